Source: an optimization exercise on an open RTL-to-GDS flow (aim: a short achievable clock period and few clock cycles). Production flows keep margins and buffers that such runs may drop. Where RTL was checked, it was by simulation tests only, not by an equivalence proof against the original. The runs stand in the order in which they began. Some may have run side by side, so a run need not build on the results above it, and the first need not be the original design. The series may have gaps, and a smaller design here may also do less where the tests do not look. The RTL of runs 3 to 6, 10, 12 to 14, 17, 18, 20 and 21 was laid out without a check of its function. No activity file was given, so power comes from the tool's default toggle rates.

File: run.sh
#!/bin/bash
# synth_recipe.tcl (not shown) runs the flow's synth.tcl, then flattens the netlist and writes it again
# the make line also repeats each setting of config.mk as NAME=value (left out here)
make -C /OpenROAD-flow-scripts/flow DESIGN_CONFIG=/design/flow/config.mk WORK_HOME=/design/flow/orfs CLKGATE_MAP_FILE= SYNTH_SCRIPT=/design/flow/synth_recipe.tcl finish
File: config.mk
export PLATFORM = sky130hd
export DESIGN_NAME = CPU
export DESIGN_NICKNAME = CPU
export VERILOG_FILES = /design/flow/design.v
export SDC_FILE = /design/flow/constraint.sdc
export NUM_CORES = 4
export LEC_CHECK = 0
export CAP_MARGIN = 20
export CORE_MARGIN = 2
export CORE_UTILIZATION = 40
export SLEW_MARGIN = 20
File: constraint.sdc
create_clock -name core_clock -period 13.0 [get_ports {clk}]
set_input_delay 2.6000 -clock core_clock [delete_from_list [all_inputs] [get_ports {clk}]]
set_output_delay 2.6000 -clock core_clock [all_outputs]
set_load 0.01 [all_outputs]
File: design.v
`timescale 1ns / 1ps
module alu1b(
  input [8:0] ctrl,  
  input a, b, ci, ri,
  output q, co, ro
  );
  and (and_b, b, ctrl[8]);
  xor (nb, and_b, ctrl[7]);
  xor (xor_ab, nb, a);
  xor (sum_ab, xor_ab, ci);
  and (and_ab, nb, a);
  and (and_xabc, xor_ab, ci);
  or (co_ab, and_xabc, and_ab);
  and (qsum, sum_ab, ctrl[1]);
  and (csum, co_ab, ctrl[1]);
  and (qxor, xor_ab, ctrl[0]);
  or (or_ab, nb, a);
  and (qor, or_ab, ctrl[3]);
  nor (nor_ab, nb, a);
  and (qnor, nor_ab, ctrl[4]);
  and (qand, and_ab, ctrl[2]);
  and (cshl, a, ctrl[5]);
  and (qshl, ci, ctrl[5]);
  and (qshr, ri, ctrl[6]);  
  or (q, qxor, qsum, qand, qor, qnor, qshl, qshr);
  or (co, csum, cshl);
  buf (ro, a);
endmodule
`timescale 1ns / 1ps
module ALU(
  input [15:0] Ai, Bi,
  input [5:0] oper,  
  input wb, CFi,
  output [15:0] Qo,
  output CF, ZF, SF, VF, HCF, ALU_en
  );
  wire [8:0] ctrl;  
  not (nalu2, oper[5]);
  not (nalu1, oper[4]);
  not (nalu0, oper[3]);
  not (narg1, oper[2]);
  not (narg0, oper[1]);
  not (nfunc, oper[0]);
  and (xor_and_ctrl, oper[5], nalu1, nalu0);
  and (shift_ctrl, nalu2, nalu1, oper[3]);
  and (or_nor_ctrl, oper[5], nalu1, oper[3]);
  and (add_ctrl, oper[4], nalu0);
  and (notb_ctrl, oper[4], oper[3]);
  buf (ctrl[8], oper[5]);
  buf (ctrl[7], notb_ctrl);
  and (ctrl[6], oper[0], shift_ctrl);
  and (ctrl[5], nfunc,   shift_ctrl);
  and (ctrl[4], oper[0], or_nor_ctrl);
  and (ctrl[3], nfunc,   or_nor_ctrl);
  and (ctrl[2], oper[0], xor_and_ctrl);
  or  (ctrl[1], add_ctrl, notb_ctrl);
  and (ctrl[0], nfunc, xor_and_ctrl);
  or (ALU_en, oper[5], oper[4], oper[3]);
  alu1b u0(ctrl, Ai[0], Bi[0], carryi0, righti1,
           Qo0, carryo1, righto0);
  or (Qo[0], Qo0, ci0);
  buf (carryi1, carryo1); buf (righti1, righto1);
  alu1b u1(ctrl, Ai[1], Bi[1], carryi1, righti2,
           Qo[1], carryo2, righto1);
  buf (carryi2, carryo2); buf (righti2, righto2);  
  alu1b u2(ctrl, Ai[2], Bi[2], carryi2, righti3,
           Qo[2], carryo3, righto2);
  buf (carryi3, carryo3); buf (righti3, righto3);  
  alu1b u3(ctrl, Ai[3], Bi[3], carryi3, righti4,
           Qo[3], carryo4, righto3);
  buf (carryi4, carryo4); buf (righti4, righto4);  
  alu1b u4(ctrl, Ai[4], Bi[4], carryi4, righti5,
           Qo[4], carryo5, righto4);
  buf (carryi5, carryo5); buf (righti5, righto5);  
  alu1b u5(ctrl, Ai[5], Bi[5], carryi5, righti6,
           Qo[5], carryo6, righto5);
  buf (carryi6, carryo6); buf (righti6, righto6);  
  alu1b u6(ctrl, Ai[6], Bi[6], carryi6, righti7,
           Qo[6], carryo7, righto6);
  buf (carryi7, carryo7); buf (righti7, righto7);  
  alu1b u7(ctrl, Ai[7], Bi[7], carryi7, righti8,
           Qo[7], carryo8, righto7);
  buf (carryi8, carryo8); or (righti8, righto8, ri8);  
  alu1b u8(ctrl, Ai[8], Bi[8], carryi8, righti9,
           Qo[8], carryo9, righto8);
  buf (carryi9, carryo9); buf (righti9, righto9);  
  alu1b u9(ctrl, Ai[9], Bi[9], carryi9, righti10,
           Qo[9], carryo10, righto9);
  buf (carryi10, carryo10); buf (righti10, righto10);  
  alu1b u10(ctrl, Ai[10], Bi[10], carryi10, righti11,
           Qo[10], carryo11, righto10);
  buf (carryi11, carryo11); buf (righti11, righto11);  
  alu1b u11(ctrl, Ai[11], Bi[11], carryi11, righti12,
           Qo[11], carryo12, righto11);
  buf (carryi12, carryo12); buf (righti12, righto12);  
  alu1b u12(ctrl, Ai[12], Bi[12], carryi12, righti13,
           Qo[12], carryo13, righto12);
  buf (carryi13, carryo13); buf (righti13, righto13);  
  alu1b u13(ctrl, Ai[13], Bi[13], carryi13, righti14,
           Qo[13], carryo14, righto13);
  buf (carryi14, carryo14); buf (righti14, righto14);  
  alu1b u14(ctrl, Ai[14], Bi[14], carryi14, righti15,
           Qo[14], carryo15, righto14);
  buf (carryi15, carryo15); buf (righti15, righto15);  
  alu1b u15(ctrl, Ai[15], Bi[15], carryi15, righti16,
           Qo[15], carryo16, righto15);
  assign CF = (notb_ctrl ^ (wb ? carryo8 : carryo16)) | 
              (righto0 & ctrl[6]);   
  nor (lo_zero, Qo[0], Qo[1], Qo[2], Qo[3], Qo[4], Qo[5], Qo[6], Qo[7]);
  nor (hi_zero, Qo[8], Qo[9], Qo[10], Qo[11], Qo[12], Qo[13], Qo[14], Qo[15]);
  assign ZF = wb ? lo_zero : (lo_zero & hi_zero);
  assign SF = wb ? Qo[7] : Qo[15];
  assign VF = wb ? (carryo8 ^ carryo7) : (carryo16 ^ carryo15);
  buf (HCF, carryo4);
  and (arth_shift, shift_ctrl, narg1, oper[1]);  
  and (rotate, shift_ctrl, oper[2], narg0);  
  and (cy_rotate, shift_ctrl, oper[2], oper[1]);  
  assign adc_sbb_rotc = notb_ctrl ^ (CFi & ((oper[0] & add_ctrl) | cy_rotate));
  assign sar = arth_shift & (wb ? Ai[7] : Ai[15]);
  assign rot = rotate & ((wb ? carryo8 : carryo16) | (righto0 & ctrl[6]));
  buf (carryi0, adc_sbb_rotc);
  not (nwb, wb);
  or (sar_rot, sar, rot);
  and (righti16, sar_rot, nwb, ctrl[6]);
  and (ri8, sar_rot, wb, ctrl[6]);
  and (ci0, rot, ctrl[5]);
endmodule
`timescale 1ns / 1ps
module REGU(
  input clk, rst, execution_signal,
  input [15:0] alu_Q, imm_value, mem_data,
  input [4:0] pcpos,
  input [2:0] isrc, idst,
  input twb, 
  tgpr_dst, titr_dst, tss_dst, tds_dst, tcs_dst, 
  tgpr_src, titr_src, imm_src, tss_src, tds_src, tcs_src, mem_src,
  input [2:0] iscra,
  input [1:0] iscrb,
  input ALU_en, awb, 
  output [15:0] out_A, out_B,  
                PC, V2, ACC,    
  output reg [7:0] CS, DS, SS
  );
  wire [15:0] main_bus;
  reg [7:0] lo_ITR [7:0];
  reg [7:0] hi_ITR [7:0];
  reg [7:0] lo_GPR [7:0];
  reg [7:0] hi_GPR [7:0];
  always @(posedge clk or posedge rst) begin
    if (rst) begin
      lo_ITR[0] <= 8'h00; hi_ITR[0] <= 8'h00;  
      lo_ITR[1] <= 8'h00; hi_ITR[1] <= 8'h00;  
      lo_ITR[2] <= 8'h00; hi_ITR[2] <= 8'h00;  
      lo_ITR[3] <= 8'h00; hi_ITR[3] <= 8'h00;  
      lo_ITR[4] <= 8'h00; hi_ITR[4] <= 8'h00;  
      lo_ITR[5] <= 8'h00; hi_ITR[5] <= 8'h00;  
      lo_ITR[6] <= 8'h00; hi_ITR[6] <= 8'h00;  
      lo_ITR[7] <= 8'h00; hi_ITR[7] <= 8'h00;  
      lo_GPR[0] <= 8'h00; hi_GPR[0] <= 8'h00;  
      lo_GPR[1] <= 8'h00; hi_GPR[1] <= 8'h00;  
      lo_GPR[2] <= 8'h00; hi_GPR[2] <= 8'h00;  
      lo_GPR[3] <= 8'h00; hi_GPR[3] <= 8'h00;  
      lo_GPR[4] <= 8'h00; hi_GPR[4] <= 8'h00;  
      lo_GPR[5] <= 8'h00; hi_GPR[5] <= 8'h00;  
      lo_GPR[6] <= 8'h00; hi_GPR[6] <= 8'h00;  
      lo_GPR[7] <= 8'h00; hi_GPR[7] <= 8'h00;  
      CS <= 8'hff;
      DS <= 8'hff;
      SS <= 8'hff;
    end
    else if (execution_signal) begin
      if (!(titr_dst && idst == 3'h7)) begin
        {hi_ITR[7], lo_ITR[7]} <= {hi_ITR[7], lo_ITR[7]} + 
          {pcpos[4] ? 10'h3ff : 10'h0, pcpos[3:0], 2'b00} + 3'h4;
      end
      if (titr_dst) begin  
        lo_ITR[idst] <= main_bus[7:0];
        if (!twb) begin
          hi_ITR[idst] <= main_bus[15:8];
        end
      end
      else if (tgpr_dst) begin  
        lo_GPR[idst] <= main_bus[7:0];
        if (!twb) begin
          hi_GPR[idst] <= main_bus[15:8];
        end
      end
      else begin  
        if (tss_dst) SS <= main_bus[7:0];
        if (tds_dst) DS <= main_bus[7:0];
        if (tcs_dst) CS <= main_bus[7:0];
      end
      if (ALU_en) begin  
        lo_ITR[3] <= alu_Q[7:0];
        if (!awb) begin
          hi_ITR[3] <= alu_Q[15:8];
        end
      end
      if (mem_src) begin
        lo_ITR[2] <= mem_data[7:0];
        if (!awb) begin
          hi_ITR[2] <= mem_data[15:8];
        end
      end
    end
  end
  assign main_bus = ({16{titr_src}} & { hi_ITR[isrc], lo_ITR[isrc] }) |
                    ({16{tgpr_src}} & { hi_GPR[isrc], lo_GPR[isrc] }) |
                    ({16{imm_src}}  & imm_value) |
                    ({16{tss_src}}  & { 8'h00, SS }) |
                    ({16{tds_src}}  & { 8'h00, DS }) |
                    ({16{tcs_src}}  & { 8'h00, CS });
  assign out_A = { hi_ITR[iscra], lo_ITR[iscra] };
  assign out_B = { hi_ITR[iscrb], lo_ITR[iscrb] };
  assign PC = {hi_ITR[7], lo_ITR[7]}; 
  assign V2 = {hi_ITR[2], lo_ITR[2]};
  assign ACC = {hi_ITR[3], lo_ITR[3]};
endmodule
`timescale 1ns / 1ps
module CPU(
  input clk, rst, ready,
  input [15:0] data_in,
  output reg load, store, 
  output code_seg, data_seg, stack_seg, alu_wb,
  output [23:0] addr_out,
  output [15:0] data_out
  );
  reg [15:0] IR [1:0];  
  reg [4:0] flags;  
  reg [3:0] main_state;  
  wire [15:0] alu_Ai, alu_Bi, alu_Qo, imm_value, mem_data, PC, V2, ACC;
  wire [7:0] CS, DS, SS;
  wire [5:0] alu_opc;
  wire [4:0] pcpos;
  wire [2:0] isrc, idst, iscra;
  wire [1:0] iscrb;
  wire new_carry_flag;
  wire [15:0] fetch_pc;
  ALU alu(
    alu_Ai, alu_Bi,
    alu_opc,  
    alu_wb, alu_CFi,
    alu_Qo,
    CF, ZF, SF, VF, HCF, ALU_en
  );
  REGU regu(
    clk, rst, execution_signal,
    alu_Qo, imm_value, mem_data,
    pcpos,
    isrc, idst,
    twb,   
    tgpr_dst, titr_dst, tss_dst, tds_dst, tcs_dst, 
    tgpr_src, titr_src, imm_src, tss_src, tds_src, tcs_src, mem_src,
    iscra,
    iscrb,
    ALU_en, alu_wb, 
    alu_Ai, alu_Bi, PC, V2, ACC,
    CS, DS, SS
  );
  always @(posedge clk or posedge rst) begin
    if (rst) begin
      IR[1] <= 16'h0; IR[0] <= 16'h0;
      main_state <= 4'b0100;  
      load <= 1'b0;
      store <= 1'b0;
    end
    else begin
      if (main_state == 4'b0001) begin  
        main_state <= 4'b0100;  
      end
      else if (main_state == 4'b0010) begin  
        if (ready) begin
          main_state <= 4'b0100;  
          load <= 1'b0;
          store <= 1'b0;
        end
        else begin
          if (IR[0][7]) store <= 1'b1;
          else load <= 1'b1;
        end
      end
      else if (main_state == 4'b0100) begin  
        if (ready && load) begin
          IR[1] <= data_in;
          main_state <= 4'b1000;  
        end 
        else begin
          load <= 1'b1;
        end
      end
      else if (main_state == 4'b1000) begin  
        if (ready && load) begin
          IR[0] <= data_in;                
          load <= 1'b0;
          if (IR[1][15:14] == 2'b01 && data_in[8]) begin
            main_state <= 4'b0010;  
          end
          else begin
            main_state <= 4'b0001;  
          end
        end
      end
    end
  end
  buf (bIR0,  IR[0][0]);
  buf (bIR30, IR[1][14]);
  buf (bIR31, IR[1][15]);
  not (nIR0,  IR[0][0]);
  not (nIR30, IR[1][14]);
  not (nIR31, IR[1][15]);  
  and (poso1, nIR31, nIR30);
  and (ctrlo, nIR31, bIR30);
  and (poso2, ctrlo, nIR0);
  and (immo1, ctrlo, bIR0);
  or (poso, poso1, poso2);
  or (immo, bIR31, immo1);
  or (aluo, bIR31, poso1);
  assign ctrl_oper = 
  (main_state[1:0] == 2'h1) | (ready && (main_state[1:0] == 2'h2)) ? ctrlo : 1'b0;
  assign alu_oper = 
  (main_state[1:0] == 2'h1) | (ready && (main_state[1:0] == 2'h2)) ? aluo : 1'b0;
  assign pstr_oper = 
  (main_state[1:0] == 2'h1) | (ready && (main_state[1:0] == 2'h2)) ? poso : 1'b0;
  assign imm_oper = 
  (main_state[1:0] == 2'h1) | (ready && (main_state[1:0] == 2'h2)) ? immo : 1'b0;
  always @(posedge clk or posedge rst) begin
    if (rst) begin
      flags <= 5'b00000;
    end
    else if (execution_signal) begin
      if (ALU_en) begin
        flags <= {CF, ZF, SF, VF, HCF};
      end
      else if (ctrl_oper) begin
        flags[4] <= new_carry_flag;
      end
    end
  end
  wire [3:0] ir_flags;
  assign ir_flags = IR[1][7:4];
  assign hc_temp  = flags[0] & (~ir_flags[3]) & (~ir_flags[2]) & (~ir_flags[1]); 
  assign c_temp   = flags[4] & (~ir_flags[3]) & ir_flags[1];
  assign z_temp1  = flags[3] & (~ir_flags[3]) & ir_flags[2];
  assign s_temp   = flags[2] & ir_flags[3]    & (~ir_flags[2]) & (~ir_flags[1]);
  assign v_temp   = flags[1] & ir_flags[3]    & (~ir_flags[2]) & ir_flags[1];
  assign ls_temp  = (flags[1] ^ flags[2])     & ir_flags[3]    & ir_flags[2];
  assign z_temp2  = flags[3] & ir_flags[3]    & ir_flags[2]    & ir_flags[1];
  assign branch_signal = ir_flags[0] ^ (hc_temp | c_temp | z_temp1 | v_temp |
                                        s_temp | c_temp | ls_temp | z_temp2);
  assign pcpos = ((branch_signal | (~IR[1][13])) & pstr_oper) ? IR[1][12:8] : 5'h0;
  assign bit_D = IR[1][3];
  assign bit_18 = IR[1][2];
  assign bit_14 = IR[0][14];
  assign twb = IR[0][10];
  assign isrc = bit_D ? {IR[1][1:0], IR[0][15]} : IR[0][13:11];
  assign idst = bit_D ? IR[0][13:11] : {IR[1][1:0], IR[0][15]} ;
  assign tgpr_src = ({pstr_oper, bit_D, bit_14} == 3'b100) ? 1'b1 : 1'b0;
  assign titr_src = ({pstr_oper, bit_D, bit_18} == 3'b111 ||
                     {pstr_oper, bit_D, bit_14} == 3'b101) ? 1'b1 : 1'b0;
  assign tcs_src  = ({pstr_oper, bit_D, bit_18, IR[1][1:0], IR[0][15]} == 6'b110100) ? 1'b1 : 1'b0;
  assign tds_src  = ({pstr_oper, bit_D, bit_18, IR[1][1:0], IR[0][15]} == 6'b110010) ? 1'b1 : 1'b0;
  assign tss_src  = ({pstr_oper, bit_D, bit_18, IR[1][1:0], IR[0][15]} == 6'b110001) ? 1'b1 : 1'b0;
  assign tgpr_dst = ({pstr_oper, imm_oper, bit_14} == 3'b010 ||
                     {pstr_oper, bit_D, bit_14}    == 3'b110) ? 1'b1 : 1'b0;
  assign titr_dst = ({pstr_oper, imm_oper, bit_14} == 3'b011 ||
                     {pstr_oper, bit_D, bit_14}    == 3'b111 ||
                     {pstr_oper, bit_D, bit_18}    == 3'b101) ? 1'b1 : 1'b0;
  assign tcs_dst  = ({pstr_oper, imm_oper, IR[1][1], twb} == 4'b0111 ||
                     {pstr_oper, bit_D, bit_18, IR[1][1]} == 4'b1001) ? 1'b1 : 1'b0;
  assign tds_dst  = ({pstr_oper, imm_oper, IR[1][1], twb} == 4'b0111 ||
                     {pstr_oper, bit_D, bit_18, IR[1][0]} == 4'b1001) ? 1'b1 : 1'b0;
  assign tss_dst  = ({pstr_oper, imm_oper, IR[1][1], twb} == 4'b0111 ||
                    {pstr_oper, bit_D, bit_18, IR[0][15]} == 4'b1001) ? 1'b1 : 1'b0;
  assign imm_src = imm_oper;
  assign imm_value = {twb ? 8'h00 : {IR[1][6:0], IR[0][15]}, 
                      alu_oper ? IR[1][14] : IR[0][5], IR[1][13:7]};
  assign alu_opc = alu_oper ? {IR[0][8:6], IR[0][2:0]} : 6'h0;
  assign iscra = IR[0][5:3];
  assign iscrb = IR[0][2:1];
  assign alu_wb = IR[0][9];
  assign alu_CFi = flags[4];
  assign code_seg = main_state[3:2] != 2'b00;
  assign data_seg = main_state[1] & (~IR[0][6]);
  assign stack_seg = main_state[1] & IR[0][6];
  assign fetch_pc = main_state[3] ? PC + 16'h2 : PC;
  assign addr_out = {stack_seg ? SS : code_seg ? CS : DS, code_seg ? fetch_pc : ACC};
  assign data_out = V2;
  assign mem_data = data_in;
  assign mem_done = main_state[1] & ready;
  assign mem_src = mem_done & ~IR[0][7];
  assign execution_signal = main_state[0] | mem_done;
  assign new_carry_flag = IR[0][4] ? IR[0][3] : flags[4] ^ IR[0][3];
endmodule
==> impl_metrics.csv, run 1 <==
group,metric,value,unit
timing,fin_crit,12.38,ns
timing,max_freq,0.0807,GHz
outcome,status,"complete, no violations",
synthesis,synthCells,2260,
cts,clock-root-buffer,"clkbuf_16",
layout,area_growth_syn_to_layout,13.6,%
route,firstDrtPassIters,5,
hold_path,min_from,"regu.lo_GPR[0][1]",
timing,max_slew_margin,26.0,%
synthesis,yosysWarnings,163,
synthesis,synth_fa_ha_area_share,5.32,%
layout,layout_common_cells,"nand2_1, dfrtp_1, nor2_1, a21oi_1, o21ai_0",
route,num_vias,18000,
critical_path,setup.worst_path.start,"ready",
synthesis,synthMuxAreaShare,8.62,%
die,initial_core_util,40.2,%
cts,cts_tree,"built",
die,dieArea,51900,um2
timing,fin_ws,0.616,ns
cts,cts_buffer_depth,3,
placed_design,port_buffers,64,
placed_design,place_ws,-0.405,ns
synthesis,netlist_area,20100,um2
timing,hold_violations,0,
synthesis,synthXorXnorAreaFrac,2.62,%
timing,rsz0062_at_grt,"false",
synthesis,synth_compound_area_share,21.8,%
critical_path,required,13.43,ns
die,io_pins,65,
placed_design,place_congestion,0.965,
layout,fin_cells,2965,
timing,setup_violations,0,
route,ant_nets,0,
die,num_rows,82,
route,drt_wl_total,75.0,mm
timing,worstMarginPinSlew,1.11,ns
critical_path,cp_slowest_stage_delay,0.48,ns
synthesis,syn_area_per_cell,8.87,um2
cts,h-tree-depth,2,
cts,path_clk_slew,0.06,ns
critical_path,crit_fanout,5,
global_routing,grt_max_degree,104,
global_routing,grt_pass1_vias,17100,
die,core-area,49900,um2
critical_path,r2r_start,"IR[0][5]",
synthesis,synth.distinct_cells,84,
global_routing,grt_overflow,0,
critical_path,end_kind,"register",
route,vias_per_cell,6.08,
synthesis,synth_top_family_by_area,"compound AO/OA/AOI/OAI gates",
synthesis,synth.net_count,2354,
synthesis,synthArstFlopShare,100,%
synthesis,yosysTopAreaCellShare,37.2,%
critical_path,crit_type,"in -> reg",
timing,maxSlewViolCount,0,
synthesis,synth_top_area_cell,"dfrtp_1",
critical_path,crit_path_start_kind,"input pin",
die,chipWidth,228,um
synthesis,synth_edf_count,0,
synthesis,synth_simple_gate_area_share,16.4,%
critical_path,reg2reg_slack,1.70,ns
synthesis,synth_flop_cell,"dfrtp_1",
route,drt_iter0_drc,1790,
placed_design,placed_cells,2895,
layout,fin_nets,2361,
synthesis,synth-seq-cells,323,
cts,postCtsHoldBufs,0,
global_routing,grt_pass1_wl,112,mm
route,wire_per_inst,25.3,um
timing,fin_skew,0.0287,ns
layout,diodes,0,
job,max_cap_violations,0,
placed_design,dp_hpwl,54.0,mm
die,die_h,228,um
layout,drive_gt1_share,13.4,%
cts,clk_latency,0.57,ns
timing,post-route-period-util,95.3,%
cts,cts.sinks,323,
hold_path,holdCritPathClass,"reg -> reg",
synthesis,ys_seq_area_share,40.5,%
route,route.detailed.drc,0,
global_routing,antenna_found_initial,2,
cts,cts-buffers-inserted,38,
critical_path,crit_path_top_delay_cell,"fa_1",
layout,final_common_cell,"nand2_1",
global_routing,grt_util_all_layers,28.3,%
timing,timing.hold.ws,0.474,ns
layout,final_util,45.7,%
synthesis,yosys-top-cells-area,"dfrtp_1, nand2_1, nor2_1, a21oi_1, o21ai_0",
critical_path,worstPathArrival,12.81,ns
## stage by stage
| stage | TNS [ns] | area (um2) |
|---|---|---|
| finish | 0 | 22800 |
| global route | 0 | 22800 |
| CTS | 0 | 22600 |
| detailed placement | -0.889 | 21400 |
| global placement | -0.534 | 21400 |
| floorplan | 0 | 20100 |
## critical path, delay by kind of cell
| kind | cells | cell delay (ns) |
|---|---|---|
| adders and majority gates | 16 | 5.78 |
| AOI/OAI and AO/OA | 15 | 1.95 |
| xor gates and xnor gates | 1 | 0.21 |
| buffers and inverters | 2 | 0.28 |
| and+or+nand+nor | 19 | 2.00 |
## state kept, by name, summed over array words and instances, names as in the netlist
register,count
IR,32
flags,5
load,1
main_state,4
regu.CS,8
regu.DS,8
regu.SS,8
regu.hi_GPR,64
regu.hi_ITR,64
regu.lo_GPR,64
regu.lo_ITR,64
store,1
## path summary, 6_finish.rpt
path / endpoint / depth (start not counted)
max: flags[3] / 53
min: regu.lo_GPR[0][1] / 2
max reg2reg: flags[3] / 51
min reg2reg: regu.lo_GPR[0][1] / 2
max in group asynchronous: IR[0][3] / 3
min in group asynchronous: regu.hi_GPR[2][2] / 2
## metal layers
layer / wire length, um / share of wire, % / vias to the layer above / track usage, %
met2: 34200 / 46 / 812 / 44.6
met5: 20 / 0.027 / - / 0
met3: 5880 / 7.8 / 172 / 4.58
met1: 31700 / 42 / 8927 / 38.8
met4: 3190 / 4.3 / 4 / 11.6
li1: - / - / 8103 / -
## cell families after synthesis
kind of cell	count (synthesis)
AO/OA/AOI/OAI	678
adder cells (fa/ha/maj)	75
buffers and inverters	229
AND/OR/NAND/NOR	756
flip-flops	323
XOR/XNOR	60
multiplexers	139
## cells in the mapped netlist, types with 21 or more instances
library cell / number
a21oi_1: 192
buf_2: 54
a21o_1: 21
mux2_2: 59
ha_1: 58
inv_1: 56
dfstp_2: 25
nand2_1: 311
a211oi_1: 28
xor2_1: 33
o211ai_1: 26
dfrtp_1: 298
a221oi_1: 27
nor2b_1: 29
clkbuf_1: 99
nor2_1: 264
mux2i_1: 57
nand3_1: 56
xnor2_1: 27
o21ai_0: 172
## final cells by class
| type | count | area (um2) |
|---|---|---|
| fill | 4885 | 27100 |
| clock inverter | 18 | 180 |
| timing repair buffer | 138 | 1200 |
| tap | 672 | 841 |
| inverter | 58 | 225 |
| clock buffer | 48 | 1070 |
| multi-input combinational | 1708 | 11100 |
| sequential | 323 | 8120 |
## what timing repair did
item / in CTS / in global routing
gates resized for setup: 0 / 26
endpoints found under the setup margin: 0 / 6
setup buffers: 0 / 3
Testbench counts, summed over its fixed seeds: cycles 48,316.
Power of run 1 is not shown: the default activity estimate is doubtful for this run.
==> inputs of run 2 (changes only) <==
==> design.v (replaced) <==
`timescale 1ns / 1ps
module alu1b(
  input [8:0] ctrl,  
  input a, b, ci, ri,
  output q, co, ro
  );
  and (and_b, b, ctrl[8]);
  xor (nb, and_b, ctrl[7]);
  xor (xor_ab, nb, a);
  xor (sum_ab, xor_ab, ci);
  and (and_ab, nb, a);
  and (and_xabc, xor_ab, ci);
  or (co_ab, and_xabc, and_ab);
  and (qsum, sum_ab, ctrl[1]);
  and (csum, co_ab, ctrl[1]);
  and (qxor, xor_ab, ctrl[0]);
  or (or_ab, nb, a);
  and (qor, or_ab, ctrl[3]);
  nor (nor_ab, nb, a);
  and (qnor, nor_ab, ctrl[4]);
  and (qand, and_ab, ctrl[2]);
  and (cshl, a, ctrl[5]);
  and (qshl, ci, ctrl[5]);
  and (qshr, ri, ctrl[6]);  
  or (q, qxor, qsum, qand, qor, qnor, qshl, qshr);
  or (co, csum, cshl);
  buf (ro, a);
endmodule
`timescale 1ns / 1ps
module ALU(
  input [15:0] Ai, Bi,
  input [5:0] oper,  
  input wb, CFi,
  output [15:0] Qo,
  output CF, ZF, SF, VF, HCF, ALU_en
  );
  wire [8:0] ctrl;  
  not (nalu2, oper[5]);
  not (nalu1, oper[4]);
  not (nalu0, oper[3]);
  not (narg1, oper[2]);
  not (narg0, oper[1]);
  not (nfunc, oper[0]);
  and (xor_and_ctrl, oper[5], nalu1, nalu0);
  and (shift_ctrl, nalu2, nalu1, oper[3]);
  and (or_nor_ctrl, oper[5], nalu1, oper[3]);
  and (add_ctrl, oper[4], nalu0);
  and (notb_ctrl, oper[4], oper[3]);
  buf (ctrl[8], oper[5]);
  buf (ctrl[7], notb_ctrl);
  and (ctrl[6], oper[0], shift_ctrl);
  and (ctrl[5], nfunc,   shift_ctrl);
  and (ctrl[4], oper[0], or_nor_ctrl);
  and (ctrl[3], nfunc,   or_nor_ctrl);
  and (ctrl[2], oper[0], xor_and_ctrl);
  or  (ctrl[1], add_ctrl, notb_ctrl);
  and (ctrl[0], nfunc, xor_and_ctrl);
  or (ALU_en, oper[5], oper[4], oper[3]);
  alu1b u0(ctrl, Ai[0], Bi[0], carryi0, righti1,
           Qo0, carryo1, righto0);
  or (Qo[0], Qo0, ci0);
  buf (carryi1, carryo1); buf (righti1, righto1);
  alu1b u1(ctrl, Ai[1], Bi[1], carryi1, righti2,
           Qo[1], carryo2, righto1);
  buf (carryi2, carryo2); buf (righti2, righto2);  
  alu1b u2(ctrl, Ai[2], Bi[2], carryi2, righti3,
           Qo[2], carryo3, righto2);
  buf (carryi3, carryo3); buf (righti3, righto3);  
  alu1b u3(ctrl, Ai[3], Bi[3], carryi3, righti4,
           Qo[3], carryo4, righto3);
  buf (carryi4, carryo4); buf (righti4, righto4);  
  alu1b u4(ctrl, Ai[4], Bi[4], carryi4, righti5,
           Qo[4], carryo5, righto4);
  buf (carryi5, carryo5); buf (righti5, righto5);  
  alu1b u5(ctrl, Ai[5], Bi[5], carryi5, righti6,
           Qo[5], carryo6, righto5);
  buf (carryi6, carryo6); buf (righti6, righto6);  
  alu1b u6(ctrl, Ai[6], Bi[6], carryi6, righti7,
           Qo[6], carryo7, righto6);
  buf (carryi7, carryo7); buf (righti7, righto7);  
  alu1b u7(ctrl, Ai[7], Bi[7], carryi7, righti8,
           Qo[7], carryo8, righto7);
  buf (carryi8, carryo8); or (righti8, righto8, ri8);  
  alu1b u8(ctrl, Ai[8], Bi[8], carryi8, righti9,
           Qo[8], carryo9, righto8);
  buf (carryi9, carryo9); buf (righti9, righto9);  
  alu1b u9(ctrl, Ai[9], Bi[9], carryi9, righti10,
           Qo[9], carryo10, righto9);
  buf (carryi10, carryo10); buf (righti10, righto10);  
  alu1b u10(ctrl, Ai[10], Bi[10], carryi10, righti11,
           Qo[10], carryo11, righto10);
  buf (carryi11, carryo11); buf (righti11, righto11);  
  alu1b u11(ctrl, Ai[11], Bi[11], carryi11, righti12,
           Qo[11], carryo12, righto11);
  buf (carryi12, carryo12); buf (righti12, righto12);  
  alu1b u12(ctrl, Ai[12], Bi[12], carryi12, righti13,
           Qo[12], carryo13, righto12);
  buf (carryi13, carryo13); buf (righti13, righto13);  
  alu1b u13(ctrl, Ai[13], Bi[13], carryi13, righti14,
           Qo[13], carryo14, righto13);
  buf (carryi14, carryo14); buf (righti14, righto14);  
  alu1b u14(ctrl, Ai[14], Bi[14], carryi14, righti15,
           Qo[14], carryo15, righto14);
  buf (carryi15, carryo15); buf (righti15, righto15);  
  alu1b u15(ctrl, Ai[15], Bi[15], carryi15, righti16,
           Qo[15], carryo16, righto15);
  assign CF = (notb_ctrl ^ (wb ? carryo8 : carryo16)) | 
              (righto0 & ctrl[6]);   
  nor (lo_zero, Qo[0], Qo[1], Qo[2], Qo[3], Qo[4], Qo[5], Qo[6], Qo[7]);
  nor (hi_zero, Qo[8], Qo[9], Qo[10], Qo[11], Qo[12], Qo[13], Qo[14], Qo[15]);
  assign ZF = wb ? lo_zero : (lo_zero & hi_zero);
  assign SF = wb ? Qo[7] : Qo[15];
  assign VF = wb ? (carryo8 ^ carryo7) : (carryo16 ^ carryo15);
  buf (HCF, carryo4);
  and (arth_shift, shift_ctrl, narg1, oper[1]);  
  and (rotate, shift_ctrl, oper[2], narg0);  
  and (cy_rotate, shift_ctrl, oper[2], oper[1]);  
  assign adc_sbb_rotc = notb_ctrl ^ (CFi & ((oper[0] & add_ctrl) | cy_rotate));
  assign sar = arth_shift & (wb ? Ai[7] : Ai[15]);
  assign rot = rotate & ((wb ? carryo8 : carryo16) | (righto0 & ctrl[6]));
  buf (carryi0, adc_sbb_rotc);
  not (nwb, wb);
  or (sar_rot, sar, rot);
  and (righti16, sar_rot, nwb, ctrl[6]);
  and (ri8, sar_rot, wb, ctrl[6]);
  and (ci0, rot, ctrl[5]);
endmodule
`timescale 1ns / 1ps
module REGU(
  input clk, rst, execution_signal,
  input [15:0] alu_Q, imm_value, mem_data,
  input [4:0] pcpos,
  input [2:0] isrc, idst,
  input twb,
  tgpr_dst, titr_dst, tss_dst, tds_dst, tcs_dst,
  tgpr_src, titr_src, imm_src, tss_src, tds_src, tcs_src, mem_src,
  input [2:0] iscra,
  input [1:0] iscrb,
  input ALU_en, awb,
  input pc_write, cs_write,
  output [15:0] out_A, out_B,  
                PC, V2, ACC,
  output reg [7:0] CS, DS, SS,
  output [15:0] pc_next,
  output [7:0] cs_next
  );
  wire [15:0] main_bus;
  reg [7:0] lo_ITR [7:0];
  reg [7:0] hi_ITR [7:0];
  reg [7:0] lo_GPR [7:0];
  reg [7:0] hi_GPR [7:0];
  wire [15:0] pc_inc = {hi_ITR[7], lo_ITR[7]} +
          {pcpos[4] ? 10'h3ff : 10'h0, pcpos[3:0], 2'b00} + 3'h4;
  integer i;
  always @(posedge clk or posedge rst) begin
    if (rst) begin
      for (i = 0; i < 8; i = i + 1) begin
        lo_ITR[i] <= 8'h00; hi_ITR[i] <= 8'h00;
        lo_GPR[i] <= 8'h00; hi_GPR[i] <= 8'h00;
      end
      CS <= 8'hff;
      DS <= 8'hff;
      SS <= 8'hff;
    end
    else if (execution_signal) begin
      if (!pc_write) begin
        {hi_ITR[7], lo_ITR[7]} <= pc_inc;
      end
      if (titr_dst) begin
        lo_ITR[idst] <= main_bus[7:0];
        if (!twb) begin
          hi_ITR[idst] <= main_bus[15:8];
        end
      end
      else if (tgpr_dst) begin
        lo_GPR[idst] <= main_bus[7:0];
        if (!twb) begin
          hi_GPR[idst] <= main_bus[15:8];
        end
      end
      else begin
        if (tss_dst) SS <= main_bus[7:0];
        if (tds_dst) DS <= main_bus[7:0];
        if (tcs_dst) CS <= main_bus[7:0];
      end
      if (ALU_en) begin
        lo_ITR[3] <= alu_Q[7:0];
        if (!awb) begin
          hi_ITR[3] <= alu_Q[15:8];
        end
      end
      if (mem_src) begin
        lo_ITR[2] <= mem_data[7:0];
        if (!awb) begin
          hi_ITR[2] <= mem_data[15:8];
        end
      end
    end
  end
  assign main_bus = ({16{titr_src}} & { hi_ITR[isrc], lo_ITR[isrc] }) |
                    ({16{tgpr_src}} & { hi_GPR[isrc], lo_GPR[isrc] }) |
                    ({16{imm_src}}  & imm_value) |
                    ({16{tss_src}}  & { 8'h00, SS }) |
                    ({16{tds_src}}  & { 8'h00, DS }) |
                    ({16{tcs_src}}  & { 8'h00, CS });
  assign out_A = { hi_ITR[iscra], lo_ITR[iscra] };
  assign out_B = { hi_ITR[iscrb], lo_ITR[iscrb] };
  assign PC = {hi_ITR[7], lo_ITR[7]};
  assign V2 = {hi_ITR[2], lo_ITR[2]};
  assign ACC = {hi_ITR[3], lo_ITR[3]};
  assign pc_next = pc_write ? {twb ? hi_ITR[7] : main_bus[15:8], main_bus[7:0]} : pc_inc;
  assign cs_next = cs_write ? main_bus[7:0] : CS;
endmodule
`timescale 1ns / 1ps
module DEC(
  input [15:0] IRH, IRL,
  input [4:0] flags,
  output ctrlo, aluo, poso, immo,
  output [4:0] pcpos,
  output [2:0] isrc, idst,
  output twb,
  output tgpr_dst, titr_dst, tss_dst, tds_dst, tcs_dst,
  output tgpr_src, titr_src, tss_src, tds_src, tcs_src,
  output [15:0] imm_value,
  output [5:0] alu_opc,
  output [2:0] iscra,
  output [1:0] iscrb,
  output awb,
  output new_carry_flag,
  output pc_write, cs_write
  );
  wire poso1 = ~IRH[15] & ~IRH[14];
  assign ctrlo = ~IRH[15] & IRH[14];
  assign poso = poso1 | (ctrlo & ~IRL[0]);
  assign immo = IRH[15] | (ctrlo & IRL[0]);
  assign aluo = IRH[15] | poso1;
  wire [3:0] ir_flags = IRH[7:4];
  wire hc_temp  = flags[0] & (~ir_flags[3]) & (~ir_flags[2]) & (~ir_flags[1]);
  wire c_temp   = flags[4] & (~ir_flags[3]) & ir_flags[1];
  wire z_temp1  = flags[3] & (~ir_flags[3]) & ir_flags[2];
  wire s_temp   = flags[2] & ir_flags[3]    & (~ir_flags[2]) & (~ir_flags[1]);
  wire v_temp   = flags[1] & ir_flags[3]    & (~ir_flags[2]) & ir_flags[1];
  wire ls_temp  = (flags[1] ^ flags[2])     & ir_flags[3]    & ir_flags[2];
  wire z_temp2  = flags[3] & ir_flags[3]    & ir_flags[2]    & ir_flags[1];
  wire branch_signal = ir_flags[0] ^ (hc_temp | c_temp | z_temp1 | v_temp |
                                      s_temp | ls_temp | z_temp2);
  assign pcpos = ((branch_signal | (~IRH[13])) & poso) ? IRH[12:8] : 5'h0;
  wire bit_D = IRH[3];
  wire bit_18 = IRH[2];
  wire bit_14 = IRL[14];
  assign twb = IRL[10];
  wire pstr_oper = poso, imm_oper = immo;
  assign isrc = bit_D ? {IRH[1:0], IRL[15]} : IRL[13:11];
  assign idst = bit_D ? IRL[13:11] : {IRH[1:0], IRL[15]};
  assign tgpr_src = ({pstr_oper, bit_D, bit_14} == 3'b100);
  assign titr_src = ({pstr_oper, bit_D, bit_18} == 3'b111 ||
                     {pstr_oper, bit_D, bit_14} == 3'b101);
  assign tcs_src  = ({pstr_oper, bit_D, bit_18, IRH[1:0], IRL[15]} == 6'b110100);
  assign tds_src  = ({pstr_oper, bit_D, bit_18, IRH[1:0], IRL[15]} == 6'b110010);
  assign tss_src  = ({pstr_oper, bit_D, bit_18, IRH[1:0], IRL[15]} == 6'b110001);
  assign tgpr_dst = ({pstr_oper, imm_oper, bit_14} == 3'b010 ||
                     {pstr_oper, bit_D, bit_14}    == 3'b110);
  assign titr_dst = ({pstr_oper, imm_oper, bit_14} == 3'b011 ||
                     {pstr_oper, bit_D, bit_14}    == 3'b111 ||
                     {pstr_oper, bit_D, bit_18}    == 3'b101);
  assign tcs_dst  = ({pstr_oper, imm_oper, IRH[1], twb} == 4'b0111 ||
                     {pstr_oper, bit_D, bit_18, IRH[1]} == 4'b1001);
  assign tds_dst  = ({pstr_oper, imm_oper, IRH[1], twb} == 4'b0111 ||
                     {pstr_oper, bit_D, bit_18, IRH[0]} == 4'b1001);
  assign tss_dst  = ({pstr_oper, imm_oper, IRH[1], twb} == 4'b0111 ||
                     {pstr_oper, bit_D, bit_18, IRL[15]} == 4'b1001);
  assign imm_value = {twb ? 8'h00 : {IRH[6:0], IRL[15]},
                      aluo ? IRH[14] : IRL[5], IRH[13:7]};
  assign alu_opc = aluo ? {IRL[8:6], IRL[2:0]} : 6'h0;
  assign iscra = IRL[5:3];
  assign iscrb = IRL[2:1];
  assign awb = IRL[9];
  assign new_carry_flag = IRL[4] ? IRL[3] : flags[4] ^ IRL[3];
  assign pc_write = titr_dst && idst == 3'h7;
  assign cs_write = !titr_dst && !tgpr_dst && tcs_dst;
endmodule
module CPU(
  input clk, rst, ready,
  input [15:0] data_in,
  output reg load, store,
  output reg code_seg, data_seg, stack_seg,
  output alu_wb,
  output [23:0] addr_out,
  output [15:0] data_out
  );
  reg [15:0] IR [1:0];  
  reg [4:0] flags;  
  reg st_H, st_L, st_M, st_B;  
  reg xp;  
  reg [23:0] addr_r;
  wire [15:0] alu_Ai, alu_Bi, alu_Qo, PC, V2, ACC, pc_next;
  wire [7:0] CS, DS, SS, cs_next;
  wire ctrlo, aluo, poso, immo, twb, awb, new_carry_flag;
  wire tgpr_dst, titr_dst, tss_dst, tds_dst, tcs_dst;
  wire tgpr_src, titr_src, tss_src, tds_src, tcs_src;
  wire [4:0] pcpos;
  wire [2:0] isrc, idst, iscra;
  wire [1:0] iscrb;
  wire [15:0] imm_value;
  wire [5:0] alu_opc;
  wire pc_write_x, cs_write_x;
  DEC dec_x(IR[1], IR[0], flags,
    ctrlo, aluo, poso, immo, pcpos, isrc, idst, twb,
    tgpr_dst, titr_dst, tss_dst, tds_dst, tcs_dst,
    tgpr_src, titr_src, tss_src, tds_src, tcs_src,
    imm_value, alu_opc, iscra, iscrb, awb, new_carry_flag,
    pc_write_x, cs_write_x);
  wire n_ctrlo, n_aluo, n_poso, n_immo, n_twb, n_awb, n_ncf;
  wire n_tgpr_dst, n_titr_dst, n_tss_dst, n_tds_dst, n_tcs_dst;
  wire n_tgpr_src, n_titr_src, n_tss_src, n_tds_src, n_tcs_src;
  wire [4:0] n_pcpos;
  wire [2:0] n_isrc, n_idst, n_iscra;
  wire [1:0] n_iscrb;
  wire [15:0] n_imm_value;
  wire [5:0] n_alu_opc;
  wire n_pc_write, n_cs_write;
  DEC dec_n(IR[1], data_in, flags,
    n_ctrlo, n_aluo, n_poso, n_immo, n_pcpos, n_isrc, n_idst, n_twb,
    n_tgpr_dst, n_titr_dst, n_tss_dst, n_tds_dst, n_tcs_dst,
    n_tgpr_src, n_titr_src, n_tss_src, n_tds_src, n_tcs_src,
    n_imm_value, n_alu_opc, n_iscra, n_iscrb, n_awb, n_ncf,
    n_pc_write, n_cs_write);
  wire mem_done = st_M & ready;
  wire execution_signal = xp | st_B | mem_done;
  wire mem_src = mem_done & ~IR[0][7];
  ALU alu(
    alu_Ai, alu_Bi,
    alu_opc,
    awb, flags[4],
    alu_Qo,
    CF, ZF, SF, VF, HCF, ALU_en
  );
  REGU regu(
    clk, rst, execution_signal,
    alu_Qo, imm_value, data_in,
    pcpos,
    isrc, idst,
    twb,
    tgpr_dst, titr_dst, tss_dst, tds_dst, tcs_dst,
    tgpr_src, titr_src, immo, tss_src, tds_src, tcs_src, mem_src,
    iscra,
    iscrb,
    ALU_en, awb,
    pc_write_x, cs_write_x,
    alu_Ai, alu_Bi, PC, V2, ACC,
    CS, DS, SS,
    pc_next, cs_next
  );
  wire [15:0] pc_seq = PC + 16'h4;
  wire [15:0] pc_br = PC + {{10{IR[1][12]}}, IR[1][11:8], 2'b00} + 16'h4;
  wire [15:0] pc_pred = n_pcpos[4] | n_pcpos[3] | n_pcpos[2] | n_pcpos[1] | n_pcpos[0]
                        ? pc_br : pc_seq;
  wire n_mem = IR[1][15:14] == 2'b01 && data_in[8];
  wire n_bub = n_pc_write | n_cs_write;
  always @(posedge clk or posedge rst) begin
    if (rst) begin
      IR[1] <= 16'h0; IR[0] <= 16'h0;
      st_H <= 1'b1; st_L <= 1'b0; st_M <= 1'b0; st_B <= 1'b0;
      xp <= 1'b0;
      load <= 1'b0;
      store <= 1'b0;
      code_seg <= 1'b1; data_seg <= 1'b0; stack_seg <= 1'b0;
      addr_r <= 24'hff0000;
    end
    else begin
      xp <= 1'b0;
      if (st_H) begin
        if (ready && load) begin
          IR[1] <= data_in;
          st_H <= 1'b0; st_L <= 1'b1;
          addr_r[15:0] <= addr_r[15:0] + 16'h2;
        end
        else load <= 1'b1;
      end
      if (st_L && ready) begin
        IR[0] <= data_in;
        st_L <= 1'b0;
        if (n_mem) begin
          st_M <= 1'b1;
          load <= ~data_in[7];
          store <= data_in[7];
          code_seg <= 1'b0;
          data_seg <= ~data_in[6];
          stack_seg <= data_in[6];
          addr_r <= {data_in[6] ? SS : DS, ACC};
        end
        else if (n_bub) begin
          st_B <= 1'b1;
          load <= 1'b0;
        end
        else begin
          st_H <= 1'b1;
          xp <= 1'b1;
          addr_r <= {CS, pc_pred};
        end
      end
      if (mem_done | st_B) begin
        st_M <= 1'b0; st_B <= 1'b0; st_H <= 1'b1;
        load <= 1'b1; store <= 1'b0;
        code_seg <= 1'b1; data_seg <= 1'b0; stack_seg <= 1'b0;
        addr_r <= {cs_next, pc_next};
      end
    end
  end
  always @(posedge clk or posedge rst) begin
    if (rst) begin
      flags <= 5'b00000;
    end
    else if (execution_signal) begin
      if (ALU_en) begin
        flags <= {CF, ZF, SF, VF, HCF};
      end
      else if (ctrlo) begin
        flags[4] <= new_carry_flag;
      end
    end
  end
  assign alu_wb = awb;
  assign addr_out = addr_r;
  assign data_out = V2;
endmodule
==> impl_metrics.csv, run 2 <==
group,metric,value,unit
outcome,status,"complete, no violations",
critical_path,crit_path_start_kind,"register",
die,num_rows,87,
synthesis,synth_top_family_by_area,"compound AO/OA/AOI/OAI gates",
timing,rsz0062_at_grt,"false",
synthesis,ys_seq_area_share,39.0,%
route,ant_nets,0,
critical_path,crit_top_cell,"fa_1",
timing,tns,0,ns
synthesis,synth_compound_area_share,21.5,%
layout,final_util,45.5,%
placed_design,port_buffers,64,
die,core-area,56200,um2
synthesis,synthXorXnorAreaFrac,3.33,%
route,num_vias,20300,
critical_path,reg2reg_slack,1.02,ns
timing,fin_ws,1.02,ns
layout,area_growth_syn_to_layout,12.8,%
die,io_pins,65,
cts,cts.sinks,351,
route,wire_per_inst,27.0,um
critical_path,crit_path_top_delay_cell,"fa_1",
global_routing,grt_overflow,0,
cts,postCtsHoldBufs,0,
cts,cts_tree,"built",
critical_path,crit_type,"reg -> reg",
hold_path,min_from,"code_seg",
cts,cts-buffers-inserted,43,
die,die_h,242,um
synthesis,synthMuxAreaShare,9.94,%
critical_path,end_kind,"register",
synthesis,synth.net_count,2606,
synthesis,synthCells,2485,
global_routing,grt_pass1_wl,132,mm
global_routing,grt_util_all_layers,29.9,%
critical_path,worstPathArrival,12.49,ns
synthesis,synth_simple_gate_area_share,15.0,%
synthesis,netlist_area,22600,um2
cts,cts_buffer_depth,3,
cts,h-tree-depth,2,
synthesis,synth_top_area_cell,"dfrtp_1",
synthesis,synth_fa_ha_area_share,6.23,%
critical_path,required,13.50,ns
critical_path,critical-path-top-delay-family,"adder cells",
layout,final_common_cell,"nand2_1",
synthesis,synth_edf_count,0,
synthesis,yosys-top-cells-area,"dfrtp_1, nand2_1, a21oi_1, ha_1, nor2_1",
critical_path,cp_slowest_stage_delay,0.51,ns
route,drt_wl_total,88.6,mm
synthesis,synth_flop_cell,"dfrtp_1",
critical_path,crit_fanout,9,
timing,maxSlewViolCount,0,
route,drt_iter0_drc,2167,
synthesis,synth_commonest_cells,"nand2_1, dfrtp_1, nor2_1",
die,initial_core_util,40.3,%
global_routing,grt_max_degree,154,
route,vias_per_cell,6.17,
route,firstDrtPassIters,6,
critical_path,r2r_start,"IR[1][15]",
global_routing,antenna_found_initial,3,
route,route.detailed.drc,0,
die,dieArea,58500,um2
synthesis,synthArstFlopShare,100,%
layout,layout_common_cells,"nand2_1, dfrtp_1, nor2_1, a21oi_1, o21ai_0",
cts,cts-resized-gates,0,
job,max_cap_violations,0,
timing,fin_crit,11.98,ns
synthesis,synth.distinct_cells,92,
timing,max_freq,0.0835,GHz
cts,path_clk_slew,0.06,ns
placed_design,dp_hpwl,63.8,mm
hold_path,holdCritPathClass,"reg -> reg",
timing,max_slew_margin,21.1,%
timing,hold_violations,0,
timing,setup_violations,0,
layout,fin_nets,2614,
synthesis,yosysMostFrequentCell,"nand2_1",
cts,clk_latency,0.59,ns
timing,worstMarginPinSlew,1.17,ns
synthesis,synth-seq-cells,351,
die,chipWidth,242,um
global_routing,grt_pass1_vias,19500,
timing,fin_skew,0.0392,ns
placed_design,place_ws,1.07,ns
placed_design,place_congestion,0.957,
layout,fillers,5462,
timing,post-route-period-util,92.2,%
cts,clock-root-buffer,"clkbuf_16",
cts,postCtsSetupBuffers,0,
critical_path,setup.worst_path.start,"IR[1][15]",
layout,drive_gt1_share,13.8,%
synthesis,yosysTopAreaCellShare,35.0,%
synthesis,syn_area_per_cell,9.11,um2
critical_path,path_buf_inv,1,
synthesis,yosysWarnings,126,
[run 2: through the flow]
stage	cell area, um2	instances	hold WS [ns]
3_5_place_dp	24000	3204	0.454
5_1_grt	25500	3284	0.487
3_3_place_gp	24000	3204	0.452
2_1_floorplan	22600	2485	0.445
4_1_cts	25500	3284	0.463
6_report	25500	3286	0.463
[run 2: kinds of logic after synthesis]
family,after synthesis
simple gates,791
compound gates,745
flops,351
buf+inv,244
mux,166
fa+ha+maj,102
xor+xnor,86
[run 2: layout make-up]
class | count | area, um2 | share of cell area (%)
Sequential cell | 351 | 8830 | 34.6
Clock buffer | 61 | 1220 | 4.80
Multi-Input combinational cell | 1890 | 12800 | 50.0
Inverter | 59 | 229 | 0.896
Timing Repair Buffer | 148 | 1280 | 5.03
Tap cell | 756 | 946 | 3.70
Antenna cell | 2 | 5.00 | 0.0196
Clock inverter | 19 | 270 | 1.06
[run 2: path summary, 6_finish.rpt]
kind | end | cells past startpoint
min | code_seg | 2
max | flags[3] | 52
min reg2reg | code_seg | 2
max in group asynchronous | IR[0][0] | 3
min in group asynchronous | regu.hi_GPR[4][4] | 2
max reg2reg | flags[3] | 52
[run 2: tightest hold or removal path: stages, from the launching register on]
cell	delay (ns)
dfstp_2	0.37
nand2_1	0.05
nand2_1	0.05
[run 2: routing by layer]
metal  GRT usage [%]  wire [um]  vias up
met5               0         11        -
li1                -          -     8974
met1            41.0      37700    10200
met3            5.78       7390      187
met2            45.7      39300      898
met4            13.6       4140        2
Testbench counts for the RTL of run 2, summed over its fixed seeds: cycles 26,244.
Power of run 2 is not shown: the default activity estimate is doubtful for this run.
==> inputs of run 3 (changes only) <==
==> design.v (replaced) <==
`timescale 1ns / 1ps
`timescale 1ns / 1ps
module ALU(
  input [15:0] Ai, Bi,
  input [5:0] oper,
  input wb, CFi,
  output [15:0] Qo,
  output CF, ZF, SF, VF, HCF, ALU_en
  );
  wire A2 = oper[5], A1 = oper[4], A0 = oper[3], G1 = oper[2], G0 = oper[1], F = oper[0];
  wire xa = A2 & ~A1 & ~A0;
  wire sh = ~A2 & ~A1 & A0;
  wire on = A2 & ~A1 & A0;
  wire nbc = A1 & A0;
  wire c_xor = ~F & xa, c_and = F & xa, c_or = ~F & on, c_nor = F & on;
  wire c_sum = A1, c_shl = ~F & sh, c_shr = F & sh;
  assign ALU_en = A2 | A1 | A0;
  wire [15:0] nb = ({16{A2}} & Bi) ^ {16{nbc}};
  wire cy_rot = sh & G1 & G0;
  wire cin = nbc ^ (CFi & ((F & A1 & ~A0) | cy_rot));
  wire [16:0] s = {1'b0, Ai} + {1'b0, nb} + {16'h0, cin};
  wire [15:0] x = nb ^ Ai;
  wire [16:0] ca = {s[16], s[15:1] ^ x[15:1], cin};
  wire [16:0] c = c_sum ? ca : c_shl ? {Ai, cin} : {16'h0, cin};
  wire arth = sh & ~G1 & G0;
  wire rotate = sh & G1 & ~G0;
  wire sar = arth & (wb ? Ai[7] : Ai[15]);
  wire rot = rotate & ((wb ? c[8] : c[16]) | (Ai[0] & c_shr));
  wire sr = (sar | rot) & c_shr;
  wire [15:0] rin = {sr & ~wb, Ai[15:9], Ai[8] | (sr & wb), Ai[7:1]};
  wire [15:0] q = ({16{c_xor}} & x) | ({16{c_sum}} & s[15:0]) |
                  ({16{c_and}} & (nb & Ai)) | ({16{c_or}} & (nb | Ai)) |
                  ({16{c_nor}} & ~(nb | Ai)) | ({16{c_shl}} & c[15:0]) |
                  ({16{c_shr}} & rin);
  assign Qo = {q[15:1], q[0] | (rot & c_shl)};
  assign CF = (nbc ^ (wb ? c[8] : c[16])) | (Ai[0] & c_shr);
  wire lo_zero = ~|Qo[7:0];
  wire hi_zero = ~|Qo[15:8];
  assign ZF = wb ? lo_zero : (lo_zero & hi_zero);
  assign SF = wb ? Qo[7] : Qo[15];
  assign VF = wb ? (c[8] ^ c[7]) : (c[16] ^ c[15]);
  assign HCF = c[4];
endmodule
`timescale 1ns / 1ps
module REGU(
  input clk, rst,
  input exec,                      
  input [15:0] bus_q, alu_Q, mem_data,
  input [15:0] pc_next,
  input [2:0] idst,
  input twb,
  input titr_dst, tgpr_dst, tss_dst, tds_dst, tcs_dst,
  input ALU_en, awb,
  input mem_wr,                    
  input [2:0] rsel_a,
  input [1:0] rsel_b,
  input [2:0] isrc,
  input titr_src, tgpr_src, imm_src, tss_src, tds_src, tcs_src,
  input [15:0] imm_value,
  output [15:0] out_A, out_B, main_bus,
  output [15:0] PC, V2, ACC,
  output reg [7:0] CS, DS, SS
  );
  reg [7:0] lo_ITR [7:0];
  reg [7:0] hi_ITR [7:0];
  reg [7:0] lo_GPR [7:0];
  reg [7:0] hi_GPR [7:0];
  integer i;
  always @(posedge clk or posedge rst) begin
    if (rst) begin
      for (i = 0; i < 8; i = i + 1) begin
        lo_ITR[i] <= 8'h00; hi_ITR[i] <= 8'h00;
        lo_GPR[i] <= 8'h00; hi_GPR[i] <= 8'h00;
      end
      CS <= 8'hff;
      DS <= 8'hff;
      SS <= 8'hff;
    end
    else begin
      if (exec) begin
        {hi_ITR[7], lo_ITR[7]} <= pc_next;
        if (titr_dst) begin
          if (idst != 3'h7) begin
            lo_ITR[idst] <= bus_q[7:0];
            if (!twb) hi_ITR[idst] <= bus_q[15:8];
          end
        end
        else if (tgpr_dst) begin
          lo_GPR[idst] <= bus_q[7:0];
          if (!twb) hi_GPR[idst] <= bus_q[15:8];
        end
        else begin
          if (tss_dst) SS <= bus_q[7:0];
          if (tds_dst) DS <= bus_q[7:0];
          if (tcs_dst) CS <= bus_q[7:0];
        end
        if (ALU_en) begin
          lo_ITR[3] <= alu_Q[7:0];
          if (!awb) hi_ITR[3] <= alu_Q[15:8];
        end
      end
      if (mem_wr) begin
        lo_ITR[2] <= mem_data[7:0];
        if (!awb) hi_ITR[2] <= mem_data[15:8];
      end
    end
  end
  assign main_bus = ({16{titr_src}} & { hi_ITR[isrc], lo_ITR[isrc] }) |
                    ({16{tgpr_src}} & { hi_GPR[isrc], lo_GPR[isrc] }) |
                    ({16{imm_src}}  & imm_value) |
                    ({16{tss_src}}  & { 8'h00, SS }) |
                    ({16{tds_src}}  & { 8'h00, DS }) |
                    ({16{tcs_src}}  & { 8'h00, CS });
  assign out_A = { hi_ITR[rsel_a], lo_ITR[rsel_a] };
  assign out_B = { hi_ITR[rsel_b], lo_ITR[rsel_b] };
  assign PC = {hi_ITR[7], lo_ITR[7]};
  assign V2 = {hi_ITR[2], lo_ITR[2]};
  assign ACC = {hi_ITR[3], lo_ITR[3]};
endmodule
`timescale 1ns / 1ps
module DEC(
  input [15:0] IRH, IRL,
  input [4:0] flags,
  output ctrlo, aluo, poso, immo,
  output [4:0] pcpos,
  output [2:0] isrc, idst,
  output twb,
  output tgpr_dst, titr_dst, tss_dst, tds_dst, tcs_dst,
  output tgpr_src, titr_src, tss_src, tds_src, tcs_src,
  output [15:0] imm_value,
  output [5:0] alu_opc,
  output [2:0] iscra,
  output [1:0] iscrb,
  output awb,
  output new_carry_flag,
  output pc_write, cs_write
  );
  wire poso1 = ~IRH[15] & ~IRH[14];
  assign ctrlo = ~IRH[15] & IRH[14];
  assign poso = poso1 | (ctrlo & ~IRL[0]);
  assign immo = IRH[15] | (ctrlo & IRL[0]);
  assign aluo = IRH[15] | poso1;
  wire [3:0] ir_flags = IRH[7:4];
  wire hc_temp  = flags[0] & (~ir_flags[3]) & (~ir_flags[2]) & (~ir_flags[1]);
  wire c_temp   = flags[4] & (~ir_flags[3]) & ir_flags[1];
  wire z_temp1  = flags[3] & (~ir_flags[3]) & ir_flags[2];
  wire s_temp   = flags[2] & ir_flags[3]    & (~ir_flags[2]) & (~ir_flags[1]);
  wire v_temp   = flags[1] & ir_flags[3]    & (~ir_flags[2]) & ir_flags[1];
  wire ls_temp  = (flags[1] ^ flags[2])     & ir_flags[3]    & ir_flags[2];
  wire z_temp2  = flags[3] & ir_flags[3]    & ir_flags[2]    & ir_flags[1];
  wire branch_signal = ir_flags[0] ^ (hc_temp | c_temp | z_temp1 | v_temp |
                                      s_temp | ls_temp | z_temp2);
  assign pcpos = ((branch_signal | (~IRH[13])) & poso) ? IRH[12:8] : 5'h0;
  wire bit_D = IRH[3];
  wire bit_18 = IRH[2];
  wire bit_14 = IRL[14];
  assign twb = IRL[10];
  wire pstr_oper = poso, imm_oper = immo;
  assign isrc = bit_D ? {IRH[1:0], IRL[15]} : IRL[13:11];
  assign idst = bit_D ? IRL[13:11] : {IRH[1:0], IRL[15]};
  assign tgpr_src = ({pstr_oper, bit_D, bit_14} == 3'b100);
  assign titr_src = ({pstr_oper, bit_D, bit_18} == 3'b111 ||
                     {pstr_oper, bit_D, bit_14} == 3'b101);
  assign tcs_src  = ({pstr_oper, bit_D, bit_18, IRH[1:0], IRL[15]} == 6'b110100);
  assign tds_src  = ({pstr_oper, bit_D, bit_18, IRH[1:0], IRL[15]} == 6'b110010);
  assign tss_src  = ({pstr_oper, bit_D, bit_18, IRH[1:0], IRL[15]} == 6'b110001);
  assign tgpr_dst = ({pstr_oper, imm_oper, bit_14} == 3'b010 ||
                     {pstr_oper, bit_D, bit_14}    == 3'b110);
  assign titr_dst = ({pstr_oper, imm_oper, bit_14} == 3'b011 ||
                     {pstr_oper, bit_D, bit_14}    == 3'b111 ||
                     {pstr_oper, bit_D, bit_18}    == 3'b101);
  assign tcs_dst  = ({pstr_oper, imm_oper, IRH[1], twb} == 4'b0111 ||
                     {pstr_oper, bit_D, bit_18, IRH[1]} == 4'b1001);
  assign tds_dst  = ({pstr_oper, imm_oper, IRH[1], twb} == 4'b0111 ||
                     {pstr_oper, bit_D, bit_18, IRH[0]} == 4'b1001);
  assign tss_dst  = ({pstr_oper, imm_oper, IRH[1], twb} == 4'b0111 ||
                     {pstr_oper, bit_D, bit_18, IRL[15]} == 4'b1001);
  assign imm_value = {twb ? 8'h00 : {IRH[6:0], IRL[15]},
                      aluo ? IRH[14] : IRL[5], IRH[13:7]};
  assign alu_opc = aluo ? {IRL[8:6], IRL[2:0]} : 6'h0;
  assign iscra = IRL[5:3];
  assign iscrb = IRL[2:1];
  assign awb = IRL[9];
  assign new_carry_flag = IRL[4] ? IRL[3] : flags[4] ^ IRL[3];
  assign pc_write = titr_dst && idst == 3'h7;
  assign cs_write = !titr_dst && !tgpr_dst && tcs_dst;
endmodule
module CPU(
  input clk, rst, ready,
  input [15:0] data_in,
  output reg load, store,
  output reg code_seg, data_seg, stack_seg,
  output alu_wb,
  output [23:0] addr_out,
  output [15:0] data_out
  );
  reg [15:0] IR [1:0];  
  reg [4:0] flags;  
  reg st_H, st_L, st_M, st_B;  
  reg xe;  
  reg [23:0] addr_r;
  reg [15:0] opA, opB, bus_q, npc, dout;
  reg [5:0] alu_opc;
  wire [15:0] rd_A, rd_B, main_bus, alu_Qo, PC, V2, ACC;
  wire [7:0] CS, DS, SS;
  wire ctrlo, aluo, poso, immo, twb, awb, new_carry_flag;
  wire tgpr_dst, titr_dst, tss_dst, tds_dst, tcs_dst;
  wire tgpr_src, titr_src, tss_src, tds_src, tcs_src;
  wire [4:0] pcpos;
  wire [2:0] isrc, idst, iscra;
  wire [1:0] iscrb;
  wire [15:0] imm_value;
  wire [5:0] alu_opc_x;
  wire pc_write, cs_write;
  DEC dec_x(IR[1], IR[0], flags,
    ctrlo, aluo, poso, immo, pcpos, isrc, idst, twb,
    tgpr_dst, titr_dst, tss_dst, tds_dst, tcs_dst,
    tgpr_src, titr_src, tss_src, tds_src, tcs_src,
    imm_value, alu_opc_x, iscra, iscrb, awb, new_carry_flag,
    pc_write, cs_write);
  wire n_ctrlo, n_aluo, n_poso, n_immo, n_twb, n_awb, n_ncf;
  wire n_tgpr_dst, n_titr_dst, n_tss_dst, n_tds_dst, n_tcs_dst;
  wire n_tgpr_src, n_titr_src, n_tss_src, n_tds_src, n_tcs_src;
  wire [4:0] n_pcpos;
  wire [2:0] n_isrc, n_idst, n_iscra;
  wire [1:0] n_iscrb;
  wire [15:0] n_imm_value;
  wire [5:0] n_alu_opc;
  wire n_pc_write, n_cs_write;
  DEC dec_n(IR[1], data_in, flags,
    n_ctrlo, n_aluo, n_poso, n_immo, n_pcpos, n_isrc, n_idst, n_twb,
    n_tgpr_dst, n_titr_dst, n_tss_dst, n_tds_dst, n_tcs_dst,
    n_tgpr_src, n_titr_src, n_tss_src, n_tds_src, n_tcs_src,
    n_imm_value, n_alu_opc, n_iscra, n_iscrb, n_awb, n_ncf,
    n_pc_write, n_cs_write);
  wire CF, ZF, SF, VF, HCF, ALU_en;
  ALU alu(
    opA, opB,
    alu_opc,
    awb, flags[4],
    alu_Qo,
    CF, ZF, SF, VF, HCF, ALU_en
  );
  wire [15:0] pc_next = pc_write ? {twb ? PC[15:8] : bus_q[15:8], bus_q[7:0]} : npc;
  wire [7:0] cs_next = cs_write ? bus_q[7:0] : CS;
  wire mem_wr = st_M & ready & ~IR[0][7];
  REGU regu(
    clk, rst, xe,
    bus_q, alu_Qo, data_in,
    pc_next,
    idst, twb,
    titr_dst, tgpr_dst, tss_dst, tds_dst, tcs_dst,
    ALU_en, awb,
    mem_wr,
    n_iscra, n_iscrb,
    n_isrc,
    n_titr_src, n_tgpr_src, n_immo, n_tss_src, n_tds_src, n_tcs_src,
    n_imm_value,
    rd_A, rd_B, main_bus,
    PC, V2, ACC,
    CS, DS, SS
  );
  wire [15:0] pc_seq = PC + 16'h4;
  wire [15:0] pc_br = PC + {{10{IR[1][12]}}, IR[1][11:8], 2'b00} + 16'h4;
  wire [15:0] pc_pred = |n_pcpos ? pc_br : pc_seq;
  wire n_mem = IR[1][15:14] == 2'b01 && data_in[8];
  wire n_bub = n_pc_write | n_cs_write;
  always @(posedge clk or posedge rst) begin
    if (rst) begin
      IR[1] <= 16'h0; IR[0] <= 16'h0;
      st_H <= 1'b1; st_L <= 1'b0; st_M <= 1'b0; st_B <= 1'b0;
      xe <= 1'b0;
      load <= 1'b0;
      store <= 1'b0;
      code_seg <= 1'b1; data_seg <= 1'b0; stack_seg <= 1'b0;
      addr_r <= 24'hff0000;
      opA <= 16'h0; opB <= 16'h0; bus_q <= 16'h0; npc <= 16'h0; dout <= 16'h0;
      alu_opc <= 6'h0;
    end
    else begin
      xe <= 1'b0;
      if (st_H) begin
        if (ready && load) begin
          IR[1] <= data_in;
          st_H <= 1'b0; st_L <= 1'b1;
          addr_r[15:0] <= addr_r[15:0] + 16'h2;
        end
        else load <= 1'b1;
      end
      if (st_L) begin
        IR[0] <= data_in;
        opA <= rd_A;
        opB <= rd_B;
        bus_q <= main_bus;
        alu_opc <= n_alu_opc;
        npc <= pc_pred;
        dout <= V2;
      end
      if (st_L && ready) begin
        st_L <= 1'b0;
        xe <= 1'b1;
        if (n_mem) begin
          st_M <= 1'b1;
          load <= ~data_in[7];
          store <= data_in[7];
          code_seg <= 1'b0;
          data_seg <= ~data_in[6];
          stack_seg <= data_in[6];
          addr_r <= {data_in[6] ? SS : DS, ACC};
        end
        else begin
          if (n_bub) begin
            st_B <= 1'b1;
            load <= 1'b0;
          end
          else st_H <= 1'b1;
          addr_r <= {CS, pc_pred};
        end
      end
      if ((st_M & ready) | st_B) begin
        st_M <= 1'b0; st_B <= 1'b0; st_H <= 1'b1;
        load <= 1'b1; store <= 1'b0;
        code_seg <= 1'b1; data_seg <= 1'b0; stack_seg <= 1'b0;
        addr_r <= {cs_next, pc_next};
      end
    end
  end
  always @(posedge clk or posedge rst) begin
    if (rst) begin
      flags <= 5'b00000;
    end
    else if (xe) begin
      if (ALU_en) begin
        flags <= {CF, ZF, SF, VF, HCF};
      end
      else if (ctrlo) begin
        flags[4] <= new_carry_flag;
      end
    end
  end
  assign alu_wb = awb;
  assign addr_out = addr_r;
  assign data_out = dout;
endmodule
==> impl_metrics.csv, run 3 <==
group,metric,value,unit
synthesis,synth.distinct_cells,90,
placed_design,port_buffers,64,
cts,clock-root-buffer,"clkbuf_16",
global_routing,grt_pass1_wl,133,mm
global_routing,antenna_found_initial,2,
synthesis,synth_flop_cell,"dfrtp_1",
die,die_h,256,um
die,num_rows,92,
critical_path,crit_path_top_delay_cell,"clkdlybuf4s50_1",
critical_path,r2r_start,"alu_opc[3]",
cts,cts.sinks,432,
timing,max_slew_margin,21.4,%
synthesis,synthMuxAreaShare,20.6,%
cts,clk_latency,0.60,ns
cts,h-tree-depth,2,
critical_path,crit_type,"in -> reg",
global_routing,grt_util_all_layers,26.2,%
hold_path,min_from,"code_seg",
layout,layout_common_cells,"dfrtp_1, nand2_1, mux2_2, a21oi_1",
critical_path,required,13.46,ns
power,ir_worst_vdd,0.000130,V
synthesis,synthArstFlopShare,100,%
timing,tns,0,ns
timing,rsz0062_at_grt,"false",
global_routing,use_met2,40.6,%
global_routing,globalRouteMet3Util,3.83,%
synthesis,yosys-top-cells-area,"dfrtp_1, mux2_2, nand2_1, mux4_2, mux2i_1",
global_routing,grt_max_degree,189,
route,firstDrtPassIters,7,
synthesis,synth_fa_ha_area_share,3.14,%
cts,cts-resized-gates,0,
placed_design,place_congestion,0.941,
timing,fin_crit,5.47,ns
placed_design,placed_cells,3276,
critical_path,crit_path_start_kind,"input pin",
synthesis,synth_top_family_by_area,"multiplexers",
synthesis,synth_compound_area_share,15.9,%
timing,worstMarginPinSlew,1.18,ns
die,chipWidth,256,um
die,core-area,63000,um2
power,p_leak,12.0,nW
hold_path,holdCritPathClass,"reg -> reg",
cts,postCtsSetupBuffers,0,
synthesis,synth_edf_count,0,
route,num_vias,20900,
hold_path,min_to,"code_seg",
timing,post-route-period-util,42.1,%
die,dieArea,65600,um2
critical_path,reg2reg_slack,7.95,ns
cts,cts_buffer_depth,3,
critical_path,end_kind,"register",
power,power,8.00,mW
route,route.detailed.drc,0,
route,drt_iter0_drc,2515,
power,p_per_area,282,nW/um2
job,max_cap_violations,0,
synthesis,synth_simple_gate_area_share,11.5,%
hold_path,whs_path_depth,2,
layout,fin_cells,3363,
layout,fin_nets,2564,
synthesis,yosysTopAreaCellShare,39.2,%
placed_design,dpl_cell_area,26800,um2
synthesis,synthCells,2499,
die,initial_core_util,40.4,%
route,ant_nets,0,
critical_path,r2r_cells,13,
cts,cts-buffers-inserted,49,
synthesis,yosysMostFrequentCell,"dfrtp_1",
critical_path,r2r_end,"regu.lo_ITR[3][0]",
synthesis,ys_seq_area_share,42.7,%
timing,hold_violations,0,
outcome,status,"complete, no violations",
critical_path,crit_top_cell,"nor2_1",
synthesis,synth_commonest_cells,"dfrtp_1, nand2_1, mux2_2",
critical_path,worstPathArrival,5.93,ns
timing,max_freq,0.183,GHz
synthesis,netlist_area,25400,um2
route,vias_per_cell,6.22,
critical_path,cp_slowest_stage_delay,0.72,ns
critical_path,crit_chain,"clkdlybuf4s50_1, mux2_2, buf_4, nor2_1, nand2_1, o21ai_0, a221oi_1, nor2_1",
route,wire_per_inst,26.1,um
layout,post-route-cell-area,28400,um2
synthesis,yosysWarnings,8,
global_routing,grt_busiest_layer,"met2",
layout,area_growth_syn_to_layout,11.8,%
layout,final_common_cell,"dfrtp_1",
synthesis,syn_area_per_cell,10.2,um2
placed_design,dp_hpwl,61.4,mm
cts,cts_tree,"built",
synthesis,synth-seq-cells,432,
global_routing,grt_pass1_vias,20400,
timing,setup_violations,0,
die,io_pins,65,
global_routing,grt_overflow,0,
synthesis,synthXorXnorAreaFrac,2.27,%
cts,postCtsHoldBufs,0,
route,drt_wl_total,87.9,mm
timing,fin_skew,0.0274,ns
global_routing,use_met1,36.6,%
timing,maxSlewViolCount,0,
cts,path_clk_slew,0.06,ns
synthesis,synth_top_area_cell,"dfrtp_1",
synthesis,synth.net_count,2580,
layout,diodes,0,
layout,drive_gt1_share,21.1,%
critical_path,crit_fanout,28,
-- run 3: logic make-up (layout without fill, tap and decap cells) --
group           count (synthesis)  in the layout
fa+ha+maj                      62             62
simple gates                  631            631
xor+xnor                       66             66
compound gates                628            628
flops                         432            432
buf+inv                       250            268
mux                           430            430
-- run 3: worst max-delay path by stage --
stage	from	endpoint	slack, ns
5_1_grt	data_in[11]	bus_q[13]	7.40
3_3_place_gp	data_in[11]	bus_q[7]	7.11
2_1_floorplan	rst	IR[0][0]	4.59
6_report	data_in[11]	bus_q[1]	7.53
4_1_cts	data_in[11]	bus_q[7]	7.65
3_5_place_dp	data_in[11]	bus_q[7]	7.03
-- run 3: power by group --
part | switching, mW | internal, mW
registers | 0.838 | 1.96
logic | 2.17 | 1.63
clock network | 0.576 | 0.835
total | 3.59 | 4.42
-- run 3: metal layers --
metal	up-vias	routed length, um
li1	9118	-
met2	1010	39300
met5	-	11
met4	2	4130
met1	10600	37600
met3	199	6860
-- run 3: area by class of cell --
| type | count | area [um2] |
|---|---|---|
| Inverter | 74 | 282 |
| Timing Repair Buffer | 109 | 1010 |
| Fill cell | 5930 | 34500 |
| Clock buffer | 72 | 1470 |
| Clock inverter | 13 | 148 |
| Multi-Input combinational cell | 1817 | 13600 |
| Sequential cell | 432 | 10900 |
| Tap cell | 846 | 1060 |
-- run 3: stage by stage --
stage          setup WS, ns  hold slack, ns  util, %
6_report               7.53           0.460     45.1
5_1_grt                7.40           0.506     45.1
4_1_cts                7.65           0.462     45.1
3_5_place_dp           7.03           0.457     42.5
3_3_place_gp           7.11           0.448     42.5
2_1_floorplan          4.59           0.445        -
-- run 3: worst max-delay path: cells and delay by family --
| family | cells | cell delay [ns] |
|---|---|---|
| AND/OR/NAND/NOR | 3 | 0.97 |
| buffers and inverters | 2 | 1.20 |
| multiplexers | 1 | 0.63 |
| AO/OA/AOI/OAI | 2 | 0.51 |
==> inputs of run 4 (changes only) <==
--- a/config.mk
+++ b/config.mk
@@ -6,6 +6,7 @@
 export NUM_CORES = 4
 export LEC_CHECK = 0
-export CAP_MARGIN = 20
+export CAP_MARGIN = 60
 export CORE_MARGIN = 2
-export CORE_UTILIZATION = 40
-export SLEW_MARGIN = 20
+export CORE_UTILIZATION = 55
+export SETUP_SLACK_MARGIN = 5
+export SLEW_MARGIN = 60
==> impl_metrics.csv, run 4 <==
group,metric,value,unit
outcome,status,"complete, no violations",
synthesis,synth_fa_ha_area_share,3.14,%
job,max_cap_violations,0,
die,initial_core_util,55.9,%
die,io_pins,65,
critical_path,crit_chain,"clkdlybuf4s50_1, mux2_2, buf_6, nor2_1, buf_4, a22oi_1, nor2_1, a221oi_1, o22ai_1, a221oi_1, nor2_1",
synthesis,synth.net_count,2580,
timing,tns,0,ns
layout,fillers,3788,
cts,cts-resized-gates,0,
route,wire_per_inst,27.9,um
critical_path,critical-path-top-delay-family,"buffers and inverters",
synthesis,yosysWarnings,8,
synthesis,syn_area_per_cell,10.2,um2
timing,fin_crit,5.00,ns
layout,fin_nets,2586,
timing,max_slew_margin,57.9,%
synthesis,yosys-top-cells-area,"dfrtp_1, mux2_2, nand2_1, mux4_2, mux2i_1",
synthesis,synth_top_area_cell,"dfrtp_1",
cts,cts_tree,"built",
route,num_vias,21200,
synthesis,synthArstFlopShare,100,%
global_routing,grt_busiest_layer,"met2",
synthesis,synthXorXnorAreaFrac,2.27,%
global_routing,antenna_found_initial,7,
synthesis,netlist_area,25400,um2
timing,setup_violations,0,
placed_design,dp_hpwl,62.2,mm
route,firstDrtPassIters,8,
critical_path,crit_fanout,47,
die,die_h,219,um
critical_path,crit_type,"in -> reg",
timing,rsz0062_at_grt,"false",
synthesis,synth_flop_cell,"dfrtp_1",
timing,worstMarginPinSlew,0.631,ns
global_routing,grt_util_all_layers,37.3,%
cts,path_clk_slew,0.06,ns
cts,cts-buffers-inserted,49,
synthesis,synth.distinct_cells,90,
hold_path,holdCritPathClass,"reg -> reg",
synthesis,synth_top_family_by_area,"multiplexers",
global_routing,grt_overflow,0,
global_routing,grt_pass1_wl,134,mm
route,route.detailed.drc,0,
route,drt_wl_total,87.9,mm
synthesis,synthMuxAreaShare,20.6,%
critical_path,worstPathArrival,5.48,ns
critical_path,crit_path_start_kind,"input pin",
die,chipWidth,219,um
cts,h-tree-depth,2,
synthesis,yosysTopAreaCellShare,39.2,%
timing,post-route-period-util,38.4,%
placed_design,port_buffers,64,
global_routing,grt_max_degree,71,
synthesis,ys_seq_area_share,42.7,%
cts,cts_buffer_depth,3,
synthesis,synth_simple_gate_area_share,11.5,%
route,drt_iter0_drc,2618,
power,p_leak,12.3,nW
die,num_rows,78,
layout,area_growth_syn_to_layout,12.8,%
global_routing,grt_pass1_vias,20600,
placed_design,placed_cells,3047,
synthesis,synth_compound_area_share,15.9,%
critical_path,cp_slowest_stage_delay,0.77,ns
power,ir_worst_vdd,0.000211,V
critical_path,crit_top_cell,"nor2_1",
cts,postCtsSetupBuffers,0,
timing,hold_violations,0,
layout,layout_common_cells,"dfrtp_1, nand2_1, mux2_2, a21oi_1, o21ai_0",
power,power,8.12,mW
synthesis,synth_edf_count,0,
cts,clk_latency,0.60,ns
synthesis,yosysMostFrequentCell,"dfrtp_1",
layout,fin_cells,3148,
placed_design,place_congestion,0.939,
timing,max_freq,0.200,GHz
layout,drive_gt1_share,23.3,%
critical_path,end_kind,"register",
critical_path,required,13.48,ns
global_routing,globalRouteMet3Util,8.32,%
layout,final_common_cell,"dfrtp_1",
global_routing,use_met1,52.7,%
cts,postCtsHoldBufs,0,
layout,post-route-cell-area,28700,um2
timing,maxSlewViolCount,0,
synthesis,synth_commonest_cells,"dfrtp_1, nand2_1, mux2_2",
power,p_per_area,283,nW/um2
cts,cts.sinks,432,
die,dieArea,47900,um2
route,vias_per_cell,6.72,
placed_design,dpl_cell_area,26900,um2
global_routing,use_met2,56.4,%
cts,clock-root-buffer,"clkbuf_16",
critical_path,path_buf_inv,3,
die,core-area,45500,um2
synthesis,synthCells,2499,
route,ant_nets,0,
timing,fin_skew,0.0233,ns
critical_path,crit_path_top_delay_cell,"clkdlybuf4s50_1",
synthesis,synth-seq-cells,432,
[run 4: stage by stage]
stage	hold WS (ns)	worst slack [ns]	utilization [%]
final	0.461	8.00	63.0
after global routing	0.488	7.85	63.0
after CTS	0.467	8.04	62.7
after detailed placement	0.458	7.42	59.1
after global placement	0.446	7.07	58.2
after floorplan	0.445	4.59	-
[run 4: worst paths after layout]
| kind | start | end | slack (ns) | cells after the start |
|---|---|---|---|---|
| max in group asynchronous | rst | opA[11] | 9.17 | 7 |
| setup reg to reg | alu_opc[4] | flags[3] | 8.48 | 13 |
| hold / removal | code_seg | code_seg | 0.46 | 2 |
| min in group asynchronous | rst | regu.lo_GPR[4][4] | 2.27 | 2 |
| setup / recovery | data_in[11] | bus_q[1] | 8.00 | 11 |
| hold reg to reg | code_seg | code_seg | 0.46 | 2 |
[run 4: cells by family after synthesis]
group	after synthesis
XOR/XNOR	66
buffers and inverters	250
AND/OR/NAND/NOR	631
flip-flops	432
AO/OA/AOI/OAI	628
adder cells (fa/ha/maj)	62
multiplexers	430
[run 4: final cells by class]
cell class,count,area [um2],area share (%)
diodes,3,7.51,0.0262
repair buffers,131,1300,4.54
clock inverters,18,163,0.567
well taps,600,751,2.62
multi-input cells,1817,13800,48.2
clock buffers,73,1470,5.12
flip-flops and latches,432,10900,37.9
inverters,74,282,0.982
[run 4: where the power goes]
part / total [mW] / switching [mW] / leakage (nW) / internal (mW)
logic: 3.94 / 2.27 / 6.02 / 1.67
clock network: 1.41 / 0.587 / 0.805 / 0.821
registers: 2.77 / 0.814 / 5.43 / 1.96
[run 4: worst register-to-register path, cell delays in order (launching register included)]
cell and delay [ns]:
dfrtp_1 0.36, buf_4 0.25, inv_2 0.41, o21ai_0 0.29
fa_1 0.52, fa_1 0.54, a211oi_4 0.29, o211ai_2 0.22
a31o_1 0.23, or3_1 0.39, a2111oi_2 0.38, nor4b_2 0.25
a31oi_1 0.14, o21ai_1 0.17
[run 4: metal layers]
metal	wire length (um)	vias to the layer above
met5	57	-
met4	3460	8
met3	7940	219
met2	39100	1034
met1	37400	10700
li1	-	9171
==> inputs of run 5 (changes only) <==
--- a/config.mk
+++ b/config.mk
@@ -6,7 +6,6 @@
 export NUM_CORES = 4
 export LEC_CHECK = 0
-export CAP_MARGIN = 60
+export CAP_MARGIN = 85
 export CORE_MARGIN = 2
-export CORE_UTILIZATION = 55
-export SETUP_SLACK_MARGIN = 5
-export SLEW_MARGIN = 60
+export CORE_UTILIZATION = 40
+export SLEW_MARGIN = 85
==> impl_metrics.csv, run 5 <==
group,metric,value,unit
layout,drive_gt1_share,43.1,%
timing,hold_violations,0,
route,wire_per_inst,25.5,um
critical_path,critical-path-top-delay-family,"buffers and inverters",
synthesis,yosys-top-cells-area,"dfrtp_1, mux2_2, nand2_1, mux4_2, mux2i_1",
power,swShare,44.2,%
timing,timing.hold.ws,0.459,ns
critical_path,path_buf_inv,20,
timing,fin_skew,0.0222,ns
route,drt_wl_total,94.8,mm
placed_design,dp_hpwl,71.8,mm
critical_path,crit_path_start_kind,"register",
power,p_per_area,284,nW/um2
synthesis,ys_seq_area_share,42.7,%
layout,diodes,0,
die,dieArea,65600,um2
route,drt_iter0_drc,2265,
global_routing,antenna_found_initial,1,
layout,layout_common_cells,"dfrtp_1, mux2_2, nand2_1, a21oi_1, nor2_1",
cts,h-tree-depth,2,
critical_path,required,13.52,ns
critical_path,end_kind,"register",
critical_path,worstPathArrival,10.24,ns
critical_path,crit_path_top_delay_cell,"clkdlybuf4s50_1",
outcome,status,"complete, no violations",
placed_design,place_congestion,0.941,
cts,postCtsHoldBufs,0,
die,core-area,63000,um2
hold_path,holdCritPathClass,"reg -> reg",
placed_design,dpl_cell_area,32700,um2
timing,fin_crit,9.72,ns
synthesis,synth.net_count,2580,
global_routing,grt_pass1_vias,22900,
global_routing,grt_max_degree,31,
timing,post-route-period-util,74.8,%
cts,postCtsSetupBuffers,0,
cts,cts_tree,"built",
die,initial_core_util,40.4,%
layout,fin_nets,2917,
route,num_vias,22900,
synthesis,yosysWarnings,8,
layout,final_common_cell,"dfrtp_1",
layout,area_growth_syn_to_layout,39.7,%
critical_path,crit_type,"reg -> reg",
critical_path,crit_fanout,18,
cts,cts-buffers-inserted,50,
power,internal_power,5.63,mW
synthesis,synth.distinct_cells,90,
synthesis,synth-seq-cells,432,
critical_path,crit_top_cell,"clkdlybuf4s50_1",
cts,cts_buffer_depth,3,
synthesis,synth_flop_cell,"dfrtp_1",
route,ant_nets,0,
power,ir_worst_vdd,0.000125,V
timing,rsz0062_at_grt,"false",
timing,worstMarginPinSlew,0.278,ns
placed_design,port_buffers,64,
global_routing,grt_overflow,0,
timing,setup_violations,0,
cts,cts-resized-gates,0,
power,seqPwrFrac,28.1,%
layout,post-route-cell-area,35500,um2
cts,cts.sinks,432,
cts,path_clk_slew,0.06,ns
timing,maxSlewViolCount,0,
global_routing,grt_pass1_wl,144,mm
timing,max_slew_margin,81.5,%
job,max_cap_violations,0,
critical_path,cp_slowest_stage_delay,0.57,ns
power,clock_power_share,14.6,%
power,power,10.1,mW
power,p_leak,14.4,nW
power,power.switching,4.45,mW
die,io_pins,65,
synthesis,yosysTopAreaCellShare,39.2,%
cts,clk_latency,0.61,ns
route,route.detailed.drc,0,
route,vias_per_cell,6.15,
synthesis,synthArstFlopShare,100,%
power,pwr-share-comb,57.3,%
synthesis,synth_edf_count,0,
route,firstDrtPassIters,7,
synthesis,syn_area_per_cell,10.2,um2
synthesis,netlist_area,25400,um2
synthesis,synthCells,2499,
timing,tns,0,ns
synthesis,yosysMostFrequentCell,"dfrtp_1",
cts,clock-root-buffer,"clkbuf_16",
die,chipWidth,256,um
die,die_h,256,um
timing,max_freq,0.103,GHz
synthesis,synth_commonest_cells,"dfrtp_1, nand2_1, mux2_2",
die,num_rows,92,
global_routing,grt_util_all_layers,28.3,%
synthesis,synth_top_area_cell,"dfrtp_1",
## run 5: cell count changes in the layout (fill, tap and decap cells not counted), moves of 38 or more
cell             before  now
buf_8                 3   57
dfrtp_1             391  303
buf_1                 3   87
mux2i_1              96   55
buf_2                 9   75
o21ai_0             145   97
dfrtp_2               6   56
a21oi_1             182  138
dfrtp_4               1   39
clkdlybuf4s50_1      58  102
## run 5: power by group through the flow
stage	Combinational (mW)	Sequential [mW]	Clock (mW)
final	5.78	2.83	1.47
after floorplan	2.76	2.35	0
after CTS	5.24	2.79	1.49
after detailed placement	5.21	2.81	0
after global placement	3.65	2.76	0
after global routing	6.11	2.87	1.55
## run 5: kinds of logic (layout without fill, tap and decap cells)
| kind of cell | after synthesis | count (layout) | share of synthesized area, % |
|---|---|---|---|
| AND/OR/NAND/NOR | 631 | 631 | 11.5 |
| AO/OA/AOI/OAI | 628 | 628 | 15.9 |
| flip-flops | 432 | 432 | 42.7 |
| multiplexers | 430 | 430 | 20.6 |
| buffers and inverters | 250 | 628 | 4.01 |
| XOR/XNOR | 66 | 66 | 2.27 |
| adder cells (fa/ha/maj) | 62 | 62 | 3.14 |
## run 5: area by class of cell
class / instances / area (um2)
fillers: 5061 / 27500
repair buffers: 461 / 4360
clock buffers: 73 / 1480
multi-input cells: 1817 / 17000
flip-flops and latches: 432 / 11100
clock inverters: 20 / 228
inverters: 74 / 299
well taps: 846 / 1060
## run 5: per-stage QoR
stage / util [%] / cells / setup WS [ns]
2_1_floorplan: - / 2499 / 4.59
3_3_place_gp: 42.5 / 3276 / 7.11
3_5_place_dp: 51.9 / 3587 / 6.57
4_1_cts: 54.6 / 3680 / 6.49
5_1_grt: 56.4 / 3723 / 3.02
6_report: 56.4 / 3723 / 3.28
## run 5: final timing paths
| kind | from | endpoint | slack [ns] | depth (start not counted) |
|---|---|---|---|---|
| setup / recovery | alu_opc[3] | flags[2] | 3.28 | 31 |
| hold / removal | code_seg | code_seg | 0.46 | 2 |
| setup reg to reg | alu_opc[3] | flags[2] | 3.28 | 31 |
| hold reg to reg | code_seg | code_seg | 0.46 | 2 |
| max in group asynchronous | rst | regu.hi_ITR[2][6] | 9.23 | 9 |
| min in group asynchronous | rst | IR[1][11] | 2.37 | 3 |
## run 5: metal layers
layer	up-vias	GRT usage (%)	routed length [um]
met5	-	0	13
met4	2	16.1	5920
met3	275	4.38	7240
met2	1119	43.8	43200
met1	11600	37.9	38400
li1	9857	-	-
## run 5: worst register-to-register path: cells and delay by family, from the launching register on
| kind | cells | cell delay (ns) |
|---|---|---|
| AO/OA/AOI/OAI | 5 | 1.01 |
| XOR/XNOR | 1 | 0.18 |
| adder cells (fa/ha/maj) | 1 | 0.28 |
| buffers and inverters | 20 | 7.22 |
| flip-flops | 1 | 0.39 |
| multiplexers | 1 | 0.27 |
| AND/OR/NAND/NOR | 3 | 0.26 |
==> inputs of run 6 (changes only) <==
--- a/design.v
+++ b/design.v
@@ -1,10 +1,10 @@
 `timescale 1ns / 1ps
 `timescale 1ns / 1ps
-module ALU(
-  input [15:0] Ai, Bi,
-  input [5:0] oper,
-  input wb, CFi,
-  output [15:0] Qo,
-  output CF, ZF, SF, VF, HCF, ALU_en
+module ALU_DEC(
+  input [5:0] oper,  
+  input CFi,
+  output b_en, notb, cin,
+  output c_xor, c_and, c_or, c_nor, c_sum, c_shl, c_shr, arth, rotate,
+  output ALU_en
   );
   wire A2 = oper[5], A1 = oper[4], A0 = oper[3], G1 = oper[2], G0 = oper[1], F = oper[0];
@@ -12,17 +12,30 @@
   wire sh = ~A2 & ~A1 & A0;
   wire on = A2 & ~A1 & A0;
-  wire nbc = A1 & A0;
-  wire c_xor = ~F & xa, c_and = F & xa, c_or = ~F & on, c_nor = F & on;
-  wire c_sum = A1, c_shl = ~F & sh, c_shr = F & sh;
+  assign b_en = A2;
+  assign notb = A1 & A0;
+  assign c_xor = ~F & xa;
+  assign c_and = F & xa;
+  assign c_or = ~F & on;
+  assign c_nor = F & on;
+  assign c_sum = A1;
+  assign c_shl = ~F & sh;
+  assign c_shr = F & sh;
+  assign arth = sh & ~G1 & G0;
+  assign rotate = sh & G1 & ~G0;
+  assign cin = notb ^ (CFi & ((F & A1 & ~A0) | (sh & G1 & G0)));
   assign ALU_en = A2 | A1 | A0;
-  wire [15:0] nb = ({16{A2}} & Bi) ^ {16{nbc}};
-  wire cy_rot = sh & G1 & G0;
-  wire cin = nbc ^ (CFi & ((F & A1 & ~A0) | cy_rot));
+endmodule
+module ALU(
+  input [15:0] Ai, nb,  
+  input cin, notb,
+  input c_xor, c_and, c_or, c_nor, c_sum, c_shl, c_shr, arth, rotate,
+  input wb,
+  output [15:0] Qo,
+  output CF, ZF, SF, VF, HCF
+  );
   wire [16:0] s = {1'b0, Ai} + {1'b0, nb} + {16'h0, cin};
   wire [15:0] x = nb ^ Ai;
   wire [16:0] ca = {s[16], s[15:1] ^ x[15:1], cin};
   wire [16:0] c = c_sum ? ca : c_shl ? {Ai, cin} : {16'h0, cin};
-  wire arth = sh & ~G1 & G0;
-  wire rotate = sh & G1 & ~G0;
   wire sar = arth & (wb ? Ai[7] : Ai[15]);
   wire rot = rotate & ((wb ? c[8] : c[16]) | (Ai[0] & c_shr));
@@ -34,5 +47,5 @@
                   ({16{c_shr}} & rin);
   assign Qo = {q[15:1], q[0] | (rot & c_shl)};
-  assign CF = (nbc ^ (wb ? c[8] : c[16])) | (Ai[0] & c_shr);
+  assign CF = (notb ^ (wb ? c[8] : c[16])) | (Ai[0] & c_shr);
   wire lo_zero = ~|Qo[7:0];
   wire hi_zero = ~|Qo[15:8];
@@ -56,7 +69,5 @@
   input [1:0] rsel_b,
   input [2:0] isrc,
-  input titr_src, tgpr_src, imm_src, tss_src, tds_src, tcs_src,
-  input [15:0] imm_value,
-  output [15:0] out_A, out_B, main_bus,
+  output [15:0] out_A, out_B, out_itr, out_gpr,
   output [15:0] PC, V2, ACC,
   output reg [7:0] CS, DS, SS
@@ -106,10 +117,6 @@
     end
   end
-  assign main_bus = ({16{titr_src}} & { hi_ITR[isrc], lo_ITR[isrc] }) |
-                    ({16{tgpr_src}} & { hi_GPR[isrc], lo_GPR[isrc] }) |
-                    ({16{imm_src}}  & imm_value) |
-                    ({16{tss_src}}  & { 8'h00, SS }) |
-                    ({16{tds_src}}  & { 8'h00, DS }) |
-                    ({16{tcs_src}}  & { 8'h00, CS });
+  assign out_itr = { hi_ITR[isrc], lo_ITR[isrc] };
+  assign out_gpr = { hi_GPR[isrc], lo_GPR[isrc] };
   assign out_A = { hi_ITR[rsel_a], lo_ITR[rsel_a] };
   assign out_B = { hi_ITR[rsel_b], lo_ITR[rsel_b] };
@@ -200,7 +207,11 @@
   reg xe;  
   reg [23:0] addr_r;
-  reg [15:0] opA, opB, bus_q, npc, dout;
-  reg [5:0] alu_opc;
-  wire [15:0] rd_A, rd_B, main_bus, alu_Qo, PC, V2, ACC;
+  reg [15:0] dout;
+  reg wb_out;
+  reg [15:0] opA, opNB, itr_q, gpr_q, imm_q, npc;
+  reg [7:0] seg_q;
+  reg titr_src_q, tgpr_src_q;
+  reg q_notb, q_cin, q_xor, q_and, q_or, q_nor, q_sum, q_shl, q_shr, q_arth, q_rot, q_alu_en;
+  wire [15:0] rd_A, rd_B, rd_itr, rd_gpr, alu_Qo, PC, V2, ACC;
   wire [7:0] CS, DS, SS;
   wire ctrlo, aluo, poso, immo, twb, awb, new_carry_flag;
@@ -234,12 +245,18 @@
     n_imm_value, n_alu_opc, n_iscra, n_iscrb, n_awb, n_ncf,
     n_pc_write, n_cs_write);
-  wire CF, ZF, SF, VF, HCF, ALU_en;
+  wire n_b_en, n_notb, n_cin, n_xor, n_and, n_or, n_nor, n_sum, n_shl, n_shr, n_arth, n_rot, n_alu_en;
+  ALU_DEC alu_dec(n_alu_opc, flags[4],
+    n_b_en, n_notb, n_cin, n_xor, n_and, n_or, n_nor, n_sum, n_shl, n_shr, n_arth, n_rot,
+    n_alu_en);
+  wire CF, ZF, SF, VF, HCF;
   ALU alu(
-    opA, opB,
-    alu_opc,
-    awb, flags[4],
+    opA, opNB, q_cin, q_notb,
+    q_xor, q_and, q_or, q_nor, q_sum, q_shl, q_shr, q_arth, q_rot,
+    awb,
     alu_Qo,
-    CF, ZF, SF, VF, HCF, ALU_en
+    CF, ZF, SF, VF, HCF
   );
+  wire [15:0] bus_q = ({16{titr_src_q}} & itr_q) | ({16{tgpr_src_q}} & gpr_q) |
+                      imm_q | {8'h00, seg_q};
   wire [15:0] pc_next = pc_write ? {twb ? PC[15:8] : bus_q[15:8], bus_q[7:0]} : npc;
   wire [7:0] cs_next = cs_write ? bus_q[7:0] : CS;
@@ -251,11 +268,9 @@
     idst, twb,
     titr_dst, tgpr_dst, tss_dst, tds_dst, tcs_dst,
-    ALU_en, awb,
+    q_alu_en, awb,
     mem_wr,
     n_iscra, n_iscrb,
     n_isrc,
-    n_titr_src, n_tgpr_src, n_immo, n_tss_src, n_tds_src, n_tcs_src,
-    n_imm_value,
-    rd_A, rd_B, main_bus,
+    rd_A, rd_B, rd_itr, rd_gpr,
     PC, V2, ACC,
     CS, DS, SS
@@ -275,6 +290,11 @@
       code_seg <= 1'b1; data_seg <= 1'b0; stack_seg <= 1'b0;
       addr_r <= 24'hff0000;
-      opA <= 16'h0; opB <= 16'h0; bus_q <= 16'h0; npc <= 16'h0; dout <= 16'h0;
-      alu_opc <= 6'h0;
+      dout <= 16'h0; wb_out <= 1'b0;
+      opA <= 16'h0; opNB <= 16'h0; itr_q <= 16'h0; gpr_q <= 16'h0; imm_q <= 16'h0;
+      npc <= 16'h0; seg_q <= 8'h0;
+      titr_src_q <= 1'b0; tgpr_src_q <= 1'b0;
+      q_notb <= 1'b0; q_cin <= 1'b0; q_xor <= 1'b0; q_and <= 1'b0; q_or <= 1'b0;
+      q_nor <= 1'b0; q_sum <= 1'b0; q_shl <= 1'b0; q_shr <= 1'b0; q_arth <= 1'b0;
+      q_rot <= 1'b0; q_alu_en <= 1'b0;
     end
     else begin
@@ -291,9 +311,17 @@
         IR[0] <= data_in;
         opA <= rd_A;
-        opB <= rd_B;
-        bus_q <= main_bus;
-        alu_opc <= n_alu_opc;
+        opNB <= ({16{n_b_en}} & rd_B) ^ {16{n_notb}};
+        itr_q <= rd_itr;
+        gpr_q <= rd_gpr;
+        titr_src_q <= n_titr_src;
+        tgpr_src_q <= n_tgpr_src;
+        imm_q <= {16{n_immo}} & n_imm_value;
+        seg_q <= ({8{n_tss_src}} & SS) | ({8{n_tds_src}} & DS) | ({8{n_tcs_src}} & CS);
+        q_notb <= n_notb; q_cin <= n_cin; q_xor <= n_xor; q_and <= n_and; q_or <= n_or;
+        q_nor <= n_nor; q_sum <= n_sum; q_shl <= n_shl; q_shr <= n_shr; q_arth <= n_arth;
+        q_rot <= n_rot; q_alu_en <= n_alu_en;
         npc <= pc_pred;
         dout <= V2;
+        if (n_mem) wb_out <= data_in[9];
       end
       if (st_L && ready) begin
@@ -331,5 +359,5 @@
     end
     else if (xe) begin
-      if (ALU_en) begin
+      if (q_alu_en) begin
         flags <= {CF, ZF, SF, VF, HCF};
       end
@@ -339,5 +367,5 @@
     end
   end
-  assign alu_wb = awb;
+  assign alu_wb = wb_out;
   assign addr_out = addr_r;
   assign data_out = dout;
--- a/config.mk
+++ b/config.mk
@@ -6,6 +6,6 @@
 export NUM_CORES = 4
 export LEC_CHECK = 0
-export CAP_MARGIN = 85
+export CAP_MARGIN = 20
 export CORE_MARGIN = 2
 export CORE_UTILIZATION = 40
-export SLEW_MARGIN = 85
+export SLEW_MARGIN = 20
==> impl_metrics.csv, run 6 <==
group,metric,value,unit
layout,fin_nets,3027,
cts,cts_tree,"built",
critical_path,crit_top_cell,"buf_4",
critical_path,crit_type,"in -> reg",
timing,maxSlewViolCount,0,
synthesis,ys_seq_area_share,45.9,%
critical_path,required,13.44,ns
synthesis,synth_edf_count,0,
global_routing,grt_pass1_wl,141,mm
cts,clock-root-buffer,"clkbuf_16",
global_routing,grt_max_degree,134,
timing,worstMarginPinSlew,1.09,ns
timing,post-route-period-util,44.0,%
critical_path,cp_slowest_stage_delay,0.65,ns
die,io_pins,65,
synthesis,yosysWarnings,8,
timing,hold_violations,0,
cts,cts-buffers-inserted,54,
layout,layout_common_cells,"dfrtp_1, nor2_1, nand2_1, a21oi_1, o21ai_0",
global_routing,grt_pass1_vias,22100,
cts,path_clk_slew,0.06,ns
critical_path,end_kind,"register",
placed_design,port_buffers,64,
die,die_h,261,um
global_routing,grt_overflow,0,
layout,final_common_cell,"dfrtp_1",
synthesis,synthCells,2983,
synthesis,netlist_area,26300,um2
layout,area_growth_syn_to_layout,12.9,%
layout,fillers,6271,
route,drt_iter0_drc,2794,
cts,postCtsHoldBufs,0,
die,dieArea,67900,um2
critical_path,crit_path_start_kind,"input pin",
cts,clk_latency,0.63,ns
die,chipWidth,261,um
cts,cts-resized-gates,0,
timing,setup_violations,0,
placed_design,dp_hpwl,65.3,mm
synthesis,synth-seq-cells,481,
job,max_cap_violations,0,
hold_path,holdCritPathClass,"reg -> reg",
layout,seqCellArea,12100,um2
synthesis,synth_top_area_cell,"dfrtp_1",
cts,postCtsSetupBuffers,0,
layout,post-route-cell-area,29700,um2
timing,rsz0062_at_grt,"false",
outcome,status,"complete, no violations",
synthesis,synth_commonest_cells,"dfrtp_1, nor2_1, nand2_1",
route,num_vias,23200,
synthesis,synth_flop_cell,"dfrtp_1",
route,ant_nets,0,
placed_design,dpl_cell_area,27800,um2
timing,max_freq,0.175,GHz
critical_path,worstPathArrival,6.16,ns
route,firstDrtPassIters,6,
die,initial_core_util,40.2,%
global_routing,antenna_found_initial,1,
critical_path,crit_fanout,46,
synthesis,yosysTopAreaCellShare,42.5,%
layout,multi_input_area,13100,um2
die,core-area,65500,um2
timing,timing.hold.ws,0.469,ns
synthesis,synthArstFlopShare,100,%
power,p_per_area,293,nW/um2
cts,h-tree-depth,2,
timing,fin_crit,5.72,ns
route,drt_wl_total,93.3,mm
layout,diodes,0,
die,num_rows,94,
timing,tns,0,ns
synthesis,yosysMostFrequentCell,"dfrtp_1",
placed_design,place_congestion,0.984,
power,ir_worst_vdd,0.000129,V
synthesis,synth.net_count,3064,
cts,cts.sinks,481,
synthesis,yosys-top-cells-area,"dfrtp_1, a21oi_1, nor2_1, o21ai_0, nand2_1",
power,p_leak,12.4,nW
global_routing,grt_util_all_layers,27.4,%
route,route.detailed.drc,0,
route,wire_per_inst,24.2,um
cts,cts_buffer_depth,3,
route,vias_per_cell,6.02,
critical_path,crit_chain,"clkdlybuf4s50_1, mux2i_4, buf_4, buf_4, and2_1, nand2_1, buf_4, o221ai_1, o21ai_0",
timing,max_slew_margin,27.2,%
layout,drive_gt1_share,11.2,%
critical_path,crit_path_top_delay_cell,"clkdlybuf4s50_1",
timing,fin_ws,7.28,ns
synthesis,syn_area_per_cell,8.82,um2
timing,fin_skew,0.0305,ns
synthesis,synth.distinct_cells,81,
placed_design,place_ws,6.75,ns
-- run 6: cell types whose count changed in the layout (fill, tap and decap cells not counted), moves of 57 or more --
cell,change
nand2_1,+95
o21ai_0,+187
nor2_1,+300
buf_1,-87
buf_2,-74
dfrtp_1,+143
a21oi_1,+177
buf_8,-57
mux2_2,-204
-- run 6: final cells by class --
class,instances,share of cell area [%]
multi-input combinational,2172,44.0
inverter,106,1.35
clock buffer,78,5.39
timing repair buffer,131,3.92
clock inverter,24,1.01
sequential,481,40.7
tap,864,3.64
-- run 6: through the flow --
step           utilization (%)  total power [mW]  std cells
5_1_grt                   45.4              9.22       3856
3_5_place_dp              42.4              6.98       3752
2_1_floorplan                -              5.41       2983
6_report                  45.4              8.70       3856
4_1_cts                   45.3              8.63       3854
3_3_place_gp              42.4              6.88       3752
-- run 6: final timing paths --
| check | from | endpoint | slack [ns] | depth (start not counted) |
|---|---|---|---|---|
| max | data_in[15] | gpr_q[9] | 7.28 | 9 |
| min | code_seg | code_seg | 0.47 | 2 |
| max reg2reg | IR[1][3] | gpr_q[9] | 8.75 | 8 |
| min reg2reg | code_seg | code_seg | 0.47 | 2 |
| max in group asynchronous | rst | q_shr | 8.59 | 4 |
| min in group asynchronous | rst | regu.hi_GPR[3][1] | 2.37 | 2 |
-- run 6: critical path: cells and delay by family --
kind	cells	cell delay, ns
buffers and inverters	4	2.11
and+or+nand+nor	2	0.85
AOI/OAI and AO/OA	2	0.33
muxes	1	0.23
-- run 6: per-layer routing --
metal	vias up	global-route usage (%)	part of all wire, %
li1	10500	-	-
met1	11400	38.2	42
met2	1104	41.2	44
met3	226	4.68	8.1
met4	2	13.4	5.3
met5	-	0	0.017
-- run 6: power by group --
group	switching, mW	internal (mW)	leakage [nW]	total (mW)
clock network	0.653	0.975	0.942	1.63
registers	0.839	2.19	6.01	3.03
logic	2.49	1.55	5.48	4.04
total	3.98	4.72	12.4	8.70
-- run 6: cells by family after synthesis --
group                      after synthesis  share of synthesized area (%)
and+or+nand+nor                        952                           15.0
adders and majority gates               62                           3.03
DFF                                    481                           45.9
AOI/OAI and AO/OA                      955                           22.2
xor gates and xnor gates                56                           1.86
buffers and inverters                  330                           4.96
muxes                                  147                           7.06
==> inputs of run 7 (changes only) <==
--- a/design.v
+++ b/design.v
@@ -69,5 +69,7 @@
   input [1:0] rsel_b,
   input [2:0] isrc,
-  output [15:0] out_A, out_B, out_itr, out_gpr,
+  input titr_src, tgpr_src, imm_src, tss_src, tds_src, tcs_src,
+  input [15:0] imm_value,
+  output [15:0] out_A, out_B, main_bus,
   output [15:0] PC, V2, ACC,
   output reg [7:0] CS, DS, SS
@@ -117,6 +119,10 @@
     end
   end
-  assign out_itr = { hi_ITR[isrc], lo_ITR[isrc] };
-  assign out_gpr = { hi_GPR[isrc], lo_GPR[isrc] };
+  assign main_bus = ({16{titr_src}} & { hi_ITR[isrc], lo_ITR[isrc] }) |
+                    ({16{tgpr_src}} & { hi_GPR[isrc], lo_GPR[isrc] }) |
+                    ({16{imm_src}}  & imm_value) |
+                    ({16{tss_src}}  & { 8'h00, SS }) |
+                    ({16{tds_src}}  & { 8'h00, DS }) |
+                    ({16{tcs_src}}  & { 8'h00, CS });
   assign out_A = { hi_ITR[rsel_a], lo_ITR[rsel_a] };
   assign out_B = { hi_ITR[rsel_b], lo_ITR[rsel_b] };
@@ -209,9 +215,8 @@
   reg [15:0] dout;
   reg wb_out;
-  reg [15:0] opA, opNB, itr_q, gpr_q, imm_q, npc;
-  reg [7:0] seg_q;
-  reg titr_src_q, tgpr_src_q;
+  reg [15:0] opA, opNB, npc;
+  reg [23:0] nxa;  
   reg q_notb, q_cin, q_xor, q_and, q_or, q_nor, q_sum, q_shl, q_shr, q_arth, q_rot, q_alu_en;
-  wire [15:0] rd_A, rd_B, rd_itr, rd_gpr, alu_Qo, PC, V2, ACC;
+  wire [15:0] rd_A, rd_B, bus_q, alu_Qo, PC, V2, ACC;
   wire [7:0] CS, DS, SS;
   wire ctrlo, aluo, poso, immo, twb, awb, new_carry_flag;
@@ -257,6 +262,4 @@
     CF, ZF, SF, VF, HCF
   );
-  wire [15:0] bus_q = ({16{titr_src_q}} & itr_q) | ({16{tgpr_src_q}} & gpr_q) |
-                      imm_q | {8'h00, seg_q};
   wire [15:0] pc_next = pc_write ? {twb ? PC[15:8] : bus_q[15:8], bus_q[7:0]} : npc;
   wire [7:0] cs_next = cs_write ? bus_q[7:0] : CS;
@@ -271,6 +274,8 @@
     mem_wr,
     n_iscra, n_iscrb,
-    n_isrc,
-    rd_A, rd_B, rd_itr, rd_gpr,
+    isrc,
+    titr_src, tgpr_src, immo, tss_src, tds_src, tcs_src,
+    imm_value,
+    rd_A, rd_B, bus_q,
     PC, V2, ACC,
     CS, DS, SS
@@ -291,7 +296,5 @@
       addr_r <= 24'hff0000;
       dout <= 16'h0; wb_out <= 1'b0;
-      opA <= 16'h0; opNB <= 16'h0; itr_q <= 16'h0; gpr_q <= 16'h0; imm_q <= 16'h0;
-      npc <= 16'h0; seg_q <= 8'h0;
-      titr_src_q <= 1'b0; tgpr_src_q <= 1'b0;
+      opA <= 16'h0; opNB <= 16'h0; npc <= 16'h0; nxa <= 24'h0;
       q_notb <= 1'b0; q_cin <= 1'b0; q_xor <= 1'b0; q_and <= 1'b0; q_or <= 1'b0;
       q_nor <= 1'b0; q_sum <= 1'b0; q_shl <= 1'b0; q_shr <= 1'b0; q_arth <= 1'b0;
@@ -300,4 +303,5 @@
     else begin
       xe <= 1'b0;
+      if (xe) nxa <= {cs_next, pc_next};
       if (st_H) begin
         if (ready && load) begin
@@ -312,10 +316,4 @@
         opA <= rd_A;
         opNB <= ({16{n_b_en}} & rd_B) ^ {16{n_notb}};
-        itr_q <= rd_itr;
-        gpr_q <= rd_gpr;
-        titr_src_q <= n_titr_src;
-        tgpr_src_q <= n_tgpr_src;
-        imm_q <= {16{n_immo}} & n_imm_value;
-        seg_q <= ({8{n_tss_src}} & SS) | ({8{n_tds_src}} & DS) | ({8{n_tcs_src}} & CS);
         q_notb <= n_notb; q_cin <= n_cin; q_xor <= n_xor; q_and <= n_and; q_or <= n_or;
         q_nor <= n_nor; q_sum <= n_sum; q_shl <= n_shl; q_shr <= n_shr; q_arth <= n_arth;
@@ -350,5 +348,5 @@
         load <= 1'b1; store <= 1'b0;
         code_seg <= 1'b1; data_seg <= 1'b0; stack_seg <= 1'b0;
-        addr_r <= {cs_next, pc_next};
+        addr_r <= xe ? {cs_next, pc_next} : nxa;
       end
     end
--- a/config.mk
+++ b/config.mk
@@ -8,4 +8,5 @@
 export CAP_MARGIN = 20
 export CORE_MARGIN = 2
-export CORE_UTILIZATION = 40
+export CORE_UTILIZATION = 65
+export PLACE_DENSITY_LB_ADDON = 0.1
 export SLEW_MARGIN = 20
==> impl_metrics.csv, run 7 <==
group,metric,value,unit
outcome,status,"complete, no violations",
synthesis,synth.net_count,2959,
layout,diodes,0,
power,p_leak,12.1,nW
layout,drive_gt1_share,10.3,%
layout,final_util,71.6,%
layout,multi_input_area,13400,um2
cts,clk_latency,0.60,ns
power,clock_power_share,16.3,%
die,num_rows,73,
layout,post-route-cell-area,28200,um2
global_routing,use_met1,59.5,%
power,seqPwrFrac,32.3,%
cts,cts-resized-gates,0,
cts,cts_buffer_depth,3,
route,drt_wl_total,89.1,mm
power,p_per_area,311,nW/um2
timing,max_slew_margin,18.6,%
global_routing,grt_pass1_vias,22600,
placed_design,dpl_cell_area,26600,um2
route,vias_per_cell,6.98,
layout,layout_common_cells,"nand2_1, dfrtp_1, nor2_1, o21ai_0, a21oi_1",
cts,path_clk_slew,0.06,ns
synthesis,synthCells,2878,
synthesis,synthArstFlopShare,100,%
timing,post-route-period-util,37.6,%
critical_path,end_kind,"register",
timing,max_freq,0.205,GHz
die,io_pins,65,
layout,area_growth_syn_to_layout,9.35,%
route,route.detailed.drc,0,
layout,fillers,3081,
synthesis,synth.distinct_cells,91,
power,swShare,48.6,%
cts,postCtsHoldBufs,0,
timing,fin_skew,0.0282,ns
hold_path,holdCritPathClass,"reg -> reg",
cts,postCtsSetupBuffers,0,
power,power,8.79,mW
power,power.switching,4.27,mW
die,initial_core_util,65.4,%
job,max_cap_violations,0,
cts,clock-root-buffer,"clkbuf_16",
global_routing,grt_overflow,0,
global_routing,grt_max_degree,185,
synthesis,synth_edf_count,0,
die,core-area,39500,um2
synthesis,yosysWarnings,8,
cts,cts-buffers-inserted,47,
layout,fin_nets,2904,
synthesis,ys_seq_area_share,43.6,%
timing,setup_violations,0,
synthesis,synth_flop_cell,"dfrtp_1",
die,die_h,203,um
route,ant_nets,0,
route,wire_per_inst,26.3,um
die,dieArea,41300,um2
placed_design,port_buffers,64,
cts,cts.sinks,448,
timing,hold_violations,0,
critical_path,worstPathArrival,5.40,ns
route,num_vias,23600,
synthesis,yosysMostFrequentCell,"nand2_1",
power,pwr-share-comb,51.4,%
route,drt_iter0_drc,3396,
critical_path,reg2reg_slack,8.28,ns
synthesis,syn_area_per_cell,8.97,um2
global_routing,grt_util_all_layers,43.5,%
synthesis,synth-seq-cells,448,
synthesis,synth_top_area_cell,"dfrtp_1",
synthesis,yosysTopAreaCellShare,40.1,%
power,internal_power,4.52,mW
critical_path,crit_type,"in -> reg",
critical_path,crit_path_start_kind,"input pin",
timing,tns,0,ns
timing,worstMarginPinSlew,1.22,ns
placed_design,dp_hpwl,61.9,mm
synthesis,netlist_area,25800,um2
power,ir_worst_vdd,0.000176,V
critical_path,required,13.51,ns
route,firstDrtPassIters,8,
die,chipWidth,203,um
timing,fin_crit,4.89,ns
synthesis,yosys-top-cells-area,"dfrtp_1, nand2_1, o21ai_0, a21oi_1, nor2_1",
timing,maxSlewViolCount,0,
global_routing,use_met2,65.3,%
global_routing,grt_busiest_layer,"met2",
cts,cts_tree,"built",
layout,seqCellArea,11300,um2
critical_path,crit_fanout,23,
placed_design,place_congestion,1.01,
global_routing,grt_pass1_wl,137,mm
cts,h-tree-depth,2,
global_routing,antenna_found_initial,1,
global_routing,globalRouteMet3Util,9.01,%
timing,rsz0062_at_grt,"false",
layout,final_common_cell,"nand2_1",
synthesis,synth_commonest_cells,"nand2_1, dfrtp_1, nor2_1",
-- run 7: cell types whose count changed in the layout (fill, tap and decap cells not counted), moves of 24 or more --
cell and delta:
nor2_1 -141, a21oi_1 -74, nand2_1 +58, nand3_1 +47
mux2i_1 +41, o21ai_0 -38, dfrtp_1 -34, o221ai_1 -31
a21o_1 +29, inv_1 -25, mux2_2 -25, buf_4 -24
-- run 7: per-stage QoR --
step / worst slack (ns) / std cells / hold slack, ns
finish: 8.11 / 3386 / 0.461
global route: 7.97 / 3386 / 0.495
global placement: 7.58 / 3299 / 0.446
CTS: 8.16 / 3386 / 0.466
floorplan: 4.37 / 2878 / 0.442
detailed placement: 7.56 / 3299 / 0.454
-- run 7: cell families (layout without fill, tap and decap cells) --
group                    count (synthesis)  count (layout)  synth area share [%]
AO/OA/AOI/OAI                          886             886                  22.0
XOR/XNOR                                50              50                  1.70
adder cells (fa/ha/maj)                 62              62                  3.09
buffers and inverters                  292             275                  4.75
flip-flops                             448             448                  43.6
multiplexers                           173             173                  8.52
AND/OR/NAND/NOR                        967             967                  16.3
-- run 7: final cells by class --
class,count,area share [%]
clock inverters,18,0.908
inverters,81,1.09
multi-input cells,2138,47.4
flip-flops and latches,448,39.9
repair buffers,107,3.48
well taps,525,2.33
clock buffers,69,4.92
-- run 7: final timing paths --
check,from,to,depth (start not counted)
min reg2reg,code_seg,code_seg,2
min in group asynchronous,rst,opA[8],2
max in group asynchronous,rst,regu.hi_GPR[4][4],4
min,code_seg,code_seg,2
max,ready,addr_r[12],9
max reg2reg,IR[1][3],addr_r[11],10
-- run 7: critical path: stages --
cell	delay (ns)
clkdlybuf4s50_1	0.56
nand3_1	0.68
nor3_1	0.64
nand3_1	0.23
nor2_1	0.19
xor2_1	0.17
a21oi_1	0.09
o21a_1	0.12
mux2i_1	0.12
-- run 7: power groups by stage --
stage | registers, mW | clock network [mW] | logic (mW)
after detailed placement | 2.80 | 0 | 4.33
after global routing | 2.88 | 1.49 | 4.86
after CTS | 2.78 | 1.44 | 4.38
after floorplan | 2.45 | 0 | 3.12
after global placement | 2.77 | 0 | 4.22
final | 2.84 | 1.43 | 4.52
-- run 7: routing by layer --
metal / vias to the layer above / part of all wire (%)
met5: - / 0
met1: 11500 / 38
met2: 1631 / 44
met3: 274 / 12
li1: 10200 / -
met4: 0 / 6.3
Testbench counts for the RTL of run 7, summed over its fixed seeds: cycles 26,244.
==> inputs of run 8 (changes only) <==
--- a/config.mk
+++ b/config.mk
@@ -6,7 +6,7 @@
 export NUM_CORES = 4
 export LEC_CHECK = 0
-export CAP_MARGIN = 20
+export CAP_MARGIN = 60
 export CORE_MARGIN = 2
-export CORE_UTILIZATION = 65
-export PLACE_DENSITY_LB_ADDON = 0.1
-export SLEW_MARGIN = 20
+export CORE_UTILIZATION = 55
+export SETUP_SLACK_MARGIN = 5
+export SLEW_MARGIN = 60
==> impl_metrics.csv, run 8 <==
group,metric,value,unit
cts,h-tree-depth,2,
cts,cts.sinks,448,
synthesis,synth-seq-cells,448,
cts,clock-root-buffer,"clkbuf_16",
critical_path,end_kind,"register",
cts,postCtsHoldBufs,0,
timing,maxSlewViolCount,0,
placed_design,place_congestion,0.992,
critical_path,crit_type,"in -> reg",
outcome,status,"complete, no violations",
synthesis,yosysTopAreaCellShare,40.1,%
critical_path,crit_path_start_kind,"input pin",
critical_path,r2r_cells,11,
die,chipWidth,221,um
timing,fin_crit,4.57,ns
layout,fin_nets,2931,
route,ant_nets,0,
synthesis,netlist_area,25800,um2
power,ir_worst_vdd,0.000177,V
route,m1WireLength,37.6,mm
timing,max_slew_margin,58.7,%
synthesis,synth.distinct_cells,91,
synthesis,syn_area_per_cell,8.97,um2
timing,max_freq,0.219,GHz
layout,drive_gt1_share,13.8,%
timing,fin_skew,0.0268,ns
cts,clk_latency,0.62,ns
global_routing,grt_pass1_vias,22100,
global_routing,antenna_found_initial,2,
layout,fin_cells,3502,
synthesis,yosysMostFrequentCell,"nand2_1",
critical_path,worstPathArrival,5.04,ns
route,route.met2.wl,41.5,mm
timing,setup_violations,0,
route,wire_per_inst,26.5,um
layout,area_growth_syn_to_layout,12.9,%
cts,cts-resized-gates,0,
timing,rsz0062_at_grt,"false",
power,p_per_area,309,nW/um2
die,io_pins,65,
die,die_h,221,um
layout,final_common_cell,"nand2_1",
die,core-area,46500,um2
route,drt_iter0_drc,2849,
route,top_layer,"met4",
timing,tns,0,ns
power,p_leak,12.4,nW
route,num_vias,23100,
critical_path,required,13.48,ns
layout,layout_common_cells,"nand2_1, dfrtp_1, nor2_1, o21ai_0, a21oi_1",
route,dr_wl_met3,8.48,mm
synthesis,synth_top_area_cell,"dfrtp_1",
die,dieArea,48700,um2
hold_path,whs_path_depth,2,
synthesis,ys_seq_area_share,43.6,%
synthesis,synth_commonest_cells,"nand2_1, dfrtp_1, nor2_1",
timing,timing.hold.ws,0.464,ns
power,power,8.99,mW
route,drt_wl_total,92.6,mm
global_routing,grt_pass1_wl,139,mm
die,num_rows,79,
synthesis,synth_edf_count,0,
synthesis,synth_flop_cell,"dfrtp_1",
placed_design,port_buffers,64,
cts,cts_buffer_depth,3,
global_routing,grt_util_all_layers,38.3,%
route,vias_per_cell,6.60,
route,firstDrtPassIters,7,
placed_design,dp_hpwl,65.1,mm
cts,path_clk_slew,0.06,ns
synthesis,synthCells,2878,
layout,fillers,4056,
placed_design,dpl_cell_area,27200,um2
synthesis,yosys-top-cells-area,"dfrtp_1, nand2_1, o21ai_0, a21oi_1, nor2_1",
synthesis,synth.net_count,2959,
critical_path,crit_fanout,12,
synthesis,synthArstFlopShare,100,%
global_routing,grt_overflow,0,
cts,cts_tree,"built",
job,max_cap_violations,0,
cts,cts-buffers-inserted,50,
timing,worstMarginPinSlew,0.617,ns
hold_path,holdCritPathClass,"reg -> reg",
critical_path,reg2reg_slack,8.71,ns
layout,post-route-cell-area,29100,um2
placed_design,placed_cells,3401,
timing,hold_violations,0,
global_routing,grt_max_degree,73,
route,route.detailed.drc,0,
timing,post-route-period-util,35.1,%
die,initial_core_util,55.6,%
synthesis,yosysWarnings,8,
cts,postCtsSetupBuffers,0,
## run 8: cell types whose count changed in the layout (fill, tap and decap cells not counted), sizes merged, moves of 2 or more
cell,change
clkinv,-2
clkbuf,+9
clkinvlp,+3
diode,+3
buf,+23
## run 8: path summary, 6_finish.rpt
kind	startpoint	endpoint
min	code_seg	code_seg
min reg2reg	code_seg	code_seg
max reg2reg	IR[1][3]	addr_r[11]
max in group asynchronous	rst	regu.DS[4]
min in group asynchronous	rst	opA[10]
max	data_in[0]	addr_r[12]
## run 8: logic make-up after synthesis
group                    Yosys count  share of synthesized area, %
adder cells (fa/ha/maj)           62                          3.09
AO/OA/AOI/OAI                    886                          22.0
buffers and inverters            292                          4.75
flip-flops                       448                          43.6
multiplexers                     173                          8.52
AND/OR/NAND/NOR                  967                          16.3
XOR/XNOR                          50                          1.70
## run 8: routing by layer
layer  vias to the layer above  global-route usage [%]
met5                         -                       0
met4                         0                    19.1
met3                       248                    8.27
met2                      1113                    57.9
met1                     11500                    52.4
li1                      10300                       -
## run 8: layout make-up
class | count | area [um2] | share of cell area [%]
multi-input combinational | 2138 | 13800 | 47.3
sequential | 448 | 11300 | 38.7
clock buffer | 77 | 1510 | 5.19
timing repair buffer | 131 | 1290 | 4.44
tap | 607 | 759 | 2.61
inverter | 81 | 310 | 1.06
clock inverter | 17 | 215 | 0.738
antenna | 3 | 7.51 | 0.0258
## run 8: report_power, final
part / leakage, nW / internal [mW] / switching, mW
registers: 5.63 / 2.04 / 0.750
clock network: 0.845 / 0.882 / 0.610
logic: 5.93 / 1.73 / 2.98
## run 8: stage by stage
stage,worst slack (ns),utilization [%]
2_1_floorplan,4.37,-
3_3_place_gp,7.29,57.6
3_5_place_dp,7.62,58.6
4_1_cts,8.28,62.3
5_1_grt,8.33,62.7
6_report,8.43,62.7
## run 8: worst max-delay path: stages
cell	delay (ns)
clkdlybuf4s50_1	0.60
a21o_1	0.29
a21oi_1	0.42
nand2_2	0.33
a2111oi_1	0.53
o21a_1	0.21
mux2i_1	0.06
==> inputs of run 9 (changes only) <==
==> flow/run.sh (new file) <==
#!/bin/bash
# Own layout flow: the standard flow, with two changes to how cells are
# chosen after synthesis:
#  - every input and output port is buffered with sky130_fd_sc_hd__buf_4
#    (the standard flow lets the resizer pick the port buffer, and it picks a
#    delay cell, clkdlybuf4s50_1);
#  - the delay cells (clkdlybuf4s*, dlygate*, dlymetal*) are kept out of the
#    resizer's buffering, so long wires are not repaired with delay cells.
# Synthesis is the standard synthesis, run unchanged.
set -euo pipefail
bash standard.sh synth > flow_synth.log 2>&1
export DONT_USE_CELLS="sky130_fd_sc_hd__clkdlybuf4s15_1 sky130_fd_sc_hd__clkdlybuf4s15_2 sky130_fd_sc_hd__clkdlybuf4s18_1 sky130_fd_sc_hd__clkdlybuf4s18_2 sky130_fd_sc_hd__clkdlybuf4s25_1 sky130_fd_sc_hd__clkdlybuf4s25_2 sky130_fd_sc_hd__clkdlybuf4s50_1 sky130_fd_sc_hd__clkdlybuf4s50_2 sky130_fd_sc_hd__dlygate4sd1_1 sky130_fd_sc_hd__dlygate4sd2_1 sky130_fd_sc_hd__dlygate4sd3_1 sky130_fd_sc_hd__dlymetal6s2s_1 sky130_fd_sc_hd__dlymetal6s4s_1 sky130_fd_sc_hd__dlymetal6s6s_1"
export BUFFER_PORTS_ARGS="-buffer_cell sky130_fd_sc_hd__buf_4"
bash standard.sh > flow_layout.log 2>&1
==> standard.sh (new file) <==
#!/bin/bash
# synth_recipe.tcl (not shown) runs the flow's synth.tcl, then flattens the netlist and writes it again
# the make line also repeats each setting of config.mk as NAME=value (left out here)
make -C /OpenROAD-flow-scripts/flow DESIGN_CONFIG=/design/flow/config.mk WORK_HOME=/design/flow/orfs CLKGATE_MAP_FILE= SYNTH_SCRIPT=/design/flow/synth_recipe.tcl "${@:-finish}"
removed: run.sh
==> impl_metrics.csv, run 9 <==
group,metric,value,unit
synthesis,yosysTopAreaCellShare,40.1,%
die,chipWidth,221,um
route,wire_per_inst,26.0,um
synthesis,synth_compound_area_share,22.0,%
synthesis,synthXorXnorAreaFrac,1.70,%
synthesis,synth.distinct_cells,91,
synthesis,yosys-top-cells-area,"dfrtp_1, nand2_1, o21ai_0, a21oi_1, nor2_1",
route,drt_iter0_drc,2574,
critical_path,crit_type,"reg -> reg",
cts,cts-buffers-inserted,50,
die,initial_core_util,55.6,%
layout,post-route-cell-area,29100,um2
cts,clock-root-buffer,"clkbuf_16",
cts,postCtsSetupBuffers,0,
layout,final_common_cell,"nand2_1",
layout,layout_common_cells,"nand2_1, dfrtp_1, nor2_1, o21ai_0, a21oi_1",
outcome,status,"complete, no violations",
layout,area_growth_syn_to_layout,12.5,%
die,io_pins,65,
die,die_h,221,um
critical_path,path_buf_inv,3,
synthesis,yosysMostFrequentCell,"nand2_1",
critical_path,worstPathArrival,4.79,ns
cts,h-tree-depth,2,
critical_path,cp_slowest_stage_delay,0.52,ns
timing,max_freq,0.233,GHz
timing,fin_crit,4.30,ns
global_routing,grt_overflow,0,
cts,path_clk_slew,0.07,ns
timing,maxSlewViolCount,0,
cts,cts-resized-gates,0,
route,num_vias,23000,
critical_path,crit_path_top_delay_cell,"buf_4",
cts,postCtsHoldBufs,0,
placed_design,port_buffers,64,
cts,cts_buffer_depth,3,
die,dieArea,48700,um2
route,firstDrtPassIters,6,
die,num_rows,79,
synthesis,synth-seq-cells,448,
cts,cts_tree,"built",
synthesis,ys_seq_area_share,43.6,%
synthesis,synth_simple_gate_area_share,16.3,%
route,ant_nets,0,
synthesis,yosysWarnings,8,
critical_path,end_kind,"register",
route,route.detailed.drc,0,
die,core-area,46500,um2
critical_path,critical-path-top-delay-family,"compound AO/OA/AOI/OAI gates",
synthesis,synthCells,2878,
timing,hold_violations,0,
critical_path,crit_path_start_kind,"register",
global_routing,antenna_found_initial,2,
critical_path,r2r_start,"IR[1][3]",
global_routing,grt_max_degree,75,
power,p_per_area,309,nW/um2
route,drt_wl_total,90.9,mm
route,vias_per_cell,6.58,
layout,drive_gt1_share,15.9,%
critical_path,required,13.50,ns
critical_path,r2r_cells,11,
timing,fin_skew,0.0228,ns
synthesis,synth_edf_count,0,
placed_design,dp_hpwl,64.6,mm
critical_path,crit_top_cell,"buf_4",
power,p_leak,12.5,nW
synthesis,netlist_area,25800,um2
critical_path,cp-endpoint,"addr_r[11]",
critical_path,crit_cells,11,
timing,worstMarginPinSlew,0.618,ns
placed_design,place_congestion,0.976,
critical_path,crit_fanout,42,
synthesis,synthArstFlopShare,100,%
synthesis,synth_top_area_cell,"dfrtp_1",
placed_design,dpl_cell_area,27100,um2
critical_path,reg2reg_slack,8.70,ns
timing,rsz0062_at_grt,"false",
synthesis,synth.net_count,2959,
critical_path,crit_chain,"buf_4, mux2i_4, buf_4, buf_4, mux2i_1, o2bb2ai_1, a221oi_1, o311a_2, a21oi_1, a211o_1, a32o_1",
timing,setup_violations,0,
synthesis,synth_top_family_by_area,"compound AO/OA/AOI/OAI gates",
synthesis,synthMuxAreaShare,8.52,%
synthesis,synth_commonest_cells,"nand2_1, dfrtp_1, nor2_1",
critical_path,r2r_end,"addr_r[11]",
critical_path,setup.worst_path.start,"IR[1][3]",
timing,max_slew_margin,58.8,%
power,ir_worst_vdd,0.000180,V
hold_path,holdCritPathClass,"reg -> reg",
timing,post-route-period-util,33.1,%
global_routing,grt_pass1_vias,21900,
synthesis,synth_flop_cell,"dfrtp_1",
global_routing,grt_util_all_layers,37.8,%
cts,cts.sinks,448,
timing,tns,0,ns
global_routing,grt_pass1_wl,138,mm
layout,fin_nets,2927,
job,max_cap_violations,0,
synthesis,syn_area_per_cell,8.97,um2
synthesis,synth_fa_ha_area_share,3.09,%
cts,clk_latency,0.62,ns
-- run 9: worst min path at each step --
| stage | from | endpoint | slack [ns] | cells past startpoint |
|---|---|---|---|---|
| 2_1_floorplan | regu.lo_GPR[1][0] | regu.lo_GPR[1][0] | 0.44 | 2 |
| 6_report | code_seg | code_seg | 0.47 | 2 |
| 5_1_grt | regu.hi_GPR[5][6] | regu.hi_GPR[5][6] | 0.50 | 2 |
| 3_3_place_gp | code_seg | code_seg | 0.45 | 2 |
| 3_5_place_dp | code_seg | code_seg | 0.46 | 2 |
| 4_1_cts | code_seg | code_seg | 0.47 | 2 |
-- run 9: cell type report --
| type | instances | area [um2] |
|---|---|---|
| diodes | 3 | 7.51 |
| clock buffers | 70 | 1450 |
| clock inverters | 22 | 313 |
| fillers | 3980 | 17400 |
| inverters | 81 | 310 |
| multi-input cells | 2138 | 13800 |
| flip-flops and latches | 448 | 11300 |
| well taps | 607 | 759 |
| repair buffers | 127 | 1130 |
-- run 9: per-layer routing --
layer,part of all wire (%),up-vias,global-route usage (%)
met5,0,-,0
met4,5.2,0,19.6
met3,8.7,200,6.68
met2,44,1112,56.2
met1,42,11400,53.0
li1,-,10300,-
-- run 9: power by group --
group          total [mW]  internal [mW]  switching, mW
sequential           2.78           2.04          0.742
clock                1.53          0.918          0.611
combinational        4.68           1.72           2.96
-- run 9: worst min-delay path, cell delays in order (launching register included) --
cell     delay (ns)
dfstp_2        0.37
nand2_1        0.05
nand2_1        0.05
-- run 9: cells by family after synthesis --
group	Yosys count
AOI/OAI and AO/OA	886
muxes	173
and+or+nand+nor	967
buffers and inverters	292
xor gates and xnor gates	50
adders and majority gates	62
DFF	448
-- run 9: metrics by stage --
stage               total power, mW  hold slack (ns)  instances  setup WS, ns  utilization [%]
floorplan                      5.57            0.442       2878          4.37                -
detailed placement             7.27            0.460       3392          8.26             58.3
global route                   9.50            0.500       3493          8.51             62.5
global placement               7.04            0.446       3378          7.91             57.1
CTS                            8.82            0.475       3484          8.79             62.1
finish                         8.99            0.469       3496          8.70             62.6
==> inputs of run 10 (changes only) <==
--- a/design.v
+++ b/design.v
@@ -147,5 +147,6 @@
   output awb,
   output new_carry_flag,
-  output pc_write, cs_write
+  output pc_write, cs_write,
+  output branch
   );
   wire poso1 = ~IRH[15] & ~IRH[14];
@@ -164,4 +165,5 @@
   wire branch_signal = ir_flags[0] ^ (hc_temp | c_temp | z_temp1 | v_temp |
                                       s_temp | ls_temp | z_temp2);
+  assign branch = branch_signal;
   assign pcpos = ((branch_signal | (~IRH[13])) & poso) ? IRH[12:8] : 5'h0;
   wire bit_D = IRH[3];
@@ -228,5 +230,5 @@
   wire [15:0] imm_value;
   wire [5:0] alu_opc_x;
-  wire pc_write, cs_write;
+  wire pc_write, cs_write, dec_x_branch;
   DEC dec_x(IR[1], IR[0], flags,
     ctrlo, aluo, poso, immo, pcpos, isrc, idst, twb,
@@ -234,5 +236,5 @@
     tgpr_src, titr_src, tss_src, tds_src, tcs_src,
     imm_value, alu_opc_x, iscra, iscrb, awb, new_carry_flag,
-    pc_write, cs_write);
+    pc_write, cs_write, dec_x_branch);
   wire n_ctrlo, n_aluo, n_poso, n_immo, n_twb, n_awb, n_ncf;
   wire n_tgpr_dst, n_titr_dst, n_tss_dst, n_tds_dst, n_tcs_dst;
@@ -243,5 +245,5 @@
   wire [15:0] n_imm_value;
   wire [5:0] n_alu_opc;
-  wire n_pc_write, n_cs_write;
+  wire n_pc_write, n_cs_write, n_branch;
   DEC dec_n(IR[1], data_in, flags,
     n_ctrlo, n_aluo, n_poso, n_immo, n_pcpos, n_isrc, n_idst, n_twb,
@@ -249,5 +251,5 @@
     n_tgpr_src, n_titr_src, n_tss_src, n_tds_src, n_tcs_src,
     n_imm_value, n_alu_opc, n_iscra, n_iscrb, n_awb, n_ncf,
-    n_pc_write, n_cs_write);
+    n_pc_write, n_cs_write, n_branch);
   wire n_b_en, n_notb, n_cin, n_xor, n_and, n_or, n_nor, n_sum, n_shl, n_shr, n_arth, n_rot, n_alu_en;
   ALU_DEC alu_dec(n_alu_opc, flags[4],
@@ -283,7 +285,15 @@
   wire [15:0] pc_seq = PC + 16'h4;
   wire [15:0] pc_br = PC + {{10{IR[1][12]}}, IR[1][11:8], 2'b00} + 16'h4;
-  wire [15:0] pc_pred = |n_pcpos ? pc_br : pc_seq;
+  wire br_ok = ~IR[1][15] & (dec_x_branch | ~IR[1][13]) & (|IR[1][12:8]);
+  wire n_br = br_ok & ~(IR[1][14] & data_in[0]);
+  wire [15:0] pc_pred = n_br ? pc_br : pc_seq;
   wire n_mem = IR[1][15:14] == 2'b01 && data_in[8];
   wire n_bub = n_pc_write | n_cs_write;
+  wire [23:0] a_L = n_mem ? {data_in[6] ? SS : DS, ACC} : {CS, pc_pred};
+  wire [23:0] a_nx = xe ? {cs_next, pc_next} : nxa;
+  wire [23:0] a_rdy = st_L ? a_L :
+                      st_H ? (load ? {addr_r[23:16], addr_r[15:0] + 16'h2} : addr_r) :
+                      st_M ? a_nx : addr_r;
+  wire [23:0] a_next = ready ? a_rdy : (st_B ? a_nx : addr_r);
   always @(posedge clk or posedge rst) begin
     if (rst) begin
@@ -303,4 +313,5 @@
     else begin
       xe <= 1'b0;
+      addr_r <= a_next;
       if (xe) nxa <= {cs_next, pc_next};
       if (st_H) begin
@@ -308,5 +319,4 @@
           IR[1] <= data_in;
           st_H <= 1'b0; st_L <= 1'b1;
-          addr_r[15:0] <= addr_r[15:0] + 16'h2;
         end
         else load <= 1'b1;
@@ -333,14 +343,10 @@
           data_seg <= ~data_in[6];
           stack_seg <= data_in[6];
-          addr_r <= {data_in[6] ? SS : DS, ACC};
         end
-        else begin
-          if (n_bub) begin
-            st_B <= 1'b1;
-            load <= 1'b0;
-          end
-          else st_H <= 1'b1;
-          addr_r <= {CS, pc_pred};
+        else if (n_bub) begin
+          st_B <= 1'b1;
+          load <= 1'b0;
         end
+        else st_H <= 1'b1;
       end
       if ((st_M & ready) | st_B) begin
@@ -348,5 +354,4 @@
         load <= 1'b1; store <= 1'b0;
         code_seg <= 1'b1; data_seg <= 1'b0; stack_seg <= 1'b0;
-        addr_r <= xe ? {cs_next, pc_next} : nxa;
       end
     end
--- a/config.mk
+++ b/config.mk
@@ -6,7 +6,7 @@
 export NUM_CORES = 4
 export LEC_CHECK = 0
-export CAP_MARGIN = 60
+export CAP_MARGIN = 75
 export CORE_MARGIN = 2
 export CORE_UTILIZATION = 55
 export SETUP_SLACK_MARGIN = 5
-export SLEW_MARGIN = 60
+export SLEW_MARGIN = 75
==> impl_metrics.csv, run 10 <==
group,metric,value,unit
route,wire_per_inst,28.0,um
cts,h-tree-depth,2,
critical_path,worstPathArrival,4.52,ns
global_routing,grt_overflow,0,
timing,post-route-period-util,30.9,%
synthesis,synth_edf_count,0,
layout,area_growth_syn_to_layout,17.2,%
die,num_rows,79,
synthesis,synth_top_area_cell,"dfrtp_1",
synthesis,netlist_area,25900,um2
route,firstDrtPassIters,8,
cts,cts_tree,"built",
synthesis,yosysMostFrequentCell,"dfrtp_1",
synthesis,yosys-top-cells-area,"dfrtp_1, mux2_2, nand2_1, o21ai_0, a21oi_1",
synthesis,synth.distinct_cells,96,
timing,hold_violations,0,
synthesis,synthArstFlopShare,100,%
placed_design,place_congestion,0.950,
timing,rsz0062_at_grt,"false",
route,num_vias,22700,
critical_path,critical-path-top-delay-family,"compound AO/OA/AOI/OAI gates",
critical_path,crit_type,"in -> reg",
cts,path_clk_slew,0.06,ns
die,core-area,46600,um2
die,io_pins,65,
synthesis,synth_commonest_cells,"dfrtp_1, nand2_1, nor2_1",
route,vias_per_cell,6.71,
placed_design,port_buffers,64,
route,drt_iter0_drc,2808,
critical_path,path_buf_inv,1,
timing,fin_crit,4.02,ns
die,chipWidth,221,um
synthesis,yosysTopAreaCellShare,40.0,%
critical_path,r2r_start,"IR[1][3]",
synthesis,ys_seq_area_share,43.4,%
critical_path,end_kind,"register",
timing,fin_skew,0.0147,ns
layout,final_common_cell,"dfrtp_1",
job,max_cap_violations,0,
synthesis,yosysWarnings,8,
power,p_per_area,307,nW/um2
cts,cts-resized-gates,0,
cts,clock-root-buffer,"clkbuf_16",
route,drt_wl_total,94.7,mm
hold_path,min_from,"code_seg",
placed_design,dp_hpwl,69.3,mm
critical_path,required,13.50,ns
global_routing,grt_util_all_layers,38.5,%
layout,layout_common_cells,"dfrtp_1, nand2_1, nor2_1, o21ai_0, a21oi_1",
die,dieArea,48900,um2
cts,cts_buffer_depth,3,
synthesis,syn_area_per_cell,9.58,um2
layout,diodes,0,
critical_path,crit_fanout,17,
global_routing,grt_pass1_vias,21900,
synthesis,synth_flop_cell,"dfrtp_1",
power,power,9.34,mW
power,ir_worst_vdd,0.000162,V
route,route.detailed.drc,0,
timing,setup_violations,0,
critical_path,setup.worst_path.start,"data_in[0]",
die,die_h,221,um
synthesis,synth.net_count,2788,
die,initial_core_util,55.7,%
route,ant_nets,0,
timing,tns,0,ns
critical_path,cp_slowest_stage_delay,0.37,ns
timing,max_slew_margin,73.0,%
cts,postCtsHoldBufs,0,
synthesis,synth-seq-cells,448,
cts,cts.sinks,448,
timing,worstMarginPinSlew,0.397,ns
hold_path,holdCritPathClass,"reg -> reg",
critical_path,crit_path_top_delay_cell,"and2_4",
cts,cts-buffers-inserted,49,
global_routing,grt_pass1_wl,143,mm
critical_path,crit_path_start_kind,"input pin",
critical_path,crit_chain,"buf_4, a21oi_1, o21ai_1, a31oi_4, and2_4, mux2i_1, a211oi_1, o32a_1",
timing,max_freq,0.249,GHz
power,p_leak,12.9,nW
cts,clk_latency,0.62,ns
cts,postCtsSetupBuffers,0,
global_routing,grt_max_degree,50,
layout,drive_gt1_share,25.6,%
global_routing,antenna_found_initial,0,
layout,fin_nets,2816,
synthesis,synthCells,2707,
timing,maxSlewViolCount,0,
outcome,status,"complete, no violations",
run 10: report_power, final:
part / switching (mW) / internal, mW / total [mW]
logic: 3.02 / 1.99 / 5.02
clock network: 0.611 / 0.882 / 1.49
registers: 0.817 / 2.01 / 2.83
run 10: cell families (layout without fill, tap and decap cells):
family	after synthesis	after routing	share of synthesized area, %
simple gates	755	755	12.8
buf+inv	286	355	4.44
flops	448	448	43.4
compound gates	811	811	20.5
xor+xnor	56	56	1.89
fa+ha+maj	62	62	3.08
mux	289	289	13.8
run 10: path summary, 6_finish.rpt:
| check | to | slack [ns] | cells after the start |
|---|---|---|---|
| hold reg to reg | code_seg | 0.46 | 2 |
| min in group asynchronous | regu.hi_GPR[7][2] | 1.90 | 2 |
| setup / recovery | addr_r[8] | 8.98 | 8 |
| max in group asynchronous | IR[1][0] | 9.49 | 8 |
| setup reg to reg | addr_r[11] | 9.04 | 13 |
| hold / removal | code_seg | 0.46 | 2 |
run 10: metal layers:
layer | track usage (%) | vias up | part of all wire, %
li1 | - | 9953 | -
met1 | 53.6 | 11300 | 41
met2 | 57.2 | 1213 | 44
met3 | 7.71 | 264 | 9.5
met4 | 19.9 | 0 | 5.7
met5 | 0 | - | 0
run 10: area by class of cell:
cell class | instances | area [um2]
clock buffers | 71 | 1420
flip-flops and latches | 448 | 11300
fillers | 3832 | 16200
well taps | 607 | 759
repair buffers | 185 | 1760
multi-input cells | 1973 | 14500
clock inverters | 21 | 288
inverters | 78 | 299
run 10: through the flow:
step / setup slack (ns) / hold slack [ns] / area, um2 / std cells / util [%]
2_1_floorplan: 4.37 / 0.439 / 25900 / 2707 / -
3_3_place_gp: 7.39 / 0.450 / 26700 / 3212 / 57.3
3_5_place_dp: 8.37 / 0.455 / 28400 / 3281 / 61.0
4_1_cts: 9.00 / 0.464 / 30100 / 3373 / 64.7
5_1_grt: 8.90 / 0.483 / 30400 / 3383 / 65.3
6_report: 8.98 / 0.458 / 30400 / 3383 / 65.3
run 10: tightest hold or removal path: stages, from the launching register on:
cell	delay, ns
dfstp_2	0.37
nand2_1	0.05
nand2_1	0.04
==> inputs of run 11 (changes only) <==
--- a/design.v
+++ b/design.v
@@ -59,16 +59,16 @@
   input clk, rst,
   input exec,                      
-  input [15:0] bus_q, alu_Q, mem_data,
+  input [15:0] alu_Q, mem_data,
   input [15:0] pc_next,
-  input [2:0] idst,
+  input [7:0] wr_itr, wr_gpr,      
+  input wr_ss, wr_ds, wr_cs,
   input twb,
-  input titr_dst, tgpr_dst, tss_dst, tds_dst, tcs_dst,
   input ALU_en, awb,
   input mem_wr,                    
   input [2:0] rsel_a,
   input [1:0] rsel_b,
-  input [2:0] isrc,
-  input titr_src, tgpr_src, imm_src, tss_src, tds_src, tcs_src,
-  input [15:0] imm_value,
+  input [7:0] sel_itr, sel_gpr,
+  input sel_ss, sel_ds, sel_cs,
+  input [15:0] imm_q,
   output [15:0] out_A, out_B, main_bus,
   output [15:0] PC, V2, ACC,
@@ -93,19 +93,19 @@
       if (exec) begin
         {hi_ITR[7], lo_ITR[7]} <= pc_next;
-        if (titr_dst) begin
-          if (idst != 3'h7) begin
-            lo_ITR[idst] <= bus_q[7:0];
-            if (!twb) hi_ITR[idst] <= bus_q[15:8];
+        for (i = 0; i < 7; i = i + 1) begin
+          if (wr_itr[i]) begin
+            lo_ITR[i] <= main_bus[7:0];
+            if (!twb) hi_ITR[i] <= main_bus[15:8];
           end
         end
-        else if (tgpr_dst) begin
-          lo_GPR[idst] <= bus_q[7:0];
-          if (!twb) hi_GPR[idst] <= bus_q[15:8];
-        end
-        else begin
-          if (tss_dst) SS <= bus_q[7:0];
-          if (tds_dst) DS <= bus_q[7:0];
-          if (tcs_dst) CS <= bus_q[7:0];
+        for (i = 0; i < 8; i = i + 1) begin
+          if (wr_gpr[i]) begin
+            lo_GPR[i] <= main_bus[7:0];
+            if (!twb) hi_GPR[i] <= main_bus[15:8];
+          end
         end
+        if (wr_ss) SS <= main_bus[7:0];
+        if (wr_ds) DS <= main_bus[7:0];
+        if (wr_cs) CS <= main_bus[7:0];
         if (ALU_en) begin
           lo_ITR[3] <= alu_Q[7:0];
@@ -119,10 +119,12 @@
     end
   end
-  assign main_bus = ({16{titr_src}} & { hi_ITR[isrc], lo_ITR[isrc] }) |
-                    ({16{tgpr_src}} & { hi_GPR[isrc], lo_GPR[isrc] }) |
-                    ({16{imm_src}}  & imm_value) |
-                    ({16{tss_src}}  & { 8'h00, SS }) |
-                    ({16{tds_src}}  & { 8'h00, DS }) |
-                    ({16{tcs_src}}  & { 8'h00, CS });
+  reg [15:0] bus_r;
+  always @* begin
+    bus_r = imm_q | {8'h00, ({8{sel_ss}} & SS) | ({8{sel_ds}} & DS) | ({8{sel_cs}} & CS)};
+    for (i = 0; i < 8; i = i + 1)
+      bus_r = bus_r | ({16{sel_itr[i]}} & {hi_ITR[i], lo_ITR[i]}) |
+                      ({16{sel_gpr[i]}} & {hi_GPR[i], lo_GPR[i]});
+  end
+  assign main_bus = bus_r;
   assign out_A = { hi_ITR[rsel_a], lo_ITR[rsel_a] };
   assign out_B = { hi_ITR[rsel_b], lo_ITR[rsel_b] };
@@ -219,4 +221,7 @@
   reg [15:0] opA, opNB, npc;
   reg [23:0] nxa;  
+  reg [7:0] q_sel_itr, q_sel_gpr, q_wr_itr, q_wr_gpr;
+  reg q_sel_ss, q_sel_ds, q_sel_cs, q_wr_ss, q_wr_ds, q_wr_cs, q_twb, q_pcw, q_csw;
+  reg [15:0] imm_q;
   reg q_notb, q_cin, q_xor, q_and, q_or, q_nor, q_sum, q_shl, q_shr, q_arth, q_rot, q_alu_en;
   wire [15:0] rd_A, rd_B, bus_q, alu_Qo, PC, V2, ACC;
@@ -264,19 +269,23 @@
     CF, ZF, SF, VF, HCF
   );
-  wire [15:0] pc_next = pc_write ? {twb ? PC[15:8] : bus_q[15:8], bus_q[7:0]} : npc;
-  wire [7:0] cs_next = cs_write ? bus_q[7:0] : CS;
+  wire [15:0] pc_next = q_pcw ? {q_twb ? PC[15:8] : bus_q[15:8], bus_q[7:0]} : npc;
+  wire [7:0] cs_next = q_csw ? bus_q[7:0] : CS;
+  wire [7:0] n_isrc_oh = 8'h1 << n_isrc;
+  wire [7:0] n_idst_oh = 8'h1 << n_idst;
+  wire n_seg_dst = ~n_titr_dst & ~n_tgpr_dst;
   wire mem_wr = st_M & ready & ~IR[0][7];
   REGU regu(
     clk, rst, xe,
-    bus_q, alu_Qo, data_in,
+    alu_Qo, data_in,
     pc_next,
-    idst, twb,
-    titr_dst, tgpr_dst, tss_dst, tds_dst, tcs_dst,
+    q_wr_itr, q_wr_gpr,
+    q_wr_ss, q_wr_ds, q_wr_cs,
+    q_twb,
     q_alu_en, awb,
     mem_wr,
     n_iscra, n_iscrb,
-    isrc,
-    titr_src, tgpr_src, immo, tss_src, tds_src, tcs_src,
-    imm_value,
+    q_sel_itr, q_sel_gpr,
+    q_sel_ss, q_sel_ds, q_sel_cs,
+    imm_q,
     rd_A, rd_B, bus_q,
     PC, V2, ACC,
@@ -307,4 +316,8 @@
       dout <= 16'h0; wb_out <= 1'b0;
       opA <= 16'h0; opNB <= 16'h0; npc <= 16'h0; nxa <= 24'h0;
+      q_sel_itr <= 8'h0; q_sel_gpr <= 8'h0; q_wr_itr <= 8'h0; q_wr_gpr <= 8'h0;
+      q_sel_ss <= 1'b0; q_sel_ds <= 1'b0; q_sel_cs <= 1'b0;
+      q_wr_ss <= 1'b0; q_wr_ds <= 1'b0; q_wr_cs <= 1'b0;
+      q_twb <= 1'b0; q_pcw <= 1'b0; q_csw <= 1'b0; imm_q <= 16'h0;
       q_notb <= 1'b0; q_cin <= 1'b0; q_xor <= 1'b0; q_and <= 1'b0; q_or <= 1'b0;
       q_nor <= 1'b0; q_sum <= 1'b0; q_shl <= 1'b0; q_shr <= 1'b0; q_arth <= 1'b0;
@@ -330,4 +343,14 @@
         q_rot <= n_rot; q_alu_en <= n_alu_en;
         npc <= pc_pred;
+        q_sel_itr <= {8{n_titr_src}} & n_isrc_oh;
+        q_sel_gpr <= {8{n_tgpr_src}} & n_isrc_oh;
+        q_sel_ss <= n_tss_src; q_sel_ds <= n_tds_src; q_sel_cs <= n_tcs_src;
+        imm_q <= {16{n_immo}} & n_imm_value;
+        q_wr_itr <= {8{n_titr_dst}} & n_idst_oh & 8'h7f;
+        q_wr_gpr <= {8{~n_titr_dst & n_tgpr_dst}} & n_idst_oh;
+        q_wr_ss <= n_seg_dst & n_tss_dst;
+        q_wr_ds <= n_seg_dst & n_tds_dst;
+        q_wr_cs <= n_seg_dst & n_tcs_dst;
+        q_twb <= n_twb; q_pcw <= n_pc_write; q_csw <= n_cs_write;
         dout <= V2;
         if (n_mem) wb_out <= data_in[9];
==> impl_metrics.csv, run 11 <==
group,metric,value,unit
timing,setup_violations,0,
global_routing,grt_pass1_wl,144,mm
layout,final_util,65.6,%
synthesis,ys_seq_area_share,47.4,%
die,num_rows,79,
timing,hold_violations,0,
route,vias_per_cell,6.74,
cts,clk_latency,0.62,ns
global_routing,antenna_found_initial,0,
global_routing,grt_util_all_layers,38.7,%
synthesis,netlist_area,26200,um2
cts,cts-resized-gates,0,
cts,cts_buffer_depth,3,
route,num_vias,23300,
timing,tns,0,ns
cts,clock-root-buffer,"clkbuf_16",
cts,cts-buffers-inserted,52,
power,power,8.86,mW
timing,post-route-period-util,30.1,%
synthesis,yosysTopAreaCellShare,44.0,%
synthesis,synthArstFlopShare,100,%
synthesis,synth_top_area_cell,"dfrtp_1",
power,seqPwrFrac,35.7,%
die,core-area,46800,um2
cts,cts.sinks,495,
power,p_leak,12.9,nW
synthesis,synth.net_count,2888,
global_routing,grt_overflow,0,
power,internal_power,4.81,mW
route,drt_wl_total,95.1,mm
die,dieArea,49400,um2
cts,cts_tree,"built",
global_routing,grt_max_degree,47,
timing,fin_skew,0.0224,ns
power,clock_power_share,18.2,%
synthesis,synth_edf_count,0,
cts,path_clk_slew,0.06,ns
synthesis,yosys-top-cells-area,"dfrtp_1, a21oi_1, nand2_1, o21ai_0, nor2_1",
timing,fin_crit,3.91,ns
critical_path,worstPathArrival,1.31,ns
power,power.switching,4.05,mW
timing,max_slew_margin,73.0,%
layout,layout_common_cells,"dfrtp_1, nand2_1, a21oi_1, nor2_1, o21ai_0",
timing,worstMarginPinSlew,0.406,ns
layout,area_growth_syn_to_layout,17.0,%
critical_path,crit_path_top_delay_cell,"dfrtp_1",
job,max_cap_violations,0,
cts,postCtsSetupBuffers,0,
timing,rsz0062_at_grt,"false",
power,swShare,45.7,%
critical_path,critical-path-top-delay-family,"flip-flops",
outcome,status,"complete, no violations",
synthesis,synthCells,2807,
global_routing,grt_pass1_vias,22100,
critical_path,cp_slowest_stage_delay,0.50,ns
critical_path,required,10.40,ns
critical_path,crit_fanout,6,
synthesis,synth_flop_cell,"dfrtp_1",
power,pwr-share-comb,46.1,%
timing,maxSlewViolCount,0,
placed_design,port_buffers,64,
synthesis,synth_commonest_cells,"dfrtp_1, nand2_1, a21oi_1",
die,initial_core_util,56.1,%
layout,diodes,0,
route,route.detailed.drc,0,
placed_design,place_congestion,0.951,
critical_path,end_kind,"output port",
layout,drive_gt1_share,19.5,%
route,firstDrtPassIters,6,
power,ir_worst_vdd,0.000160,V
layout,fillers,3779,
route,ant_nets,0,
route,wire_per_inst,27.5,um
timing,max_freq,0.256,GHz
die,chipWidth,222,um
cts,postCtsHoldBufs,0,
route,drt_iter0_drc,2937,
critical_path,crit_type,"reg -> out",
synthesis,synth-seq-cells,495,
cts,h-tree-depth,2,
placed_design,dp_hpwl,69.5,mm
layout,final_common_cell,"dfrtp_1",
synthesis,yosysWarnings,8,
synthesis,yosysMostFrequentCell,"dfrtp_1",
synthesis,synth.distinct_cells,81,
critical_path,crit_path_start_kind,"register",
power,p_per_area,289,nW/um2
synthesis,syn_area_per_cell,9.34,um2
hold_path,holdCritPathClass,"reg -> reg",
critical_path,path_buf_inv,1,
die,io_pins,65,
die,die_h,222,um
critical_path,crit_chain,"buf_4",
layout,fin_nets,2896,
==> run 11: changes by cell type in the layout (fill, tap and decap cells not counted), moves of 22 or more <==
cell,change
a21oi_1,+97
a22oi_1,+91
dfrtp_1,+47
mux2_2,-111
mux2i_1,-44
nor2_1,+67
o2bb2ai_1,+22
==> run 11: worst paths after layout <==
path                       startpoint          end  slack, ns  depth (start not counted)
min in group asynchronous         rst      opA[10]       1.88                          2
max in group asynchronous         rst   regu.SS[3]       9.14                          9
max reg2reg                    opA[0]     flags[3]       9.27                         11
max                         addr_r[6]  addr_out[6]       9.09                          1
min                           nxa[18]      nxa[18]       0.48                          1
min reg2reg                   nxa[18]      nxa[18]       0.48                          1
==> run 11: cells by family (layout without fill, tap and decap cells) <==
family / Yosys count / after routing / share of synthesized area, %
buffers and inverters: 321 / 369 / 4.67
DFF: 495 / 495 / 47.4
AOI/OAI and AO/OA: 941 / 941 / 23.1
and+or+nand+nor: 808 / 808 / 13.3
muxes: 124 / 124 / 6.61
adders and majority gates: 62 / 62 / 3.05
xor gates and xnor gates: 56 / 56 / 1.87
==> run 11: metrics by stage <==
stage | area, um2 | cells | worst slack (ns) | hold slack [ns]
finish | 30700 | 3462 | 9.09 | 0.475
global route | 30700 | 3462 | 8.93 | 0.500
CTS | 30400 | 3451 | 9.08 | 0.480
detailed placement | 28500 | 3357 | 8.45 | 0.466
global placement | 27100 | 3300 | 8.16 | 0.462
floorplan | 26200 | 2807 | 3.71 | 0.447
==> run 11: power groups by stage <==
stage / Combinational [mW] / Clock, mW / Sequential [mW]
CTS: 3.92 / 1.62 / 3.11
global route: 4.41 / 1.68 / 3.21
detailed placement: 3.89 / 0 / 3.13
global placement: 3.46 / 0 / 3.12
finish: 4.09 / 1.61 / 3.16
floorplan: 2.51 / 0 / 2.67
==> run 11: area by class of cell <==
cell class | count | area (um2) | share of cell area (%)
multi-input cells | 1991 | 13400 | 43.8
flip-flops and latches | 495 | 12500 | 40.8
repair buffers | 180 | 1720 | 5.60
clock buffers | 76 | 1610 | 5.24
well taps | 607 | 759 | 2.48
inverters | 95 | 378 | 1.23
clock inverters | 18 | 234 | 0.763
==> run 11: layer usage <==
layer | routed length (um) | vias to the layer above | track usage, %
met1 | 39900 | 11600 | 56.1
met4 | 4050 | 0 | 15.7
met2 | 41400 | 1343 | 56.8
met3 | 9750 | 209 | 8.20
met5 | 0 | - | 0
li1 | - | 10100 | -
Testbench counts for the RTL of run 11, summed over its fixed seeds: cycles 26,244.
==> inputs of run 12 (changes only) <==
--- a/design.v
+++ b/design.v
@@ -220,5 +220,8 @@
   reg wb_out;
   reg [15:0] opA, opNB, npc;
-  reg [23:0] nxa;  
+  reg [23:0] nxa, nxa2;  
+  reg [23:0] addr2_r;  
+  reg [15:0] npc2;
+  reg idle;  
   reg [7:0] q_sel_itr, q_sel_gpr, q_wr_itr, q_wr_gpr;
   reg q_sel_ss, q_sel_ds, q_sel_cs, q_wr_ss, q_wr_ds, q_wr_cs, q_twb, q_pcw, q_csw;
@@ -292,21 +295,36 @@
     CS, DS, SS
   );
+  wire [15:0] pc_off = {{10{IR[1][12]}}, IR[1][11:8], 2'b00};
   wire [15:0] pc_seq = PC + 16'h4;
-  wire [15:0] pc_br = PC + {{10{IR[1][12]}}, IR[1][11:8], 2'b00} + 16'h4;
+  wire [15:0] pc_br = PC + pc_off + 16'h4;
+  wire [15:0] pc_seq2 = PC + 16'h6;
+  wire [15:0] pc_br2 = PC + pc_off + 16'h6;
   wire br_ok = ~IR[1][15] & (dec_x_branch | ~IR[1][13]) & (|IR[1][12:8]);
   wire n_br = br_ok & ~(IR[1][14] & data_in[0]);
   wire [15:0] pc_pred = n_br ? pc_br : pc_seq;
-  wire n_mem = IR[1][15:14] == 2'b01 && data_in[8];
-  wire n_bub = n_pc_write | n_cs_write;
+  wire [15:0] pc_pred2 = n_br ? pc_br2 : pc_seq2;
+  wire n_mem = ~IR[1][15] & IR[1][14] & data_in[8];
+  wire n_t = IR[1][14] & data_in[0];
+  wire n_id7 = IR[1][3] ? (data_in[13] & data_in[12] & data_in[11]) :
+                          (IR[1][1] & IR[1][0] & data_in[15]);
+  wire n_pcw = n_id7 & ((IR[1][3] | IR[1][15] | n_t) ? data_in[14] : IR[1][2]);
+  wire n_csw = ~IR[1][15] & ~n_t & ~IR[1][3] & ~IR[1][2] & IR[1][1];
+  wire n_bub = n_pcw | n_csw;
+  wire [15:0] pc_bus = {q_twb ? PC[15:8] : bus_q[15:8], bus_q[7:0]};
+  wire [15:0] pc_next2 = q_pcw ? pc_bus + 16'h2 : npc2;
   wire [23:0] a_L = n_mem ? {data_in[6] ? SS : DS, ACC} : {CS, pc_pred};
   wire [23:0] a_nx = xe ? {cs_next, pc_next} : nxa;
+  wire [23:0] a_nx2 = xe ? {cs_next, pc_next2} : nxa2;
   wire [23:0] a_rdy = st_L ? a_L :
-                      st_H ? (load ? {addr_r[23:16], addr_r[15:0] + 16'h2} : addr_r) :
+                      st_H ? (idle ? addr_r : addr2_r) :
                       st_M ? a_nx : addr_r;
   wire [23:0] a_next = ready ? a_rdy : (st_B ? a_nx : addr_r);
+  wire [23:0] a2_next = (ready & st_L) ? {CS, pc_pred2} :
+                        ((ready & st_M) | st_B) ? a_nx2 : addr2_r;
   always @(posedge clk or posedge rst) begin
     if (rst) begin
       IR[1] <= 16'h0; IR[0] <= 16'h0;
       st_H <= 1'b1; st_L <= 1'b0; st_M <= 1'b0; st_B <= 1'b0;
+      idle <= 1'b1;
       xe <= 1'b0;
       load <= 1'b0;
@@ -314,6 +332,8 @@
       code_seg <= 1'b1; data_seg <= 1'b0; stack_seg <= 1'b0;
       addr_r <= 24'hff0000;
+      addr2_r <= 24'hff0002;
       dout <= 16'h0; wb_out <= 1'b0;
-      opA <= 16'h0; opNB <= 16'h0; npc <= 16'h0; nxa <= 24'h0;
+      opA <= 16'h0; opNB <= 16'h0; npc <= 16'h0; npc2 <= 16'h0;
+      nxa <= 24'h0; nxa2 <= 24'h0;
       q_sel_itr <= 8'h0; q_sel_gpr <= 8'h0; q_wr_itr <= 8'h0; q_wr_gpr <= 8'h0;
       q_sel_ss <= 1'b0; q_sel_ds <= 1'b0; q_sel_cs <= 1'b0;
@@ -326,8 +346,13 @@
     else begin
       xe <= 1'b0;
+      idle <= 1'b0;
       addr_r <= a_next;
-      if (xe) nxa <= {cs_next, pc_next};
+      addr2_r <= a2_next;
+      if (xe) begin
+        nxa <= {cs_next, pc_next};
+        nxa2 <= {cs_next, pc_next2};
+      end
       if (st_H) begin
-        if (ready && load) begin
+        if (ready && !idle) begin
           IR[1] <= data_in;
           st_H <= 1'b0; st_L <= 1'b1;
@@ -343,4 +368,5 @@
         q_rot <= n_rot; q_alu_en <= n_alu_en;
         npc <= pc_pred;
+        npc2 <= pc_pred2;
         q_sel_itr <= {8{n_titr_src}} & n_isrc_oh;
         q_sel_gpr <= {8{n_tgpr_src}} & n_isrc_oh;
@@ -352,5 +378,5 @@
         q_wr_ds <= n_seg_dst & n_tds_dst;
         q_wr_cs <= n_seg_dst & n_tcs_dst;
-        q_twb <= n_twb; q_pcw <= n_pc_write; q_csw <= n_cs_write;
+        q_twb <= n_twb; q_pcw <= n_pcw; q_csw <= n_csw;
         dout <= V2;
         if (n_mem) wb_out <= data_in[9];
==> impl_metrics.csv, run 12 <==
group,metric,value,unit
outcome,status,"complete, no violations",
critical_path,reg2reg_slack,8.55,ns
synthesis,synth.net_count,3254,
die,core-area,53600,um2
critical_path,crit_path_top_delay_cell,"or4b_4",
die,chipWidth,236,um
critical_path,crit_fanout,7,
global_routing,grt_max_degree,47,
placed_design,port_buffers,64,
cts,h-tree-depth,2,
die,die_h,236,um
critical_path,crit_type,"in -> reg",
critical_path,crit_chain,"buf_4, a21o_1, a21oi_4, nand2_2, mux2i_2, ha_1, nor2_1, or4b_4, and2_4, nor4_4, xnor2_1, a221o_1",
route,wire_per_inst,28.7,um
synthesis,syn_area_per_cell,9.34,um2
timing,max_freq,0.192,GHz
synthesis,yosysWarnings,8,
route,num_vias,26700,
placed_design,dpl_cell_area,32400,um2
power,p_per_area,288,nW/um2
timing,maxSlewViolCount,0,
route,firstDrtPassIters,6,
cts,postCtsHoldBufs,0,
global_routing,antenna_found_initial,4,
global_routing,grt_pass1_vias,25700,
placed_design,place_congestion,0.951,
cts,clk_latency,0.67,ns
synthesis,synth_top_area_cell,"dfrtp_1",
critical_path,r2r_end,"addr2_r[15]",
placed_design,place_ws,7.19,ns
synthesis,netlist_area,29700,um2
synthesis,ys_seq_area_share,47.3,%
global_routing,grt_overflow,0,
synthesis,synth_edf_count,0,
synthesis,synth.distinct_cells,91,
route,ant_nets,0,
critical_path,r2r_start,"q_sel_gpr[7]",
layout,post-route-cell-area,34800,um2
timing,setup_violations,0,
die,initial_core_util,55.5,%
timing,hold_violations,0,
route,drt_wl_total,114,mm
timing,tns,0,ns
cts,cts_tree,"built",
hold_path,min_to,"code_seg",
cts,cts-buffers-inserted,61,
route,vias_per_cell,6.75,
cts,cts.sinks,560,
die,io_pins,65,
layout,drive_gt1_share,19.8,%
cts,cts_buffer_depth,3,
timing,post-route-period-util,40.0,%
layout,area_growth_syn_to_layout,17.2,%
die,dieArea,55900,um2
timing,fin_ws,7.80,ns
hold_path,min_from,"code_seg",
cts,path_clk_slew,0.06,ns
timing,fin_crit,5.20,ns
synthesis,synth-seq-cells,560,
hold_path,whs_path_depth,2,
critical_path,cp_slowest_stage_delay,0.50,ns
cts,clock-root-buffer,"clkbuf_16",
synthesis,yosysTopAreaCellShare,43.4,%
layout,fin_nets,3272,
synthesis,yosysMostFrequentCell,"dfrtp_1",
critical_path,path_buf_inv,1,
placed_design,dp_hpwl,80.9,mm
synthesis,synth_flop_cell,"dfrtp_1",
cts,cts-resized-gates,0,
timing,fin_skew,0.0402,ns
route,route.detailed.drc,0,
timing,rsz0062_at_grt,"false",
global_routing,grt_util_all_layers,40.4,%
critical_path,required,13.52,ns
critical_path,end_kind,"register",
die,num_rows,85,
route,drt_iter0_drc,3626,
cts,postCtsSetupBuffers,0,
synthesis,yosys-top-cells-area,"dfrtp_1, a21oi_1, o21ai_0, nand2_1, dfstp_2",
synthesis,synth_commonest_cells,"dfrtp_1, nand2_1, a21oi_1",
hold_path,holdCritPathClass,"reg -> reg",
critical_path,critical-path-top-delay-family,"simple AND/OR/NAND/NOR gates",
global_routing,grt_pass1_wl,169,mm
timing,timing.hold.ws,0.459,ns
synthesis,synthArstFlopShare,100,%
layout,final_common_cell,"dfrtp_1",
critical_path,r2r_cells,13,
critical_path,worstPathArrival,5.72,ns
layout,layout_common_cells,"dfrtp_1, nand2_1, a21oi_1, nor2_1, o21ai_0",
critical_path,crit_path_start_kind,"input pin",
synthesis,synthCells,3183,
power,p_leak,14.7,nW
job,max_cap_violations,0,
power,ir_worst_vdd,0.000152,V
-- run 12: changes by cell type after synthesis, moves of 17 or more --
cell / before / now
mux2i_1: 37 / 77
a211oi_1: 30 / 11
o211ai_1: 24 / 41
nand2_1: 321 / 356
dfrtp_1: 461 / 516
o21ai_0: 225 / 279
nand2b_1: 16 / 36
a22oi_1: 115 / 135
-- run 12: metal layers --
| layer | share of wire [%] | up-vias | GRT usage (%) |
|---|---|---|---|
| met1 | 40 | 13200 | 56.0 |
| li1 | - | 11500 | - |
| met4 | 4.8 | 2 | 17.7 |
| met5 | 0.0088 | - | 0 |
| met3 | 12 | 310 | 11.4 |
| met2 | 43 | 1666 | 59.5 |
-- run 12: cell type report --
type | count | area [um2]
inverter | 114 | 435
multi-input combinational | 2258 | 15100
clock buffer | 92 | 1850
antenna | 4 | 10.0
tap | 696 | 871
fill | 4397 | 18800
timing repair buffer | 206 | 2080
sequential | 560 | 14200
clock inverter | 24 | 285
-- run 12: stage by stage --
stage | power [mW] | std cells | utilization [%]
finish | 10.1 | 3954 | 65.0
global route | 10.5 | 3950 | 65.0
CTS | 9.80 | 3936 | 64.3
detailed placement | 7.95 | 3820 | 60.4
global placement | 7.46 | 3754 | 57.1
floorplan | 5.92 | 3183 | -
-- run 12: logic make-up after synthesis --
group / synth area share, %
XOR/XNOR: 1.97
AO/OA/AOI/OAI: 23.2
flip-flops: 47.3
buffers and inverters: 4.87
other: 0.0126
multiplexers: 7.07
AND/OR/NAND/NOR: 13.3
adder cells (fa/ha/maj): 2.26
-- run 12: worst register-to-register path, stage by stage, from the launching register on --
cell             delay (ns)
dfrtp_2                0.53
buf_4                  0.32
a222oi_1               0.15
clkdlybuf4s50_1        0.49
buf_1                  0.14
nor2b_1                0.16
a221oi_1               0.34
clkdlybuf4s50_1        0.58
nand4b_1               0.22
buf_2                  0.23
nor4bb_1               0.33
xor2_1                 0.35
a21oi_1                0.16
a221o_1                0.30
-- run 12: how the worst max path moves through the flow --
stage	start	endpoint	slack, ns	cells past startpoint
2_1_floorplan	rst	IR[0][3]	2.81	1
3_3_place_gp	data_in[0]	addr2_r[15]	6.33	12
3_5_place_dp	data_in[0]	addr2_r[15]	7.19	12
4_1_cts	data_in[0]	addr2_r[15]	7.84	12
5_1_grt	data_in[0]	addr2_r[15]	7.63	12
6_report	data_in[0]	addr2_r[15]	7.80	12
-- run 12: power by group --
group / leakage [nW] / switching (mW) / internal (mW)
clock network: 1.05 / 0.778 / 1.07
registers: 7.00 / 0.898 / 2.52
logic: 6.63 / 2.93 / 1.85
==> inputs of run 13 (changes only) <==
--- a/design.v
+++ b/design.v
@@ -220,7 +220,6 @@
   reg wb_out;
   reg [15:0] opA, opNB, npc;
-  reg [23:0] nxa, nxa2;  
-  reg [23:0] addr2_r;  
-  reg [15:0] npc2;
+  reg [23:0] nxa;  
+  reg [23:0] fa_r;  
   reg idle;  
   reg [7:0] q_sel_itr, q_sel_gpr, q_wr_itr, q_wr_gpr;
@@ -298,10 +297,7 @@
   wire [15:0] pc_seq = PC + 16'h4;
   wire [15:0] pc_br = PC + pc_off + 16'h4;
-  wire [15:0] pc_seq2 = PC + 16'h6;
-  wire [15:0] pc_br2 = PC + pc_off + 16'h6;
   wire br_ok = ~IR[1][15] & (dec_x_branch | ~IR[1][13]) & (|IR[1][12:8]);
   wire n_br = br_ok & ~(IR[1][14] & data_in[0]);
   wire [15:0] pc_pred = n_br ? pc_br : pc_seq;
-  wire [15:0] pc_pred2 = n_br ? pc_br2 : pc_seq2;
   wire n_mem = ~IR[1][15] & IR[1][14] & data_in[8];
   wire n_t = IR[1][14] & data_in[0];
@@ -311,15 +307,11 @@
   wire n_csw = ~IR[1][15] & ~n_t & ~IR[1][3] & ~IR[1][2] & IR[1][1];
   wire n_bub = n_pcw | n_csw;
-  wire [15:0] pc_bus = {q_twb ? PC[15:8] : bus_q[15:8], bus_q[7:0]};
-  wire [15:0] pc_next2 = q_pcw ? pc_bus + 16'h2 : npc2;
   wire [23:0] a_L = n_mem ? {data_in[6] ? SS : DS, ACC} : {CS, pc_pred};
   wire [23:0] a_nx = xe ? {cs_next, pc_next} : nxa;
-  wire [23:0] a_nx2 = xe ? {cs_next, pc_next2} : nxa2;
-  wire [23:0] a_rdy = st_L ? a_L :
-                      st_H ? (idle ? addr_r : addr2_r) :
-                      st_M ? a_nx : addr_r;
-  wire [23:0] a_next = ready ? a_rdy : (st_B ? a_nx : addr_r);
-  wire [23:0] a2_next = (ready & st_L) ? {CS, pc_pred2} :
-                        ((ready & st_M) | st_B) ? a_nx2 : addr2_r;
+  wire [23:0] a_inc = {fa_r[23:16], fa_r[15:0] + 16'h2};
+  wire [23:0] a_next = ready ? (st_L ? a_L : st_H ? (idle ? addr_r : a_inc) : st_M ? a_nx : addr_r)
+                             : (st_B ? a_nx : addr_r);
+  wire [23:0] fa_next = ready ? (st_L ? a_L : st_H ? (idle ? fa_r : a_inc) : st_M ? a_nx : fa_r)
+                              : (st_B ? a_nx : fa_r);
   always @(posedge clk or posedge rst) begin
     if (rst) begin
@@ -332,8 +324,8 @@
       code_seg <= 1'b1; data_seg <= 1'b0; stack_seg <= 1'b0;
       addr_r <= 24'hff0000;
-      addr2_r <= 24'hff0002;
+      fa_r <= 24'hff0000;
       dout <= 16'h0; wb_out <= 1'b0;
-      opA <= 16'h0; opNB <= 16'h0; npc <= 16'h0; npc2 <= 16'h0;
-      nxa <= 24'h0; nxa2 <= 24'h0;
+      opA <= 16'h0; opNB <= 16'h0; npc <= 16'h0;
+      nxa <= 24'h0;
       q_sel_itr <= 8'h0; q_sel_gpr <= 8'h0; q_wr_itr <= 8'h0; q_wr_gpr <= 8'h0;
       q_sel_ss <= 1'b0; q_sel_ds <= 1'b0; q_sel_cs <= 1'b0;
@@ -348,9 +340,6 @@
       idle <= 1'b0;
       addr_r <= a_next;
-      addr2_r <= a2_next;
-      if (xe) begin
-        nxa <= {cs_next, pc_next};
-        nxa2 <= {cs_next, pc_next2};
-      end
+      fa_r <= fa_next;
+      if (xe) nxa <= {cs_next, pc_next};
       if (st_H) begin
         if (ready && !idle) begin
@@ -368,5 +357,4 @@
         q_rot <= n_rot; q_alu_en <= n_alu_en;
         npc <= pc_pred;
-        npc2 <= pc_pred2;
         q_sel_itr <= {8{n_titr_src}} & n_isrc_oh;
         q_sel_gpr <= {8{n_tgpr_src}} & n_isrc_oh;
==> impl_metrics.csv, run 13 <==
group,metric,value,unit
outcome,status,"complete, no violations",
global_routing,grt_util_all_layers,37.9,%
critical_path,reg2reg_slack,9.43,ns
synthesis,yosys-top-cells-area,"dfrtp_1, a21oi_1, nand2_1, o21ai_0, dfstp_2",
die,chipWidth,224,um
critical_path,r2r_cells,12,
power,p_leak,13.1,nW
layout,fin_nets,2911,
critical_path,crit_fanout,9,
route,m1WireLength,39.7,mm
layout,drive_gt1_share,19.7,%
critical_path,required,13.55,ns
die,io_pins,65,
layout,area_growth_syn_to_layout,15.9,%
placed_design,place_congestion,0.960,
die,die_h,224,um
timing,rsz0062_at_grt,"false",
timing,fin_crit,4.36,ns
route,drt_iter0_drc,2911,
cts,postCtsHoldBufs,0,
timing,fin_ws,8.64,ns
global_routing,grt_overflow,0,
die,core-area,47800,um2
cts,cts_tree,"built",
placed_design,dpl_cell_area,28900,um2
route,top_layer,"met5",
timing,max_freq,0.229,GHz
synthesis,synthCells,2817,
synthesis,synth_flop_cell,"dfrtp_1",
die,initial_core_util,55.8,%
synthesis,synth.distinct_cells,89,
route,route.detailed.drc,0,
route,num_vias,23300,
synthesis,ys_seq_area_share,47.6,%
critical_path,crit_type,"in -> reg",
die,num_rows,80,
critical_path,r2r_end,"flags[3]",
synthesis,netlist_area,26700,um2
cts,path_clk_slew,0.06,ns
job,max_cap_violations,0,
cts,cts_buffer_depth,3,
critical_path,worstPathArrival,4.91,ns
synthesis,yosysMostFrequentCell,"dfrtp_1",
layout,post-route-cell-area,30900,um2
route,firstDrtPassIters,8,
placed_design,place_ws,8.03,ns
global_routing,grt_pass1_wl,143,mm
route,route.met2.wl,41.3,mm
cts,clk_latency,0.62,ns
global_routing,grt_max_degree,50,
hold_path,holdCritPathClass,"reg -> reg",
route,vias_per_cell,6.66,
synthesis,synth.net_count,2898,
layout,layout_common_cells,"dfrtp_1, nand2_1, nor2_1, a21oi_1, o21ai_0",
critical_path,end_kind,"register",
synthesis,synth-seq-cells,506,
route,ant_nets,0,
placed_design,dp_hpwl,69.0,mm
timing,post-route-period-util,33.5,%
cts,cts-resized-gates,0,
cts,h-tree-depth,2,
synthesis,synth_top_area_cell,"dfrtp_1",
power,p_per_area,275,nW/um2
power,ir_worst_vdd,0.000133,V
timing,hold_violations,0,
route,wire_per_inst,27.1,um
synthesis,yosysTopAreaCellShare,43.4,%
hold_path,min_to,"code_seg",
cts,clock-root-buffer,"clkbuf_16",
hold_path,whs_path_depth,2,
critical_path,crit_path_start_kind,"input pin",
global_routing,antenna_found_initial,3,
hold_path,min_from,"code_seg",
timing,tns,0,ns
route,drt_wl_total,94.7,mm
cts,cts-buffers-inserted,53,
die,dieArea,50300,um2
global_routing,grt_pass1_vias,22100,
critical_path,r2r_start,"q_cin",
timing,fin_skew,0.0231,ns
synthesis,synth_commonest_cells,"dfrtp_1, nand2_1, nor2_1",
cts,cts.sinks,506,
layout,final_common_cell,"dfrtp_1",
timing,setup_violations,0,
synthesis,yosysWarnings,8,
placed_design,port_buffers,64,
route,dr_wl_met3,9.78,mm
synthesis,syn_area_per_cell,9.48,um2
cts,postCtsSetupBuffers,0,
synthesis,synth_edf_count,0,
timing,maxSlewViolCount,0,
synthesis,synthArstFlopShare,100,%
[run 13: changes by cell type in the layout (fill, tap and decap cells not counted), sizes merged, moves of 11 or more]
| cell | delta |
|---|---|
| o21ai | -34 |
| o221ai | -11 |
| nand2 | -18 |
| dfrtp | -53 |
| mux2i | -34 |
| nand2b | -23 |
| nor3 | -14 |
| buf | -23 |
| a21oi | -50 |
| a22oi | -21 |
| nor2 | -27 |
[run 13: metrics by stage]
| stage | util, % | hold WS [ns] | power [mW] | instances |
|---|---|---|---|---|
| CTS | 64.1 | 0.466 | 8.32 | 3477 |
| finish | 64.7 | 0.464 | 8.51 | 3491 |
| global route | 64.7 | 0.484 | 8.94 | 3490 |
| floorplan | - | 0.447 | 5.09 | 2817 |
| detailed placement | 60.3 | 0.456 | 6.71 | 3378 |
| global placement | 57.6 | 0.456 | 6.37 | 3325 |
[run 13: per-layer routing]
| layer | global-route usage (%) | up-vias |
|---|---|---|
| li1 | - | 10200 |
| met5 | 0 | - |
| met3 | 7.81 | 214 |
| met4 | 15.2 | 2 |
| met2 | 55.5 | 1271 |
| met1 | 55.4 | 11600 |
[run 13: worst max-delay path by stage]
| stage | from | endpoint | slack (ns) | depth (start not counted) |
|---|---|---|---|---|
| floorplan | rst | IR[0][3] | 3.57 | 1 |
| global placement | rst | regu.hi_ITR[4][5] | 7.57 | 5 |
| detailed placement | data_in[0] | addr_r[9] | 8.03 | 11 |
| CTS | data_in[0] | addr_r[9] | 8.67 | 11 |
| global route | data_in[0] | addr_r[9] | 8.57 | 11 |
| finish | data_in[0] | addr_r[9] | 8.64 | 11 |
[run 13: report_power, final]
part,internal [mW],switching [mW]
logic,1.51,2.24
registers,2.27,0.894
clock network,0.941,0.653
total,4.72,3.79
[run 13: area by class of cell]
type,count,area (um2)
fill,3907,16900
timing repair buffer,175,1580
inverter,109,438
antenna,2,5.00
tap,615,769
clock buffer,85,1640
multi-input combinational,1985,13500
sequential,506,12800
clock inverter,14,198
[run 13: critical path, stage by stage]
cell and delay (ns):
buf_4 0.17, a21o_2 0.29, a221oi_4 0.27, clkdlybuf4s18_2 0.33
buf_2 0.20, buf_2 0.17, buf_2 0.18, buf_2 0.18
mux2i_1 0.25, a21o_1 0.14, o22a_1 0.12
[run 13: cells by family (layout without fill, tap and decap cells)]
| kind of cell | Yosys count | in the layout | share of synthesized area (%) |
|---|---|---|---|
| DFF | 506 | 506 | 47.6 |
| muxes | 138 | 138 | 7.14 |
| and+or+nand+nor | 785 | 785 | 12.5 |
| other | 1 | 3 | 0.0140 |
| adders and majority gates | 62 | 62 | 2.99 |
| AOI/OAI and AO/OA | 941 | 941 | 23.2 |
| buffers and inverters | 326 | 383 | 4.69 |
| xor gates and xnor gates | 58 | 58 | 1.90 |
==> inputs of run 14 (changes only) <==
--- a/design.v
+++ b/design.v
@@ -221,5 +221,4 @@
   reg [15:0] opA, opNB, npc;
   reg [23:0] nxa;  
-  reg [23:0] fa_r;  
   reg idle;  
   reg [7:0] q_sel_itr, q_sel_gpr, q_wr_itr, q_wr_gpr;
@@ -309,9 +308,7 @@
   wire [23:0] a_L = n_mem ? {data_in[6] ? SS : DS, ACC} : {CS, pc_pred};
   wire [23:0] a_nx = xe ? {cs_next, pc_next} : nxa;
-  wire [23:0] a_inc = {fa_r[23:16], fa_r[15:0] + 16'h2};
+  wire [23:0] a_inc = {addr_r[23:16], addr_r[15:0] + 16'h2};
   wire [23:0] a_next = ready ? (st_L ? a_L : st_H ? (idle ? addr_r : a_inc) : st_M ? a_nx : addr_r)
                              : (st_B ? a_nx : addr_r);
-  wire [23:0] fa_next = ready ? (st_L ? a_L : st_H ? (idle ? fa_r : a_inc) : st_M ? a_nx : fa_r)
-                              : (st_B ? a_nx : fa_r);
   always @(posedge clk or posedge rst) begin
     if (rst) begin
@@ -324,5 +321,4 @@
       code_seg <= 1'b1; data_seg <= 1'b0; stack_seg <= 1'b0;
       addr_r <= 24'hff0000;
-      fa_r <= 24'hff0000;
       dout <= 16'h0; wb_out <= 1'b0;
       opA <= 16'h0; opNB <= 16'h0; npc <= 16'h0;
@@ -340,5 +336,4 @@
       idle <= 1'b0;
       addr_r <= a_next;
-      fa_r <= fa_next;
       if (xe) nxa <= {cs_next, pc_next};
       if (st_H) begin
==> impl_metrics.csv, run 14 <==
group,metric,value,unit
outcome,status,"complete, no violations",
die,die_h,222,um
hold_path,min_from,"regu.hi_GPR[2][0]",
synthesis,netlist_area,26200,um2
route,route.detailed.drc,0,
global_routing,grt_max_degree,49,
cts,path_clk_slew,0.06,ns
synthesis,yosysWarnings,8,
synthesis,synthCells,2831,
critical_path,r2r_start,"regu.lo_ITR[7][3]",
route,num_vias,23500,
timing,fin_crit,4.13,ns
global_routing,grt_pass1_vias,22300,
cts,postCtsSetupBuffers,0,
synthesis,syn_area_per_cell,9.26,um2
power,pwr-share-comb,44.1,%
synthesis,synth_top_area_cell,"dfrtp_1",
global_routing,grt_util_all_layers,40.0,%
die,num_rows,79,
layout,fin_nets,2922,
die,initial_core_util,56.1,%
synthesis,yosys-top-cells-area,"dfrtp_1, a21oi_1, o21ai_0, nor2_1, nand2_1",
power,clock_power_share,18.8,%
critical_path,worstPathArrival,4.62,ns
timing,maxSlewViolCount,0,
cts,cts-buffers-inserted,53,
timing,tns,0,ns
layout,multi_input_area,13000,um2
power,power,8.58,mW
critical_path,end_kind,"register",
layout,fillers,3824,
critical_path,setup.worst_path.start,"data_in[0]",
synthesis,synth.net_count,2912,
die,chipWidth,222,um
timing,fin_skew,0.0295,ns
route,vias_per_cell,6.72,
power,p_per_area,283,nW/um2
power,internal_power,4.70,mW
die,core-area,46800,um2
global_routing,globalRouteMet3Util,9.46,%
critical_path,crit_path_start_kind,"input pin",
synthesis,synth_edf_count,0,
global_routing,grt_busiest_layer,"met1",
synthesis,ys_seq_area_share,47.6,%
timing,max_freq,0.242,GHz
timing,post-route-period-util,31.8,%
layout,area_growth_syn_to_layout,15.6,%
global_routing,grt_pass1_wl,148,mm
global_routing,antenna_found_initial,2,
layout,diodes,0,
route,drt_iter0_drc,3569,
cts,clk_latency,0.63,ns
cts,cts-resized-gates,0,
power,ir_worst_vdd,0.000160,V
route,firstDrtPassIters,7,
power,power.switching,3.89,mW
global_routing,grt_overflow,0,
cts,cts_tree,"built",
die,io_pins,65,
global_routing,use_met1,57.5,%
job,max_cap_violations,0,
layout,final_common_cell,"dfrtp_1",
layout,seqCellArea,12600,um2
synthesis,yosysTopAreaCellShare,44.1,%
cts,postCtsHoldBufs,0,
global_routing,use_met2,57.1,%
critical_path,crit_type,"in -> reg",
timing,setup_violations,0,
synthesis,synth.distinct_cells,80,
placed_design,place_congestion,0.974,
synthesis,synth_commonest_cells,"dfrtp_1, nor2_1, nand2_1",
cts,cts.sinks,497,
route,wire_per_inst,28.2,um
cts,h-tree-depth,2,
synthesis,synth-seq-cells,497,
layout,fin_cells,3492,
power,seqPwrFrac,37.1,%
placed_design,placed_cells,3380,
route,drt_wl_total,98.5,mm
route,ant_nets,0,
die,dieArea,49400,um2
power,swShare,45.3,%
timing,rsz0062_at_grt,"false",
timing,hold_violations,0,
placed_design,port_buffers,64,
critical_path,crit_fanout,20,
layout,drive_gt1_share,18.1,%
placed_design,dp_hpwl,70.9,mm
synthesis,yosysMostFrequentCell,"dfrtp_1",
critical_path,required,13.49,ns
synthesis,synth_flop_cell,"dfrtp_1",
cts,cts_buffer_depth,3,
layout,layout_common_cells,"dfrtp_1, nor2_1, a21oi_1, nand2_1, o21ai_0",
hold_path,holdCritPathClass,"reg -> reg",
cts,clock-root-buffer,"clkbuf_16",
synthesis,synthArstFlopShare,100,%
power,p_leak,12.7,nW
## run 14: cells by family (layout without fill, tap and decap cells)
family	after synthesis	count (layout)	synth area share [%]
AOI/OAI and AO/OA	955	955	23.4
and+or+nand+nor	801	801	13.0
DFF	497	497	47.6
buffers and inverters	327	381	4.77
muxes	129	129	6.15
adders and majority gates	62	62	3.05
xor gates and xnor gates	59	59	1.97
other	1	1	0.0143
## run 14: worst max-delay path, stage by stage
cell,delay (ns)
buf_4,0.17
a21o_2,0.30
a221oi_2,0.20
buf_4,0.33
mux2_2,0.39
mux2_2,0.28
a221oi_2,0.26
nor2_1,0.07
## run 14: worst paths after layout
path	end	slack (ns)	depth (start not counted)
max	addr_r[12]	8.87	8
min	regu.hi_GPR[2][0]	0.48	2
max reg2reg	addr_r[13]	9.22	12
min reg2reg	regu.hi_GPR[2][0]	0.48	2
max in group asynchronous	regu.SS[7]	9.19	10
min in group asynchronous	regu.hi_ITR[0][1]	1.90	2
## run 14: power groups by stage
stage / clock [mW] / combinational [mW] / sequential [mW]
floorplan: 0 / 2.46 / 2.69
global placement: 0 / 3.37 / 3.13
detailed placement: 0 / 3.62 / 3.16
CTS: 1.62 / 3.64 / 3.14
global route: 1.69 / 4.11 / 3.23
finish: 1.61 / 3.79 / 3.18
## run 14: layout make-up
type,count,area share (%)
clock buffer,81,5.09
clock inverter,18,1.02
inverter,103,1.35
multi-input combinational,2007,43.0
sequential,497,41.5
tap,607,2.51
timing repair buffer,179,5.54
## run 14: layer usage
| layer | routed length, um | share of wire [%] |
|---|---|---|
| met1 | 40300 | 41 |
| met2 | 41500 | 42 |
| met3 | 11500 | 12 |
| met4 | 5200 | 5.3 |
| met5 | 16 | 0.016 |
## run 14: metrics by stage
step           worst slack, ns  utilization, %  cell area, um2  hold WS, ns
4_1_cts                   8.88            64.3           30100        0.481
6_report                  8.87            64.8           30300        0.483
3_3_place_gp              7.90            58.0           27100        0.461
5_1_grt                   8.84            64.8           30300        0.500
2_1_floorplan             3.69               -           26200        0.445
3_5_place_dp              8.24            60.4           28200        0.468
==> inputs of run 15 (changes only) <==
==> design.v: back to that of run 11 <==
--- a/config.mk
+++ b/config.mk
@@ -6,7 +6,7 @@
 export NUM_CORES = 4
 export LEC_CHECK = 0
-export CAP_MARGIN = 75
+export CAP_MARGIN = 80
 export CORE_MARGIN = 2
-export CORE_UTILIZATION = 55
+export CORE_UTILIZATION = 60
 export SETUP_SLACK_MARGIN = 5
-export SLEW_MARGIN = 75
+export SLEW_MARGIN = 80
==> impl_metrics.csv, run 15 <==
group,metric,value,unit
cts,cts-resized-gates,0,
cts,cts-buffers-inserted,52,
layout,fin_nets,2950,
synthesis,synthCells,2807,
job,max_cap_violations,0,
route,ant_nets,0,
route,num_vias,24100,
synthesis,synth.net_count,2888,
route,route.detailed.drc,0,
cts,cts.sinks,495,
cts,path_clk_slew,0.06,ns
route,wire_per_inst,27.2,um
timing,hold_violations,0,
synthesis,yosysWarnings,8,
global_routing,grt_util_all_layers,42.5,%
die,chipWidth,213,um
global_routing,grt_pass1_wl,143,mm
placed_design,port_buffers,64,
die,num_rows,76,
synthesis,synth-seq-cells,495,
synthesis,syn_area_per_cell,9.34,um2
power,ir_worst_vdd,0.000183,V
timing,max_freq,0.238,GHz
layout,drive_gt1_share,23.0,%
synthesis,ys_seq_area_share,47.4,%
synthesis,yosysTopAreaCellShare,44.0,%
die,die_h,213,um
critical_path,crit_path_start_kind,"input pin",
layout,layout_common_cells,"dfrtp_1, nand2_1, a21oi_1, nor2_1, o21ai_0",
layout,final_common_cell,"dfrtp_1",
timing,post-route-period-util,32.3,%
timing,tns,0,ns
die,io_pins,65,
die,initial_core_util,60.8,%
timing,setup_violations,0,
timing,fin_skew,0.0152,ns
global_routing,grt_pass1_vias,22800,
timing,rsz0062_at_grt,"false",
synthesis,synth_flop_cell,"dfrtp_1",
synthesis,synthArstFlopShare,100,%
cts,clk_latency,0.62,ns
route,drt_wl_total,95.3,mm
timing,fin_crit,4.20,ns
critical_path,worstPathArrival,4.70,ns
critical_path,cp-endpoint,"addr_r[11]",
outcome,status,"complete, no violations",
critical_path,end_kind,"register",
synthesis,synth_commonest_cells,"dfrtp_1, nand2_1, a21oi_1",
power,p_per_area,287,nW/um2
global_routing,antenna_found_initial,2,
route,drt_iter0_drc,3217,
power,p_leak,13.3,nW
cts,cts_buffer_depth,3,
cts,postCtsSetupBuffers,0,
critical_path,reg2reg_slack,9.08,ns
placed_design,place_congestion,0.963,
global_routing,grt_overflow,0,
layout,area_growth_syn_to_layout,21.6,%
die,dieArea,45400,um2
critical_path,r2r_start,"opA[0]",
synthesis,netlist_area,26200,um2
synthesis,yosysMostFrequentCell,"dfrtp_1",
critical_path,setup.worst_path.start,"data_in[0]",
timing,max_slew_margin,77.3,%
route,firstDrtPassIters,7,
synthesis,yosys-top-cells-area,"dfrtp_1, a21oi_1, nand2_1, o21ai_0, nor2_1",
timing,maxSlewViolCount,0,
critical_path,crit_type,"in -> reg",
critical_path,r2r_cells,12,
critical_path,crit_fanout,15,
synthesis,synth_top_area_cell,"dfrtp_1",
critical_path,required,13.50,ns
layout,diodes,0,
cts,clock-root-buffer,"clkbuf_16",
critical_path,r2r_end,"flags[3]",
hold_path,holdCritPathClass,"reg -> reg",
synthesis,synth.distinct_cells,81,
timing,worstMarginPinSlew,0.340,ns
placed_design,dp_hpwl,70.0,mm
cts,cts_tree,"built",
cts,postCtsHoldBufs,0,
synthesis,synth_edf_count,0,
layout,final_util,74.0,%
cts,h-tree-depth,2,
die,core-area,43100,um2
global_routing,grt_max_degree,31,
route,vias_per_cell,6.90,
## run 15: changes by cell type in the layout (fill, tap and decap cells not counted), sizes merged, moves of 13 or more
cell    before  now
a221oi      42   14
a21oi      291  305
buf        167  210
a211oi      17   30
a22oi       79  115
nand2      300  321
mux2i       55   37
o21ai      259  228
mux4        20   34
a22o        44   25
nor2       322  292
## run 15: cell families (layout without fill, tap and decap cells)
family          after synthesis  count (layout)  share of synthesized area, %
compound gates              941             941                          23.1
xor+xnor                     56              56                          1.87
fa+ha+maj                    62              62                          3.05
buf+inv                     321             426                          4.67
flops                       495             495                          47.4
mux                         124             124                          6.61
simple gates                808             808                          13.3
## run 15: layer usage
layer  GRT usage, %  wire length (um)  vias up
met5              0                22        -
met4           21.6              5380        4
met3           11.1             11700      316
met2           61.1             41200     1649
met1           59.7             37000    11900
li1               -                 -    10300
## run 15: where the power goes
part	switching, mW	internal [mW]
Clock	0.650	0.902
Combinational	2.62	1.80
Sequential	0.917	2.26
## run 15: through the flow
step / hold slack [ns] / std cells / instance area, um2 / power, mW / setup slack (ns)
finish: 0.481 / 3497 / 31900 / 9.16 / 8.80
floorplan: 0.447 / 2807 / 26200 / 5.18 / 3.71
CTS: 0.482 / 3486 / 31400 / 8.82 / 8.89
global placement: 0.461 / 3283 / 27100 / 6.52 / 7.80
global route: 0.501 / 3497 / 31900 / 9.56 / 8.65
detailed placement: 0.468 / 3389 / 29700 / 7.25 / 8.27
## run 15: cell type report
class,count,area [um2]
multi-input cells,1991,14000
fillers,3144,11200
clock buffers,78,1510
well taps,585,732
inverters,95,378
clock inverters,19,244
flip-flops and latches,495,12600
repair buffers,234,2460
## run 15: worst min path at each step
| stage | startpoint | to | slack [ns] | cells after the start |
|---|---|---|---|---|
| floorplan | q_wr_gpr[0] | q_wr_gpr[0] | 0.45 | 1 |
| global placement | q_wr_gpr[0] | q_wr_gpr[0] | 0.46 | 1 |
| detailed placement | nxa[18] | nxa[18] | 0.47 | 1 |
| CTS | nxa[18] | nxa[18] | 0.48 | 1 |
| global route | q_wr_gpr[6] | q_wr_gpr[6] | 0.50 | 1 |
| finish | nxa[18] | nxa[18] | 0.48 | 1 |
## run 15: critical path: stages
cell	delay, ns
buf_4	0.16
a21oi_1	0.13
buf_4	0.25
nand2_1	0.22
nor2_4	0.25
buf_2	0.22
buf_2	0.25
mux2i_1	0.29
o221ai_1	0.16
o22a_1	0.17
Testbench counts for the RTL of run 15, summed over its fixed seeds: cycles 26,244.
==> inputs of run 16 (changes only) <==
--- a/config.mk
+++ b/config.mk
@@ -6,7 +6,7 @@
 export NUM_CORES = 4
 export LEC_CHECK = 0
-export CAP_MARGIN = 80
+export CAP_MARGIN = 70
 export CORE_MARGIN = 2
-export CORE_UTILIZATION = 60
+export CORE_UTILIZATION = 50
 export SETUP_SLACK_MARGIN = 5
-export SLEW_MARGIN = 80
+export SLEW_MARGIN = 70
==> impl_metrics.csv, run 16 <==
group,metric,value,unit
cts,h-tree-depth,2,
timing,tns,0,ns
die,chipWidth,233,um
route,ant_nets,0,
layout,final_common_cell,"dfrtp_1",
layout,multi_input_area,13000,um2
route,wire_per_inst,27.7,um
die,io_pins,65,
synthesis,synthCells,2807,
die,num_rows,83,
cts,postCtsHoldBufs,0,
layout,area_growth_syn_to_layout,14.2,%
synthesis,synth.net_count,2888,
critical_path,crit_type,"in -> reg",
die,core-area,51600,um2
layout,fillers,4495,
synthesis,synth-seq-cells,495,
hold_path,min_from,"regu.hi_GPR[1][0]",
critical_path,crit_fanout,12,
synthesis,synth_commonest_cells,"dfrtp_1, nand2_1, a21oi_1",
layout,drive_gt1_share,17.7,%
global_routing,grt_max_degree,63,
hold_path,whs_path_depth,2,
route,route.detailed.drc,0,
critical_path,reg2reg_slack,9.45,ns
synthesis,synth_top_area_cell,"dfrtp_1",
cts,cts-buffers-inserted,54,
timing,rsz0062_at_grt,"false",
critical_path,r2r_end,"flags[3]",
synthesis,synth_flop_cell,"dfrtp_1",
layout,layout_common_cells,"dfrtp_1, nand2_1, a21oi_1, nor2_1, o21ai_0",
job,max_cap_violations,0,
cts,cts_buffer_depth,3,
cts,postCtsSetupBuffers,0,
placed_design,place_congestion,0.978,
die,die_h,233,um
die,initial_core_util,50.8,%
cts,cts.sinks,495,
hold_path,holdCritPathClass,"reg -> reg",
critical_path,r2r_start,"opA[0]",
global_routing,grt_pass1_vias,21900,
layout,fin_nets,2868,
critical_path,required,13.49,ns
timing,max_freq,0.238,GHz
route,vias_per_cell,6.57,
critical_path,worstPathArrival,4.69,ns
global_routing,grt_overflow,0,
synthesis,synth.distinct_cells,81,
cts,path_clk_slew,0.06,ns
timing,post-route-period-util,32.3,%
synthesis,yosysTopAreaCellShare,44.0,%
synthesis,yosys-top-cells-area,"dfrtp_1, a21oi_1, nand2_1, o21ai_0, nor2_1",
global_routing,grt_util_all_layers,36.2,%
cts,clk_latency,0.63,ns
global_routing,grt_pass1_wl,145,mm
die,dieArea,54300,um2
synthesis,yosysWarnings,8,
power,p_per_area,285,nW/um2
layout,final_util,58.0,%
layout,seqCellArea,12500,um2
timing,hold_violations,0,
synthesis,synthArstFlopShare,100,%
timing,setup_violations,0,
timing,fin_crit,4.20,ns
cts,clock-root-buffer,"clkbuf_16",
route,firstDrtPassIters,6,
placed_design,dp_hpwl,69.8,mm
timing,worstMarginPinSlew,0.460,ns
synthesis,synth_edf_count,0,
timing,maxSlewViolCount,0,
outcome,status,"complete, no violations",
synthesis,ys_seq_area_share,47.4,%
route,drt_wl_total,97.2,mm
route,num_vias,23100,
hold_path,min_to,"regu.hi_GPR[1][0]",
synthesis,yosysMostFrequentCell,"dfrtp_1",
critical_path,r2r_cells,11,
timing,fin_skew,0.0301,ns
global_routing,antenna_found_initial,3,
synthesis,syn_area_per_cell,9.34,um2
placed_design,port_buffers,64,
route,drt_iter0_drc,2816,
timing,max_slew_margin,68.4,%
power,ir_worst_vdd,0.000127,V
cts,cts-resized-gates,0,
critical_path,end_kind,"register",
cts,cts_tree,"built",
synthesis,netlist_area,26200,um2
power,p_leak,12.6,nW
critical_path,crit_path_start_kind,"input pin",
run 16: worst max-delay path by stage:
stage / start / to / slack (ns) / cells after the start
after floorplan: rst / IR[0][3] / 3.71 / 1
after global placement: data_in[0] / addr_r[15] / 7.68 / 8
after detailed placement: data_in[0] / addr_r[15] / 8.08 / 10
after CTS: data_in[0] / addr_r[15] / 8.73 / 10
after global routing: data_in[0] / npc[15] / 8.68 / 10
final: data_in[0] / addr_r[15] / 8.80 / 10
run 16: power by group:
group	switching [mW]	internal, mW	total [mW]
clock	0.655	0.885	1.54
combinational	2.38	1.50	3.88
sequential	0.885	2.24	3.12
run 16: worst max-delay path, stage by stage:
cell       delay (ns)
buf_4            0.16
a21oi_4          0.28
buf_4            0.23
nand2_1          0.16
nor2_4           0.27
buf_4            0.22
buf_4            0.19
nor2b_1          0.08
a2111oi_1        0.39
nor3_1           0.11
run 16: per-layer routing:
layer  global-route usage [%]  vias up  part of all wire [%]
li1                         -    10100                     -
met1                     51.3    11500                    42
met2                     53.5     1220                    44
met3                     8.26      243                   9.6
met4                     15.1        0                   4.6
met5                        0        -                     0
run 16: metrics by stage:
step                total power, mW  instances  hold slack (ns)  area [um2]  setup WS [ns]
floorplan                      5.18       2807            0.447       26200           3.71
global placement               6.60       3380            0.461       27200           7.68
detailed placement             6.84       3403            0.466       28000           8.08
CTS                            8.39       3503            0.483       29800           8.73
global route                   9.00       3511            0.507       29900           8.68
finish                         8.55       3514            0.484       29900           8.80
run 16: cells by family after synthesis:
kind of cell | Yosys count | share of synthesized area, %
muxes | 124 | 6.61
AOI/OAI and AO/OA | 941 | 23.1
buffers and inverters | 321 | 4.67
DFF | 495 | 47.4
xor gates and xnor gates | 56 | 1.87
adders and majority gates | 62 | 3.05
and+or+nand+nor | 808 | 13.3
run 16: cell type report:
cell class                 instances  area share [%]
multi-input combinational       1991            43.5
sequential                       495            41.7
clock buffer                      87            5.50
timing repair buffer             150            4.80
tap                              680            2.84
inverter                          95            1.22
clock inverter                    13           0.372
antenna                            3          0.0251
==> inputs of run 17 (changes only) <==
--- a/design.v
+++ b/design.v
@@ -68,8 +68,10 @@
   input [2:0] rsel_a,
   input [1:0] rsel_b,
+  input [3:0] rsel_c,              
   input [7:0] sel_itr, sel_gpr,
   input sel_ss, sel_ds, sel_cs,
   input [15:0] imm_q,
   output [15:0] out_A, out_B, main_bus,
+  output [7:0] out_C,
   output [15:0] PC, V2, ACC,
   output reg [7:0] CS, DS, SS
@@ -129,4 +131,5 @@
   assign out_A = { hi_ITR[rsel_a], lo_ITR[rsel_a] };
   assign out_B = { hi_ITR[rsel_b], lo_ITR[rsel_b] };
+  assign out_C = rsel_c[3] ? lo_ITR[rsel_c[2:0]] : lo_GPR[rsel_c[2:0]];
   assign PC = {hi_ITR[7], lo_ITR[7]};
   assign V2 = {hi_ITR[2], lo_ITR[2]};
@@ -226,5 +229,5 @@
   reg q_notb, q_cin, q_xor, q_and, q_or, q_nor, q_sum, q_shl, q_shr, q_arth, q_rot, q_alu_en;
   wire [15:0] rd_A, rd_B, bus_q, alu_Qo, PC, V2, ACC;
-  wire [7:0] CS, DS, SS;
+  wire [7:0] CS, DS, SS, rd_C;
   wire ctrlo, aluo, poso, immo, twb, awb, new_carry_flag;
   wire tgpr_dst, titr_dst, tss_dst, tds_dst, tcs_dst;
@@ -284,9 +287,9 @@
     q_alu_en, awb,
     mem_wr,
-    n_iscra, n_iscrb,
+    n_iscra, n_iscrb, data_in[14:11],
     q_sel_itr, q_sel_gpr,
     q_sel_ss, q_sel_ds, q_sel_cs,
     imm_q,
-    rd_A, rd_B, bus_q,
+    rd_A, rd_B, bus_q, rd_C,
     PC, V2, ACC,
     CS, DS, SS
@@ -298,6 +301,6 @@
   wire [15:0] pc_pred = n_br ? pc_br : pc_seq;
   wire n_mem = IR[1][15:14] == 2'b01 && data_in[8];
-  wire n_bub = n_pc_write | n_cs_write;
-  wire [23:0] a_L = n_mem ? {data_in[6] ? SS : DS, ACC} : {CS, pc_pred};
+  wire n_bub = n_pc_write;
+  wire [23:0] a_L = n_mem ? {data_in[6] ? SS : DS, ACC} : {n_cs_write ? rd_C : CS, pc_pred};
   wire [23:0] a_nx = xe ? {cs_next, pc_next} : nxa;
   wire [23:0] a_rdy = st_L ? a_L :
--- a/config.mk
+++ b/config.mk
@@ -6,7 +6,7 @@
 export NUM_CORES = 4
 export LEC_CHECK = 0
-export CAP_MARGIN = 70
+export CAP_MARGIN = 75
 export CORE_MARGIN = 2
-export CORE_UTILIZATION = 50
+export CORE_UTILIZATION = 55
 export SETUP_SLACK_MARGIN = 5
-export SLEW_MARGIN = 70
+export SLEW_MARGIN = 75
==> impl_metrics.csv, run 17 <==
group,metric,value,unit
cts,cts_tree,"built",
cts,cts-buffers-inserted,52,
die,io_pins,65,
synthesis,syn_area_per_cell,9.26,um2
cts,clock-root-buffer,"clkbuf_16",
die,die_h,227,um
synthesis,synth_commonest_cells,"dfrtp_1, nor2_1, nand2_1",
synthesis,synthArstFlopShare,100,%
global_routing,antenna_found_initial,2,
synthesis,synth.net_count,3046,
synthesis,synthCells,2965,
hold_path,holdCritPathClass,"reg -> reg",
timing,maxSlewViolCount,0,
timing,post-route-period-util,32.7,%
timing,setup_violations,0,
route,ant_nets,0,
layout,drive_gt1_share,19.8,%
cts,cts-resized-gates,0,
global_routing,grt_pass1_vias,24600,
cts,postCtsSetupBuffers,0,
route,drt_wl_total,109,mm
layout,multi_input_area,14300,um2
route,wire_per_inst,29.6,um
synthesis,synth_top_area_cell,"dfrtp_1",
route,vias_per_cell,6.89,
timing,worstMarginPinSlew,0.384,ns
cts,path_clk_slew,0.06,ns
timing,tns,0,ns
timing,max_slew_margin,73.6,%
synthesis,yosysTopAreaCellShare,42.0,%
synthesis,yosys-top-cells-area,"dfrtp_1, a21oi_1, o21ai_0, nor2_1, nand2_1",
cts,h-tree-depth,2,
power,p_per_area,284,nW/um2
die,dieArea,51700,um2
die,num_rows,81,
layout,area_growth_syn_to_layout,15.6,%
synthesis,synth.distinct_cells,75,
hold_path,whs_path_depth,2,
layout,seqCellArea,12500,um2
critical_path,r2r_cells,15,
synthesis,yosysWarnings,8,
placed_design,port_buffers,64,
synthesis,synth_flop_cell,"dfrtp_1",
synthesis,synth-seq-cells,495,
die,initial_core_util,55.9,%
die,chipWidth,227,um
synthesis,synth_edf_count,0,
route,firstDrtPassIters,6,
timing,fin_skew,0.0261,ns
route,num_vias,25300,
global_routing,grt_util_all_layers,42.5,%
timing,rsz0062_at_grt,"false",
route,drt_iter0_drc,3180,
timing,max_freq,0.235,GHz
timing,hold_violations,0,
critical_path,crit_fanout,10,
layout,fillers,4052,
route,route.detailed.drc,0,
global_routing,grt_max_degree,57,
timing,fin_crit,4.25,ns
synthesis,ys_seq_area_share,45.3,%
cts,clk_latency,0.63,ns
synthesis,netlist_area,27400,um2
global_routing,grt_pass1_wl,161,mm
placed_design,place_congestion,0.991,
power,ir_worst_vdd,0.000183,V
outcome,status,"complete, no violations",
cts,postCtsHoldBufs,0,
global_routing,grt_overflow,0,
critical_path,crit_type,"in -> reg",
layout,fin_nets,3044,
placed_design,dp_hpwl,78.2,mm
layout,final_util,64.7,%
critical_path,worstPathArrival,4.74,ns
cts,cts_buffer_depth,3,
critical_path,required,13.49,ns
layout,layout_common_cells,"dfrtp_1, nor2_1, a21oi_1, nand2_1, o21ai_0",
cts,cts.sinks,495,
job,max_cap_violations,0,
die,core-area,49100,um2
power,p_leak,13.3,nW
synthesis,yosysMostFrequentCell,"dfrtp_1",
layout,final_common_cell,"dfrtp_1",
critical_path,end_kind,"register",
critical_path,crit_path_start_kind,"input pin",
## run 17: cell types whose count changed after synthesis, moves of 16 or more
cell / change
a22o_1: +24
nand3_1: +16
o21ai_0: +31
mux2_2: +17
a221oi_1: +36
nor2_1: +39
## run 17: worst max-delay path, stage by stage
cell             delay (ns)
buf_4                  0.16
a21o_2                 0.30
a221oi_4               0.20
buf_2                  0.23
clkdlybuf4s18_2        0.29
buf_2                  0.19
buf_2                  0.20
mux2i_1                0.27
nor2_1                 0.08
a21oi_1                0.12
a21oi_1                0.08
## run 17: routing by layer
layer	GRT usage (%)	up-vias	share of wire (%)
met5	0	-	0.0092
met4	23.7	2	6.2
met3	9.89	402	10
met2	66.2	1563	45
met1	55.1	12600	38
li1	-	10700	-
## run 17: layout make-up
| class | instances | share of cell area (%) |
|---|---|---|
| clock inverters | 18 | 0.883 |
| inverters | 97 | 1.21 |
| multi-input cells | 2129 | 45.0 |
| well taps | 664 | 2.62 |
| diodes | 1 | 0.00789 |
| repair buffers | 188 | 5.78 |
| flip-flops and latches | 495 | 39.5 |
| clock buffers | 80 | 5.04 |
## run 17: logic make-up after synthesis
kind of cell | synth area share (%)
AO/OA/AOI/OAI | 24.3
XOR/XNOR | 1.91
adder cells (fa/ha/maj) | 2.91
buffers and inverters | 4.83
flip-flops | 45.3
multiplexers | 7.43
AND/OR/NAND/NOR | 13.3
## run 17: power breakdown
group	internal, mW	switching [mW]	leakage, nW	total, mW
logic	1.63	2.49	6.16	4.12
registers	2.24	1.03	6.19	3.27
clock network	0.968	0.662	0.928	1.63
total	4.84	4.18	13.3	9.02
## run 17: worst paths after layout
kind                                        start                end  slack (ns)
worst max-delay path                   data_in[0]          addr_r[3]        8.75
worst min-delay path            regu.hi_GPR[5][1]  regu.hi_GPR[5][1]        0.48
worst max register to register           IR[1][8]         addr_r[15]        9.46
worst min register to register  regu.hi_GPR[5][1]  regu.hi_GPR[5][1]        0.48
max in group asynchronous                     rst           q_alu_en        9.09
min in group asynchronous                     rst  regu.hi_GPR[1][4]        1.88
## run 17: through the flow
stage / cell area [um2] / cells / power [mW] / hold slack, ns / worst slack (ns)
floorplan: 27400 / 2965 / 5.29 / 0.447 / 3.71
detailed placement: 29600 / 3560 / 7.16 / 0.471 / 8.18
finish: 31700 / 3672 / 9.02 / 0.482 / 8.75
global placement: 28300 / 3510 / 6.82 / 0.461 / 7.83
global route: 31700 / 3671 / 9.42 / 0.497 / 8.59
CTS: 31400 / 3658 / 8.80 / 0.484 / 8.83
==> inputs of run 18 (changes only) <==
==> flow/run.sh (replaced) <==
#!/bin/bash
# Own layout flow: the standard flow, with two changes to how cells are
# chosen after synthesis:
#  - every input and output port is buffered with sky130_fd_sc_hd__buf_4
#    (the standard flow lets the resizer pick the port buffer, and it picks a
#    delay cell, clkdlybuf4s50_1);
#  - the delay cells (clkdlybuf4s*, dlygate*, dlymetal*) are added to the
#    platform's DONT_USE_CELLS for the steps after synthesis, so the resizer
#    does not repair slew and long wires with delay cells.
# Synthesis is the standard synthesis, run unchanged.
set -euo pipefail
bash standard.sh synth > flow_synth.log 2>&1
# the platform's own list, as ORFS's make reads it
base=$(make -s -C "$FLOW_HOME" DESIGN_CONFIG="$PWD/config.mk" WORK_HOME="$PWD/orfs" print-DONT_USE_CELLS 2> flow_dont_use.log | sed -n 's/^DONT_USE_CELLS: *//p')
echo "platform DONT_USE_CELLS: $base" >> flow_dont_use.log
[[ -n "$base" ]] || { echo "no DONT_USE_CELLS from ORFS" >&2; exit 1; }
delay="sky130_fd_sc_hd__clkdlybuf4s15_1 sky130_fd_sc_hd__clkdlybuf4s15_2 sky130_fd_sc_hd__clkdlybuf4s18_1 sky130_fd_sc_hd__clkdlybuf4s18_2 sky130_fd_sc_hd__clkdlybuf4s25_1 sky130_fd_sc_hd__clkdlybuf4s25_2 sky130_fd_sc_hd__clkdlybuf4s50_1 sky130_fd_sc_hd__clkdlybuf4s50_2 sky130_fd_sc_hd__dlygate4sd1_1 sky130_fd_sc_hd__dlygate4sd2_1 sky130_fd_sc_hd__dlygate4sd3_1 sky130_fd_sc_hd__dlymetal6s2s_1 sky130_fd_sc_hd__dlymetal6s4s_1 sky130_fd_sc_hd__dlymetal6s6s_1"
export BUFFER_PORTS_ARGS="-buffer_cell sky130_fd_sc_hd__buf_4"
bash standard.sh finish "DONT_USE_CELLS=$base $delay" > flow_layout.log 2>&1
==> impl_metrics.csv, run 18 <==
group,metric,value,unit
layout,fin_cells,3692,
synthesis,ys_seq_area_share,45.3,%
global_routing,grt_pass1_wl,162,mm
cts,clock-root-buffer,"clkbuf_16",
placed_design,placed_cells,3584,
cts,cts_buffer_depth,3,
critical_path,r2r_start,"regu.lo_ITR[7][2]",
die,dieArea,51700,um2
critical_path,end_kind,"register",
outcome,status,"complete, no violations",
global_routing,antenna_found_initial,3,
power,swShare,46.6,%
timing,max_freq,0.240,GHz
timing,rsz0062_at_grt,"false",
synthesis,synth.net_count,3046,
cts,clk_latency,0.63,ns
synthesis,synth.distinct_cells,75,
global_routing,grt_overflow,0,
job,max_cap_violations,0,
route,wire_per_inst,29.6,um
timing,worstMarginPinSlew,0.428,ns
timing,hold_violations,0,
die,initial_core_util,55.9,%
timing,fin_crit,4.16,ns
critical_path,setup.worst_path.start,"data_in[11]",
cts,h-tree-depth,2,
synthesis,synth_edf_count,0,
critical_path,required,13.54,ns
critical_path,crit_path_start_kind,"input pin",
route,vias_per_cell,6.85,
power,seqPwrFrac,37.3,%
die,die_h,227,um
layout,fillers,4087,
die,core-area,49100,um2
global_routing,grt_pass1_vias,24500,
critical_path,r2r_cells,15,
global_routing,grt_max_degree,49,
synthesis,yosysWarnings,8,
synthesis,synthCells,2965,
route,num_vias,25300,
layout,area_growth_syn_to_layout,15.0,%
placed_design,dp_hpwl,79.6,mm
power,internal_power,4.76,mW
critical_path,crit_type,"in -> reg",
critical_path,reg2reg_slack,9.43,ns
layout,post-route-cell-area,31600,um2
route,drt_wl_total,109,mm
layout,fin_nets,3062,
power,clock_power_share,18.0,%
die,num_rows,81,
synthesis,synth_commonest_cells,"dfrtp_1, nor2_1, nand2_1",
placed_design,place_congestion,0.985,
critical_path,r2r_end,"addr_r[15]",
critical_path,cp-endpoint,"addr_r[16]",
cts,cts_tree,"built",
power,p_leak,13.2,nW
timing,maxSlewViolCount,0,
cts,cts.sinks,495,
die,io_pins,65,
synthesis,yosysMostFrequentCell,"dfrtp_1",
power,ir_worst_vdd,0.000153,V
power,power.switching,4.16,mW
cts,path_clk_slew,0.06,ns
timing,post-route-period-util,32.0,%
global_routing,grt_util_all_layers,42.8,%
placed_design,port_buffers,64,
synthesis,synth-seq-cells,495,
power,pwr-share-comb,44.7,%
route,firstDrtPassIters,7,
die,chipWidth,227,um
synthesis,yosys-top-cells-area,"dfrtp_1, a21oi_1, o21ai_0, nor2_1, nand2_1",
hold_path,holdCritPathClass,"reg -> reg",
critical_path,worstPathArrival,4.70,ns
route,drt_iter0_drc,3165,
timing,fin_skew,0.0259,ns
timing,setup_violations,0,
synthesis,yosysTopAreaCellShare,42.0,%
cts,cts-resized-gates,0,
timing,tns,0,ns
cts,postCtsSetupBuffers,0,
synthesis,synth_flop_cell,"dfrtp_1",
synthesis,syn_area_per_cell,9.26,um2
critical_path,crit_fanout,45,
route,ant_nets,0,
placed_design,dpl_cell_area,29500,um2
power,p_per_area,283,nW/um2
layout,final_common_cell,"dfrtp_1",
layout,layout_common_cells,"dfrtp_1, nor2_1, nand2_1, a21oi_1, o21ai_0",
synthesis,synthArstFlopShare,100,%
synthesis,synth_top_area_cell,"dfrtp_1",
cts,postCtsHoldBufs,0,
cts,cts-buffers-inserted,53,
route,route.detailed.drc,0,
timing,max_slew_margin,71.5,%
synthesis,netlist_area,27400,um2
layout,drive_gt1_share,20.8,%
-- run 18: cell types whose count changed in the layout (fill, tap and decap cells not counted), moves of 8 or more --
cell / before / now
buf_2: 6 / 63
buf_4: 115 / 65
clkbuf_1: 11 / 19
dfrtp_1: 405 / 393
-- run 18: layout make-up --
cell class | instances | area, um2 | share of cell area, %
Antenna cell | 2 | 5.00 | 0.0159
Sequential cell | 495 | 12600 | 39.8
Clock buffer | 82 | 1560 | 4.93
Clock inverter | 18 | 273 | 0.864
Tap cell | 664 | 831 | 2.63
Inverter | 97 | 378 | 1.20
Multi-Input combinational cell | 2129 | 14200 | 45.1
Timing Repair Buffer | 205 | 1730 | 5.48
-- run 18: per-layer routing --
layer	GRT usage (%)	wire, um	vias to the layer above
met1	56.1	41800	12400
met4	27.0	7990	4
met5	0	23	-
li1	-	-	10800
met3	8.42	10900	465
met2	65.5	48400	1674
-- run 18: power by group through the flow --
stage / clock, mW / sequential [mW] / combinational, mW
floorplan: 0 / 2.70 / 2.60
detailed placement: 0 / 3.27 / 3.83
global placement: 0 / 3.26 / 3.47
finish: 1.61 / 3.33 / 3.98
CTS: 1.61 / 3.25 / 3.85
global route: 1.68 / 3.34 / 4.31
-- run 18: metrics by stage --
step | hold slack (ns) | utilization (%) | worst slack (ns) | total power [mW]
finish | 0.483 | 64.3 | 8.84 | 8.92
global route | 0.511 | 64.3 | 8.76 | 9.33
CTS | 0.484 | 63.9 | 8.91 | 8.72
detailed placement | 0.471 | 60.1 | 8.26 | 7.10
global placement | 0.461 | 57.3 | 7.74 | 6.73
floorplan | 0.447 | - | 3.71 | 5.29
-- run 18: worst min path at each step --
stage	startpoint	cells after the start	to	slack, ns
floorplan	q_wr_gpr[0]	1	q_wr_gpr[0]	0.45
global placement	q_wr_gpr[6]	1	q_wr_gpr[6]	0.46
detailed placement	regu.hi_GPR[2][0]	2	regu.hi_GPR[2][0]	0.47
CTS	regu.hi_GPR[2][0]	2	regu.hi_GPR[2][0]	0.48
global route	regu.hi_GPR[2][2]	2	regu.hi_GPR[2][2]	0.51
finish	regu.hi_GPR[2][3]	2	regu.hi_GPR[2][3]	0.48
-- run 18: kinds of logic (layout without fill, tap and decap cells) --
kind of cell | count (synthesis) | count (layout) | synth area share [%]
and+or+nand+nor | 854 | 854 | 13.3
buffers and inverters | 341 | 402 | 4.83
adders and majority gates | 62 | 62 | 2.91
other | 0 | 2 | 0
muxes | 150 | 150 | 7.43
AOI/OAI and AO/OA | 1003 | 1003 | 24.3
DFF | 495 | 495 | 45.3
xor gates and xnor gates | 60 | 60 | 1.91
-- run 18: worst max-delay path, cell delays in order --
cell     delay [ns]
buf_8          0.19
or3_2          0.70
o21ai_0        0.33
mux2_2         0.24
o21ai_0        0.08
a21o_1         0.19
a221o_1        0.34
==> inputs of run 19 (changes only) <==
--- a/design.v
+++ b/design.v
@@ -68,10 +68,8 @@
   input [2:0] rsel_a,
   input [1:0] rsel_b,
-  input [3:0] rsel_c,              
   input [7:0] sel_itr, sel_gpr,
   input sel_ss, sel_ds, sel_cs,
   input [15:0] imm_q,
   output [15:0] out_A, out_B, main_bus,
-  output [7:0] out_C,
   output [15:0] PC, V2, ACC,
   output reg [7:0] CS, DS, SS
@@ -131,5 +129,4 @@
   assign out_A = { hi_ITR[rsel_a], lo_ITR[rsel_a] };
   assign out_B = { hi_ITR[rsel_b], lo_ITR[rsel_b] };
-  assign out_C = rsel_c[3] ? lo_ITR[rsel_c[2:0]] : lo_GPR[rsel_c[2:0]];
   assign PC = {hi_ITR[7], lo_ITR[7]};
   assign V2 = {hi_ITR[2], lo_ITR[2]};
@@ -229,5 +226,5 @@
   reg q_notb, q_cin, q_xor, q_and, q_or, q_nor, q_sum, q_shl, q_shr, q_arth, q_rot, q_alu_en;
   wire [15:0] rd_A, rd_B, bus_q, alu_Qo, PC, V2, ACC;
-  wire [7:0] CS, DS, SS, rd_C;
+  wire [7:0] CS, DS, SS;
   wire ctrlo, aluo, poso, immo, twb, awb, new_carry_flag;
   wire tgpr_dst, titr_dst, tss_dst, tds_dst, tcs_dst;
@@ -287,9 +284,9 @@
     q_alu_en, awb,
     mem_wr,
-    n_iscra, n_iscrb, data_in[14:11],
+    n_iscra, n_iscrb,
     q_sel_itr, q_sel_gpr,
     q_sel_ss, q_sel_ds, q_sel_cs,
     imm_q,
-    rd_A, rd_B, bus_q, rd_C,
+    rd_A, rd_B, bus_q,
     PC, V2, ACC,
     CS, DS, SS
@@ -301,6 +298,6 @@
   wire [15:0] pc_pred = n_br ? pc_br : pc_seq;
   wire n_mem = IR[1][15:14] == 2'b01 && data_in[8];
-  wire n_bub = n_pc_write;
-  wire [23:0] a_L = n_mem ? {data_in[6] ? SS : DS, ACC} : {n_cs_write ? rd_C : CS, pc_pred};
+  wire n_bub = n_pc_write | n_cs_write;
+  wire [23:0] a_L = n_mem ? {data_in[6] ? SS : DS, ACC} : {CS, pc_pred};
   wire [23:0] a_nx = xe ? {cs_next, pc_next} : nxa;
   wire [23:0] a_rdy = st_L ? a_L :
==> impl_metrics.csv, run 19 <==
group,metric,value,unit
synthesis,synth_top_area_cell,"dfrtp_1",
timing,maxSlewViolCount,0,
cts,cts.sinks,495,
power,power.switching,4.05,mW
global_routing,grt_overflow,0,
timing,post-route-period-util,31.3,%
global_routing,grt_pass1_vias,22500,
critical_path,r2r_start,"opA[0]",
power,clock_power_share,18.2,%
cts,h-tree-depth,2,
synthesis,ys_seq_area_share,47.4,%
critical_path,cp_slowest_stage_delay,0.30,ns
critical_path,crit_type,"in -> reg",
route,wire_per_inst,27.8,um
critical_path,critical-path-top-delay-family,"compound AO/OA/AOI/OAI gates",
synthesis,synth-seq-cells,495,
route,drt_wl_total,96.9,mm
placed_design,dp_hpwl,70.9,mm
cts,clk_latency,0.62,ns
power,ir_worst_vdd,0.000137,V
cts,path_clk_slew,0.06,ns
timing,fin_skew,0.0287,ns
layout,diodes,0,
layout,final_common_cell,"dfrtp_1",
layout,fin_nets,2916,
synthesis,synth_edf_count,0,
die,num_rows,79,
route,route.detailed.drc,0,
synthesis,synth_flop_cell,"dfrtp_1",
synthesis,netlist_area,26200,um2
route,ant_nets,0,
route,firstDrtPassIters,9,
cts,cts_buffer_depth,3,
cts,postCtsHoldBufs,0,
cts,postCtsSetupBuffers,0,
critical_path,path_buf_inv,3,
critical_path,crit_chain,"buf_4, a21oi_2, nand2_1, nor2_4, buf_4, buf_4, mux2i_1, o221ai_1, o22a_1",
power,p_leak,12.9,nW
power,pwr-share-comb,45.5,%
global_routing,grt_pass1_wl,147,mm
placed_design,port_buffers,64,
die,chipWidth,222,um
synthesis,yosysWarnings,8,
critical_path,worstPathArrival,4.56,ns
synthesis,yosysTopAreaCellShare,44.0,%
cts,cts-resized-gates,0,
power,swShare,45.9,%
synthesis,yosys-top-cells-area,"dfrtp_1, a21oi_1, nand2_1, o21ai_0, nor2_1",
die,die_h,222,um
placed_design,place_congestion,0.936,
hold_path,holdCritPathClass,"reg -> reg",
timing,rsz0062_at_grt,"false",
route,vias_per_cell,6.75,
critical_path,crit_top_cell,"buf_4",
die,dieArea,49400,um2
outcome,status,"complete, no violations",
power,p_per_area,288,nW/um2
hold_path,whs_path_depth,2,
synthesis,synth.net_count,2888,
layout,layout_common_cells,"dfrtp_1, nand2_1, a21oi_1, nor2_1, o21ai_0",
hold_path,min_to,"regu.hi_GPR[3][4]",
cts,clock-root-buffer,"clkbuf_16",
layout,fillers,3849,
timing,tns,0,ns
synthesis,yosysMostFrequentCell,"dfrtp_1",
critical_path,crit_path_start_kind,"input pin",
power,seqPwrFrac,36.3,%
power,power,8.81,mW
critical_path,r2r_cells,11,
timing,worstMarginPinSlew,0.397,ns
timing,hold_violations,0,
critical_path,setup.worst_path.start,"data_in[0]",
critical_path,reg2reg_slack,9.47,ns
power,internal_power,4.76,mW
synthesis,synth_commonest_cells,"dfrtp_1, nand2_1, a21oi_1",
route,drt_iter0_drc,3053,
die,initial_core_util,56.1,%
critical_path,end_kind,"register",
global_routing,grt_util_all_layers,39.4,%
synthesis,synthCells,2807,
hold_path,min_from,"regu.hi_GPR[3][4]",
cts,cts_tree,"built",
die,io_pins,65,
global_routing,grt_max_degree,50,
synthesis,syn_area_per_cell,9.34,um2
critical_path,crit_fanout,11,
layout,drive_gt1_share,20.5,%
die,core-area,46800,um2
timing,max_freq,0.246,GHz
timing,fin_crit,4.06,ns
timing,setup_violations,0,
cts,cts-buffers-inserted,53,
route,num_vias,23500,
critical_path,r2r_end,"flags[3]",
critical_path,crit_path_top_delay_cell,"a21oi_2",
timing,max_slew_margin,72.7,%
layout,area_growth_syn_to_layout,16.7,%
critical_path,required,13.50,ns
synthesis,synth.distinct_cells,81,
job,max_cap_violations,0,
synthesis,synthArstFlopShare,100,%
global_routing,antenna_found_initial,2,
## run 19: cell count changes in the layout (fill, tap and decap cells not counted), moves of 8 or more
cell	change
o21ai_0	-38
a221oi_1	-36
nor2_1	-28
a22o_1	-24
nand3_1	-18
mux2_2	-17
a22oi_1	+15
dfrtp_2	-13
dfrtp_1	+11
nand2_1	+11
a31oi_1	+9
nand3b_1	+8
o31ai_1	+8
## run 19: worst register-to-register path: stages, from the launching register on
cell and delay [ns]:
dfrtp_1 0.48, fa_1 0.27, inv_1 0.06, fa_1 0.40, and2b_1 0.27, o2111ai_2 0.20
and3_1 0.29, o32a_1 0.44, a21o_1 0.20, a2111oi_1 0.41, nand4_1 0.16, o31ai_1 0.26
## run 19: routing by layer
layer  share of wire, %  track usage (%)  vias up  wire, um
met5              0.027                0        -        26
met4                4.1             15.7        4      3980
met3                 11             8.37      228     10300
met2                 44             58.5     1388     42500
met1                 41             56.6    11700     40100
li1                   -                -    10200         -
## run 19: cell type report
type                            count  area, um2  area share, %
Clock buffer                       82       1570           5.12
Clock inverter                     17        251          0.822
Inverter                           95        378           1.24
Multi-Input combinational cell   1991      13400           43.8
Sequential cell                   495      12500           41.0
Tap cell                          607        759           2.48
Timing Repair Buffer              199       1700           5.57
## run 19: how the worst max path moves through the flow
stage	endpoint	slack (ns)	depth (start not counted)
3_3_place_gp	regu.lo_GPR[0][0]	7.58	4
4_1_cts	addr_r[15]	8.99	9
6_report	addr_r[11]	8.94	9
5_1_grt	addr_r[11]	8.83	9
3_5_place_dp	addr_r[15]	8.38	9
2_1_floorplan	IR[0][3]	3.71	1
## run 19: per-stage QoR
stage               cells  area (um2)  hold slack (ns)  utilization, %  worst slack [ns]
floorplan            2807       26200            0.447               -              3.71
global placement     3309       26900            0.461            57.6              7.58
detailed placement   3375       28500            0.465            61.0              8.38
CTS                  3474       30300            0.482            64.9              8.99
global route         3486       30600            0.509            65.4              8.83
finish               3486       30600            0.481            65.4              8.94
## run 19: cell families after synthesis
| family | count (synthesis) | synth area share, % |
|---|---|---|
| multiplexers | 124 | 6.61 |
| XOR/XNOR | 56 | 1.87 |
| buffers and inverters | 321 | 4.67 |
| AND/OR/NAND/NOR | 808 | 13.3 |
| AO/OA/AOI/OAI | 941 | 23.1 |
| adder cells (fa/ha/maj) | 62 | 3.05 |
| flip-flops | 495 | 47.4 |
## run 19: power groups by stage
stage,combinational (mW),clock (mW),sequential (mW)
3_3_place_gp,3.38,0,3.14
3_5_place_dp,3.83,0,3.16
5_1_grt,4.34,1.67,3.25
2_1_floorplan,2.51,0,2.67
4_1_cts,3.86,1.61,3.14
6_report,4.00,1.61,3.20
Testbench counts for the RTL of run 19, summed over its fixed seeds: cycles 26,244.
==> inputs of run 20 (changes only) <==
--- a/design.v
+++ b/design.v
@@ -68,8 +68,10 @@
   input [2:0] rsel_a,
   input [1:0] rsel_b,
+  input [3:0] rsel_c,              
   input [7:0] sel_itr, sel_gpr,
   input sel_ss, sel_ds, sel_cs,
   input [15:0] imm_q,
   output [15:0] out_A, out_B, main_bus,
+  output [7:0] out_C,
   output [15:0] PC, V2, ACC,
   output reg [7:0] CS, DS, SS
@@ -129,4 +131,5 @@
   assign out_A = { hi_ITR[rsel_a], lo_ITR[rsel_a] };
   assign out_B = { hi_ITR[rsel_b], lo_ITR[rsel_b] };
+  assign out_C = rsel_c[3] ? lo_ITR[rsel_c[2:0]] : lo_GPR[rsel_c[2:0]];
   assign PC = {hi_ITR[7], lo_ITR[7]};
   assign V2 = {hi_ITR[2], lo_ITR[2]};
@@ -226,5 +229,5 @@
   reg q_notb, q_cin, q_xor, q_and, q_or, q_nor, q_sum, q_shl, q_shr, q_arth, q_rot, q_alu_en;
   wire [15:0] rd_A, rd_B, bus_q, alu_Qo, PC, V2, ACC;
-  wire [7:0] CS, DS, SS;
+  wire [7:0] CS, DS, SS, rd_C;
   wire ctrlo, aluo, poso, immo, twb, awb, new_carry_flag;
   wire tgpr_dst, titr_dst, tss_dst, tds_dst, tcs_dst;
@@ -284,9 +287,9 @@
     q_alu_en, awb,
     mem_wr,
-    n_iscra, n_iscrb,
+    n_iscra, n_iscrb, data_in[14:11],
     q_sel_itr, q_sel_gpr,
     q_sel_ss, q_sel_ds, q_sel_cs,
     imm_q,
-    rd_A, rd_B, bus_q,
+    rd_A, rd_B, bus_q, rd_C,
     PC, V2, ACC,
     CS, DS, SS
@@ -298,6 +301,6 @@
   wire [15:0] pc_pred = n_br ? pc_br : pc_seq;
   wire n_mem = IR[1][15:14] == 2'b01 && data_in[8];
-  wire n_bub = n_pc_write | n_cs_write;
-  wire [23:0] a_L = n_mem ? {data_in[6] ? SS : DS, ACC} : {CS, pc_pred};
+  wire n_bub = n_pc_write;
+  wire [23:0] a_L = n_mem ? {data_in[6] ? SS : DS, ACC} : {n_cs_write ? rd_C : CS, pc_pred};
   wire [23:0] a_nx = xe ? {cs_next, pc_next} : nxa;
   wire [23:0] a_rdy = st_L ? a_L :
--- a/config.mk
+++ b/config.mk
@@ -8,5 +8,5 @@
 export CAP_MARGIN = 75
 export CORE_MARGIN = 2
-export CORE_UTILIZATION = 55
+export CORE_UTILIZATION = 50
 export SETUP_SLACK_MARGIN = 5
 export SLEW_MARGIN = 75
==> impl_metrics.csv, run 20 <==
group,metric,value,unit
timing,worstMarginPinSlew,0.443,ns
timing,setup_violations,0,
cts,h-tree-depth,2,
power,pwr-share-comb,43.9,%
placed_design,dp_hpwl,80.8,mm
hold_path,holdCritPathClass,"reg -> reg",
layout,drive_gt1_share,21.5,%
layout,fin_cells,3730,
die,dieArea,56800,um2
power,internal_power,4.94,mW
timing,hold_violations,0,
placed_design,dpl_cell_area,29700,um2
route,wire_per_inst,29.8,um
placed_design,placed_cells,3611,
timing,maxSlewViolCount,0,
cts,cts-buffers-inserted,55,
route,vias_per_cell,6.77,
synthesis,synth.net_count,3046,
layout,multi_input_area,14300,um2
route,drt_wl_total,111,mm
layout,final_util,59.4,%
global_routing,grt_pass1_wl,164,mm
route,num_vias,25300,
cts,postCtsSetupBuffers,0,
timing,max_slew_margin,70.5,%
placed_design,port_buffers,64,
layout,final_common_cell,"dfrtp_1",
cts,cts_buffer_depth,3,
synthesis,ys_seq_area_share,45.3,%
power,clock_power_share,19.5,%
power,power.switching,4.21,mW
timing,fin_crit,4.35,ns
die,num_rows,85,
cts,path_clk_slew,0.06,ns
layout,fillers,4605,
timing,fin_skew,0.0345,ns
synthesis,synthArstFlopShare,100,%
job,max_cap_violations,0,
die,die_h,238,um
layout,post-route-cell-area,32100,um2
route,firstDrtPassIters,9,
route,ant_nets,0,
synthesis,yosysMostFrequentCell,"dfrtp_1",
power,p_leak,13.4,nW
layout,area_growth_syn_to_layout,17.0,%
critical_path,crit_fanout,14,
critical_path,worstPathArrival,4.87,ns
synthesis,synth_commonest_cells,"dfrtp_1, nor2_1, nand2_1",
layout,fin_nets,3064,
synthesis,synthCells,2965,
timing,fin_ws,8.65,ns
global_routing,grt_overflow,0,
critical_path,crit_path_start_kind,"input pin",
placed_design,place_ws,8.05,ns
synthesis,syn_area_per_cell,9.26,um2
timing,rsz0062_at_grt,"false",
critical_path,required,13.51,ns
power,swShare,46.0,%
cts,postCtsHoldBufs,0,
synthesis,netlist_area,27400,um2
global_routing,antenna_found_initial,2,
synthesis,synth-seq-cells,495,
synthesis,synth_flop_cell,"dfrtp_1",
die,chipWidth,238,um
synthesis,synth_edf_count,0,
die,initial_core_util,50.8,%
cts,clock-root-buffer,"clkbuf_16",
timing,post-route-period-util,33.5,%
critical_path,crit_type,"in -> reg",
placed_design,place_congestion,0.990,
layout,seqCellArea,12600,um2
cts,cts.sinks,495,
timing,tns,0,ns
synthesis,yosysWarnings,8,
global_routing,grt_pass1_vias,24200,
cts,clk_latency,0.65,ns
outcome,status,"complete, no violations",
synthesis,synth_top_area_cell,"dfrtp_1",
critical_path,end_kind,"register",
die,core-area,54000,um2
power,ir_worst_vdd,0.000147,V
cts,cts-resized-gates,0,
synthesis,yosysTopAreaCellShare,42.0,%
route,route.detailed.drc,0,
die,io_pins,65,
layout,layout_common_cells,"dfrtp_1, nor2_1, a21oi_1, nand2_1, o21ai_0",
synthesis,synth.distinct_cells,75,
global_routing,grt_max_degree,47,
cts,cts_tree,"built",
timing,max_freq,0.230,GHz
power,seqPwrFrac,36.6,%
synthesis,yosys-top-cells-area,"dfrtp_1, a21oi_1, o21ai_0, nor2_1, nand2_1",
power,p_per_area,285,nW/um2
global_routing,grt_util_all_layers,39.3,%
route,drt_iter0_drc,3124,
## run 20: layout make-up
type	instances	area share, %
Clock buffer	77	5.04
Clock inverter	27	1.43
Timing Repair Buffer	205	5.90
Antenna cell	4	0.0312
Multi-Input combinational cell	2129	44.6
Inverter	97	1.21
Tap cell	696	2.71
Sequential cell	495	39.1
## run 20: cells by family (layout without fill, tap and decap cells)
kind of cell    count (synthesis)  in the layout  synth area share [%]
compound gates               1003           1003                  24.3
simple gates                  854            854                  13.3
mux                           150            150                  7.43
fa+ha+maj                      62             62                  2.91
buf+inv                       341            406                  4.83
xor+xnor                       60             60                  1.91
flops                         495            495                  45.3
other cells                     0              4                     0
## run 20: worst paths after layout
path | cells after the start | slack (ns) | start | end
worst max register to register | 15 | 9.33 | IR[1][8] | addr_r[15]
worst min-delay path | 2 | 0.48 | regu.hi_GPR[6][4] | regu.hi_GPR[6][4]
max in group asynchronous | 11 | 9.13 | rst | regu.DS[3]
min in group asynchronous | 3 | 1.92 | rst | regu.hi_GPR[6][3]
worst min register to register | 2 | 0.48 | regu.hi_GPR[6][4] | regu.hi_GPR[6][4]
worst max-delay path | 10 | 8.65 | data_in[0] | addr_r[9]
## run 20: worst max-delay path: stages
cell and delay [ns]:
buf_4 0.16, a21o_2 0.29, a221oi_4 0.20, buf_2 0.23, buf_2 0.20, buf_2 0.30, mux2_2 0.39, mux2i_1 0.16
o21ai_1 0.07, mux2_2 0.27
## run 20: routing by layer
metal	GRT usage (%)	part of all wire, %	up-vias
li1	-	-	10800
met1	51.6	39	12500
met2	61.8	45	1585
met3	8.36	9.7	384
met4	19.8	6.0	2
met5	0	0.012	-
## run 20: power by group through the flow
stage               Sequential [mW]  Combinational, mW  Clock, mW
finish                         3.35               4.01       1.79
CTS                            3.29               3.89       1.79
global route                   3.37               4.35       1.86
floorplan                      2.70               2.60          0
detailed placement             3.31               3.87          0
global placement               3.30               3.49          0
## run 20: through the flow
stage	total power [mW]	hold WS, ns
detailed placement	7.18	0.466
global route	9.58	0.513
floorplan	5.29	0.447
global placement	6.79	0.462
finish	9.15	0.483
CTS	8.98	0.484
==> inputs of run 21 (changes only) <==
--- a/config.mk
+++ b/config.mk
@@ -6,7 +6,7 @@
 export NUM_CORES = 4
 export LEC_CHECK = 0
-export CAP_MARGIN = 75
+export CAP_MARGIN = 70
 export CORE_MARGIN = 2
-export CORE_UTILIZATION = 50
+export CORE_UTILIZATION = 60
 export SETUP_SLACK_MARGIN = 5
-export SLEW_MARGIN = 75
+export SLEW_MARGIN = 70
==> impl_metrics.csv, run 21 <==
group,metric,value,unit
power,pwr-share-comb,43.6,%
timing,rsz0062_at_grt,"false",
global_routing,grt_max_degree,51,
global_routing,grt_pass1_wl,156,mm
outcome,status,"complete, no violations",
synthesis,synthCells,2965,
die,dieArea,47500,um2
global_routing,grt_pass1_vias,24200,
power,power.switching,4.06,mW
power,ir_worst_vdd,0.000158,V
synthesis,yosysMostFrequentCell,"dfrtp_1",
power,seqPwrFrac,38.1,%
timing,fin_skew,0.0254,ns
synthesis,synth_top_area_cell,"dfrtp_1",
route,firstDrtPassIters,8,
layout,drive_gt1_share,18.1,%
synthesis,netlist_area,27400,um2
route,ant_nets,0,
critical_path,end_kind,"register",
synthesis,synth-seq-cells,495,
placed_design,placed_cells,3474,
cts,cts.sinks,495,
cts,clk_latency,0.63,ns
route,num_vias,25300,
cts,path_clk_slew,0.06,ns
placed_design,place_congestion,0.995,
synthesis,synth_edf_count,0,
timing,setup_violations,0,
die,initial_core_util,60.6,%
critical_path,path_buf_inv,4,
critical_path,crit_fanout,20,
critical_path,crit_chain,"buf_4, buf_12, clkinv_2, nor3_2, buf_2, a22oi_1, a211oi_1, a21oi_1, o21ai_0, a21oi_1, o21ai_0",
synthesis,yosysTopAreaCellShare,42.0,%
placed_design,port_buffers,64,
global_routing,globalRouteMet3Util,10.5,%
critical_path,crit_path_top_delay_cell,"nor3_2",
layout,multi_input_area,14000,um2
cts,cts-buffers-inserted,51,
layout,seqCellArea,12500,um2
synthesis,synth.net_count,3046,
layout,fillers,3500,
cts,postCtsSetupBuffers,0,
route,drt_iter0_drc,3524,
power,p_per_area,283,nW/um2
die,num_rows,78,
die,chipWidth,218,um
synthesis,synth.distinct_cells,75,
cts,cts_tree,"built",
die,core-area,45300,um2
global_routing,use_met1,57.0,%
job,max_cap_violations,0,
route,wire_per_inst,29.5,um
cts,clock-root-buffer,"clkbuf_16",
synthesis,synth_commonest_cells,"dfrtp_1, nor2_1, nand2_1",
layout,fin_cells,3572,
placed_design,dp_hpwl,76.3,mm
placed_design,dpl_cell_area,28800,um2
timing,max_freq,0.227,GHz
timing,hold_violations,0,
critical_path,required,13.52,ns
timing,worstMarginPinSlew,0.467,ns
timing,fin_ws,8.59,ns
power,internal_power,4.65,mW
synthesis,yosysWarnings,8,
synthesis,synthArstFlopShare,100,%
critical_path,worstPathArrival,4.93,ns
critical_path,critical-path-top-delay-family,"buffers and inverters",
timing,max_slew_margin,68.0,%
power,clock_power_share,18.3,%
cts,cts_buffer_depth,3,
critical_path,crit_path_start_kind,"input pin",
layout,final_util,68.0,%
hold_path,holdCritPathClass,"reg -> reg",
route,route.detailed.drc,0,
synthesis,yosys-top-cells-area,"dfrtp_1, a21oi_1, o21ai_0, nor2_1, nand2_1",
layout,fin_nets,3013,
timing,post-route-period-util,33.9,%
power,power,8.71,mW
global_routing,grt_overflow,0,
die,die_h,218,um
synthesis,synth_flop_cell,"dfrtp_1",
critical_path,crit_type,"in -> reg",
synthesis,ys_seq_area_share,45.3,%
cts,postCtsHoldBufs,0,
global_routing,grt_util_all_layers,44.6,%
layout,post-route-cell-area,30800,um2
timing,maxSlewViolCount,0,
timing,tns,0,ns
cts,cts-resized-gates,0,
placed_design,place_ws,8.10,ns
synthesis,syn_area_per_cell,9.26,um2
global_routing,use_met2,68.8,%
global_routing,grt_busiest_layer,"met2",
die,io_pins,65,
power,swShare,46.6,%
critical_path,cp_slowest_stage_delay,0.37,ns
layout,layout_common_cells,"dfrtp_1, nor2_1, a21oi_1, nand2_1, o21ai_0",
layout,final_common_cell,"dfrtp_1",
power,p_leak,12.9,nW
cts,h-tree-depth,2,
route,vias_per_cell,7.08,
timing,fin_crit,4.41,ns
layout,area_growth_syn_to_layout,12.1,%
global_routing,antenna_found_initial,5,
route,drt_wl_total,106,mm
timing,timing.hold.ws,0.480,ns
run 21: cell count changes in the layout (fill, tap and decap cells not counted), moves of 9 or more:
cell / change
buf_12: -15
and2_4: -12
buf_2: -14
and2_2: +12
dfrtp_1: +20
dfrtp_2: -11
nand2_4: -11
dfrtp_4: -9
run 21: logic make-up after synthesis:
| group | count (synthesis) | synth area share, % |
|---|---|---|
| XOR/XNOR | 60 | 1.91 |
| flip-flops | 495 | 45.3 |
| adder cells (fa/ha/maj) | 62 | 2.91 |
| buffers and inverters | 341 | 4.83 |
| AND/OR/NAND/NOR | 854 | 13.3 |
| multiplexers | 150 | 7.43 |
| AO/OA/AOI/OAI | 1003 | 24.3 |
run 21: per-layer routing:
layer / up-vias / routed length, um
met5: - / 27
met4: 4 / 7610
met3: 473 / 12100
met2: 1786 / 47600
li1: 10700 / -
met1: 12300 / 38100
run 21: worst paths after layout:
check	start	end	slack [ns]	cells after the start
min reg2reg	q_wr_gpr[6]	q_wr_gpr[6]	0.48	1
min	q_wr_gpr[6]	q_wr_gpr[6]	0.48	1
max	data_in[12]	addr_r[19]	8.59	11
max in group asynchronous	rst	regu.hi_ITR[7][1]	9.32	9
max reg2reg	opA[0]	flags[3]	9.37	12
min in group asynchronous	rst	regu.hi_ITR[6][4]	1.92	2
run 21: power groups by stage:
| stage | clock network [mW] | logic (mW) | registers, mW |
|---|---|---|---|
| floorplan | 0 | 2.60 | 2.70 |
| global placement | 0 | 3.41 | 3.24 |
| global route | 1.65 | 4.11 | 3.34 |
| detailed placement | 0 | 3.67 | 3.26 |
| CTS | 1.59 | 3.69 | 3.24 |
| finish | 1.59 | 3.80 | 3.32 |
run 21: cell type report:
| class | count | area share, % |
|---|---|---|
| Antenna cell | 1 | 0.00813 |
| Clock buffer | 77 | 4.89 |
| Clock inverter | 15 | 0.943 |
| Inverter | 97 | 1.22 |
| Multi-Input combinational cell | 2129 | 45.6 |
| Sequential cell | 495 | 40.7 |
| Tap cell | 600 | 2.44 |
| Timing Repair Buffer | 158 | 4.21 |

==> port drivers added, routing unchanged <==
No port has a modelled driver above. Below, the same layouts with a new extraction and two added sets of constraints.
Step 1 (the two cells are an assumption about what drives the block):
set clk [get_ports {clk}]
set_driving_cell -lib_cell sky130_fd_sc_hd__clkbuf_16 $clk
set_driving_cell -lib_cell sky130_fd_sc_hd__buf_2 [delete_from_list [all_inputs] $clk]
Step 2, shift: input delay + t, output delay - t, t = (earliest + latest rising clock arrival at the registers) / 2. This alone moves slack from input paths to output paths.
Slacks: ideal / step 1 / step 2; pairs: ideal / step 1.
run	t, ns	setup WS [ns]	worst data-port slew with drivers (ns)
run 1	0.613	0.616 / 0.637 / 0.024	0.06
run 2	0.635	1.018 / 1.018 / 1.018	0.04
run 3	0.649	7.528 / 7.558 / 6.910	0.08
run 4	0.653	8.002 / 8.038 / 7.385	0.07
run 5	0.662	3.278 / 3.278 / 3.278	0.10
run 6	0.678	7.280 / 7.301 / 6.623	0.07
run 7	0.642	8.115 / 8.147 / 7.505	0.04
run 8	0.665	8.435 / 8.472 / 7.807	0.04
run 9	0.667	8.703 / 8.703 / 8.129	0.04
run 10	0.669	8.977 / 8.992 / 8.323	0.05
run 11	0.673	9.090 / 9.030 / 8.510	0.08
run 12	0.712	7.798 / 7.841 / 7.129	0.09
run 13	0.664	8.639 / 8.672 / 8.008	0.07
run 14	0.673	8.866 / 8.905 / 8.232	0.12
run 15	0.675	8.796 / 8.835 / 8.160	0.08
run 16	0.675	8.801 / 8.841 / 8.166	0.04
run 17	0.681	8.752 / 8.767 / 8.086	0.06
run 18	0.679	8.840 / 8.858 / 8.178	0.08
run 19	0.671	8.937 / 8.978 / 8.306	0.10
run 20	0.699	8.646 / 8.654 / 7.956	0.07
run 21	0.678	8.590 / 8.608 / 7.930	0.07
After both steps every run listed still meets setup and hold. The setup slack of run 20, which loses most, moves by +0.008 ns with the drivers and by -0.690 ns with both steps. Setup slack includes reset recovery checks.
